This is an optimization exercise on Yosys and OpenROAD, whose aim is small area and a short achievable clock period, not a production implementation.
Where RTL was checked, it was by simulation tests only, not by an equivalence proof against the original.
Runs are listed by start time; runs that overlapped did not see each other's results, and the first one shown may already differ from the original design.
Not every run is shown, and edits may drop behaviour that the tests do not exercise.
The RTL of runs 2 to 5 and 16 was laid out without a check of its function.

**flow/run.sh**
```bash
#!/bin/bash
# synth_recipe.tcl (not shown) runs the flow's synth.tcl, then flattens the netlist and writes it again
# the make line also repeats each setting of config.mk as NAME=value (left out here)
make -C /OpenROAD-flow-scripts/flow DESIGN_CONFIG=/design/flow/config.mk WORK_HOME=/design/flow/orfs CLKGATE_MAP_FILE= SYNTH_SCRIPT=/design/flow/synth_recipe.tcl finish
```
**flow/config.mk**
```make
export PLATFORM = sky130hd
export DESIGN_NAME = rms
export DESIGN_NICKNAME = rms
export VERILOG_FILES = /design/flow/design.v
export SDC_FILE = /design/flow/constraint.sdc
export NUM_CORES = 4
export LEC_CHECK = 0
export CAP_MARGIN = 20
export CORE_MARGIN = 2
export CORE_UTILIZATION = 40
export SLEW_MARGIN = 20
```
**flow/constraint.sdc**
```tcl
create_clock -name core_clock -period 220.0 [get_ports {clk}]
set_input_delay 44.0000 -clock core_clock [delete_from_list [all_inputs] [get_ports {clk}]]
set_output_delay 44.0000 -clock core_clock [all_outputs]
set_load 0.01 [all_outputs]
```
**flow/design.v**
```verilog
`timescale 1ns / 1ps
module dff(clk,rst,d,q);
  input clk;
  input rst;
  input  d;
  output reg q;
  always @(posedge clk or posedge rst) 
    begin
      if(rst) 
	q <= 0;
      else
	q <= d;
    end
  endmodule
`timescale 1ns / 1ps
module fifo(
  input clk,
  input rst,
  input [31:0] data_in,
  input rd_en,
  input wr_en,
  output reg [31:0] data_out,
  output full,
  output empty);
  reg [4:0] rd_ptr,wr_ptr;
  reg [5:0] status_cnt;
  reg [31:0] mem [0:31];
  assign full = (status_cnt == 6'd32);
  assign empty = (status_cnt == 6'd0);
  always @(posedge clk or posedge rst)
    begin 
      if (rst)
	wr_ptr <= 5'd0;
      else if (wr_en)
	wr_ptr <= wr_ptr+5'd1;
    end
  always @(posedge clk or posedge rst)
    begin 
      if (rst)
	rd_ptr <= 5'd0;
      else if (rd_en)
	rd_ptr <= rd_ptr+5'd1;
    end
  always @(*)
    begin 
      data_out = mem[rd_ptr];
    end
  always @(posedge clk or posedge rst)
    begin 
      if (rst)
	begin
	  mem[0] <= 32'd0;mem[8] <= 32'd0;mem[16] <= 32'd0;mem[24] <= 32'd0;
	  mem[1] <= 32'd0;mem[9] <= 32'd0;mem[17] <= 32'd0;mem[25] <= 32'd0;
	  mem[2] <= 32'd0;mem[10] <= 32'd0;mem[18] <= 32'd0;mem[26] <= 32'd0;
	  mem[3] <= 32'd0;mem[11] <= 32'd0;mem[19] <= 32'd0;mem[27] <= 32'd0;
	  mem[4] <= 32'd0;mem[12] <= 32'd0;mem[20] <= 32'd0;mem[28] <= 32'd0;
	  mem[5] <= 32'd0;mem[13] <= 32'd0;mem[21] <= 32'd0;mem[29] <= 32'd0;
	  mem[6] <= 32'd0;mem[14] <= 32'd0;mem[22] <= 32'd0;mem[30] <= 32'd0;
	  mem[7] <= 32'd0;mem[15] <= 32'd0;mem[23] <= 32'd0;mem[31] <= 32'd0;
	end
      else if (wr_en)
	mem[wr_ptr] <= data_in;
    end
  always @(posedge clk or posedge rst)
    begin 
      if (rst)
	status_cnt <= 6'd0;
      else if (!rd_en && !wr_en) status_cnt <= status_cnt;
      else if (!rd_en &&  wr_en) status_cnt <= status_cnt+6'd1;
      else if (rd_en && !wr_en) status_cnt <= status_cnt-6'd1;
      else status_cnt <= status_cnt;
    end
endmodule
`timescale 1ns / 1ps
module DW_div_pipe (clk,rst_n,en,a,b,quotient,remainder,divide_by_0);
   parameter a_width = 8;
   parameter b_width = 8;
   parameter tc_mode = 0;
   parameter rem_mode = 1;
   parameter num_stages = 8;
   parameter stall_mode = 1;
   parameter rst_mode = 1;
   parameter op_iso_mode = 0;
   input clk;
   input rst_n;
   input [a_width-1 : 0] a;
   input [b_width-1 : 0] b;
   input en;
   output [a_width-1 : 0] quotient;
   output [b_width-1 : 0] remainder;
   output 		divide_by_0;
   localparam D = num_stages-1;
   reg [a_width*D-1 : 0] a_pipe;
   reg [b_width*D-1 : 0] b_pipe;
   always @(posedge clk or negedge rst_n)
      begin
	 if (!rst_n) begin
	    a_pipe <= {a_width*D{1'b0}};
	    b_pipe <= {b_width*D{1'b0}};
	 end
	 else if (en) begin
	    if (D > 1) begin
	       a_pipe <= {a_pipe[a_width*(D-1)-1 : 0], a};
	       b_pipe <= {b_pipe[b_width*(D-1)-1 : 0], b};
	    end
	    else begin
	       a_pipe <= a;
	       b_pipe <= b;
	    end
	 end
      end
   DW_div #(a_width, b_width, tc_mode, rem_mode)
      U1 (.a(a_pipe[a_width*D-1 : a_width*(D-1)]),
	  .b(b_pipe[b_width*D-1 : b_width*(D-1)]),
	  .quotient(quotient),
	  .remainder(remainder),
	  .divide_by_0(divide_by_0));
endmodule
module DW_div (a, b, quotient, remainder, divide_by_0);
  parameter a_width  = 8;
  parameter b_width  = 8;
  parameter tc_mode  = 0;
  parameter rem_mode = 1;
  input  [a_width-1 : 0] a;
  input  [b_width-1 : 0] b;
  output [a_width-1 : 0] quotient;
  output [b_width-1 : 0] remainder;
  output 		 divide_by_0;
  reg [a_width-1 : 0] q;
  reg [b_width : 0]   r;
  integer i;
  always @(*)
    begin
      r = {(b_width+1){1'b0}};
      q = {a_width{1'b0}};
      for (i = a_width-1; i >= 0; i = i-1) begin
	r = {r[b_width-1:0], a[i]};
	if (r >= {1'b0, b}) begin
	  r = r - {1'b0, b};
	  q[i] = 1'b1;
	end
      end
    end
  assign quotient = q;
  assign remainder = r[b_width-1:0];
  assign divide_by_0 = (b == {b_width{1'b0}});
endmodule
`timescale 1ns / 1ps
module DW_sqrt_pipe (clk,rst_n,en,a,root);
   parameter width = 8;
   parameter tc_mode = 0;
   parameter num_stages = 2;
   parameter stall_mode = 1;
   parameter rst_mode = 1;
   parameter op_iso_mode = 0;
   input clk;
   input rst_n;
   input [width-1 : 0] a;
   input en;
   output [((width+1)/2)-1 : 0] root;
   localparam D = num_stages-1;
   reg [width*D-1 : 0] a_pipe;
   always @(posedge clk or negedge rst_n)
      begin
	 if (!rst_n)
	    a_pipe <= {width*D{1'b0}};
	 else if (en) begin
	    if (D > 1)
	       a_pipe <= {a_pipe[width*(D-1)-1 : 0], a};
	    else
	       a_pipe <= a;
	 end
      end
    DW_sqrt #(width,0) U1 (.a(a_pipe[width*D-1 : width*(D-1)]),.root(root));
endmodule
module DW_sqrt (a, root);
  parameter width   = 8;
  parameter tc_mode = 0;
  localparam H = (width+1)/2;
  input  [width-1 : 0] a;
  output [H-1 : 0]     root;
  wire [2*H-1 : 0] ae = a;
  reg  [H-1 : 0]   q;
  reg  [H+1 : 0]   r;
  reg  [H+1 : 0]   t;
  integer i;
  always @(*)
    begin
      r = {(H+2){1'b0}};
      q = {H{1'b0}};
      for (i = H-1; i >= 0; i = i-1) begin
	r = {r[H-1:0], ae[2*i+1], ae[2*i]};
	t = {q, 2'b01};
	if (r >= t) begin
	  r = r - t;
	  q = {q[H-2:0], 1'b1};
	end
	else
	  q = {q[H-2:0], 1'b0};
      end
    end
  assign root = q;
endmodule
`timescale 1ns / 1ps
module rms(input clk, input rst, input pushin, input [1:0] cmdin, input signed [31:0] Xin, input pullout, output stopout, output [31:0] Xout);
  reg [1:0] cmd_q;
  reg pushin_q,pullout_q;
  reg signed [31:0] Xin_q;
  reg [9:0] n_d,n_q;
  reg [71:0] sum_d,sum_q;
  reg div_en_d,div_en_q;
  reg [1:0] cmd_q1,cmd_q2;
  reg pushin_q1,pushin_q2;
  reg [9:0] n_d1,n_q1;
  reg [71:0] sum_d1,sum_q1;
  wire fifo_full,fifo_empty;
  wire fifo_wr_en,fifo_rd_en;
  wire div_en;
  wire [71:0] dividend;
  wire [9:0] divisor;
  wire mux_sel;
  wire [71:0] div_res;
  wire [31:0] rms_value;
  reg signed [63:0] temp_d,temp_q;
  always @(posedge clk or posedge rst)
    begin 
      if (rst)
	begin
	  cmd_q <= 2'b00;
	  pushin_q <= 0;
	  pullout_q <= 0;
	  Xin_q <= 32'd0;
	end
      else
	begin
	  cmd_q <= cmdin;
	  pushin_q <= pushin;
	  pullout_q <= pullout;
	  Xin_q <= Xin;
	end
    end
  always @(posedge clk or posedge rst)
    begin 
      if (rst)
	begin
	  cmd_q1 <= 2'b00;
	  cmd_q2 <= 2'b00;
	  div_en_q <= 0;
	  sum_q <= 72'd0;
	  n_q <= 10'd0;
	  sum_q1 <= 72'd0;
	  n_q1 <= 10'd0;
	  pushin_q1 <= 0;
	  pushin_q2 <= 0;
	  temp_q <= 0;
	end
      else 
        begin
	  cmd_q1 <= cmd_q;
	  cmd_q2 <= cmd_q1;
	  div_en_q <= div_en_d;
	  sum_q <= sum_d;
	  n_q <= n_d;
	  sum_q1 <= sum_d1;
	  n_q1 <= n_d1;
	  pushin_q1 <= pushin_q;
	  pushin_q2 <= pushin_q1;
	  temp_q <= temp_d;
        end
    end
  always @(*)
    begin
      sum_d = sum_q;
      n_d = n_q;
      div_en_d = div_en_q;
      sum_d1 = sum_q1;
      n_d1 = n_q1;
      temp_d = temp_q;
      if(pushin_q)
	  temp_d = Xin_q * Xin_q;   
      if(pushin_q1 && cmd_q1 == 2'b00)   
	  begin
	    sum_d = sum_q + temp_q;
	    n_d = n_q + 10'd1;
	    div_en_d = 0;
	  end
      else if(pushin_q1 && cmd_q1 == 2'b01)  
	begin
	  sum_d = sum_q - temp_q;
	  n_d = n_q - 10'd1;
	  div_en_d = 0;
	end
      else if(pushin_q1 && cmd_q1 == 2'b10)  
	begin
	  sum_d = sum_q + temp_q;
	  n_d = n_q + 10'd1;
	  div_en_d = 1;
	end
      else if(pushin_q1 && cmd_q1 == 2'b11)  
	begin
	  sum_d1 = sum_q + temp_q;
	  n_d1 = n_q + 10'd1;
	  div_en_d = 1;
	  sum_d = 72'd0;
	  n_d= 10'd0;
	end
    end
  assign mux_sel = cmd_q2[1] & cmd_q2[0]; 
  assign dividend = mux_sel ? sum_q1 : sum_q;
  assign divisor = mux_sel ? n_q1 : n_q;
  wire [69:0] datain;
  assign datain[0] = div_en;
  genvar j;
  generate
    for(j=1; j<70; j=j+1) begin : test1
      dff u2_dff (.clk(clk),.rst(rst),.d(datain[j-1]),.q(datain[j]));
    end
  endgenerate
  DW_div_pipe #(72,10,0,1,37,1,1,0) u1_DW_div_pipe (.clk(clk),.rst_n(~rst),.en(1'b1),.a(dividend),.b(divisor),.quotient(div_res),.remainder(),.divide_by_0());
  DW_sqrt_pipe #(64,0,33,1,1,0) u1_DW_sqrt_pipe (.clk(clk),.rst_n(~rst),.en(1'b1),.a(div_res[63:0]),.root(rms_value));
  fifo u1_fifo(.clk(clk),.rst(rst),.data_in(rms_value),.rd_en(fifo_rd_en),.wr_en(fifo_wr_en),.data_out(Xout),.full(fifo_full),.empty(fifo_empty));
  assign fifo_wr_en = (datain[68] && (!fifo_full));
  assign fifo_rd_en = ((pullout == 1'b1 && (!fifo_empty)));
  assign div_en = ((cmd_q2 == 2'b10 || cmd_q2 == 2'b11) && pushin_q2);
  assign stopout = fifo_empty;
endmodule
```
==> results of run 1 <==
[cell type report]
cell class	instances	area (um^2)	share of cell area, %
Antenna cell	9	22.5	0.00660
Clock buffer	872	17900	5.26
Clock inverter	273	3870	1.13
Inverter	1877	7080	2.08
Multi-Input combinational cell	17700	134000	39.4
Sequential cell	6376	160000	46.8
Tap cell	10100	12700	3.72
Timing Repair Buffer	678	5500	1.61
[placed cells by master (no fill, tap or decap), types with 330 or more instances in the layout]
cell type and n:
xor2_1 430, and2_1 340, clkbuf_16 636, nor3_1 330, nor2_1 1399, buf_4 585
xnor2_1 908, dfrtp_1 6352, fa_1 1074, mux2_2 459, inv_1 1829, a21o_1 881
o21ai_0 1956, nand2_1 2424, nand4_1 371, ha_1 1612, a21oi_1 1320
[registers in the layout (all words and copies together), names as in the netlist, 5 cells and up]
register	cells
test1.u2_dff.q	68
n_q1	10
u1_DW_div_pipe.b_pipe	360
u1_DW_div_pipe.a_pipe	2592
sum_q	72
u1_fifo.status_cnt	6
Xin_q	32
u1_fifo.wr_ptr	5
temp_q	63
u1_fifo.rd_ptr	5
n_q	10
u1_fifo.mem	1024
sum_q1	72
u1_DW_sqrt_pipe.a_pipe	2048
[timing repair]
item,CTS,global route
setup buffers,0,2
gates resized for setup,0,86
setup endpoints to repair,0,6
[metal layers]
layer	up-vias	GRT usage, %	part of all wire [%]
met5	-	0	0.0018
li1	93600	-	-
met3	1472	2.24	5.0
met2	5250	33.3	48
met4	2	6.64	3.8
met1	101000	26.8	43
[metrics by stage]
step	setup slack, ns	hold slack, ns
final	18.81	0.278
after global routing	-0.189	0.286
after CTS	6.75	0.274
after detailed placement	7.70	0.335
after global placement	9.95	0.331
after floorplan	12.04	0.331
[cell families (layout without fill, tap and decap cells)]
kind of cell | count (synthesis) | in the layout | share of synthesized area, %
other | 1 | 12 | 0.00123
adder cells (fa/ha/maj) | 2688 | 2688 | 13.7
XOR/XNOR | 1341 | 1341 | 3.86
buffers and inverters | 2945 | 3700 | 3.72
flip-flops | 6376 | 6376 | 52.4
AND/OR/NAND/NOR | 6551 | 6551 | 10.3
multiplexers | 631 | 631 | 2.28
AO/OA/AOI/OAI | 6456 | 6456 | 13.8
==> run summary, run 1 <==
final max-slew violation count 0; Clock Latency Late Sink 1.14 ns; average cell area after synthesis 11.3 um^2; Startpoint Class flop; Worst EP arrival roughly 200 ns; crit path from u1_DW_div_pipe.b_pipe[351]; HP Class reg -> reg; RR Endpoint u1_DW_sqrt_pipe.a_pipe[0]; most numerous cell in the Yosys netlist dfrtp_1; Worst R2R Path Depth between 1000 and 1500; Placed Cells between 30000 and 40000; I/O pins a little over 70; Worst Hold Depth 0; first-pass GRT wire length about 1200000 um; synth cell count leaders dfrtp_1 (6376), nand2_1 (2450), o21ai_0 (1993); Crit Path Category reg -> reg; Post-synth EDFFs 0; # DRC 0; crit share post-route about nine tenths; Tmin final approximately 200 ns; Ys Warns 8; detailed placer's ending HPWL 517000 um; placed cell area 319000 um^2; top area cells in the synthesized netlist dfrtp_1 (52%), fa_1 (7.1%), ha_1 (6.6%); Crit Reg-Reg Startpoint u1_DW_div_pipe.b_pipe[351]; r2r setup slk between 15 and 20 ns; status complete, no violations; setup TNS 0 ns; wire length per cell roughly 20 um; Final Util between 40% and 50%; Worst-Margin Slew 1.14 ns; fmax 4.97 MHz; ys flop type dfrtp_1; distinct cell type count after synthesis between 100 and 150; CP Max Fanout 30; setup violators final 0; kind of end point of the critical path flop; core footprint roughly 760000 um^2; Die Span X 876 um; Post-Layout Inst Area 341000 um^2; Routed Antenna Nets 0; vias in the first global route 207000; number of buffers created by CTS 634; Synth-to-Final Area Change 12.0%; maximum capacitance violations 0; Die ar. 768000 um^2; grt ovf 0; FILL cells 69400; Synth area leader dfrtp_1; Fin. Hold Viols 0; share of layout cells above drive strength 1 under 10%; initial antenna violation count 13; WHS Endpoint u1_DW_sqrt_pipe.a_pipe[1747]; Worst Min Path Start u1_DW_sqrt_pipe.a_pipe[1683]; nets@finish around 30000; delay-heaviest family, CP compound AO/OA/AOI/OAI gates; Post-Route Skew 0.151 ns; largest net degree at the start of global routing 210; hold_buf cts 0; # port buffers 70; clk sink count approximately 6400; total routed wirelength 770000 um; CTS tree done; Async SR Flop Fraction 100%; Longest Clk Path Bufs 4; worst path bufs/invs 77; drt first pass iters 8; sequential fraction of the synthesis area a little over half; non-filler instance count after layout roughly 38000; Critical path destination u1_DW_sqrt_pipe.a_pipe[0]; Max-Slew Margin vs Limit 22.3%; Vias 201000; Row Count 320; post-DR vias/cell 5.31; Req. time, crit path 220.93 ns; Synth top area share 52.4%; Critical Path Max Stage Delay 0.61 ns; gpl congestion 0.911; Worst path slowest cell or3_1; clock root cell clkbuf_16; Synth Register Bits 6376; Levels on crit path 807; crit-path most repeated cell a21o_1; Starting Density 40.1%; Gate Count Post-Synth ~27000; Die Ht 876 um; H-Tree Depth 6; GRT Util Overall 19.8%; mapped cell area 304000 um^2; DRT iter0 DRCs 16100; CTS clock-pin slew for the worst setup and hold paths 0.06 ns
Power of run 1 is not shown: the default activity estimate is doubtful for this run.
==> run 2: too many edits to list; what changed since run 1 <==
flow/design.v: 326 -> 12935 lines; modules unchanged: 0
  rms_fifo: new, 40 lines
  rms: edited, 122 -> 12893 lines, shown in part
  removed: dff, fifo, DW_div_pipe, DW_div, DW_sqrt_pipe, DW_sqrt
  code outside the modules changed too, not shown
==> module rms_fifo as of run 2 <==
module rms_fifo(input clk, input rst, input we, input [31:0] wdata_n,
                input pullout, output stopout, output reg [31:0] Xout);
  reg [31:0] mem [0:30];
  reg [4:0] wp, rp;
  reg wl, rl;                  
  reg so;                      
  wire empty = (wp == rp) && (wl == rl);
  wire ld = pullout | so;      
  always @(posedge clk)
    if (we) mem[wp] <= wdata_n;
  always @(posedge clk or posedge rst)
    if (rst) begin
      wp <= 5'd0;
      wl <= 1'b0;
    end else if (we) begin
      if (wp == 5'd30) begin
        wp <= 5'd0;
        wl <= ~wl;
      end else
        wp <= wp + 5'd1;
    end
  always @(posedge clk or posedge rst)
    if (rst) begin
      rp <= 5'd0;
      rl <= 1'b0;
      so <= 1'b1;
    end else if (ld) begin
      so <= empty;
      if (!empty) begin
        if (rp == 5'd30) begin
          rp <= 5'd0;
          rl <= ~rl;
        end else
          rp <= rp + 5'd1;
      end
    end
  always @(posedge clk)
    if (ld) Xout <= ~mem[rp];
  assign stopout = so;
endmodule
==> module rms, changes in run 2, first 82 of 13012 lines <==
@@ -1,122 +1,12893 @@
-module rms(input clk, input rst, input pushin, input [1:0] cmdin, input signed [31:0] Xin, input pullout, output stopout, output [31:0] Xout);
-  reg [1:0] cmd_q;
-  reg pushin_q,pullout_q;
-  reg signed [31:0] Xin_q;
-  reg [9:0] n_d,n_q;
-  reg [71:0] sum_d,sum_q;
-  reg div_en_d,div_en_q;
-  reg [1:0] cmd_q1,cmd_q2;
-  reg pushin_q1,pushin_q2;
-  reg [9:0] n_d1,n_q1;
-  reg [71:0] sum_d1,sum_q1;
-  wire fifo_full,fifo_empty;
-  wire fifo_wr_en,fifo_rd_en;
-  wire div_en;
-  wire [71:0] dividend;
-  wire [9:0] divisor;
-  wire mux_sel;
-  wire [71:0] div_res;
-  wire [31:0] rms_value;
-  reg signed [63:0] temp_d,temp_q;
+module rms(input clk, input rst, input pushin, input [1:0] cmdin, input signed [31:0] Xin,
+           input pullout, output stopout, output [31:0] Xout);
+  reg p0;
+  reg [1:0] c0;
+  reg [31:0] x0;
   always @(posedge clk or posedge rst)
-    begin 
-      if (rst)
-	begin
-	  cmd_q <= 2'b00;
-	  pushin_q <= 0;
-	  pullout_q <= 0;
-	  Xin_q <= 32'd0;
-	end
-      else
-	begin
-	  cmd_q <= cmdin;
-	  pushin_q <= pushin;
-	  pullout_q <= pullout;
-	  Xin_q <= Xin;
-	end
-    end
+    if (rst) p0 <= 1'b0; else p0 <= pushin;
+  always @(posedge clk) begin
+    c0 <= cmdin;
+    x0 <= Xin;
+  end
+  reg [71:0] S;
+  reg [9:0] N;
+  reg clr;
+  reg v1;
+  wire [31:0] xg = x0 & {32{p0}};
+  wire sub = p0 & ~c0[1] & c0[0];
+  wire [71:0] Se = S & {72{~clr}};
+  wire [9:0] Ne = N & {10{~clr}};
+  wire [71:0] T;
+  wire w1;
+  wire w2;
+  wire w3;
+  wire w4;
+  wire w5;
+  wire w6;
+  wire w7;
+  wire w8;
+  wire w9;
+  wire w10;
+  wire w11;
+  wire w12;
+  wire w13;
+  wire w14;
+  wire w15;
+  wire w16;
+  wire w17;
+  wire w18;
+  wire w19;
+  wire w20;
+  wire w21;
+  wire w22;
+  wire w23;
+  wire w24;
+  wire w25;
--- a/flow/config.mk
+++ b/flow/config.mk
@@ -5,6 +5,7 @@
 export SDC_FILE = /design/flow/constraint.sdc
 export NUM_CORES = 4
 export LEC_CHECK = 0
+export ABC_AREA = 1
 export CAP_MARGIN = 20
 export CORE_MARGIN = 2
 export CORE_UTILIZATION = 40
==> run 2 against run 1 <==
  * Clock skew shrank 0.027 ns
  * Synthesized cell count down 61%
  * Non-clock buffer count decreased by 471
  * Critical path type is now reg -> out
  * Via count down 64%
  * Highest routed layer is now met4
  * First-iteration DRC count fell by 67%
  * Setup slack gained 160 ns
  * Clock-buffer cell count down 592
==> run summary, run 2 <==
DRT iter0 DRCs 5241 (-67%); detailed placer's ending HPWL 191000 um (-63%); Gate Count Post-Synth 10400 (-61%); Max-Slew Margin vs Limit 23.7% (+1.5 points); largest net degree at the start of global routing 143 (-32%); # DRC 0 (unchanged); CP Max Fanout 2 (-93%); max FFs per register 992 (-62%); worst path bufs/invs 1 (-99%); H-Tree Depth 4 (-2); most common cell after layout, fill and taps aside nand2_1; Tmin final 45.97 ns (-155.22 ns); Worst EP arrival 1.97 ns (-200.15 ns); Synth top area share 27.4% (-25 points); post-DR vias/cell 5.03 (-5.3%); Top reg by flops u_fifo.mem; Synth area leader fa_1; setup violators final 0 (unchanged); ys flop type edfxtp_1; Synth-to-Final Area Change 10.8%; mapped cell area 115000 um^2 (-62%); gpl congestion 0.874 (-4.1%); crit share post-route 20.9% (-71 points); GRT met2 Usage 33.4% (+0.11 points); CTS clock-pin slew for the worst setup and hold paths 0.06 ns (about the same); average cell area after synthesis 11.0 um^2 (-2.5%); fmax 21.8 MHz (+340%); # port buffers 70 (unchanged); Routed Antenna Nets 0 (unchanged); pre-CTS WS 173.73 ns (+166.03 ns); synth cell count leaders nand2_1 (2394), fa_1 (1572), inv_1 (1280); Post-synth EDFFs 1024 (+1024); top area cells in the synthesized netlist fa_1 (27%), edfxtp_1 (27%), dfxtp_1 (16%); most numerous cell in the Yosys netlist nand2_1; leading cell types in the layout, fill and taps excluded nand2_1 (2393), fa_1 (1572), inv_1 (1276); share of layout cells above drive strength 1 5.98% (-3.1 points); total routed wirelength 273000 um (-65%); RSZ-0062 raised after global routing no; clock root cell clkbuf_16; Ys Warns 2 (-6); nets@finish 12200 (-59%); Synth Register Bits 1976 (-69%); Startpoint Class flop; core footprint 285000 um^2 (-62%); clk sink count 1976 (-69%); distinct cell type count after synthesis 57 (-61%); Vias 72400 (-64%); status complete, no violations; Starting Density 40.2% (+0.10 points); Worst-Margin Slew 1.14 ns (+0.00763 ns); hold_buf cts 0 (unchanged); maximum capacitance violations 0 (unchanged); met1 usage 23.8% (-3.0 points); Die Ht 540 um (-38%); Critical Path Max Stage Delay 0.52 ns (-0.09 ns); Req. time, crit path 176.00 ns (-44.93 ns); sequential fraction of the synthesis area 43.5% (-8.9 points); Row Count 196 (-39%); CTS tree done; setup TNS 0 ns (unchanged); HP Class reg -> reg; vias in the first global route 76000 (-63%); kind of end point of the critical path output port; Post-CTS Setup Bufs 0 (unchanged); I/O pins 71 (unchanged); Fin. Hold Viols 0 (unchanged); initial antenna violation count 5 (-8); met3 usage 2.36% (+0.11 points); grt ovf 0 (unchanged); Post-Route Skew 0.124 ns (-0.0271 ns); GRT Util Overall 18.9% (-0.89 points); Die Span X 540 um (-38%); Die ar. 291000 um^2 (-62%); sequence of cells on the critical path clkdlybuf4s50_1; Clock Latency Late Sink 0.95 ns (-0.19 ns); Crit Path Category reg -> out; wire length per cell 19.0 um (-6.6%); final worst slack 174.03 ns (+155.22 ns); global routing's busiest layer met2; post_cts resized 0 (unchanged); Regs by FF count u_fifo.mem x992, S x72; number of buffers created by CTS 219 (-65%); Async SR Flop Fraction 1.32% (-99 points); Worst path slowest cell dfstp_2; drt first pass iters 6 (-2); delay-heaviest family, CP flip-flops; final max-slew violation count 0 (unchanged); first-pass GRT wire length 433000 um (-64%); Longest Clk Path Bufs 4 (unchanged)
## run 2: cell types whose count changed in the layout (fill, tap and decap cells not counted), sizes merged, moves of 585 or more
cell / previous run / this run
dfxtp: 0 / 926
ha: 1612 / 189
clkbuf: 872 / 280
edfxtp: 0 / 1024
inv: 1901 / 1316
nor2: 1424 / 678
dfrtp: 6376 / 24
o21ai: 2096 / 482
xnor2: 911 / 9
a21oi: 1331 / 408
a21o: 884 / 2
## run 2: routing by layer
metal,vias to the layer above,wire [um]
li1,33500,-
met1,36400,112000
met2,1942,138000
met3,513,14300
met4,0,9070
met5,-,0
## run 2: cell type report
type	instances	area, um^2
antenna	1	2.50
clock buffer	280	5960
clock inverter	119	1200
fill	26100	158000
inverter	1333	5020
multi-input combinational	6704	58400
sequential	1976	50000
tap	3762	4710
timing repair buffer	207	1790
## run 2: stage by stage
stage / instances / util, % / area, um^2 / hold WS, ns
floorplan: 10400 / - / 115000 / 0.310
global placement: 14000 / 42.0 / 120000 / 0.310
detailed placement: 14000 / 42.0 / 120000 / 0.312
CTS: 14400 / 44.6 / 127000 / 0.250
global route: 14400 / 44.6 / 127000 / 0.262
finish: 14400 / 44.6 / 127000 / 0.249
## run 2: cell families (layout without fill, tap and decap cells)
group | Yosys count | count (layout) | synth area share [%]
buffers and inverters | 1754 | 1939 | 5.82
flip-flops | 1976 | 1976 | 43.5
other | 0 | 1 | 0
AO/OA/AOI/OAI | 1253 | 1253 | 6.52
adder cells (fa/ha/maj) | 1761 | 1761 | 29.5
multiplexers | 314 | 314 | 2.76
AND/OR/NAND/NOR | 3269 | 3269 | 11.1
XOR/XNOR | 107 | 107 | 0.817
## run 2: final timing paths
check / start / end / slack (ns) / cells past startpoint
worst min-delay path: p5_S_24 / p6_S_24 / 0.25 / 0
worst max-delay path: u_fifo.so / stopout / 174.03 / 1
max in group asynchronous: rst / u_fifo.rp[1] / 175.57 / 2
worst min register to register: p5_S_24 / p6_S_24 / 0.25 / 0
worst max register to register: p3_w1730 / p4_w2651 / 183.04 / 111
min in group asynchronous: rst / u_fifo.wp[1] / 43.72 / 2
Power of run 2 is not shown: default switching activity piles up to over one toggle a cycle in this logic, so the estimate is an artifact.
==> run 3: too many edits to list; what changed since run 2 <==
flow/design.v: 12935 -> 12631 lines; modules unchanged: 1
  rms: edited, 12893 -> 12589 lines, shown in part
==> module rms, changes in run 3, first 41 of 9318 lines <==
@@ -6119,1202 +6119,1202 @@
   assign w529 = xg[13] & w25;
   assign w530 = w26 ^ w56;
   assign w531 = w26 & w56;
-  assign c532 = (xg[14] & w27) | (w57 & (xg[14] ^ w27));
+  assign c532 = (xg[14] & w27) | (xg[14] & w57) | (w27 & w57);
   assign s533 = xg[14] ^ w27 ^ w57;
   assign w534 = w86 ^ w114;
   assign w535 = w86 & w114;
-  assign c536 = (w28 & w58) | (w87 & (w28 ^ w58));
+  assign c536 = (w28 & w58) | (w28 & w87) | (w58 & w87);
   assign s537 = w28 ^ w58 ^ w87;
   assign w538 = w115 ^ w142;
   assign w539 = w115 & w142;
-  assign c540 = (xg[15] & w29) | (w59 & (xg[15] ^ w29));
+  assign c540 = (xg[15] & w29) | (xg[15] & w59) | (w29 & w59);
   assign s541 = xg[15] ^ w29 ^ w59;
-  assign c542 = (w88 & w116) | (w143 & (w88 ^ w116));
+  assign c542 = (w88 & w116) | (w88 & w143) | (w116 & w143);
   assign s543 = w88 ^ w116 ^ w143;
   assign w544 = w169 ^ w194;
   assign w545 = w169 & w194;
-  assign c546 = (w30 & w60) | (w89 & (w30 ^ w60));
+  assign c546 = (w30 & w60) | (w30 & w89) | (w60 & w89);
   assign s547 = w30 ^ w60 ^ w89;
-  assign c548 = (w117 & w144) | (w170 & (w117 ^ w144));
+  assign c548 = (w117 & w144) | (w117 & w170) | (w144 & w170);
   assign s549 = w117 ^ w144 ^ w170;
   assign w550 = w195 ^ w219;
   assign w551 = w195 & w219;
   assign w552 = xg[16] ^ w61;
   assign w553 = ~w552;
   assign w554 = xg[16] | w61;
-  assign c555 = (w90 & w118) | (w145 & (w90 ^ w118));
+  assign c555 = (w90 & w118) | (w90 & w145) | (w118 & w145);
   assign s556 = w90 ^ w118 ^ w145;
-  assign c557 = (w171 & w196) | (w220 & (w171 ^ w196));
+  assign c557 = (w171 & w196) | (w171 & w220) | (w196 & w220);
   assign s558 = w171 ^ w196 ^ w220;
-  assign c559 = (w243 & w265) | (w286 & (w243 ^ w265));
+  assign c559 = (w243 & w265) | (w243 & w286) | (w265 & w286);
--- a/flow/config.mk
+++ b/flow/config.mk
@@ -9,4 +9,7 @@
 export CAP_MARGIN = 20
 export CORE_MARGIN = 2
 export CORE_UTILIZATION = 40
+export CTS_BUF_LIST = sky130_fd_sc_hd__clkbuf_4 sky130_fd_sc_hd__clkbuf_8
+export CTS_CLUSTER_DIAMETER = 60
+export CTS_CLUSTER_SIZE = 20
 export SLEW_MARGIN = 20
==> run 3 against run 2 <==
  * Sequential cell count is 152 lower
  * Core utilization is 1.4 points lower
  * Critical path depth stayed put
  * Sequential share of layout area is 0.72 points lower
  * Via count is 0.38% lower
  * Die area is 1.4% lower
  * Global-route usage is 0.22 points lower
  * Final area is 4.4% lower
  * Highest routed layer unchanged
==> run summary, run 3 <==
crit share post-route 20.9% (+0.026 points); Synth top area share 27.8% (+0.36 points); Vias 72100 (-0.38%); share of layout cells above drive strength 1 6.21% (+0.23 points); number of buffers created by CTS 156 (-29%); kind of end point of the critical path output port; Fin. Hold Viols 0 (unchanged); setup TNS 0 ns (unchanged); final worst slack 173.97 ns (-0.0580 ns); WL met2 132000 um (-4.3%); initial antenna violation count 4 (-1); Compound-Gate Fraction of Synth Area 6.78% (+0.26 points); CP Max Fanout 2 (unchanged); first-pass GRT wire length 422000 um (-2.5%); clk sink count 1824 (-7.7%); total routed wirelength 265000 um (-3.0%); # port buffers 70 (unchanged); nets@finish 12400 (+1.0%); Metal-1 WL 111000 um (-0.52%); worst path bufs/invs 1 (unchanged); Ys Warns 2 (unchanged); CTS tree done; Placed Cells 14200 (+1.5%); sequence of cells on the critical path clkdlybuf4s50_1; status complete, no violations; clock root cell clkbuf_8; Worst-Margin Slew 1.22 ns (+0.0756 ns); CTS clock-pin slew for the worst setup and hold paths 0.09 ns (+0.03 ns); met3 wire len 13400 um (-6.9%); GRT Util Overall 18.7% (-0.22 points); Post-Route Skew 0.120 ns (-0.00423 ns); post-synthesis simple-gate area fraction 12.3% (+1.2 points); sequential fraction of the synthesis area 41.5% (-2.1 points); Synth Register Bits 1824 (-7.7%); top sig layer met4; post-DR vias/cell 4.99 (-0.85%); H-Tree Depth 4 (unchanged); Max-Slew Margin vs Limit 18.7% (-5.0 points); I/O pins 71 (unchanged); distinct cell type count after synthesis 74 (+30%); fmax 21.7 MHz (-0.13%); Clock Latency Late Sink 1.00 ns (+0.05 ns); Critical Path Max Stage Delay 0.54 ns (+0.02 ns); HP Class reg -> reg; RR Endpoint p7_w4445; pre-CTS WS 174.49 ns (+0.762 ns); Post-synth EDFFs 1024 (unchanged); Worst path slowest cell dfstp_2; DRT iter0 DRCs 5189 (-0.99%); Tmin final 46.03 ns (+0.0580 ns); Die ar. 287000 um^2 (-1.4%); gpl congestion 0.888 (+1.6%); Worst Hold Depth 0 (unchanged); Req. time, crit path 176.00 ns (about the same); delay-heaviest family, CP flip-flops; non-filler instance count after layout 14500 (+0.47%); Async SR Flop Fraction 1.32% (unchanged); wire length per cell 18.3 um (-3.5%); ys flop type edfxtp_1; hold slack 0.266 ns (+0.0176 ns); detailed placer's ending HPWL 182000 um (-4.8%); Synth area leader fa_1; area of the multi-input gates 58700 um^2 (+0.52%); Routed Antenna Nets 0 (unchanged); drt first pass iters 6 (unchanged); Gate Count Post-Synth 10700 (+2.3%); average cell area after synthesis 10.6 um^2 (-3.6%); Starting Density 40.1% (-0.093 points); maximum capacitance violations 0 (unchanged); post_cts resized 0 (unchanged); largest net degree at the start of global routing 195 (+36%); Row Count 195 (-0.51%); xor-xnor portion of the synthesized cell area 0.844% (+0.027 points); Crit Path Category reg -> out; Startpoint Class flop; setup violators final 0 (unchanged); Worst Min Path Start v[6]; max FFs per register 992 (unchanged); portion of netlist area occupied by mux cells 2.34% (-0.42 points); leading cell types in the layout, fill and taps excluded nand2_1 (2570), fa_1 (1570), inv_1 (1486); final max-slew violation count 0 (unchanged); grt ovf 0 (unchanged); Die Span X 536 um (-0.71%); Crit Reg-Reg Startpoint p6_w1730; FILL cells 26500 (+1.4%); most common cell after layout, fill and taps aside nand2_1; hold_buf cts 0 (unchanged); top area cells in the synthesized netlist fa_1 (28%), edfxtp_1 (27%), dfxtp_1 (14%); synth cell count leaders nand2_1 (2573), fa_1 (1570), inv_1 (1489); Longest Clk Path Bufs 4 (unchanged); RSZ-0062 raised after global routing no; Regs by FF count u_fifo.mem x992, S x72; core footprint 282000 um^2 (-1.2%); largest family of logic cells by synthesized area adder cells; Synth-to-Final Area Change 7.46%; vias in the first global route 74900 (-1.5%); # DRC 0 (unchanged); Worst EP arrival 2.03 ns (+0.06 ns); Synth Area in Adders 29.4% (-0.074 points); Post-CTS Setup Bufs 0 (unchanged); register area 46900 um^2 (-6.1%); Worst R2R Path Depth 125 (+13%); most numerous cell in the Yosys netlist nand2_1; mapped cell area 113000 um^2 (-1.4%); WHS Endpoint v[7]; Die Ht 536 um (-0.71%); r2r setup slk 181.59 ns (-1.45 ns); Top reg by flops u_fifo.mem
-- run 3: changes by cell type after synthesis, moves of 31 or more --
cell and change:
dfxtp_1 -150, a21oi_1 -42, ha_1 -42, nand2_2 +67, nor2_1 -56, o21ai_0 +31, mux2i_1 -51, o21ai_1 +39
inv_1 +209, nand2_1 +179
-- run 3: layout make-up --
type                       instances  area share [%]
timing repair buffer             202            1.42
sequential                      1824            38.6
clock inverter                    87           0.950
inverter                        1570            4.98
tap                             3743            3.85
clock buffer                     169            1.87
antenna                            2         0.00412
multi-input combinational       6853            48.3
-- run 3: metrics by stage --
stage                     instance area, um^2  util, %
final                                  122000     43.1
after global routing                   122000     43.1
after CTS                              122000     43.1
after detailed placement               118000     41.9
after global placement                 118000     41.9
after floorplan                        113000        -
-- run 3: worst max path at each step --
stage                   start               to  slack, ns  depth (start not counted)
floorplan             pullout     u_fifo.rp[4]     174.42                          8
CTS                 u_fifo.so          stopout     173.86                          1
global route        u_fifo.so          stopout     173.89                          1
finish              u_fifo.so          stopout     173.97                          1
global placement      pullout     u_fifo.rp[4]     174.46                          9
detailed placement    pullout  u_fifo.Xout[10]     174.49                          4
-- run 3: routing by layer --
| metal | track usage (%) | up-vias |
|---|---|---|
| met5 | 0 | - |
| met4 | 5.72 | 0 |
| met2 | 32.9 | 1867 |
| met3 | 2.01 | 429 |
| met1 | 24.0 | 36100 |
| li1 | - | 33600 |
-- run 3: cell families (layout without fill, tap and decap cells) --
group | Yosys count | count (layout)
AO/OA/AOI/OAI | 1284 | 1284
XOR/XNOR | 109 | 109
adder cells (fa/ha/maj) | 1717 | 1717
buffers and inverters | 1992 | 2028
flip-flops | 1824 | 1824
multiplexers | 261 | 261
other | 0 | 2
AND/OR/NAND/NOR | 3482 | 3482
Power of run 3 is left out for the same reason.
==> inputs of run 4 (changes only) <==
==> flow/flow/run.sh (new file) <==
#!/bin/bash
# Layout flow: the standard flow, except that the final ABC technology
# mapping in synthesis uses an area-oriented script (flow/abc_area_map.script).
# Everything else (synthesis passes, flattening, renaming, floorplan through
# finish) is standard.sh unchanged.
set -euo pipefail
HERE=$(pwd)
SCRIPT=$HERE/flow/abc_area_map.script
{
  echo "# synth_recipe.tcl, with the final abc call using $SCRIPT"
  echo "proc abc {args} {"
  echo "  set i [lsearch -exact \$args -script]"
  echo "  if {\$i >= 0} { lset args [expr {\$i + 1}] $SCRIPT }"
  echo "  yosys abc {*}\$args"
  echo "}"
  cat synth_recipe.tcl
} > my_synth.tcl
sed "s#SYNTH_SCRIPT=[^ ]*#SYNTH_SCRIPT=$HERE/my_synth.tcl#" standard.sh > my_standard.sh
grep -q "SYNTH_SCRIPT=$HERE/my_synth.tcl" my_standard.sh
bash my_standard.sh synth > synth.log 2>&1
bash my_standard.sh finish > layout.log 2>&1
test -f out/final.def
==> flow/flow/abc_area_map.script (new file) <==
strash
dch
amap
topo
stime -c
==> flow/standard.sh (new file) <==
#!/bin/bash
# synth_recipe.tcl (not shown) runs the flow's synth.tcl, then flattens the netlist and writes it again
# the make line also repeats each setting of config.mk as NAME=value (left out here)
make -C /OpenROAD-flow-scripts/flow DESIGN_CONFIG=/design/flow/config.mk WORK_HOME=/design/flow/orfs CLKGATE_MAP_FILE= SYNTH_SCRIPT=/design/flow/synth_recipe.tcl "${@:-finish}"
--- a/flow/config.mk
+++ b/flow/config.mk
@@ -9,7 +9,4 @@
 export CAP_MARGIN = 20
 export CORE_MARGIN = 2
 export CORE_UTILIZATION = 40
-export CTS_BUF_LIST = sky130_fd_sc_hd__clkbuf_4 sky130_fd_sc_hd__clkbuf_8
-export CTS_CLUSTER_DIAMETER = 60
-export CTS_CLUSTER_SIZE = 20
 export SLEW_MARGIN = 20
removed: flow/run.sh
==> run 4 against run 3 <==
  * First-iteration DRC count up 7.2%
  * Worst hold slack better by 0.0082 ns
  * Clock skew down 0.035 ns
  * Die area down 6.4%
  * Register-to-register slack worse by 3.0 ns
  * Via count down 3.8%
  * Synthesized cell count down 21%
  * Setup slack better by 0.097 ns
  * Sequential cell count unchanged
  * Cell count down 13%
  * Clock-buffer cell count up 79
  * Final area down 2.0%
==> run summary, run 4 <==
delay-heaviest family, CP flip-flops; total routed wirelength 272000 um (+2.8%); kind of end point of the critical path output port; Crit Reg-Reg Startpoint p7_w1730; Row Count 188 (-3.6%); Longest Clk Path Bufs 4 (unchanged); Post-Route Skew 0.0847 ns (-0.0354 ns); crit share post-route 20.9% (-0.044 points); average cell area after synthesis 12.5 um^2 (+18%); mapped cell area 106000 um^2 (-6.4%); clk sink count 1824 (unchanged); global routing's busiest layer met2; GRT met2 Usage 35.3% (+2.4 points); Post-synth EDFFs 1024 (unchanged); hold_buf cts 0 (unchanged); top area cells in the synthesized netlist fa_1 (30%), edfxtp_1 (29%), dfxtp_1 (15%); Clock Latency Late Sink 0.88 ns (-0.12 ns); final max-slew violation count 0 (unchanged); status complete, no violations; Req. time, crit path 176.00 ns (about the same); post_cts resized 0 (unchanged); first-pass GRT wire length 428000 um (+1.5%); synth cell count leaders fa_1 (1570), clkinv_1 (1493), edfxtp_1 (1024); Synth area leader fa_1; Startpoint Class flop; Starting Density 40.3% (+0.14 points); Async SR Flop Fraction 1.32% (unchanged); distinct cell type count after synthesis 42 (-43%); most common cell after layout, fill and taps aside fa_1; vias in the first global route 73100 (-2.5%); Worst-Margin Slew 1.03 ns (-0.185 ns); leading cell types in the layout, fill and taps excluded fa_1 (1570), clkinv_1 (1512), edfxtp_1 (1024); CTS clock-pin slew for the worst setup and hold paths 0.06 ns (-0.03 ns); initial antenna violation count 4 (unchanged); Gate Count Post-Synth 8436 (-21%); Die Span X 518 um (-3.3%); Top reg by flops u_fifo.mem; Post-CTS Setup Bufs 0 (unchanged); fmax 21.8 MHz (+0.21%); share of layout cells above drive strength 1 5.88% (-0.33 points); Vias 69300 (-3.8%); Critical Path Max Stage Delay 0.53 ns (about the same); RR Endpoint p8_w5079; number of buffers created by CTS 200 (+28%); worst path bufs/invs 1 (unchanged); ys flop type edfxtp_1; met1 usage 26.0% (+2.0 points); grt ovf 0 (unchanged); drt first pass iters 6 (unchanged); H-Tree Depth 4 (unchanged); WHS Endpoint p4_S_19; most numerous cell in the Yosys netlist fa_1; met3 usage 2.64% (+0.62 points); core footprint 263000 um^2 (-6.8%); Routed Antenna Nets 0 (unchanged); Worst R2R Path Depth 132 (+5.6%); largest net degree at the start of global routing 194 (-0.51%); Regs by FF count u_fifo.mem x992, S x72; gpl congestion 0.889 (+0.15%); FILL cells 23800 (-10%); Worst Hold Depth 0 (unchanged); Die ar. 269000 um^2 (-6.4%); Ys Warns 2 (unchanged); Die Ht 518 um (-3.3%); Synth-to-Final Area Change 12.5%; Synth top area share 29.7% (+1.9 points); CP Max Fanout 2 (unchanged); HP Class reg -> reg; setup violators final 0 (unchanged); # port buffers 70 (unchanged); Crit Path Category reg -> out; Worst EP arrival 1.93 ns (-0.10 ns); sequential fraction of the synthesis area 44.3% (+2.9 points); nets@finish 10600 (-14%); detailed placer's ending HPWL 186000 um (+2.1%); GRT Util Overall 20.3% (+1.7 points); CTS tree done; max FFs per register 992 (unchanged); post-DR vias/cell 5.53 (+11%); # DRC 0 (unchanged); maximum capacitance violations 0 (unchanged); setup TNS 0 ns (unchanged); Worst Min Path Start p3_S_19; Worst path slowest cell dfstp_2; clock root cell clkbuf_16; RSZ-0062 raised after global routing no; Synth Register Bits 1824 (unchanged); r2r setup slk 178.64 ns (-2.95 ns); Max-Slew Margin vs Limit 30.6% (+12 points); sequence of cells on the critical path clkdlybuf4s50_1; DRT iter0 DRCs 5563 (+7.2%); Fin. Hold Viols 0 (unchanged); I/O pins 71 (unchanged); wire length per cell 21.7 um (+18%); Tmin final 45.93 ns (-0.0970 ns)
[run 4: changes by cell type after synthesis, sizes merged, moves of 309 or more]
cell and change:
nand2 -2319, inv -1543, clkinv +1466, o22ai +997
o21ai -370, o22a +314, clkbuf -309
[run 4: layout make-up]
cell class	count	area (um^2)	share of cell area, %
multi-input combinational	5119	53600	45.0
clock inverter	103	1120	0.940
sequential	1824	46900	39.4
clock buffer	248	5400	4.53
antenna	5	12.5	0.0105
inverter	1493	5620	4.72
timing repair buffer	237	1990	1.67
tap	3515	4400	3.69
[run 4: cell families after synthesis]
kind of cell | share of synthesized area (%)
AO/OA/AOI/OAI | 14.4
adder cells (fa/ha/maj) | 31.4
buffers and inverters | 5.30
flip-flops | 44.3
AND/OR/NAND/NOR | 4.55
[run 4: metal layers]
metal / up-vias / wire [um] / share of wire, %
met4: 2 / 10200 / 3.7
met1: 35700 / 109000 / 40
met3: 530 / 16500 / 6.1
met5: - / 12 / 0.0044
met2: 2310 / 137000 / 50
li1: 30800 / - / -
[run 4: stage by stage]
step | hold WS, ns | cells | setup slack (ns) | area [um^2] | util [%]
floorplan | 0.310 | 8436 | 174.70 | 106000 | -
global placement | 0.310 | 12200 | 174.20 | 113000 | 42.8
detailed placement | 0.312 | 12200 | 174.35 | 113000 | 42.8
CTS | 0.270 | 12500 | 173.99 | 119000 | 45.3
global route | 0.274 | 12500 | 174.01 | 119000 | 45.3
finish | 0.274 | 12500 | 174.07 | 119000 | 45.3
[run 4: worst max path at each step]
stage	startpoint	cells past startpoint	slack (ns)	to
4_1_cts	u_fifo.so	1	173.99	stopout
5_1_grt	u_fifo.so	1	174.01	stopout
2_1_floorplan	pullout	2	174.70	u_fifo.Xout[0]
3_3_place_gp	pullout	7	174.20	u_fifo.rp[3]
3_5_place_dp	pullout	3	174.35	u_fifo.Xout[15]
6_report	u_fifo.so	1	174.07	stopout
Power of run 4 is left out for the same reason.
==> inputs of run 5 (changes only) <==
==> flow/flow/run.sh (replaced) <==
#!/bin/bash
# Layout flow: the standard flow with two changes to synthesis only:
#  - Yosys synth runs with -noabc (no generic ABC pass before full-adder
#    extraction), so the adders written in the RTL are extracted as written;
#  - the final ABC technology mapping uses an area-oriented script
#    (flow/abc_area_map.script).
# Synthesis otherwise is synth_recipe.tcl (-nofsm -noshare, flatten, rename);
# floorplan through finish is standard.sh unchanged.
set -euo pipefail
HERE=$(pwd)
SCRIPT=$HERE/flow/abc_area_map.script
{
  echo "# synth_recipe.tcl with synth -noabc and the final abc call using $SCRIPT"
  echo "proc abc {args} {"
  echo "  set i [lsearch -exact \$args -script]"
  echo "  if {\$i >= 0} { lset args [expr {\$i + 1}] $SCRIPT }"
  echo "  yosys abc {*}\$args"
  echo "}"
  echo 'proc synth {args} { yosys synth -nofsm -noshare -noabc {*}$args }'
  tail -n +2 synth_recipe.tcl
} > my_synth.tcl
grep -q '^source .*synth.tcl' my_synth.tcl
sed "s#SYNTH_SCRIPT=[^ ]*#SYNTH_SCRIPT=$HERE/my_synth.tcl#" standard.sh > my_standard.sh
grep -q "SYNTH_SCRIPT=$HERE/my_synth.tcl" my_standard.sh
bash my_standard.sh synth > synth.log 2>&1
bash my_standard.sh finish > layout.log 2>&1
test -f out/final.def
==> flow/flow/abc_area_map.script (replaced) <==
strash
dc2
dch
amap
topo
stime -c
--- a/flow/config.mk
+++ b/flow/config.mk
@@ -9,4 +9,7 @@
 export CAP_MARGIN = 20
 export CORE_MARGIN = 2
 export CORE_UTILIZATION = 40
+export CTS_BUF_LIST = sky130_fd_sc_hd__clkbuf_4 sky130_fd_sc_hd__clkbuf_8
+export CTS_CLUSTER_DIAMETER = 50
+export CTS_CLUSTER_SIZE = 18
 export SLEW_MARGIN = 20
==> run 5 against run 4 <==
  * Still clean on timing, DRC and antenna
  * Critical path depth did not move
  * Cell count fell by 9.2%
  * Worst hold slack improved by 0.050 ns
  * Via count fell by 6.4%
  * Synthesized cell count fell by 13%
  * Core utilization fell by 0.44 points
  * First-iteration DRC count fell by 6.7%
  * Clock skew rose by 0.026 ns
  * Register-to-register slack got worse by 2.6 ns
==> run summary, run 5 <==
Startpoint Class flop; kind of end point of the critical path output port; status complete, no violations; portion of netlist area occupied by mux cells 0% (unchanged); Worst path slowest cell dfstp_2; hold_buf cts 0 (unchanged); register area 46900 um^2 (about the same); Levels on crit path 1 (unchanged); fmax 21.7 MHz (-0.34%); Synth Area in Adders 32.7% (+1.2 points); Crit Reg-Reg Startpoint p4_w1729; mapped cell area 104000 um^2 (-2.2%); ys flop type edfxtp_1; non-filler instance count after layout 11400 (-9.2%); number of buffers created by CTS 193 (-3.5%); final max-slew violation count 0 (unchanged); CTS tree done; wire length per cell 22.3 um (+2.8%); Crit Path Category reg -> out; Die Ht 513 um (-1.1%); largest family of logic cells by synthesized area adder cells; vias in the first global route 70700 (-3.3%); first-pass GRT wire length 404000 um (-5.7%); Final Util 44.9% (-0.44 points); HP Class reg -> reg; Die Span X 513 um (-1.1%); Worst Min Path Start p6_S_8; delay-heaviest family, CP flip-flops; setup TNS 0 ns (unchanged); most common cell after layout, fill and taps aside fa_1; initial antenna violation count 5 (+1); Gate Count Post-Synth 7354 (-13%); r2r setup slk 176.03 ns (-2.61 ns); post_cts resized 0 (unchanged); clock root cell clkbuf_8; sequential fraction of the synthesis area 45.3% (+0.98 points); drt first pass iters 6 (unchanged); Async SR Flop Fraction 1.32% (unchanged); maximum capacitance violations 0 (unchanged); detailed placer's ending HPWL 171000 um (-7.9%); WHS Endpoint p7_S_8; Top reg by flops u_fifo.mem; distinct cell type count after synthesis 46 (+9.5%); Tmin final 46.09 ns (+0.158 ns); largest net degree at the start of global routing 188 (-3.1%); placed cell area 111000 um^2 (-1.7%); I/O pins 71 (unchanged); core footprint 257000 um^2 (-2.1%); Routed Antenna Nets 0 (unchanged); Post-synth EDFFs 1024 (unchanged); Post-CTS Setup Bufs 0 (unchanged); DRT iter0 DRCs 5189 (-6.7%); Req. time, crit path 176.00 ns (about the same); CTS clock-pin slew for the worst setup and hold paths 0.10 ns (+0.04 ns); Die ar. 263000 um^2 (-2.1%); worst path bufs/invs 1 (unchanged); GRT Util Overall 19.6% (-0.73 points); Clock Latency Late Sink 1.03 ns (+0.15 ns); Synth-to-Final Area Change 11.5%; total routed wirelength 254000 um (-6.6%); Max-Slew Margin vs Limit 28.9% (-1.6 points); grt ovf 0 (unchanged); Worst Hold Depth 0 (unchanged); Worst EP arrival 2.09 ns (+0.16 ns); post-DR vias/cell 5.69 (+3.0%); Placed Cells 11000 (-9.5%); Post-Layout Inst Area 115000 um^2 (-3.1%); Ys Warns 2 (unchanged); setup violators final 0 (unchanged); crit share post-route 21.0% (+0.072 points); max FFs per register 992 (unchanged); Longest Clk Path Bufs 3 (-1); H-Tree Depth 4 (unchanged); synth cell count leaders fa_1 (1596), edfxtp_1 (1024), nor2_1 (856); Row Count 186 (-1.1%); Critical Path Max Stage Delay 0.54 ns (about the same); Compound-Gate Fraction of Synth Area 15.6% (+1.2 points); Worst-Margin Slew 1.05 ns (+0.0174 ns); Regs by FF count u_fifo.mem x992, S x72; area of the multi-input gates 55200 um^2 (+3.0%); post-synthesis simple-gate area fraction 4.65% (+0.097 points); crit path from u_fifo.so; xor-xnor portion of the synthesized cell area 0% (unchanged); share of layout cells above drive strength 1 8.11% (+2.2 points); clk sink count 1824 (unchanged); Synth area leader fa_1; Worst R2R Path Depth 111 (-16%); sequence of cells on the critical path clkdlybuf4s50_1; CP Max Fanout 2 (unchanged); leading cell types in the layout, fill and taps excluded fa_1 (1596), edfxtp_1 (1024), o22a_1 (833); # DRC 0 (unchanged); average cell area after synthesis 14.1 um^2 (+12%); gpl congestion 0.881 (-0.98%); Vias 64900 (-6.4%); top area cells in the synthesized netlist fa_1 (31%), edfxtp_1 (30%), dfxtp_1 (15%); Starting Density 40.3% (about the same); FILL cells 22800 (-3.9%); Post-Route Skew 0.111 ns (+0.0258 ns); nets@finish 9624 (-9.5%); Synth Register Bits 1824 (unchanged); RSZ-0062 raised after global routing no; most numerous cell in the Yosys netlist fa_1; Fin. Hold Viols 0 (unchanged); # port buffers 70 (unchanged); RR Endpoint p5_w3288; Synth top area share 30.9% (+1.2 points)
-- run 5: layer usage --
metal | track usage, % | vias up | share of wire [%]
met5 | 0 | - | 0.0091
met4 | 6.65 | 4 | 3.3
met3 | 3.70 | 501 | 6.6
met2 | 34.4 | 2069 | 50
met1 | 24.1 | 33800 | 40
li1 | - | 28500 | -
-- run 5: kinds of logic after synthesis --
logic type,Yosys count
simple gates,1201
buf+inv,490
fa+ha+maj,1747
compound gates,2092
flops,1824
-- run 5: metrics by stage --
stage          hold WS [ns]  worst slack, ns
2_1_floorplan         0.310           174.02
3_3_place_gp          0.310           173.58
3_5_place_dp          0.312           173.64
4_1_cts               0.325           173.80
5_1_grt               0.313           173.78
6_report              0.324           173.91
-- run 5: layout make-up --
cell class                 instances  share of cell area, %
multi-input combinational       5040                   47.8
sequential                      1824                   40.7
tap                             3384                   3.67
clock buffer                     209                   2.42
timing repair buffer             290                   2.09
clock inverter                   151                   1.71
inverter                         490                   1.61
antenna                            3                0.00651
-- run 5: worst max path at each step --
stage and to:
6_report stopout, 5_1_grt p6_w3806, 4_1_cts stopout, 3_5_place_dp u_fifo.rp[4], 3_3_place_gp u_fifo.rp[4], 2_1_floorplan p3_w2366
Power of run 5 is left out for the same reason.
==> inputs of run 6 (changes only) <==
--- a/flow/design.v
+++ b/flow/design.v
@@ -4,9 +4,9 @@
   reg [31:0] mem [0:30];
   reg [4:0] wp, rp;
   reg wl, rl;                  
-  reg so;                      
+  reg hv;                      
   wire empty = (wp == rp) && (wl == rl);
-  wire ld = pullout | so;      
+  wire ld = pullout | ~hv;     
   always @(posedge clk)
     if (we) mem[wp] <= wdata_n;
   always @(posedge clk or posedge rst)
@@ -24,9 +24,9 @@
     if (rst) begin
       rp <= 5'd0;
       rl <= 1'b0;
-      so <= 1'b1;
+      hv <= 1'b0;
     end else if (ld) begin
-      so <= empty;
+      hv <= ~empty;
       if (!empty) begin
         if (rp == 5'd30) begin
           rp <= 5'd0;
@@ -37,7 +37,7 @@
     end
   always @(posedge clk)
     if (ld) Xout <= ~mem[rp];
-  assign stopout = so;
+  assign stopout = ~hv;
 endmodule
 `timescale 1ns / 1ps
 module rms(input clk, input rst, input pushin, input [1:0] cmdin, input signed [31:0] Xin,
--- a/flow/flow/run.sh
+++ b/flow/flow/run.sh
@@ -4,6 +4,7 @@
 #    extraction), so the adders written in the RTL are extracted as written;
 #  - the final ABC technology mapping uses an area-oriented script
 #    (flow/abc_area_map.script).
+# Placement buffers the ports with buf_2 cells (BUFFER_PORTS_ARGS).
 # Synthesis otherwise is synth_recipe.tcl (-nofsm -noshare, flatten, rename);
 # floorplan through finish is standard.sh unchanged.
 set -euo pipefail
@@ -23,5 +24,6 @@
 sed "s#SYNTH_SCRIPT=[^ ]*#SYNTH_SCRIPT=$HERE/my_synth.tcl#" standard.sh > my_standard.sh
 grep -q "SYNTH_SCRIPT=$HERE/my_synth.tcl" my_standard.sh
 bash my_standard.sh synth > synth.log 2>&1
+export BUFFER_PORTS_ARGS="-buffer_cell sky130_fd_sc_hd__buf_2"
 bash my_standard.sh finish > layout.log 2>&1
 test -f out/final.def
==> flow/config.mk (replaced) <==
export PLATFORM = sky130hd
export DESIGN_NAME = rms
export DESIGN_NICKNAME = rms
export VERILOG_FILES = /design/flow/design.v
export SDC_FILE = /design/flow/constraint.sdc
export NUM_CORES = 4
export LEC_CHECK = 0
export ABC_AREA = 1
export CAP_MARGIN = 30
export CORE_MARGIN = 2
export CORE_UTILIZATION = 40
export CTS_BUF_LIST = sky130_fd_sc_hd__clkbuf_8 sky130_fd_sc_hd__clkbuf_16
export CTS_CLUSTER_DIAMETER = 40
export CTS_CLUSTER_SIZE = 30
export SLEW_MARGIN = 20
==> run 6 against run 5 <==
  * Cell count grew 0.37%
  * Die area shrank 0.20%
  * Register-to-register slack gained 0.28 ns
  * Sequential share of layout area shrank 1.2 points
  * Via count grew 0.78%
  * Routed wire length grew 1.4%
  * Clock skew grew 0.0026 ns
  * Maximum frequency grew 1.4%
  * Clock-buffer cell count grew 32
  * Worst hold slack lost 0.027 ns
  * Largest cell class unchanged
  * Highest routed layer is now met4
==> run summary, run 6 <==
kind of end point of the critical path output port; crit share post-route 20.7% (-0.28 points); setup TNS 0 ns (unchanged); Critical Path Max Stage Delay 0.33 ns (-0.21 ns); most common cell after layout, fill and taps aside fa_1; CP Max Fanout 2 (unchanged); total routed wirelength 258000 um (+1.4%); fmax 22.0 MHz (+1.4%); Post-synth EDFFs 1024 (unchanged); mapped cell area 103000 um^2 (-0.20%); Tmin final 45.47 ns (-0.618 ns); Vias 65400 (+0.78%); Fin. Hold Viols 0 (unchanged); clk sink count 1824 (unchanged); Ys Warns 2 (unchanged); maximum capacitance violations 0 (unchanged); Final Util 46.3% (+1.4 points); grt ovf 0 (unchanged); nets@finish 9622 (-0.021%); Die Span X 512 um (-0.10%); Worst-Margin Slew 1.17 ns (+0.119 ns); post-DR vias/cell 5.72 (+0.41%); first-pass GRT wire length 411000 um (+1.6%); Clock Latency Late Sink 0.91 ns (-0.12 ns); H-Tree Depth 4 (unchanged); Post-Route Skew 0.113 ns (+0.00263 ns); Die Ht 512 um (-0.10%); Worst EP arrival 1.47 ns (-0.62 ns); hold_buf cts 0 (unchanged); I/O pins 71 (unchanged); distinct cell type count after synthesis 48 (+4.3%); Crit Path Category reg -> out; clock root cell clkbuf_16; number of buffers created by CTS 234 (+21%); drt first pass iters 8 (+2); Starting Density 40.2% (-0.045 points); core footprint 257000 um^2 (about the same); HP Class reg -> reg; ys flop type edfxtp_1; Startpoint Class flop; gpl congestion 0.871 (-1.1%); final max-slew violation count 0 (unchanged); leading cell types in the layout, fill and taps excluded fa_1 (1596), edfxtp_1 (1024), o22a_1 (835); GRT Util Overall 19.9% (+0.33 points); share of layout cells above drive strength 1 10.2% (+2.1 points); RSZ-0062 raised after global routing no; most numerous cell in the Yosys netlist fa_1; # DRC 0 (unchanged); top area cells in the synthesized netlist fa_1 (31%), edfxtp_1 (30%), dfxtp_1 (15%); # port buffers 70 (unchanged); synth cell count leaders fa_1 (1596), edfxtp_1 (1024), o22a_1 (835); Die ar. 262000 um^2 (-0.20%); vias in the first global route 70900 (+0.27%); average cell area after synthesis 14.2 um^2 (+0.78%); CTS clock-pin slew for the worst setup and hold paths 0.07 ns (-0.03 ns); Post-CTS Setup Bufs 0 (unchanged); Max-Slew Margin vs Limit 20.9% (-8.1 points); max FFs per register 992 (unchanged); detailed placer's ending HPWL 174000 um (+1.6%); Synth top area share 30.9% (+0.063 points); sequential fraction of the synthesis area 45.4% (+0.091 points); Routed Antenna Nets 0 (unchanged); Longest Clk Path Bufs 3 (unchanged); Synth-to-Final Area Change 15.1%; Synth area leader fa_1; status complete, no violations; wire length per cell 22.5 um (+1.1%); CTS tree done; Gate Count Post-Synth 7282 (-0.98%); Regs by FF count u_fifo.mem x992, S x72; Synth Register Bits 1824 (unchanged); Async SR Flop Fraction 1.32% (unchanged); setup violators final 0 (unchanged); largest net degree at the start of global routing 168 (-11%); Row Count 186 (unchanged); Req. time, crit path 176.00 ns (about the same); initial antenna violation count 4 (-1); sequence of cells on the critical path clkinv_1 > buf_2; DRT iter0 DRCs 5330 (+2.7%); post_cts resized 0 (unchanged); Top reg by flops u_fifo.mem; Worst path slowest cell dfrtp_1
run 6: logic make-up after synthesis:
logic type | after synthesis | share of synthesized area (%)
buffers and inverters | 488 | 1.77
AOI/OAI and AO/OA | 1980 | 15.3
adders and majority gates | 1747 | 32.8
DFF | 1824 | 45.4
and+or+nand+nor | 1243 | 4.83
run 6: final timing paths:
check / from / endpoint / slack (ns) / cells after the start
worst max-delay path: u_fifo.hv / stopout / 174.53 / 2
worst min-delay path: p3_S_35 / p4_S_35 / 0.30 / 0
worst max register to register: p6_w1729 / p7_w4446 / 176.31 / 111
worst min register to register: p3_S_35 / p4_S_35 / 0.30 / 0
max in group asynchronous: rst / v[4] / 176.30 / 3
min in group asynchronous: rst / u_fifo.rp[0] / 43.23 / 3
run 6: stage by stage:
stage	area [um^2]	instances	hold slack (ns)	worst slack, ns
finish	119000	11400	0.297	174.53
global route	119000	11400	0.303	174.06
CTS	119000	11400	0.301	174.47
detailed placement	110000	11000	0.312	174.53
global placement	110000	11000	0.310	174.23
floorplan	103000	7282	0.310	174.07
run 6: layout make-up:
type,count,area [um^2]
diodes,2,5.00
flip-flops and latches,1824,46900
multi-input cells,4970,55000
clock buffers,241,5950
well taps,3384,4230
repair buffers,319,2430
clock inverters,205,2530
inverters,488,1850
fillers,22600,138000
run 6: layer usage:
layer / vias to the layer above / GRT usage [%] / routed length [um]
met5: - / 0 / 0
met4: 0 / 5.67 / 7120
met3: 483 / 3.50 / 18500
met2: 2365 / 34.7 / 130000
met1: 34100 / 25.4 / 102000
li1: 28400 / - / -
run 6: worst max-delay path: cells and delay by family (launching register included):
| kind | cells | cell delay (ns) |
|---|---|---|
| buffers and inverters | 2 | 0.23 |
| DFF | 1 | 0.33 |
Power of run 6 is left out for the same reason.
==> inputs of run 7 (changes only) <==
--- a/flow/config.mk
+++ b/flow/config.mk
@@ -9,7 +9,7 @@
 export CAP_MARGIN = 30
 export CORE_MARGIN = 2
 export CORE_UTILIZATION = 40
-export CTS_BUF_LIST = sky130_fd_sc_hd__clkbuf_8 sky130_fd_sc_hd__clkbuf_16
-export CTS_CLUSTER_DIAMETER = 40
-export CTS_CLUSTER_SIZE = 30
+export CTS_BUF_LIST = sky130_fd_sc_hd__clkbuf_4 sky130_fd_sc_hd__clkbuf_8
+export CTS_CLUSTER_DIAMETER = 50
+export CTS_CLUSTER_SIZE = 18
 export SLEW_MARGIN = 20
==> run 7 against run 6 <==
  * Largest cell class unchanged
  * First-iteration DRC count is 5.3% higher
  * Clock skew fell by 0.023 ns
  * Routed wire length down 0.66%
  * Sequential cell count is the same
  * Critical endpoint unchanged
  * Non-clock buffer count is the same
  * Via count fell by 0.91%
  * Still clean
  * Synthesized area did not move
==> run summary, run 7 <==
status complete, no violations; maximum capacitance violations 0 (unchanged); share of layout cells above drive strength 1 8.82% (-1.4 points); Regs by FF count u_fifo.mem x992, S x72; # port buffers 70 (unchanged); FILL cells 23100 (+2.1%); final max-slew violation count 0 (unchanged); Crit Reg-Reg Startpoint p6_w1729; HP Class reg -> reg; Post-synth EDFFs 1024 (unchanged); distinct cell type count after synthesis 48 (unchanged); Worst-Margin Slew 1.10 ns (-0.0673 ns); number of buffers created by CTS 172 (-26%); Post-CTS Setup Bufs 0 (unchanged); Startpoint Class flop; Worst EP arrival 1.60 ns (+0.13 ns); Synth top area share 30.9% (unchanged); post_cts resized 0 (unchanged); Routed Antenna Nets 0 (unchanged); drt first pass iters 7 (-1); Synth Register Bits 1824 (unchanged); Compound-Gate Fraction of Synth Area 15.3% (unchanged); average cell area after synthesis 14.2 um^2 (unchanged); grt ovf 0 (unchanged); Vias 64800 (-0.91%); leading cell types in the layout, fill and taps excluded fa_1 (1596), edfxtp_1 (1024), o22a_1 (835); gpl congestion 0.871 (unchanged); ys flop type edfxtp_1; Ys Warns 2 (unchanged); Synth Area in Adders 32.8% (unchanged); setup violators final 0 (unchanged); Post-Route Skew 0.0904 ns (-0.0228 ns); clock root cell clkbuf_8; kind of end point of the critical path output port; # DRC 0 (unchanged); largest family of logic cells by synthesized area adder cells; Gate Count Post-Synth 7282 (unchanged); Worst path slowest cell dfrtp_1; largest net degree at the start of global routing 168 (unchanged); Fin. Hold Viols 0 (unchanged); Async SR Flop Fraction 1.32% (unchanged); DRT iter0 DRCs 5611 (+5.3%); Worst Min Path Start p3_S_19; detailed placer's ending HPWL 174000 um (unchanged); sequential fraction of the synthesis area 45.4% (unchanged); total routed wirelength 256000 um (-0.66%); Die Span X 512 um (unchanged); r2r setup slk 176.35 ns (+0.04 ns); max FFs per register 992 (unchanged); fmax 21.9 MHz (-0.27%); WHS Endpoint p4_S_19; most numerous cell in the Yosys netlist fa_1; GRT Util Overall 19.8% (-0.13 points); core footprint 257000 um^2 (unchanged); Max-Slew Margin vs Limit 25.4% (+4.5 points); synth cell count leaders fa_1 (1596), edfxtp_1 (1024), o22a_1 (835); hold_buf cts 0 (unchanged); crit share post-route 20.7% (+0.055 points); Crit Path Category reg -> out; portion of netlist area occupied by mux cells 0% (unchanged); Die Ht 512 um (unchanged); CTS clock-pin slew for the worst setup and hold paths 0.10 ns (+0.03 ns); most common cell after layout, fill and taps aside fa_1; Row Count 186 (unchanged); Worst R2R Path Depth 111 (unchanged); sequence of cells on the critical path clkinv_1 > buf_2; Longest Clk Path Bufs 3 (unchanged); Starting Density 40.2% (unchanged); top area cells in the synthesized netlist fa_1 (31%), edfxtp_1 (30%), dfxtp_1 (15%); H-Tree Depth 4 (unchanged); RSZ-0062 raised after global routing no; Req. time, crit path 176.00 ns (about the same); Critical Path Max Stage Delay 0.35 ns (+0.02 ns); Synth area leader fa_1; nets@finish 9560 (-0.64%); Synth-to-Final Area Change 10.8%; Die ar. 262000 um^2 (unchanged); CTS tree done; post-DR vias/cell 5.73 (+0.23%); post-synthesis simple-gate area fraction 4.83% (unchanged); first-pass GRT wire length 408000 um (-0.75%); xor-xnor portion of the synthesized cell area 0% (unchanged); vias in the first global route 70100 (-1.2%); Top reg by flops u_fifo.mem; clk sink count 1824 (unchanged); Worst Hold Depth 0 (unchanged); I/O pins 71 (unchanged); setup TNS 0 ns (unchanged); CP Max Fanout 2 (unchanged); initial antenna violation count 6 (+2); Tmin final 45.60 ns (+0.122 ns); RR Endpoint p7_w4447; mapped cell area 103000 um^2 (unchanged); wire length per cell 22.7 um (+0.48%); Clock Latency Late Sink 0.99 ns (+0.08 ns)
-- run 7: cell types whose count changed in the layout (fill, tap and decap cells not counted), moves of 4 or more --
| cell | change |
|---|---|
| clkinv_4 | -21 |
| clkinv_8 | -15 |
| clkbuf_8 | +173 |
| clkbuf_16 | -234 |
| inv_6 | -13 |
| clkinvlp_4 | -6 |
| inv_1 | -12 |
| clkbuf_4 | +12 |
| clkinv_16 | -13 |
| inv_16 | -4 |
-- run 7: final cells by class --
cell class                      count  area (um^2)  area share, %
Inverter                          488         1850           1.61
Tap cell                         3384         4230           3.70
Sequential cell                  1824        46900           41.0
Multi-Input combinational cell   4970        55000           48.1
Antenna cell                        4         10.0        0.00875
Clock inverter                    122         1420           1.24
Clock buffer                      192         2570           2.24
Timing Repair Buffer              319         2430           2.13
-- run 7: stage by stage --
step	instance area, um^2	setup slack [ns]	hold WS, ns	utilization, %	std cells
6_report	114000	174.40	0.313	44.5	11300
5_1_grt	114000	174.11	0.313	44.5	11300
4_1_cts	114000	174.31	0.309	44.5	11300
3_5_place_dp	110000	174.53	0.312	42.9	11000
3_3_place_gp	110000	174.23	0.310	42.8	11000
2_1_floorplan	103000	174.07	0.310	-	7282
-- run 7: cells by family after synthesis --
family / count (synthesis)
compound gates: 1980
flops: 1824
fa+ha+maj: 1747
simple gates: 1243
buf+inv: 488
-- run 7: worst max-delay path by stage --
stage,start,end,slack [ns],cells after the start
floorplan,p2_w1729,p3_w2366,174.07,103
finish,u_fifo.hv,stopout,174.40,2
global route,p6_w1729,p7_w4446,174.11,111
CTS,u_fifo.hv,stopout,174.31,2
detailed placement,pullout,u_fifo.Xout[12],174.53,4
global placement,pullout,u_fifo.Xout[12],174.23,3
-- run 7: critical path: cells and delay by family, from the launching register on --
family,cells,cell delay (ns)
flops,1,0.35
buf+inv,2,0.23
-- run 7: routing by layer --
metal / global-route usage, % / vias up / part of all wire, %
li1: - / 28200 / -
met1: 25.4 / 33900 / 40
met2: 34.4 / 2279 / 50
met3: 3.47 / 451 / 7.3
met4: 5.50 / 0 / 2.8
met5: 0 / - / 0
Power of run 7 is left out for the same reason.
==> inputs of run 8 (changes only) <==
--- a/flow/config.mk
+++ b/flow/config.mk
@@ -8,8 +8,9 @@
 export ABC_AREA = 1
 export CAP_MARGIN = 30
 export CORE_MARGIN = 2
-export CORE_UTILIZATION = 40
+export CORE_UTILIZATION = 60
 export CTS_BUF_LIST = sky130_fd_sc_hd__clkbuf_4 sky130_fd_sc_hd__clkbuf_8
 export CTS_CLUSTER_DIAMETER = 50
 export CTS_CLUSTER_SIZE = 18
+export PLACE_DENSITY = 0.72
 export SLEW_MARGIN = 20
==> run 8 against run 7 <==
  * Still clean on timing, DRC and antenna
  * First-iteration DRC count up 7.3%
  * Cell count down 9.9%
  * Clock skew up 0.0092 ns
  * Synthesized area unchanged
  * Worst hold slack better by 0.0056 ns
  * Largest cell class unchanged
==> run summary, run 8 <==
top area cells in the synthesized netlist fa_1 (31%), edfxtp_1 (30%), dfxtp_1 (15%); GRT Util Overall 28.1% (+8.3 points); delay-heaviest family, CP flip-flops; Post-synth EDFFs 1024 (unchanged); Gate Count Post-Synth 7282 (unchanged); Worst R2R Path Depth 111 (unchanged); clock root cell clkbuf_8; gpl congestion 0.905 (+3.9%); # DRC 0 (unchanged); Die Ht 419 um (-18%); Ys Warns 2 (unchanged); grt ovf 0 (unchanged); share of layout cells above drive strength 1 8.20% (-0.62 points); Starting Density 60.3% (+20 points); xor-xnor portion of the synthesized cell area 0% (unchanged); Critical Path Max Stage Delay 0.40 ns (+0.05 ns); core footprint 171000 um^2 (-33%); Levels on crit path 1 (-1); sequence of cells on the critical path buf_2; setup violators final 0 (unchanged); Synth Register Bits 1824 (unchanged); hold_buf cts 0 (unchanged); I/O pins 71 (unchanged); post_cts resized 0 (unchanged); total routed wirelength 238000 um (-7.2%); Worst-Margin Slew 1.00 ns (-0.104 ns); Synth Area in Adders 32.8% (unchanged); RSZ-0062 raised after global routing no; Row Count 152 (-18%); Clock Latency Late Sink 1.01 ns (+0.02 ns); post-synthesis simple-gate area fraction 4.83% (unchanged); Die ar. 176000 um^2 (-33%); Synth top area share 30.9% (unchanged); largest net degree at the start of global routing 127 (-24%); distinct cell type count after synthesis 48 (unchanged); Worst EP arrival 1.56 ns (-0.04 ns); Tmin final 45.56 ns (-0.0390 ns); synth cell count leaders fa_1 (1596), edfxtp_1 (1024), o22a_1 (835); Post-CTS Setup Bufs 0 (unchanged); detailed placer's ending HPWL 161000 um (-7.4%); status complete, no violations; Vias 65000 (+0.41%); vias in the first global route 69400 (-0.93%); nets@finish 9538 (-0.23%); crit share post-route 20.7% (about the same); leading cell types in the layout, fill and taps excluded fa_1 (1596), edfxtp_1 (1024), o22a_1 (835); DRT iter0 DRCs 6018 (+7.3%); CP Max Fanout 1 (-1); HP Class reg -> reg; sequential fraction of the synthesis area 45.4% (unchanged); CTS tree done; ys flop type edfxtp_1; kind of end point of the critical path output port; initial antenna violation count 2 (-4); Req. time, crit path 176.00 ns (about the same); CTS clock-pin slew for the worst setup and hold paths 0.10 ns (about the same); wire length per cell 23.4 um (+3.1%); number of buffers created by CTS 159 (-7.6%); Async SR Flop Fraction 1.32% (unchanged); largest family of logic cells by synthesized area adder cells; Top reg by flops u_fifo.mem; most numerous cell in the Yosys netlist fa_1; FILL cells 12300 (-47%); worst path bufs/invs 1 (-1); Longest Clk Path Bufs 3 (unchanged); final max-slew violation count 0 (unchanged); max FFs per register 992 (unchanged); H-Tree Depth 4 (unchanged); Crit Path Category reg -> out; first-pass GRT wire length 384000 um (-5.9%); Post-Route Skew 0.0996 ns (+0.00925 ns); maximum capacitance violations 0 (unchanged); Synth-to-Final Area Change 8.94%; Synth area leader fa_1; average cell area after synthesis 14.2 um^2 (unchanged); Worst Hold Depth 0 (unchanged); Routed Antenna Nets 0 (unchanged); fmax 22.0 MHz (about the same); Compound-Gate Fraction of Synth Area 15.3% (unchanged); mapped cell area 103000 um^2 (unchanged); drt first pass iters 6 (-1); Max-Slew Margin vs Limit 32.5% (+7.0 points); most common cell after layout, fill and taps aside fa_1; post-DR vias/cell 6.39 (+11%); Fin. Hold Viols 0 (unchanged); Startpoint Class flop; Die Span X 419 um (-18%); Regs by FF count u_fifo.mem x992, S x72; clk sink count 1824 (unchanged); Worst path slowest cell edfxtp_1; portion of netlist area occupied by mux cells 0% (unchanged); # port buffers 70 (unchanged); setup TNS 0 ns (unchanged)
[run 8: cell counts after synthesis]
No cell type changed its count.
[run 8: cell type report]
type,instances,area (um^2),area share (%)
inverters,488,1850,1.64
flip-flops and latches,1824,46900,41.7
clock inverters,102,1300,1.15
diodes,4,10.0,0.00889
multi-input cells,4970,55000,48.9
well taps,2310,2890,2.57
repair buffers,310,2240,1.99
clock buffers,174,2340,2.08
[run 8: path summary, 6_finish.rpt]
| check | slack [ns] | to | start |
|---|---|---|---|
| max reg2reg | 176.80 | p6_w3804 | p5_w1729 |
| max in group asynchronous | 176.46 | clr | rst |
| max | 174.44 | Xout[17] | u_fifo.Xout[17] |
| min in group asynchronous | 42.97 | u_fifo.rl | rst |
| min | 0.32 | p4_S_31 | p3_S_31 |
| min reg2reg | 0.32 | p4_S_31 | p3_S_31 |
[run 8: cell families (layout without fill, tap and decap cells)]
family,after synthesis,in the layout
AOI/OAI and AO/OA,1980,1980
DFF,1824,1824
adders and majority gates,1747,1747
and+or+nand+nor,1243,1243
buffers and inverters,488,1074
other,0,4
[run 8: per-stage QoR]
stage	hold WS (ns)	util, %	setup slack, ns	cell area (um^2)	instances
global placement	0.310	63.4	174.79	109000	9890
CTS	0.317	65.6	174.32	112000	10200
floorplan	0.310	-	174.07	103000	7282
detailed placement	0.312	63.5	174.79	109000	9897
global route	0.322	65.7	174.33	113000	10200
finish	0.319	65.7	174.44	113000	10200
[run 8: routing by layer]
metal | wire [um] | global-route usage (%) | vias to the layer above
li1 | - | - | 28100
met1 | 93300 | 37.6 | 33500
met2 | 116000 | 46.7 | 2812
met3 | 19100 | 4.34 | 621
met4 | 9820 | 10.7 | 2
met5 | 20 | 0 | -
Power of run 8 is left out for the same reason.
==> inputs of run 9 (changes only) <==
--- a/flow/flow/run.sh
+++ b/flow/flow/run.sh
@@ -5,6 +5,7 @@
 #  - the final ABC technology mapping uses an area-oriented script
 #    (flow/abc_area_map.script).
 # Placement buffers the ports with buf_2 cells (BUFFER_PORTS_ARGS).
+# CTS runs without dummy loads (CTS_ARGS; same clustering as config.mk).
 # Synthesis otherwise is synth_recipe.tcl (-nofsm -noshare, flatten, rename);
 # floorplan through finish is standard.sh unchanged.
 set -euo pipefail
@@ -25,5 +26,6 @@
 grep -q "SYNTH_SCRIPT=$HERE/my_synth.tcl" my_standard.sh
 bash my_standard.sh synth > synth.log 2>&1
 export BUFFER_PORTS_ARGS="-buffer_cell sky130_fd_sc_hd__buf_2"
+export CTS_ARGS="-sink_clustering_enable -repair_clock_nets -sink_clustering_size 18 -sink_clustering_max_diameter 50 -buf_list {sky130_fd_sc_hd__clkbuf_4 sky130_fd_sc_hd__clkbuf_8} -dont_use_dummy_load"
 bash my_standard.sh finish > layout.log 2>&1
 test -f out/final.def
==> run 9 against run 8 <==
  * Synthesized cell count unchanged
  * Still clean
  * Critical endpoint is now Xout[25]
  * Sequential share of layout area rose by 0.54 points
  * Cell count decreased by 1.2%
  * Final area fell by 1.3%
  * Non-clock buffer count unchanged
  * Core utilization is 0.85 points lower
  * Clock-buffer cell count is 15 lower
  * Highest routed layer unchanged
  * Maximum frequency barely moved
==> run summary, run 9 <==
Synth Register Bits 1824 (unchanged); Starting Density 60.3% (unchanged); xor-xnor portion of the synthesized cell area 0% (unchanged); Worst Hold Depth 0 (unchanged); Synth Area in Adders 32.8% (unchanged); Top reg by flops u_fifo.mem; worst path bufs/invs 1 (unchanged); H-Tree Depth 4 (unchanged); distinct cell type count after synthesis 48 (unchanged); max FFs per register 992 (unchanged); number of buffers created by CTS 159 (unchanged); grt ovf 0 (unchanged); hold_buf cts 0 (unchanged); setup TNS 0 ns (unchanged); CTS tree done; delay-heaviest family, CP flip-flops; post-DR vias/cell 6.42 (+0.55%); leading cell types in the layout, fill and taps excluded fa_1 (1596), edfxtp_1 (1024), o22a_1 (835); r2r setup slk 176.77 ns (-0.03 ns); mapped cell area 103000 um^2 (unchanged); Ys Warns 2 (unchanged); post-synthesis simple-gate area fraction 4.83% (unchanged); nets@finish 9538 (unchanged); Die ar. 176000 um^2 (unchanged); Die Span X 419 um (unchanged); Async SR Flop Fraction 1.32% (unchanged); Synth area leader fa_1; Crit Path Category reg -> out; Tmin final 45.54 ns (-0.0180 ns); # DRC 0 (unchanged); top area cells in the synthesized netlist fa_1 (31%), edfxtp_1 (30%), dfxtp_1 (15%); Post-synth EDFFs 1024 (unchanged); sequence of cells on the critical path buf_2; clock root cell clkbuf_8; largest family of logic cells by synthesized area adder cells; largest net degree at the start of global routing 127 (unchanged); average cell area after synthesis 14.2 um^2 (unchanged); Post-CTS Setup Bufs 0 (unchanged); synth cell count leaders fa_1 (1596), edfxtp_1 (1024), o22a_1 (835); Vias 64600 (-0.62%); initial antenna violation count 3 (+1); Die Ht 419 um (unchanged); crit share post-route 20.7% (about the same); final worst slack 174.46 ns (+0.0180 ns); Post-Route Skew 0.165 ns (+0.0655 ns); Worst R2R Path Depth 111 (unchanged); Clock Latency Late Sink 0.98 ns (-0.03 ns); fmax 22.0 MHz (about the same); crit path from u_fifo.Xout[25]; gpl congestion 0.905 (unchanged); Startpoint Class flop; Synth-to-Final Area Change 7.53%; pre-CTS WS 174.79 ns (unchanged); ys flop type edfxtp_1; Longest Clk Path Bufs 3 (unchanged); Max-Slew Margin vs Limit 32.3% (-0.18 points); Worst EP arrival 1.54 ns (-0.02 ns); Fin. Hold Viols 0 (unchanged); Routed Antenna Nets 0 (unchanged); vias in the first global route 69000 (-0.54%); Levels on crit path 1 (unchanged); first-pass GRT wire length 382000 um (-0.47%); # port buffers 70 (unchanged); I/O pins 71 (unchanged); Crit Reg-Reg Startpoint p5_w1729; Row Count 152 (unchanged); CTS clock-pin slew for the worst setup and hold paths 0.11 ns (about the same); maximum capacitance violations 0 (unchanged); post_cts resized 0 (unchanged); most numerous cell in the Yosys netlist fa_1; Worst path slowest cell edfxtp_1; GRT Util Overall 28.0% (-0.12 points); HP Class reg -> reg; Req. time, crit path 176.00 ns (about the same); setup violators final 0 (unchanged); Compound-Gate Fraction of Synth Area 15.3% (unchanged); Final Util 64.8% (-0.85 points); Synth top area share 30.9% (unchanged); total routed wirelength 237000 um (-0.39%); Gate Count Post-Synth 7282 (unchanged); Worst-Margin Slew 1.01 ns (+0.0120 ns); share of layout cells above drive strength 1 6.92% (-1.3 points); kind of end point of the critical path output port; status complete, no violations; DRT iter0 DRCs 5756 (-4.4%); clk sink count 1824 (unchanged); wire length per cell 23.5 um (+0.77%); Worst Min Path Start p3_S_31; detailed placer's ending HPWL 161000 um (unchanged); RSZ-0062 raised after global routing no; CP Max Fanout 1 (unchanged); Critical Path Max Stage Delay 0.41 ns (about the same); Regs by FF count u_fifo.mem x992, S x72; most common cell after layout, fill and taps aside fa_1; core footprint 171000 um^2 (unchanged); final max-slew violation count 0 (unchanged); portion of netlist area occupied by mux cells 0% (unchanged); sequential fraction of the synthesis area 45.4% (unchanged); drt first pass iters 10 (+4)
[run 9: path summary, 6_finish.rpt]
kind,to
min reg2reg,p4_S_31
max reg2reg,p6_w3804
max,Xout[25]
min in group asynchronous,u_fifo.rl
max in group asynchronous,clr
min,p4_S_31
[run 9: layer usage]
metal	wire length, um	part of all wire (%)	up-vias	global-route usage, %
met1	93600	40	33400	37.4
met4	9440	4.0	2	10.7
met5	20	0.0084	-	0
li1	-	-	27900	-
met2	115000	49	2676	46.5
met3	18500	7.8	585	4.43
[run 9: cells by family (layout without fill, tap and decap cells)]
logic type | count (synthesis) | in the layout
compound gates | 1980 | 1980
fa+ha+maj | 1747 | 1747
buf+inv | 488 | 957
flops | 1824 | 1824
other cells | 0 | 3
simple gates | 1243 | 1243
[run 9: area by class of cell]
cell class,instances,area (um^2)
multi-input combinational,4970,55000
tap,2310,2890
antenna,3,7.51
clock buffer,159,2190
fill,12400,60300
inverter,488,1850
sequential,1824,46900
timing repair buffer,310,2240
[run 9: worst reg2reg max path: cells and delay by family, from the launching register on]
family | cells | cell delay, ns
compound gates | 17 | 4.61
fa+ha+maj | 75 | 32.09
buf+inv | 18 | 5.21
flops | 1 | 0.39
simple gates | 1 | 0.77
[run 9: stage by stage]
stage,hold slack [ns],area [um^2],cells
5_1_grt,0.269,111000,10100
3_3_place_gp,0.310,109000,9890
3_5_place_dp,0.312,109000,9897
4_1_cts,0.260,111000,10100
2_1_floorplan,0.310,103000,7282
6_report,0.260,111000,10100
Power of run 9 is left out for the same reason.
==> inputs of run 10 (changes only) <==
--- a/flow/flow/run.sh
+++ b/flow/flow/run.sh
@@ -26,6 +26,6 @@
 grep -q "SYNTH_SCRIPT=$HERE/my_synth.tcl" my_standard.sh
 bash my_standard.sh synth > synth.log 2>&1
 export BUFFER_PORTS_ARGS="-buffer_cell sky130_fd_sc_hd__buf_2"
-export CTS_ARGS="-sink_clustering_enable -repair_clock_nets -sink_clustering_size 18 -sink_clustering_max_diameter 50 -buf_list {sky130_fd_sc_hd__clkbuf_4 sky130_fd_sc_hd__clkbuf_8} -dont_use_dummy_load"
+export CTS_ARGS="-sink_clustering_enable -repair_clock_nets -sink_clustering_size 24 -sink_clustering_max_diameter 40 -buf_list {sky130_fd_sc_hd__clkbuf_4 sky130_fd_sc_hd__clkbuf_8} -dont_use_dummy_load"
 bash my_standard.sh finish > layout.log 2>&1
 test -f out/final.def
--- a/flow/config.mk
+++ b/flow/config.mk
@@ -10,7 +10,7 @@
 export CORE_MARGIN = 2
 export CORE_UTILIZATION = 60
 export CTS_BUF_LIST = sky130_fd_sc_hd__clkbuf_4 sky130_fd_sc_hd__clkbuf_8
-export CTS_CLUSTER_DIAMETER = 50
-export CTS_CLUSTER_SIZE = 18
+export CTS_CLUSTER_DIAMETER = 40
+export CTS_CLUSTER_SIZE = 24
 export PLACE_DENSITY = 0.72
 export SLEW_MARGIN = 20
==> run 10 against run 9 <==
  * Still clean on timing, DRC and antenna
  * Maximum frequency barely moved
  * Critical path depth stayed put
  * Via count rose by 0.12%
  * Synthesized cell count stayed put
  * Sequential cell count unchanged
  * Worst hold slack worse by 0.0095 ns
  * Register-to-register slack worse by 0.03 ns
  * Die area is the same
==> run summary, run 10 <==
most numerous cell in the Yosys netlist fa_1; Worst R2R Path Depth 111 (unchanged); Crit Path Category reg -> out; distinct cell type count after synthesis 48 (unchanged); Vias 64700 (+0.12%); max FFs per register 992 (unchanged); # port buffers 70 (unchanged); ys flop type edfxtp_1; CP Max Fanout 1 (unchanged); Die Span X 419 um (unchanged); average cell area after synthesis 14.2 um^2 (unchanged); I/O pins 71 (unchanged); setup TNS 0 ns (unchanged); Levels on crit path 1 (unchanged); Compound-Gate Fraction of Synth Area 15.3% (unchanged); total routed wirelength 237000 um (about the same); Synth area leader fa_1; wire length per cell 23.4 um (-0.57%); H-Tree Depth 4 (unchanged); CTS clock-pin slew for the worst setup and hold paths 0.11 ns (about the same); sequential fraction of the synthesis area 45.4% (unchanged); share of layout cells above drive strength 1 7.62% (+0.70 points); Clock Latency Late Sink 1.04 ns (+0.06 ns); Crit Reg-Reg Startpoint p5_w1729; fmax 21.9 MHz (about the same); Startpoint Class flop; portion of netlist area occupied by mux cells 0% (unchanged); HP Class reg -> reg; Worst Hold Depth 0 (unchanged); Post-synth EDFFs 1024 (unchanged); top sig layer met5; nets@finish 9597 (+0.62%); vias in the first global route 69500 (+0.69%); final max-slew violation count 0 (unchanged); Die Ht 419 um (unchanged); number of buffers created by CTS 218 (+37%); gpl congestion 0.905 (unchanged); hold slack 0.250 ns (-0.00954 ns); Synth-to-Final Area Change 8.31%; delay-heaviest family, CP flip-flops; DRT iter0 DRCs 6164 (+7.1%); setup violators final 0 (unchanged); Row Count 152 (unchanged); Critical Path Max Stage Delay 0.40 ns (about the same); Async SR Flop Fraction 1.32% (unchanged); hold_buf cts 0 (unchanged); Fin. Hold Viols 0 (unchanged); leading cell types in the layout, fill and taps excluded fa_1 (1596), edfxtp_1 (1024), o22a_1 (835); Top reg by flops u_fifo.mem; largest net degree at the start of global routing 127 (unchanged); sequence of cells on the critical path buf_2; Metal-1 WL 93700 um (+0.13%); clock root cell clkbuf_8; post_cts resized 0 (unchanged); core footprint 171000 um^2 (unchanged); drt first pass iters 7 (-3); Tmin final 45.58 ns (+0.0440 ns); kind of end point of the critical path output port; post-DR vias/cell 6.39 (-0.48%); largest family of logic cells by synthesized area adder cells; synth cell count leaders fa_1 (1596), edfxtp_1 (1024), o22a_1 (835); status complete, no violations; Die ar. 176000 um^2 (unchanged); Critical path destination Xout[25]; Longest Clk Path Bufs 3 (unchanged); # DRC 0 (unchanged); first-pass GRT wire length 383000 um (+0.29%); maximum capacitance violations 0 (unchanged); Worst-Margin Slew 1.00 ns (-0.0119 ns); Post-CTS Setup Bufs 0 (unchanged); Worst path slowest cell edfxtp_1; Starting Density 60.3% (unchanged); detailed placer's ending HPWL 161000 um (unchanged); crit share post-route 20.7% (about the same); Synth Register Bits 1824 (unchanged); Req. time, crit path 176.00 ns (about the same); Post-Route Skew 0.176 ns (+0.0106 ns); RR Endpoint p6_w3804; Max-Slew Margin vs Limit 32.4% (+0.17 points); Synth Area in Adders 32.8% (unchanged); Worst EP arrival 1.58 ns (+0.04 ns); mapped cell area 103000 um^2 (unchanged); crit path from u_fifo.Xout[25]; RSZ-0062 raised after global routing no; Gate Count Post-Synth 7282 (unchanged); CTS tree done; Routed Antenna Nets 0 (unchanged); most common cell after layout, fill and taps aside fa_1; final worst slack 174.42 ns (-0.0440 ns); Synth top area share 30.9% (unchanged); clk sink count 1824 (unchanged); post-synthesis simple-gate area fraction 4.83% (unchanged); grt ovf 0 (unchanged); GRT Util Overall 28.0% (+0.072 points); pre-CTS WS 174.79 ns (unchanged); xor-xnor portion of the synthesized cell area 0% (unchanged); Ys Warns 2 (unchanged); top area cells in the synthesized netlist fa_1 (31%), edfxtp_1 (30%), dfxtp_1 (15%); Regs by FF count u_fifo.mem x992, S x72; met3 wire len 18400 um (-0.73%); r2r setup slk 176.74 ns (-0.03 ns); worst path bufs/invs 1 (unchanged); initial antenna violation count 4 (+1); WL met2 115000 um (about the same)
[run 10: worst min-delay path by stage]
stage | from | end | slack [ns]
after floorplan | p2_S_0 | p3_S_0 | 0.31
after global placement | p2_S_49 | p3_S_49 | 0.31
after global routing | p2_S_26 | p3_S_26 | 0.25
final | p2_S_26 | p3_S_26 | 0.25
after CTS | p2_S_26 | p3_S_26 | 0.24
after detailed placement | p2_S_14 | p3_S_14 | 0.31
[run 10: final cells by class]
type | instances | area (um^2)
timing repair buffer | 310 | 2230
tap | 2310 | 2890
inverter | 488 | 1850
fill | 12300 | 59400
multi-input combinational | 4970 | 55000
sequential | 1824 | 46900
clock buffer | 218 | 3000
antenna | 4 | 10.0
[run 10: metrics by stage]
step,instance area [um^2],cells,util (%)
floorplan,103000,7282,-
global placement,109000,9890,63.4
detailed placement,109000,9897,63.5
CTS,112000,10100,65.3
global route,112000,10100,65.3
finish,112000,10100,65.3
[run 10: logic make-up after synthesis]
kind of cell    count (synthesis)
compound gates               1980
fa+ha+maj                    1747
buf+inv                       488
flops                        1824
simple gates                 1243
[run 10: metal layers]
layer	vias to the layer above	track usage (%)
li1	28100	-
met1	33200	37.4
met2	2785	46.6
met3	626	4.52
met4	4	10.7
met5	-	0
Power of run 10 is left out for the same reason.
==> inputs of run 11 (changes only) <==
--- a/flow/design.v
+++ b/flow/design.v
@@ -11280,9 +11280,20 @@
       clr <= p0 & c0[1] & c0[0];
       v1 <= p0 & c0[1];
     end
+  wire [9:0] nd = {{9{sub}}, p0};
+  wire [10:0] nc;
+  wire [9:0] Nn;
+  assign nc[0] = 1'b0;
+  genvar k;
+  generate
+    for (k = 0; k < 10; k = k + 1) begin : g_n
+      assign Nn[k] = Ne[k] ^ nd[k] ^ nc[k];
+      assign nc[k + 1] = (Ne[k] & nd[k]) | (nc[k] & (Ne[k] ^ nd[k]));
+    end
+  endgenerate
   always @(posedge clk) begin
     S <= T;
-    N <= Ne + {{9{sub}}, p0};
+    N <= Nn;
   end
   reg p2_S_59;
   reg p2_w1729;
--- a/flow/flow/run.sh
+++ b/flow/flow/run.sh
@@ -1,7 +1,8 @@
 #!/bin/bash
-# Layout flow: the standard flow with two changes to synthesis only:
+# Layout flow: the standard flow with three changes to synthesis:
 #  - Yosys synth runs with -noabc (no generic ABC pass before full-adder
 #    extraction), so the adders written in the RTL are extracted as written;
+#  - only full adders are extracted (extract_fa -fa), no half adders;
 #  - the final ABC technology mapping uses an area-oriented script
 #    (flow/abc_area_map.script).
 # Placement buffers the ports with buf_2 cells (BUFFER_PORTS_ARGS).
@@ -19,6 +20,7 @@
   echo "  yosys abc {*}\$args"
   echo "}"
   echo 'proc synth {args} { yosys synth -nofsm -noshare -noabc {*}$args }'
+  echo 'proc extract_fa {args} { yosys extract_fa -fa }'
   tail -n +2 synth_recipe.tcl
 } > my_synth.tcl
 grep -q '^source .*synth.tcl' my_synth.tcl
@@ -26,6 +28,6 @@
 grep -q "SYNTH_SCRIPT=$HERE/my_synth.tcl" my_standard.sh
 bash my_standard.sh synth > synth.log 2>&1
 export BUFFER_PORTS_ARGS="-buffer_cell sky130_fd_sc_hd__buf_2"
-export CTS_ARGS="-sink_clustering_enable -repair_clock_nets -sink_clustering_size 24 -sink_clustering_max_diameter 40 -buf_list {sky130_fd_sc_hd__clkbuf_4 sky130_fd_sc_hd__clkbuf_8} -dont_use_dummy_load"
+export CTS_ARGS="-sink_clustering_enable -repair_clock_nets -sink_clustering_size 18 -sink_clustering_max_diameter 50 -buf_list {sky130_fd_sc_hd__clkbuf_4 sky130_fd_sc_hd__clkbuf_8} -dont_use_dummy_load"
 bash my_standard.sh finish > layout.log 2>&1
 test -f out/final.def
--- a/flow/config.mk
+++ b/flow/config.mk
@@ -10,7 +10,7 @@
 export CORE_MARGIN = 2
 export CORE_UTILIZATION = 60
 export CTS_BUF_LIST = sky130_fd_sc_hd__clkbuf_4 sky130_fd_sc_hd__clkbuf_8
-export CTS_CLUSTER_DIAMETER = 40
-export CTS_CLUSTER_SIZE = 24
+export CTS_CLUSTER_DIAMETER = 50
+export CTS_CLUSTER_SIZE = 18
 export PLACE_DENSITY = 0.72
 export SLEW_MARGIN = 20
==> run 11 against run 10 <==
  * Cell count is 1.5% lower
  * Die area fell by 0.85%
  * Setup slack improved by 0.019 ns
  * First-iteration DRC count grew 2.2%
  * Via count up 0.57%
  * Clock-buffer cell count down 59
  * Maximum frequency barely moved
  * Non-clock buffer count down 8
  * Sequential share of layout area up 0.72 points
==> run summary, run 11 <==
Post-CTS Setup Bufs 0 (unchanged); DRT iter0 DRCs 6301 (+2.2%); Crit Reg-Reg Startpoint p7_w1729; Final Util 64.9% (-0.39 points); Async SR Flop Fraction 1.32% (unchanged); post-DR vias/cell 6.53 (+2.1%); post_cts resized 0 (unchanged); GRT Util Overall 28.9% (+0.87 points); most common cell after layout, fill and taps aside fa_1; Clock Latency Late Sink 1.02 ns (-0.02 ns); Starting Density 60.4% (+0.15 points); largest net degree at the start of global routing 135 (+6.3%); vias in the first global route 69200 (-0.38%); clock root cell clkbuf_8; CP Max Fanout 1 (unchanged); Req. time, crit path 176.00 ns (about the same); Worst path slowest cell edfxtp_1; Crit Path Category reg -> out; top area cells in the synthesized netlist fa_1 (31%), edfxtp_1 (30%), dfxtp_1 (15%); Post-Route Skew 0.159 ns (-0.0165 ns); Worst Min Path Start p2_S_33; fmax 21.9 MHz (about the same); max FFs per register 992 (unchanged); nets@finish 9392 (-2.1%); synth cell count leaders fa_1 (1603), edfxtp_1 (1024), nor2_1 (938); core footprint 169000 um^2 (-1.1%); most numerous cell in the Yosys netlist fa_1; status complete, no violations; drt first pass iters 8 (+1); setup TNS 0 ns (unchanged); Synth-to-Final Area Change 7.40%; Die ar. 174000 um^2 (-0.85%); detailed placer's ending HPWL 164000 um (+1.9%); Row Count 151 (-0.66%); Tmin final 45.56 ns (-0.0190 ns); mapped cell area 102000 um^2 (-0.86%); wire length per cell 24.5 um (+4.7%); Ys Warns 2 (unchanged); Critical Path Max Stage Delay 0.40 ns (about the same); worst path bufs/invs 1 (unchanged); share of layout cells above drive strength 1 6.79% (-0.83 points); first-pass GRT wire length 390000 um (+1.8%); Worst Hold Depth 0 (unchanged); RR Endpoint p8_w5072; Synth top area share 31.3% (+0.40 points); # port buffers 70 (unchanged); WHS Endpoint p3_S_33; RSZ-0062 raised after global routing no; Die Span X 417 um (-0.43%); grt ovf 0 (unchanged); Synth area leader fa_1; number of buffers created by CTS 159 (-27%); Post-synth EDFFs 1024 (unchanged); H-Tree Depth 4 (unchanged); sequential fraction of the synthesis area 45.8% (+0.39 points); Worst EP arrival 1.56 ns (-0.02 ns); Worst R2R Path Depth 123 (+11%); Routed Antenna Nets 0 (unchanged); Synth Register Bits 1824 (unchanged); Max-Slew Margin vs Limit 23.1% (-9.4 points); total routed wirelength 244000 um (+3.1%); Top reg by flops u_fifo.mem; Fin. Hold Viols 0 (unchanged); ys flop type edfxtp_1; Worst-Margin Slew 1.14 ns (+0.139 ns); maximum capacitance violations 0 (unchanged); Gate Count Post-Synth 7288 (+0.082%); I/O pins 71 (unchanged); kind of end point of the critical path output port; clk sink count 1824 (unchanged); leading cell types in the layout, fill and taps excluded fa_1 (1603), edfxtp_1 (1024), nor2_1 (901); average cell area after synthesis 14.1 um^2 (-0.94%); initial antenna violation count 6 (+2); CTS clock-pin slew for the worst setup and hold paths 0.11 ns (about the same); crit share post-route 20.7% (about the same); r2r setup slk 176.39 ns (-0.35 ns); HP Class reg -> reg; gpl congestion 0.917 (+1.4%); CTS tree done; sequence of cells on the critical path buf_2; distinct cell type count after synthesis 47 (-2.1%); Vias 65100 (+0.57%); Startpoint Class flop; final max-slew violation count 0 (unchanged); # DRC 0 (unchanged); Die Ht 417 um (-0.43%); Longest Clk Path Bufs 3 (unchanged); Regs by FF count u_fifo.mem x992, S x72; setup violators final 0 (unchanged); delay-heaviest family, CP flip-flops; hold_buf cts 0 (unchanged); Levels on crit path 1 (unchanged)
## run 11: metal layers
| metal | track usage, % | vias to the layer above | wire (um) |
|---|---|---|---|
| li1 | - | 27900 | - |
| met1 | 38.4 | 33600 | 94900 |
| met2 | 48.1 | 2927 | 118000 |
| met3 | 4.80 | 655 | 20300 |
| met4 | 11.2 | 4 | 10800 |
| met5 | 0 | - | 25 |
## run 11: worst max-delay path by stage
stage                                from        end  slack [ns]
after floorplan                  p2_w1729   p3_w2367      174.42
after global placement            pullout  u_fifo.rl      174.67
after detailed placement          pullout  u_fifo.rl      174.65
after CTS                 u_fifo.Xout[24]   Xout[24]      174.36
after global routing             p7_w1729   p8_w5072      173.58
final                     u_fifo.Xout[25]   Xout[25]      174.44
## run 11: worst reg2reg max path, delay by kind of cell (launching register included)
kind	cells	cell delay (ns)
compound gates	17	3.69
fa+ha+maj	80	34.42
buf+inv	10	2.73
flops	1	0.51
simple gates	16	2.12
## run 11: cells by family after synthesis
| family | synth area share, % |
|---|---|
| buffers and inverters | 1.21 |
| AO/OA/AOI/OAI | 15.2 |
| adder cells (fa/ha/maj) | 31.3 |
| flip-flops | 45.8 |
| AND/OR/NAND/NOR | 6.48 |
| XOR/XNOR | 0.00855 |
## run 11: final cells by class
cell class	instances	area, um^2
timing repair buffer	302	2160
sequential	1824	46900
inverter	329	1250
multi-input combinational	5135	54700
clock buffer	159	2190
tap	2218	2780
fill	12300	59500
antenna	3	7.51
## run 11: through the flow
stage / instances / setup slack, ns / hold slack [ns] / area, um^2
finish: 9970 / 174.44 / 0.296 / 110000
global route: 9968 / 173.58 / 0.301 / 110000
CTS: 9964 / 174.36 / 0.293 / 110000
detailed placement: 9805 / 174.65 / 0.312 / 108000
global placement: 9794 / 174.67 / 0.310 / 108000
floorplan: 7288 / 174.42 / 0.310 / 102000
Power of run 11 is left out for the same reason.
==> inputs of run 12 (changes only) <==
--- a/flow/config.mk
+++ b/flow/config.mk
@@ -8,9 +8,9 @@
 export ABC_AREA = 1
 export CAP_MARGIN = 30
 export CORE_MARGIN = 2
-export CORE_UTILIZATION = 60
+export CORE_UTILIZATION = 70
 export CTS_BUF_LIST = sky130_fd_sc_hd__clkbuf_4 sky130_fd_sc_hd__clkbuf_8
 export CTS_CLUSTER_DIAMETER = 50
 export CTS_CLUSTER_SIZE = 18
-export PLACE_DENSITY = 0.72
+export PLACE_DENSITY = 0.8
 export SLEW_MARGIN = 20
==> run 12 against run 11 <==
  * Critical path type unchanged
  * Non-clock buffer count shrank 8
  * Highest routed layer unchanged
  * Register-to-register slack got worse by 0.53 ns
  * Still clean on timing, DRC and antenna
  * Synthesized cell count unchanged
  * Worst hold slack worse by 0.033 ns
  * Final area decreased by 0.42%
  * Via count is 1.4% higher
  * Synthesized area unchanged
  * Global-route usage increased by 4.9 points
  * Clock skew shrank 0.0075 ns
  * Maximum frequency is essentially flat
  * Die area decreased by 14%
==> run summary, run 12 <==
Top reg by flops u_fifo.mem; wire length per cell 25.5 um (+3.9%); delay-heaviest family, CP flip-flops; HP Class reg -> reg; most numerous cell in the Yosys netlist fa_1; Post-CTS Setup Bufs 0 (unchanged); grt ovf 0 (unchanged); # DRC 0 (unchanged); status complete, no violations; RSZ-0062 raised after global routing no; leading cell types in the layout, fill and taps excluded fa_1 (1603), edfxtp_1 (1024), nor2_1 (901); crit path from u_fifo.Xout[25]; Critical Path Max Stage Delay 0.40 ns (about the same); DRT iter0 DRCs 8221 (+30%); Starting Density 70.5% (+10 points); Longest Clk Path Bufs 3 (unchanged); fmax 22.0 MHz (about the same); Worst-Margin Slew 1.19 ns (+0.0521 ns); Synth Register Bits 1824 (unchanged); Levels on crit path 1 (unchanged); CTS tree done; Row Count 140 (-7.3%); FILL cells 8979 (-27%); pre-CTS WS 174.64 ns (-0.0110 ns); final max-slew violation count 0 (unchanged); Post-synth EDFFs 1024 (unchanged); gpl congestion 0.942 (+2.7%); synth cell count leaders fa_1 (1603), edfxtp_1 (1024), nor2_1 (938); top area cells in the synthesized netlist fa_1 (31%), edfxtp_1 (30%), dfxtp_1 (15%); share of layout cells above drive strength 1 6.66% (-0.13 points); distinct cell type count after synthesis 47 (unchanged); portion of netlist area occupied by mux cells 0% (unchanged); hold_buf cts 0 (unchanged); Gate Count Post-Synth 7288 (unchanged); initial antenna violation count 8 (+2); Synth Area in Adders 31.3% (unchanged); Synth-to-Final Area Change 6.95%; max FFs per register 992 (unchanged); number of buffers created by CTS 155 (-2.5%); core footprint 145000 um^2 (-14%); Worst R2R Path Depth 120 (-2.4%); met3 usage 6.28% (+1.5 points); Async SR Flop Fraction 1.32% (unchanged); clk sink count 1824 (unchanged); RR Endpoint p4_w2784; post-synthesis simple-gate area fraction 6.48% (unchanged); Regs by FF count u_fifo.mem x992, S x72; Startpoint Class flop; register area 46900 um^2 (unchanged); post_cts resized 0 (unchanged); Max-Slew Margin vs Limit 20.6% (-2.5 points); maximum capacitance violations 0 (unchanged); worst path bufs/invs 1 (unchanged); Synth area leader fa_1; met1 usage 44.9% (+6.5 points); crit share post-route 20.7% (about the same); Ys Warns 2 (unchanged); post-DR vias/cell 6.84 (+4.7%); Post-Route Skew 0.152 ns (-0.00755 ns); nets@finish 9380 (-0.13%); Synth top area share 31.3% (unchanged); sequence of cells on the critical path buf_2; Die Ht 387 um (-7.3%); sequential fraction of the synthesis area 45.8% (unchanged); Req. time, crit path 176.00 ns (about the same); first-pass GRT wire length 392000 um (+0.51%); GRT Util Overall 33.8% (+4.9 points); area of the multi-input gates 54700 um^2 (about the same); setup TNS 0 ns (unchanged); Crit Path Category reg -> out; largest family of logic cells by synthesized area adder cells; Worst EP arrival 1.52 ns (-0.04 ns); total routed wirelength 246000 um (+0.67%); final worst slack 174.48 ns (+0.0450 ns); Clock Latency Late Sink 0.99 ns (-0.03 ns); CTS clock-pin slew for the worst setup and hold paths 0.10 ns (about the same); Critical path destination Xout[25]; drt first pass iters 14 (+6); I/O pins 71 (unchanged); average cell area after synthesis 14.1 um^2 (unchanged); CP Max Fanout 1 (unchanged); r2r setup slk 175.86 ns (-0.53 ns); Die Span X 387 um (-7.3%); Compound-Gate Fraction of Synth Area 15.2% (unchanged); clock root cell clkbuf_8; # port buffers 70 (unchanged); Routed Antenna Nets 0 (unchanged); xor-xnor portion of the synthesized cell area 0.00855% (unchanged); GRT met2 Usage 55.9% (+7.8 points); Vias 66000 (+1.4%); Die ar. 149000 um^2 (-14%); kind of end point of the critical path output port; global routing's busiest layer met2; detailed placer's ending HPWL 165000 um (+0.55%); Fin. Hold Viols 0 (unchanged); most common cell after layout, fill and taps aside fa_1; Tmin final 45.52 ns (-0.0450 ns); setup violators final 0 (unchanged); Worst path slowest cell edfxtp_1; vias in the first global route 70800 (+2.2%); Crit Reg-Reg Startpoint p3_w1729; mapped cell area 102000 um^2 (unchanged); ys flop type edfxtp_1; largest net degree at the start of global routing 134 (-0.74%); H-Tree Depth 4 (unchanged)
[run 12: changes by cell type in the layout (fill, tap and decap cells not counted), moves of 2 or more]
cell,delta
buf_4,-9
clkbuf_2,+3
clkbuf_8,-4
o41ai_2,-2
buf_2,-4
o41ai_1,+2
[run 12: cell type report]
cell class | count | share of cell area [%]
diodes | 2 | 0.00457
clock buffers | 155 | 1.95
inverters | 329 | 1.14
multi-input cells | 5135 | 50.0
flip-flops and latches | 1824 | 42.8
well taps | 1917 | 2.19
repair buffers | 294 | 1.95
[run 12: per-layer routing]
metal / part of all wire (%) / wire length, um
met1: 37 / 90700
met2: 49 / 120000
met3: 10 / 24600
met4: 4.4 / 10900
met5: 0.0053 / 13
[run 12: worst min-delay path by stage]
| stage | startpoint | end | slack (ns) | depth (start not counted) |
|---|---|---|---|---|
| after floorplan | p2_S_0 | p3_S_0 | 0.31 | 0 |
| after global placement | p3_S_28 | p4_S_28 | 0.31 | 0 |
| after detailed placement | p3_S_2 | p4_S_2 | 0.31 | 0 |
| after CTS | p3_S_32 | p4_S_32 | 0.26 | 0 |
| after global routing | p2_S_33 | p3_S_33 | 0.27 | 0 |
| final | p3_S_32 | p4_S_32 | 0.26 | 0 |
[run 12: kinds of logic (layout without fill, tap and decap cells)]
kind of cell / Yosys count / in the layout
buffers and inverters: 329 / 778
adder cells (fa/ha/maj): 1603 / 1603
AO/OA/AOI/OAI: 1955 / 1955
other: 0 / 2
flip-flops: 1824 / 1824
XOR/XNOR: 1 / 1
AND/OR/NAND/NOR: 1576 / 1576
[run 12: per-stage QoR]
step | instances | area [um^2] | hold slack, ns | util [%]
final | 9656 | 110000 | 0.263 | 75.4
after global routing | 9655 | 110000 | 0.267 | 75.4
after CTS | 9647 | 109000 | 0.264 | 75.3
after detailed placement | 9492 | 107000 | 0.312 | 73.8
after global placement | 9482 | 107000 | 0.310 | 73.7
after floorplan | 7288 | 102000 | 0.310 | -
[run 12: worst register-to-register path: cells and delay by family (launching register included)]
kind                     cells  cell delay (ns)
AND/OR/NAND/NOR             14             2.00
flip-flops                   1             0.51
AO/OA/AOI/OAI               17             3.70
adder cells (fa/ha/maj)     79            34.79
buffers and inverters       10             2.99
Power of run 12 is left out for the same reason.
==> inputs of run 13 (changes only) <==
--- a/flow/config.mk
+++ b/flow/config.mk
@@ -12,5 +12,6 @@
 export CTS_BUF_LIST = sky130_fd_sc_hd__clkbuf_4 sky130_fd_sc_hd__clkbuf_8
 export CTS_CLUSTER_DIAMETER = 50
 export CTS_CLUSTER_SIZE = 18
+export GPL_TIMING_DRIVEN = 0
 export PLACE_DENSITY = 0.8
 export SLEW_MARGIN = 20
==> run 13 against run 12 <==
  * Critical path type is now reg -> reg
  * Global-route usage rose by 0.91 points
  * Synthesized cell count did not move
  * Routed wire length rose by 2.5%
  * Clock-buffer cell count down 1
  * Sequential share of layout area shrank 0.89 points
  * Largest cell class unchanged
  * Still clean
  * Critical path depth is 113 higher
  * Die area did not move
  * Worst hold slack is essentially flat
==> run summary, run 13 <==
status complete, no violations; DRT iter0 DRCs 7572 (-7.9%); wire length per cell 26.2 um (+2.7%); Routed Antenna Nets 0 (unchanged); maximum capacitance violations 0 (unchanged); Worst EP arrival 47.79 ns (+46.27 ns); xor-xnor portion of the synthesized cell area 0.00855% (unchanged); H-Tree Depth 4 (unchanged); Worst path slowest cell a221oi_1; Crit Path Category reg -> reg; fmax 21.3 MHz (-3.2%); # port buffers 70 (unchanged); ys flop type edfxtp_1; gpl congestion 0.897 (-4.8%); average cell area after synthesis 14.1 um^2 (unchanged); Compound-Gate Fraction of Synth Area 15.2% (unchanged); Synth Area in Adders 31.3% (unchanged); hold slack 0.263 ns (-0.000376 ns); Top reg by flops u_fifo.mem; Max-Slew Margin vs Limit 31.0% (+10 points); Clock Latency Late Sink 1.01 ns (+0.02 ns); GRT Util Overall 34.7% (+0.91 points); post_cts resized 0 (unchanged); crit share post-route 21.4% (+0.68 points); r2r setup slk 172.99 ns (-2.87 ns); Row Count 140 (unchanged); core footprint 145000 um^2 (unchanged); largest family of logic cells by synthesized area adder cells; I/O pins 71 (unchanged); Post-Route Skew 0.159 ns (+0.00771 ns); mapped cell area 102000 um^2 (unchanged); clock root cell clkbuf_8; distinct cell type count after synthesis 47 (unchanged); Post-synth EDFFs 1024 (unchanged); portion of netlist area occupied by mux cells 0% (unchanged); hold_buf cts 0 (unchanged); first-pass GRT wire length 400000 um (+2.0%); RSZ-0062 raised after global routing no; vias in the first global route 71300 (+0.74%); Tmin final 47.01 ns (+1.49 ns); RR Endpoint p3_w2367; Vias 66800 (+1.2%); Req. time, crit path 220.78 ns (+44.78 ns); Worst Hold Depth 0 (unchanged); Critical Path Max Stage Delay 0.70 ns (+0.30 ns); Startpoint Class flop; total routed wirelength 252000 um (+2.5%); post-synthesis simple-gate area fraction 6.48% (unchanged); Async SR Flop Fraction 1.32% (unchanged); setup violators final 0 (unchanged); crit path from p2_w1729; Crit Reg-Reg Startpoint p2_w1729; CP Max Fanout 19 (+18); Synth-to-Final Area Change 9.29%; grt ovf 0 (unchanged); sequential fraction of the synthesis area 45.8% (unchanged); final max-slew violation count 0 (unchanged); Regs by FF count u_fifo.mem x992, S x72; nets@finish 9363 (-0.18%); clk sink count 1824 (unchanged); Synth Register Bits 1824 (unchanged); leading cell types in the layout, fill and taps excluded fa_1 (1603), edfxtp_1 (1024), nor2_1 (896); most common cell after layout, fill and taps aside fa_1; Die ar. 149000 um^2 (unchanged); # DRC 0 (unchanged); max FFs per register 992 (unchanged); most numerous cell in the Yosys netlist fa_1; Die Ht 387 um (unchanged); Fin. Hold Viols 0 (unchanged); initial antenna violation count 4 (-4); Worst-Margin Slew 1.03 ns (-0.163 ns); Longest Clk Path Bufs 3 (unchanged); setup TNS 0 ns (unchanged); number of buffers created by CTS 154 (-0.65%); Starting Density 70.5% (unchanged); share of layout cells above drive strength 1 7.01% (+0.35 points); Ys Warns 2 (unchanged); Post-CTS Setup Bufs 0 (unchanged); Worst R2R Path Depth 114 (-5.0%); CTS clock-pin slew for the worst setup and hold paths 0.10 ns (about the same); post-DR vias/cell 6.93 (+1.4%); Synth top area share 31.3% (unchanged); WHS Endpoint p6_S_8; synth cell count leaders fa_1 (1603), edfxtp_1 (1024), nor2_1 (938); Gate Count Post-Synth 7288 (unchanged); crit-path most repeated cell fa_1; detailed placer's ending HPWL 178000 um (+7.8%); CTS tree done; largest net degree at the start of global routing 82 (-39%); Synth area leader fa_1; top area cells in the synthesized netlist fa_1 (31%), edfxtp_1 (30%), dfxtp_1 (15%); kind of end point of the critical path flop; HP Class reg -> reg; drt first pass iters 6 (-8); Worst Min Path Start p5_S_8; Die Span X 387 um (unchanged)
## run 13: cell counts after synthesis
Identical to the previous run, type by type.
## run 13: worst max-delay path by stage
stage          cells after the start  slack [ns]        to
2_1_floorplan                    103      174.42  p3_w2367
3_3_place_gp                     101      168.46  p3_w2367
3_5_place_dp                     111      172.61  p4_w2777
4_1_cts                          111      172.12  p4_w2784
5_1_grt                          111      170.50  p4_w2781
6_report                         114      172.99  p3_w2367
## run 13: cell families (layout without fill, tap and decap cells)
logic type                 Yosys count  count (layout)
buffers and inverters              329             761
DFF                               1824            1824
other                                0               4
xor gates and xnor gates             1               1
and+or+nand+nor                   1576            1576
adders and majority gates         1603            1603
AOI/OAI and AO/OA                 1955            1955
## run 13: layer usage
| metal | global-route usage (%) | part of all wire [%] |
|---|---|---|
| met2 | 58.1 | 49 |
| met1 | 44.6 | 36 |
| met5 | 0 | 0 |
| met4 | 16.5 | 5.5 |
| met3 | 6.17 | 9.2 |
## run 13: stage by stage
| stage | cells | setup WS [ns] | instance area, um^2 | utilization (%) |
|---|---|---|---|---|
| CTS | 9618 | 172.12 | 112000 | 76.8 |
| finish | 9641 | 172.99 | 112000 | 77.0 |
| global placement | 9275 | 168.46 | 105000 | 72.3 |
| detailed placement | 9464 | 172.61 | 109000 | 75.3 |
| floorplan | 7288 | 174.42 | 102000 | - |
| global route | 9639 | 170.50 | 112000 | 77.0 |
## run 13: final cells by class
class,count,area (um^2)
antenna,4,10.0
clock buffer,154,2120
fill,8458,33400
inverter,329,1270
multi-input combinational,5135,55000
sequential,1824,46900
tap,1917,2400
timing repair buffer,278,4280
## run 13: worst max-delay path: cells and delay by family (launching register included)
family / cells / cell delay, ns
AOI/OAI and AO/OA: 17 / 6.97
adders and majority gates: 77 / 33.92
buffers and inverters: 10 / 3.99
DFF: 1 / 0.48
and+or+nand+nor: 10 / 1.50
Power of run 13 is left out for the same reason.
==> inputs of run 14 (changes only) <==
--- a/flow/config.mk
+++ b/flow/config.mk
@@ -6,12 +6,11 @@
 export NUM_CORES = 4
 export LEC_CHECK = 0
 export ABC_AREA = 1
-export CAP_MARGIN = 30
+export CAP_MARGIN = 20
 export CORE_MARGIN = 2
 export CORE_UTILIZATION = 70
 export CTS_BUF_LIST = sky130_fd_sc_hd__clkbuf_4 sky130_fd_sc_hd__clkbuf_8
 export CTS_CLUSTER_DIAMETER = 50
 export CTS_CLUSTER_SIZE = 18
-export GPL_TIMING_DRIVEN = 0
 export PLACE_DENSITY = 0.8
-export SLEW_MARGIN = 20
+export SLEW_MARGIN = 10
==> run 14 against run 13 <==
  * Core utilization shrank 1.7 points
  * Critical endpoint is now Xout[15]
  * Largest cell class unchanged
  * Clock skew down 0.0084 ns
  * Worst hold slack improved by 0.0090 ns
  * Routed wire length is 2.7% lower
  * Sequential cell count unchanged
  * Clock-buffer cell count rose by 3
  * Cell count increased by 0.17%
  * Critical path depth down 113
==> run summary, run 14 <==
Post-Route Skew 0.151 ns (-0.00843 ns); average cell area after synthesis 14.1 um^2 (unchanged); most common cell after layout, fill and taps aside fa_1; wire length per cell 25.4 um (-2.8%); Req. time, crit path 176.00 ns (-44.78 ns); hold slack 0.272 ns (+0.00901 ns); drt first pass iters 8 (+2); clk sink count 1824 (unchanged); Fin. Hold Viols 0 (unchanged); H-Tree Depth 4 (unchanged); share of layout cells above drive strength 1 6.58% (-0.43 points); status complete, no violations; Clock Latency Late Sink 0.96 ns (-0.05 ns); # DRC 0 (unchanged); setup violators final 0 (unchanged); CP Max Fanout 1 (-18); Longest Clk Path Bufs 3 (unchanged); I/O pins 71 (unchanged); Gate Count Post-Synth 7288 (unchanged); HP Class reg -> reg; Synth Register Bits 1824 (unchanged); Worst path slowest cell edfxtp_1; maximum capacitance violations 0 (unchanged); worst path bufs/invs 1 (-9); largest net degree at the start of global routing 134 (+63%); CTS tree done; Crit Path Category reg -> out; CTS clock-pin slew for the worst setup and hold paths 0.10 ns (about the same); Regs by FF count u_fifo.mem x992, S x72; GRT Util Overall 33.8% (-0.91 points); first-pass GRT wire length 393000 um (-1.8%); Row Count 140 (unchanged); Worst R2R Path Depth 120 (+5.3%); Starting Density 70.5% (unchanged); Worst EP arrival 1.52 ns (-46.27 ns); synth cell count leaders fa_1 (1603), edfxtp_1 (1024), nor2_1 (938); nets@finish 9376 (+0.14%); gpl congestion 0.942 (+5.0%); delay-heaviest family, CP flip-flops; # port buffers 70 (unchanged); Routed Antenna Nets 0 (unchanged); Die Span X 387 um (unchanged); kind of end point of the critical path output port; total routed wirelength 245000 um (-2.7%); Async SR Flop Fraction 1.32% (unchanged); clock root cell clkbuf_8; sequence of cells on the critical path buf_2; leading cell types in the layout, fill and taps excluded fa_1 (1603), edfxtp_1 (1024), nor2_1 (901); top area cells in the synthesized netlist fa_1 (31%), edfxtp_1 (30%), dfxtp_1 (15%); Worst Hold Depth 0 (unchanged); Worst-Margin Slew 1.21 ns (+0.181 ns); Ys Warns 2 (unchanged); detailed placer's ending HPWL 164000 um (-7.4%); final max-slew violation count 0 (unchanged); Synth area leader fa_1; r2r setup slk 175.80 ns (+2.81 ns); mapped cell area 102000 um^2 (unchanged); WHS Endpoint p3_S_26; ys flop type edfxtp_1; Top reg by flops u_fifo.mem; fmax 22.0 MHz (+3.3%); RSZ-0062 raised after global routing no; hold_buf cts 0 (unchanged); Startpoint Class flop; DRT iter0 DRCs 7647 (+0.99%); vias in the first global route 70700 (-0.81%); FILL cells 8961 (+5.9%); grt ovf 0 (unchanged); core footprint 145000 um^2 (unchanged); Tmin final 45.52 ns (-1.49 ns); Die Ht 387 um (unchanged); crit share post-route 20.7% (-0.68 points); Critical Path Max Stage Delay 0.40 ns (-0.30 ns); sequential fraction of the synthesis area 45.8% (unchanged); Post-CTS Setup Bufs 0 (unchanged); Crit Reg-Reg Startpoint p3_w1729; Die ar. 149000 um^2 (unchanged); Worst Min Path Start p2_S_26; Synth-to-Final Area Change 6.92%; initial antenna violation count 6 (+2); Post-synth EDFFs 1024 (unchanged); Vias 66200 (-0.94%); most numerous cell in the Yosys netlist fa_1; number of buffers created by CTS 157 (+1.9%); distinct cell type count after synthesis 47 (unchanged); RR Endpoint p4_w2776; post-DR vias/cell 6.85 (-1.1%); post_cts resized 0 (unchanged); Synth top area share 31.3% (unchanged); setup TNS 0 ns (unchanged); max FFs per register 992 (unchanged); Max-Slew Margin vs Limit 19.4% (-12 points)
## run 14: cell types whose count changed in the layout (fill, tap and decap cells not counted), sizes merged
| cell | change |
|---|---|
| inv | +6 |
| clkdlybuf4s18 | -3 |
| buf | +12 |
| clkinv | -6 |
| clkbuf | +4 |
| diode | +3 |
## run 14: logic make-up after synthesis
group / synth area share (%)
compound gates: 15.2
flops: 45.8
fa+ha+maj: 31.3
simple gates: 6.48
buf+inv: 1.21
xor+xnor: 0.00855
## run 14: worst max-delay path by stage
stage | start | end | slack, ns | depth (start not counted)
6_report | u_fifo.Xout[15] | Xout[15] | 174.48 | 1
5_1_grt | p3_w1729 | p4_w2779 | 173.72 | 120
4_1_cts | u_fifo.Xout[15] | Xout[15] | 174.41 | 1
3_5_place_dp | pullout | u_fifo.Xout[1] | 174.64 | 3
3_3_place_gp | pullout | u_fifo.rl | 174.67 | 7
2_1_floorplan | p2_w1729 | p3_w2367 | 174.42 | 103
## run 14: worst register-to-register path, delay by kind of cell (launching register included)
kind	cells	cell delay, ns
buffers and inverters	10	2.99
AO/OA/AOI/OAI	17	3.72
adder cells (fa/ha/maj)	79	34.73
AND/OR/NAND/NOR	14	2.00
flip-flops	1	0.51
## run 14: stage by stage
step | cells | setup WS, ns | util, % | cell area, um^2
4_1_cts | 9641 | 174.41 | 75.2 | 109000
3_5_place_dp | 9484 | 174.64 | 73.8 | 107000
3_3_place_gp | 9482 | 174.67 | 73.7 | 107000
5_1_grt | 9653 | 173.72 | 75.3 | 110000
6_report | 9657 | 174.48 | 75.3 | 110000
2_1_floorplan | 7288 | 174.42 | - | 102000
## run 14: layout make-up
type | instances | area, um^2 | area share, %
timing repair buffer | 288 | 2080 | 1.90
sequential | 1824 | 46900 | 42.8
multi-input combinational | 5135 | 54700 | 50.0
clock buffer | 157 | 2160 | 1.97
inverter | 329 | 1250 | 1.14
antenna | 7 | 17.5 | 0.0160
tap | 1917 | 2400 | 2.19
## run 14: per-layer routing
metal  up-vias  wire length, um  GRT usage [%]
li1      27900                -              -
met1     33500            89800           44.7
met2      3826           119000           55.7
met3       872            24900           6.51
met4         2            12200           14.2
met5         -               20              0
Power of run 14 is left out for the same reason.
==> inputs of run 15 (changes only) <==
--- a/flow/flow/run.sh
+++ b/flow/flow/run.sh
@@ -28,6 +28,6 @@
 grep -q "SYNTH_SCRIPT=$HERE/my_synth.tcl" my_standard.sh
 bash my_standard.sh synth > synth.log 2>&1
 export BUFFER_PORTS_ARGS="-buffer_cell sky130_fd_sc_hd__buf_2"
-export CTS_ARGS="-sink_clustering_enable -repair_clock_nets -sink_clustering_size 18 -sink_clustering_max_diameter 50 -buf_list {sky130_fd_sc_hd__clkbuf_4 sky130_fd_sc_hd__clkbuf_8} -dont_use_dummy_load"
+export CTS_ARGS="-sink_clustering_enable -repair_clock_nets -sink_clustering_size 20 -sink_clustering_max_diameter 45 -buf_list {sky130_fd_sc_hd__clkbuf_4 sky130_fd_sc_hd__clkbuf_8} -dont_use_dummy_load"
 bash my_standard.sh finish > layout.log 2>&1
 test -f out/final.def
==> flow/config.mk (replaced) <==
export PLATFORM = sky130hd
export DESIGN_NAME = rms
export DESIGN_NICKNAME = rms
export VERILOG_FILES = /design/flow/design.v
export SDC_FILE = /design/flow/constraint.sdc
export NUM_CORES = 4
export LEC_CHECK = 0
export ABC_AREA = 1
export CAP_MARGIN = 30
export CORE_MARGIN = 2
export CORE_UTILIZATION = 70
export CTS_BUF_LIST = sky130_fd_sc_hd__clkbuf_4 sky130_fd_sc_hd__clkbuf_8
export CTS_CLUSTER_DIAMETER = 45
export CTS_CLUSTER_SIZE = 20
export PLACE_DENSITY = 0.8
export SLEW_MARGIN = 20
==> run 15 against run 14 <==
  * Register-to-register slack improved by 0.10 ns
  * Core utilization rose by 0.11 points
  * Critical endpoint is now stopout
  * Highest routed layer is now met4
  * Still clean on timing, DRC and antenna
  * Synthesized cell count did not move
  * Clock-buffer cell count rose by 8
  * Synthesized area did not move
  * Critical path depth rose by 1
  * Cell count barely moved
  * Non-clock buffer count rose by 6
==> run summary, run 15 <==
status complete, no violations; fmax 22.0 MHz (about the same); Die ar. 149000 um^2 (unchanged); Synth-to-Final Area Change 7.08%; RSZ-0062 raised after global routing no; CTS clock-pin slew for the worst setup and hold paths 0.11 ns (about the same); Die Span X 387 um (unchanged); share of layout cells above drive strength 1 6.78% (+0.19 points); final worst slack 174.44 ns (-0.0380 ns); non-filler instance count after layout 9665 (+0.083%); Die Ht 387 um (unchanged); setup violators final 0 (unchanged); Post-synth EDFFs 1024 (unchanged); largest net degree at the start of global routing 134 (unchanged); GRT Util Overall 33.8% (+0.035 points); WHS Endpoint p4_S_5; most numerous cell in the Yosys netlist fa_1; Row Count 140 (unchanged); # port buffers 70 (unchanged); clk sink count 1824 (unchanged); Longest Clk Path Bufs 3 (unchanged); HP Class reg -> reg; synth cell count leaders fa_1 (1603), edfxtp_1 (1024), nor2_1 (938); Post-Route Skew 0.153 ns (+0.00154 ns); Starting Density 70.5% (unchanged); Worst-Margin Slew 1.21 ns (+0.00245 ns); Clock Latency Late Sink 0.98 ns (+0.02 ns); r2r setup slk 175.90 ns (+0.10 ns); DRT iter0 DRCs 8167 (+6.8%); Top reg by flops u_fifo.mem; nets@finish 9390 (+0.15%); wire length per cell 25.5 um (+0.34%); core footprint 145000 um^2 (unchanged); Startpoint Class flop; sequential fraction of the synthesis area 45.8% (unchanged); Req. time, crit path 176.00 ns (about the same); worst path bufs/invs 2 (+1); setup TNS 0 ns (unchanged); first-pass GRT wire length 393000 um (about the same); hold_buf cts 0 (unchanged); Placed Cells 9492 (+0.084%); sequence of cells on the critical path clkinv_1 > buf_2; Gate Count Post-Synth 7288 (unchanged); total routed wirelength 247000 um (+0.42%); CP Max Fanout 2 (+1); Synth top area share 31.3% (unchanged); top area cells in the synthesized netlist fa_1 (31%), edfxtp_1 (30%), dfxtp_1 (15%); Crit Path Category reg -> out; delay-heaviest family, CP flip-flops; initial antenna violation count 7 (+1); max FFs per register 992 (unchanged); gpl congestion 0.942 (unchanged); Max-Slew Margin vs Limit 19.2% (-0.16 points); final max-slew violation count 0 (unchanged); Ys Warns 2 (unchanged); Post-CTS Setup Bufs 0 (unchanged); FILL cells 8952 (-0.10%); Worst Min Path Start p3_S_5; maximum capacitance violations 0 (unchanged); H-Tree Depth 4 (unchanged); crit share post-route 20.7% (about the same); CTS tree done; Worst EP arrival 1.56 ns (+0.04 ns); detailed placer's ending HPWL 165000 um (+0.13%); clock root cell clkbuf_8; Routed Antenna Nets 0 (unchanged); Synth Register Bits 1824 (unchanged); post_cts resized 0 (unchanged); I/O pins 71 (unchanged); Tmin final 45.56 ns (+0.0380 ns); distinct cell type count after synthesis 47 (unchanged); Fin. Hold Viols 0 (unchanged); grt ovf 0 (unchanged); # DRC 0 (unchanged); post-DR vias/cell 6.85 (about the same); kind of end point of the critical path output port; Async SR Flop Fraction 1.32% (unchanged); Crit Reg-Reg Startpoint p3_w1729; pre-CTS WS 174.64 ns (+0.00200 ns); Levels on crit path 2 (+1); Vias 66200 (+0.076%); vias in the first global route 70800 (+0.044%); Synth area leader fa_1; RR Endpoint p4_w2781; most common cell after layout, fill and taps aside fa_1; Regs by FF count u_fifo.mem x992, S x72; drt first pass iters 6 (-2); number of buffers created by CTS 165 (+5.1%); Worst R2R Path Depth 120 (unchanged); Worst path slowest cell dfrtp_1; average cell area after synthesis 14.1 um^2 (unchanged); Worst Hold Depth 0 (unchanged); ys flop type edfxtp_1; Critical Path Max Stage Delay 0.36 ns (-0.04 ns); leading cell types in the layout, fill and taps excluded fa_1 (1603), edfxtp_1 (1024), nor2_1 (901); mapped cell area 102000 um^2 (unchanged)
## run 15: cell counts after synthesis
No cell type changed its count.
## run 15: metrics by stage
stage,hold slack [ns],area [um^2],util [%]
after floorplan,0.310,102000,-
after global placement,0.310,107000,73.7
after detailed placement,0.312,107000,73.8
after CTS,0.257,110000,75.4
after global routing,0.242,110000,75.4
final,0.266,110000,75.4
## run 15: kinds of logic (layout without fill, tap and decap cells)
logic type      count (synthesis)  after routing  share of synthesized area (%)
flops                        1824           1824                           45.8
buf+inv                       329            788                           1.21
xor+xnor                        1              1                        0.00855
fa+ha+maj                    1603           1603                           31.3
simple gates                 1576           1576                           6.48
other cells                     0              1                              0
compound gates               1955           1955                           15.2
## run 15: how the worst max path moves through the flow
stage | start | endpoint
after detailed placement | pullout | u_fifo.rl
final | u_fifo.hv | stopout
after global placement | pullout | u_fifo.rl
after global routing | p3_w1729 | p4_w2781
after floorplan | p2_w1729 | p3_w2367
after CTS | u_fifo.hv | stopout
## run 15: worst register-to-register path, delay by kind of cell (launching register included)
kind	cells	cell delay, ns
fa+ha+maj	79	34.84
flops	1	0.52
buf+inv	10	2.95
compound gates	17	3.70
simple gates	14	1.99
## run 15: layout make-up
type | count | area, um^2 | share of cell area (%)
timing repair buffer | 294 | 2130 | 1.94
clock buffer | 165 | 2270 | 2.07
inverter | 329 | 1250 | 1.14
sequential | 1824 | 46900 | 42.8
tap | 1917 | 2400 | 2.19
multi-input combinational | 5135 | 54700 | 49.9
antenna | 1 | 2.50 | 0.00228
## run 15: layer usage
layer  vias to the layer above  track usage [%]  wire (um)
met3                       820             6.36      24700
met4                         0             13.9      11600
met5                         -                0          0
li1                      28000                -          -
met2                      3911             55.9     119000
met1                     33500             44.9      90900
Power of run 15 is left out for the same reason.
==> inputs of run 16 (changes only) <==
--- a/flow/design.v
+++ b/flow/design.v
@@ -1,11 +1,13 @@
 `timescale 1ns / 1ps
-module rms_fifo(input clk, input rst, input we, input [31:0] wdata_n,
-                input pullout, output stopout, output reg [31:0] Xout);
-  reg [31:0] mem [0:30];
+module rms_fifo #(parameter DEPTH = 23)
+               (input clk, input rst, input we, input [31:0] wdata_n,
+                output full, input pullout, output stopout, output reg [31:0] Xout);
+  reg [31:0] mem [0:DEPTH-1];
   reg [4:0] wp, rp;
   reg wl, rl;                  
   reg hv;                      
   wire empty = (wp == rp) && (wl == rl);
+  assign full = (wp == rp) && (wl != rl);
   wire ld = pullout | ~hv;     
   always @(posedge clk)
     if (we) mem[wp] <= wdata_n;
@@ -14,7 +16,7 @@
       wp <= 5'd0;
       wl <= 1'b0;
     end else if (we) begin
-      if (wp == 5'd30) begin
+      if (wp == DEPTH - 1) begin
         wp <= 5'd0;
         wl <= ~wl;
       end else
@@ -28,7 +30,7 @@
     end else if (ld) begin
       hv <= ~empty;
       if (!empty) begin
-        if (rp == 5'd30) begin
+        if (rp == DEPTH - 1) begin
           rp <= 5'd0;
           rl <= ~rl;
         end else
@@ -11295,6 +11297,27 @@
     S <= T;
     N <= Nn;
   end
+  wire ram_full;
+  reg [9:2] v;
+  wire [10:2] fr;
+  assign fr[10] = ~ram_full;
+  genvar s;
+  generate
+    for (s = 2; s <= 9; s = s + 1) begin : g_fr
+      assign fr[s] = ~v[s] | fr[s + 1];
+    end
+  endgenerate
+  always @(posedge clk or posedge rst)
+    if (rst) v[2] <= 1'b0;
+    else if (fr[2]) v[2] <= v1;
+  generate
+    for (s = 3; s <= 9; s = s + 1) begin : g_v
+      always @(posedge clk or posedge rst)
+        if (rst) v[s] <= 1'b0;
+        else if (fr[s]) v[s] <= v[s - 1];
+    end
+  endgenerate
+  wire wvalid = v[9] & ~ram_full;
   reg p2_S_59;
   reg p2_w1729;
   reg p2_w1992;
@@ -11380,93 +11403,94 @@
   reg p2_S_2;
   reg p2_S_1;
   reg p2_S_0;
-  always @(posedge clk) begin
-    p2_S_59 <= S[59];
-    p2_w1729 <= w1729;
-    p2_w1992 <= w1992;
-    p2_w1730 <= w1730;
-    p2_w1993 <= w1993;
-    p2_w1731 <= w1731;
-    p2_w1994 <= w1994;
-    p2_w1732 <= w1732;
-    p2_w1995 <= w1995;
-    p2_w1733 <= w1733;
-    p2_w1996 <= w1996;
-    p2_w1734 <= w1734;
-    p2_w1997 <= w1997;
-    p2_w1735 <= w1735;
-    p2_w1998 <= w1998;
-    p2_w1736 <= w1736;
-    p2_w1999 <= w1999;
-    p2_w1737 <= w1737;
-    p2_w2000 <= w2000;
-    p2_w1738 <= w1738;
-    p2_w2001 <= w2001;
-    p2_S_58 <= S[58];
-    p2_w2009 <= w2009;
-    p2_w2012 <= w2012;
-    p2_w2010 <= w2010;
-    p2_w1937 <= w1937;
-    p2_w2011 <= w2011;
-    p2_S_57 <= S[57];
-    p2_S_56 <= S[56];
-    p2_S_55 <= S[55];
-    p2_S_54 <= S[54];
-    p2_S_53 <= S[53];
-    p2_S_52 <= S[52];
-    p2_S_51 <= S[51];
-    p2_S_50 <= S[50];
-    p2_S_49 <= S[49];
-    p2_S_48 <= S[48];
-    p2_S_47 <= S[47];
-    p2_S_46 <= S[46];
-    p2_S_45 <= S[45];
-    p2_S_44 <= S[44];
-    p2_S_43 <= S[43];
-    p2_S_42 <= S[42];
-    p2_S_41 <= S[41];
-    p2_S_40 <= S[40];
-    p2_S_39 <= S[39];
-    p2_S_38 <= S[38];
-    p2_S_37 <= S[37];
-    p2_S_36 <= S[36];
-    p2_S_35 <= S[35];
-    p2_S_34 <= S[34];
-    p2_S_33 <= S[33];
-    p2_S_32 <= S[32];
-    p2_S_31 <= S[31];
-    p2_S_30 <= S[30];
-    p2_S_29 <= S[29];
-    p2_S_28 <= S[28];
-    p2_S_27 <= S[27];
-    p2_S_26 <= S[26];
-    p2_S_25 <= S[25];
-    p2_S_24 <= S[24];
-    p2_S_23 <= S[23];
-    p2_S_22 <= S[22];
-    p2_S_21 <= S[21];
-    p2_S_20 <= S[20];
-    p2_S_19 <= S[19];
-    p2_S_18 <= S[18];
-    p2_S_17 <= S[17];
-    p2_S_16 <= S[16];
-    p2_S_15 <= S[15];
-    p2_S_14 <= S[14];
-    p2_S_13 <= S[13];
-    p2_S_12 <= S[12];
-    p2_S_11 <= S[11];
-    p2_S_10 <= S[10];
-    p2_S_9 <= S[9];
-    p2_S_8 <= S[8];
-    p2_S_7 <= S[7];
-    p2_S_6 <= S[6];
-    p2_S_5 <= S[5];
-    p2_S_4 <= S[4];
-    p2_S_3 <= S[3];
-    p2_S_2 <= S[2];
-    p2_S_1 <= S[1];
-    p2_S_0 <= S[0];
-  end
+  always @(posedge clk)
+    if (fr[2]) begin
+      p2_S_59 <= S[59];
+      p2_w1729 <= w1729;
+      p2_w1992 <= w1992;
+      p2_w1730 <= w1730;
+      p2_w1993 <= w1993;
+      p2_w1731 <= w1731;
+      p2_w1994 <= w1994;
+      p2_w1732 <= w1732;
+      p2_w1995 <= w1995;
+      p2_w1733 <= w1733;
+      p2_w1996 <= w1996;
+      p2_w1734 <= w1734;
+      p2_w1997 <= w1997;
+      p2_w1735 <= w1735;
+      p2_w1998 <= w1998;
+      p2_w1736 <= w1736;
+      p2_w1999 <= w1999;
+      p2_w1737 <= w1737;
+      p2_w2000 <= w2000;
+      p2_w1738 <= w1738;
+      p2_w2001 <= w2001;
+      p2_S_58 <= S[58];
+      p2_w2009 <= w2009;
+      p2_w2012 <= w2012;
+      p2_w2010 <= w2010;
+      p2_w1937 <= w1937;
+      p2_w2011 <= w2011;
+      p2_S_57 <= S[57];
+      p2_S_56 <= S[56];
+      p2_S_55 <= S[55];
+      p2_S_54 <= S[54];
+      p2_S_53 <= S[53];
+      p2_S_52 <= S[52];
+      p2_S_51 <= S[51];
+      p2_S_50 <= S[50];
+      p2_S_49 <= S[49];
+      p2_S_48 <= S[48];
+      p2_S_47 <= S[47];
+      p2_S_46 <= S[46];
+      p2_S_45 <= S[45];
+      p2_S_44 <= S[44];
+      p2_S_43 <= S[43];
+      p2_S_42 <= S[42];
+      p2_S_41 <= S[41];
+      p2_S_40 <= S[40];
+      p2_S_39 <= S[39];
+      p2_S_38 <= S[38];
+      p2_S_37 <= S[37];
+      p2_S_36 <= S[36];
+      p2_S_35 <= S[35];
+      p2_S_34 <= S[34];
+      p2_S_33 <= S[33];
+      p2_S_32 <= S[32];
+      p2_S_31 <= S[31];
+      p2_S_30 <= S[30];
+      p2_S_29 <= S[29];
+      p2_S_28 <= S[28];
+      p2_S_27 <= S[27];
+      p2_S_26 <= S[26];
+      p2_S_25 <= S[25];
+      p2_S_24 <= S[24];
+      p2_S_23 <= S[23];
+      p2_S_22 <= S[22];
+      p2_S_21 <= S[21];
+      p2_S_20 <= S[20];
+      p2_S_19 <= S[19];
+      p2_S_18 <= S[18];
+      p2_S_17 <= S[17];
+      p2_S_16 <= S[16];
+      p2_S_15 <= S[15];
+      p2_S_14 <= S[14];
+      p2_S_13 <= S[13];
+      p2_S_12 <= S[12];
+      p2_S_11 <= S[11];
+      p2_S_10 <= S[10];
+      p2_S_9 <= S[9];
+      p2_S_8 <= S[8];
+      p2_S_7 <= S[7];
+      p2_S_6 <= S[6];
+      p2_S_5 <= S[5];
+      p2_S_4 <= S[4];
+      p2_S_3 <= S[3];
+      p2_S_2 <= S[2];
+      p2_S_1 <= S[1];
+      p2_S_0 <= S[0];
+    end
   reg p3_S_50;
   reg p3_w1729;
   reg p3_w2365;
@@ -11552,93 +11576,94 @@
   reg p3_S_2;
   reg p3_S_1;
   reg p3_S_0;
-  always @(posedge clk) begin
-    p3_S_50 <= p2_S_50;
-    p3_w1729 <= p2_w1729;
-    p3_w2365 <= w2365;
-    p3_w1730 <= p2_w1730;
-    p3_w2366 <= w2366;
-    p3_w1731 <= p2_w1731;
-    p3_w2367 <= w2367;
-    p3_w1732 <= p2_w1732;
-    p3_w2368 <= w2368;
-    p3_w1733 <= p2_w1733;
-    p3_w2369 <= w2369;
-    p3_w1734 <= p2_w1734;
-    p3_w2370 <= w2370;
-    p3_w1735 <= p2_w1735;
-    p3_w2371 <= w2371;
-    p3_w1736 <= p2_w1736;
-    p3_w2372 <= w2372;
-    p3_w1737 <= p2_w1737;
-    p3_w2373 <= w2373;
-    p3_w1738 <= p2_w1738;
-    p3_w2374 <= w2374;
-    p3_w2364 <= w2364;
-    p3_w2335 <= w2335;
-    p3_w2342 <= w2342;
-    p3_w2336 <= w2336;
-    p3_w2255 <= w2255;
-    p3_w2337 <= w2337;
-    p3_w2171 <= w2171;
-    p3_w2338 <= w2338;
-    p3_w2090 <= w2090;
-    p3_w2339 <= w2339;
-    p3_w2012 <= p2_w2012;
-    p3_w2340 <= w2340;
-    p3_w1937 <= p2_w1937;
-    p3_w2341 <= w2341;
-    p3_S_49 <= p2_S_49;
-    p3_S_48 <= p2_S_48;
-    p3_S_47 <= p2_S_47;
-    p3_S_46 <= p2_S_46;
-    p3_S_45 <= p2_S_45;
-    p3_S_44 <= p2_S_44;
-    p3_S_43 <= p2_S_43;
-    p3_S_42 <= p2_S_42;
-    p3_S_41 <= p2_S_41;
-    p3_S_40 <= p2_S_40;
-    p3_S_39 <= p2_S_39;
-    p3_S_38 <= p2_S_38;
-    p3_S_37 <= p2_S_37;
-    p3_S_36 <= p2_S_36;
-    p3_S_35 <= p2_S_35;
-    p3_S_34 <= p2_S_34;
-    p3_S_33 <= p2_S_33;
-    p3_S_32 <= p2_S_32;
-    p3_S_31 <= p2_S_31;
-    p3_S_30 <= p2_S_30;
-    p3_S_29 <= p2_S_29;
-    p3_S_28 <= p2_S_28;
-    p3_S_27 <= p2_S_27;
-    p3_S_26 <= p2_S_26;
-    p3_S_25 <= p2_S_25;
-    p3_S_24 <= p2_S_24;
-    p3_S_23 <= p2_S_23;
-    p3_S_22 <= p2_S_22;
-    p3_S_21 <= p2_S_21;
-    p3_S_20 <= p2_S_20;
-    p3_S_19 <= p2_S_19;
-    p3_S_18 <= p2_S_18;
-    p3_S_17 <= p2_S_17;
-    p3_S_16 <= p2_S_16;
-    p3_S_15 <= p2_S_15;
-    p3_S_14 <= p2_S_14;
-    p3_S_13 <= p2_S_13;
-    p3_S_12 <= p2_S_12;
-    p3_S_11 <= p2_S_11;
-    p3_S_10 <= p2_S_10;
-    p3_S_9 <= p2_S_9;
-    p3_S_8 <= p2_S_8;
-    p3_S_7 <= p2_S_7;
-    p3_S_6 <= p2_S_6;
-    p3_S_5 <= p2_S_5;
-    p3_S_4 <= p2_S_4;
-    p3_S_3 <= p2_S_3;
-    p3_S_2 <= p2_S_2;
-    p3_S_1 <= p2_S_1;
-    p3_S_0 <= p2_S_0;
-  end
+  always @(posedge clk)
+    if (fr[3]) begin
+      p3_S_50 <= p2_S_50;
+      p3_w1729 <= p2_w1729;
+      p3_w2365 <= w2365;
+      p3_w1730 <= p2_w1730;
+      p3_w2366 <= w2366;
+      p3_w1731 <= p2_w1731;
+      p3_w2367 <= w2367;
+      p3_w1732 <= p2_w1732;
+      p3_w2368 <= w2368;
+      p3_w1733 <= p2_w1733;
+      p3_w2369 <= w2369;
+      p3_w1734 <= p2_w1734;
+      p3_w2370 <= w2370;
+      p3_w1735 <= p2_w1735;
+      p3_w2371 <= w2371;
+      p3_w1736 <= p2_w1736;
+      p3_w2372 <= w2372;
+      p3_w1737 <= p2_w1737;
+      p3_w2373 <= w2373;
+      p3_w1738 <= p2_w1738;
+      p3_w2374 <= w2374;
+      p3_w2364 <= w2364;
+      p3_w2335 <= w2335;
+      p3_w2342 <= w2342;
+      p3_w2336 <= w2336;
+      p3_w2255 <= w2255;
+      p3_w2337 <= w2337;
+      p3_w2171 <= w2171;
+      p3_w2338 <= w2338;
+      p3_w2090 <= w2090;
+      p3_w2339 <= w2339;
+      p3_w2012 <= p2_w2012;
+      p3_w2340 <= w2340;
+      p3_w1937 <= p2_w1937;
+      p3_w2341 <= w2341;
+      p3_S_49 <= p2_S_49;
+      p3_S_48 <= p2_S_48;
+      p3_S_47 <= p2_S_47;
+      p3_S_46 <= p2_S_46;
+      p3_S_45 <= p2_S_45;
+      p3_S_44 <= p2_S_44;
+      p3_S_43 <= p2_S_43;
+      p3_S_42 <= p2_S_42;
+      p3_S_41 <= p2_S_41;
+      p3_S_40 <= p2_S_40;
+      p3_S_39 <= p2_S_39;
+      p3_S_38 <= p2_S_38;
+      p3_S_37 <= p2_S_37;
+      p3_S_36 <= p2_S_36;
+      p3_S_35 <= p2_S_35;
+      p3_S_34 <= p2_S_34;
+      p3_S_33 <= p2_S_33;
+      p3_S_32 <= p2_S_32;
+      p3_S_31 <= p2_S_31;
+      p3_S_30 <= p2_S_30;
+      p3_S_29 <= p2_S_29;
+      p3_S_28 <= p2_S_28;
+      p3_S_27 <= p2_S_27;
+      p3_S_26 <= p2_S_26;
+      p3_S_25 <= p2_S_25;
+      p3_S_24 <= p2_S_24;
+      p3_S_23 <= p2_S_23;
+      p3_S_22 <= p2_S_22;
+      p3_S_21 <= p2_S_21;
+      p3_S_20 <= p2_S_20;
+      p3_S_19 <= p2_S_19;
+      p3_S_18 <= p2_S_18;
+      p3_S_17 <= p2_S_17;
+      p3_S_16 <= p2_S_16;
+      p3_S_15 <= p2_S_15;
+      p3_S_14 <= p2_S_14;
+      p3_S_13 <= p2_S_13;
+      p3_S_12 <= p2_S_12;
+      p3_S_11 <= p2_S_11;
+      p3_S_10 <= p2_S_10;
+      p3_S_9 <= p2_S_9;
+      p3_S_8 <= p2_S_8;
+      p3_S_7 <= p2_S_7;
+      p3_S_6 <= p2_S_6;
+      p3_S_5 <= p2_S_5;
+      p3_S_4 <= p2_S_4;
+      p3_S_3 <= p2_S_3;
+      p3_S_2 <= p2_S_2;
+      p3_S_1 <= p2_S_1;
+      p3_S_0 <= p2_S_0;
+    end
   reg p4_w2774;
   reg p4_w2742;
   reg p4_w2709;
@@ -11724,93 +11749,94 @@
   reg p4_S_2;
   reg p4_S_1;
   reg p4_S_0;
-  always @(posedge clk) begin
-    p4_w2774 <= w2774;
-    p4_w2742 <= w2742;
-    p4_w2709 <= w2709;
-    p4_w2720 <= w2720;
-    p4_w2710 <= w2710;
-    p4_w2621 <= w2621;
-    p4_w2711 <= w2711;
-    p4_w2525 <= w2525;
-    p4_w2712 <= w2712;
-    p4_w2432 <= w2432;
-    p4_w2713 <= w2713;
-    p4_w2342 <= p3_w2342;
-    p4_w2714 <= w2714;
-    p4_w2255 <= p3_w2255;
-    p4_w2715 <= w2715;
-    p4_w2171 <= p3_w2171;
-    p4_w2716 <= w2716;
-    p4_w2090 <= p3_w2090;
-    p4_w2717 <= w2717;
-    p4_w2012 <= p3_w2012;
-    p4_w2718 <= w2718;
-    p4_w1937 <= p3_w1937;
-    p4_w2719 <= w2719;
-    p4_S_41 <= p3_S_41;
-    p4_w1729 <= p3_w1729;
-    p4_w2775 <= w2775;
-    p4_w1730 <= p3_w1730;
-    p4_w2776 <= w2776;
-    p4_w1731 <= p3_w1731;
-    p4_w2777 <= w2777;
-    p4_w1732 <= p3_w1732;
-    p4_w2778 <= w2778;
-    p4_w1733 <= p3_w1733;
-    p4_w2779 <= w2779;
-    p4_w1734 <= p3_w1734;
-    p4_w2780 <= w2780;
-    p4_w1735 <= p3_w1735;
-    p4_w2781 <= w2781;
-    p4_w1736 <= p3_w1736;
-    p4_w2782 <= w2782;
-    p4_w1737 <= p3_w1737;
-    p4_w2783 <= w2783;
-    p4_w1738 <= p3_w1738;
-    p4_w2784 <= w2784;
-    p4_S_40 <= p3_S_40;
-    p4_S_39 <= p3_S_39;
-    p4_S_38 <= p3_S_38;
-    p4_S_37 <= p3_S_37;
-    p4_S_36 <= p3_S_36;
-    p4_S_35 <= p3_S_35;
-    p4_S_34 <= p3_S_34;
-    p4_S_33 <= p3_S_33;
-    p4_S_32 <= p3_S_32;
-    p4_S_31 <= p3_S_31;
-    p4_S_30 <= p3_S_30;
-    p4_S_29 <= p3_S_29;
-    p4_S_28 <= p3_S_28;
-    p4_S_27 <= p3_S_27;
-    p4_S_26 <= p3_S_26;
-    p4_S_25 <= p3_S_25;
-    p4_S_24 <= p3_S_24;
-    p4_S_23 <= p3_S_23;
-    p4_S_22 <= p3_S_22;
-    p4_S_21 <= p3_S_21;
-    p4_S_20 <= p3_S_20;
-    p4_S_19 <= p3_S_19;
-    p4_S_18 <= p3_S_18;
-    p4_S_17 <= p3_S_17;
-    p4_S_16 <= p3_S_16;
-    p4_S_15 <= p3_S_15;
-    p4_S_14 <= p3_S_14;
-    p4_S_13 <= p3_S_13;
-    p4_S_12 <= p3_S_12;
-    p4_S_11 <= p3_S_11;
-    p4_S_10 <= p3_S_10;
-    p4_S_9 <= p3_S_9;
-    p4_S_8 <= p3_S_8;
-    p4_S_7 <= p3_S_7;
-    p4_S_6 <= p3_S_6;
-    p4_S_5 <= p3_S_5;
-    p4_S_4 <= p3_S_4;
-    p4_S_3 <= p3_S_3;
-    p4_S_2 <= p3_S_2;
-    p4_S_1 <= p3_S_1;
-    p4_S_0 <= p3_S_0;
-  end
+  always @(posedge clk)
+    if (fr[4]) begin
+      p4_w2774 <= w2774;
+      p4_w2742 <= w2742;
+      p4_w2709 <= w2709;
+      p4_w2720 <= w2720;
+      p4_w2710 <= w2710;
+      p4_w2621 <= w2621;
+      p4_w2711 <= w2711;
+      p4_w2525 <= w2525;
+      p4_w2712 <= w2712;
+      p4_w2432 <= w2432;
+      p4_w2713 <= w2713;
+      p4_w2342 <= p3_w2342;
+      p4_w2714 <= w2714;
+      p4_w2255 <= p3_w2255;
+      p4_w2715 <= w2715;
+      p4_w2171 <= p3_w2171;
+      p4_w2716 <= w2716;
+      p4_w2090 <= p3_w2090;
+      p4_w2717 <= w2717;
+      p4_w2012 <= p3_w2012;
+      p4_w2718 <= w2718;
+      p4_w1937 <= p3_w1937;
+      p4_w2719 <= w2719;
+      p4_S_41 <= p3_S_41;
+      p4_w1729 <= p3_w1729;
+      p4_w2775 <= w2775;
+      p4_w1730 <= p3_w1730;
+      p4_w2776 <= w2776;
+      p4_w1731 <= p3_w1731;
+      p4_w2777 <= w2777;
+      p4_w1732 <= p3_w1732;
+      p4_w2778 <= w2778;
+      p4_w1733 <= p3_w1733;
+      p4_w2779 <= w2779;
+      p4_w1734 <= p3_w1734;
+      p4_w2780 <= w2780;
+      p4_w1735 <= p3_w1735;
+      p4_w2781 <= w2781;
+      p4_w1736 <= p3_w1736;
+      p4_w2782 <= w2782;
+      p4_w1737 <= p3_w1737;
+      p4_w2783 <= w2783;
+      p4_w1738 <= p3_w1738;
+      p4_w2784 <= w2784;
+      p4_S_40 <= p3_S_40;
+      p4_S_39 <= p3_S_39;
+      p4_S_38 <= p3_S_38;
+      p4_S_37 <= p3_S_37;
+      p4_S_36 <= p3_S_36;
+      p4_S_35 <= p3_S_35;
+      p4_S_34 <= p3_S_34;
+      p4_S_33 <= p3_S_33;
+      p4_S_32 <= p3_S_32;
+      p4_S_31 <= p3_S_31;
+      p4_S_30 <= p3_S_30;
+      p4_S_29 <= p3_S_29;
+      p4_S_28 <= p3_S_28;
+      p4_S_27 <= p3_S_27;
+      p4_S_26 <= p3_S_26;
+      p4_S_25 <= p3_S_25;
+      p4_S_24 <= p3_S_24;
+      p4_S_23 <= p3_S_23;
+      p4_S_22 <= p3_S_22;
+      p4_S_21 <= p3_S_21;
+      p4_S_20 <= p3_S_20;
+      p4_S_19 <= p3_S_19;
+      p4_S_18 <= p3_S_18;
+      p4_S_17 <= p3_S_17;
+      p4_S_16 <= p3_S_16;
+      p4_S_15 <= p3_S_15;
+      p4_S_14 <= p3_S_14;
+      p4_S_13 <= p3_S_13;
+      p4_S_12 <= p3_S_12;
+      p4_S_11 <= p3_S_11;
+      p4_S_10 <= p3_S_10;
+      p4_S_9 <= p3_S_9;
+      p4_S_8 <= p3_S_8;
+      p4_S_7 <= p3_S_7;
+      p4_S_6 <= p3_S_6;
+      p4_S_5 <= p3_S_5;
+      p4_S_4 <= p3_S_4;
+      p4_S_3 <= p3_S_3;
+      p4_S_2 <= p3_S_2;
+      p4_S_1 <= p3_S_1;
+      p4_S_0 <= p3_S_0;
+    end
   reg p5_w3200;
   reg p5_w3168;
   reg p5_w3131;
@@ -11896,93 +11922,94 @@
   reg p5_S_2;
   reg p5_S_1;
   reg p5_S_0;
-  always @(posedge clk) begin
-    p5_w3200 <= w3200;
-    p5_w3168 <= w3168;
-    p5_w3131 <= w3131;
-    p5_w3146 <= w3146;
-    p5_w3132 <= w3132;
-    p5_w3035 <= w3035;
-    p5_w3133 <= w3133;
-    p5_w2927 <= w2927;
-    p5_w3134 <= w3134;
-    p5_w2822 <= w2822;
-    p5_w3135 <= w3135;
-    p5_w2720 <= p4_w2720;
-    p5_w3136 <= w3136;
-    p5_w2621 <= p4_w2621;
-    p5_w3137 <= w3137;
-    p5_w2525 <= p4_w2525;
-    p5_w3138 <= w3138;
-    p5_w2432 <= p4_w2432;
-    p5_w3139 <= w3139;
-    p5_w2342 <= p4_w2342;
-    p5_w3140 <= w3140;
-    p5_w2255 <= p4_w2255;
-    p5_w3141 <= w3141;
-    p5_w2171 <= p4_w2171;
-    p5_w3142 <= w3142;
-    p5_w2090 <= p4_w2090;
-    p5_w3143 <= w3143;
-    p5_w2012 <= p4_w2012;
-    p5_w3144 <= w3144;
-    p5_w1937 <= p4_w1937;
-    p5_w3145 <= w3145;
-    p5_S_32 <= p4_S_32;
-    p5_w1729 <= p4_w1729;
-    p5_w3283 <= w3283;
-    p5_w1730 <= p4_w1730;
-    p5_w3284 <= w3284;
-    p5_w1731 <= p4_w1731;
-    p5_w3285 <= w3285;
-    p5_w1732 <= p4_w1732;
-    p5_w3286 <= w3286;
-    p5_w1733 <= p4_w1733;
-    p5_w3287 <= w3287;
-    p5_w1734 <= p4_w1734;
-    p5_w3288 <= w3288;
-    p5_w1735 <= p4_w1735;
-    p5_w3289 <= w3289;
-    p5_w1736 <= p4_w1736;
-    p5_w3290 <= w3290;
-    p5_w1737 <= p4_w1737;
-    p5_w3291 <= w3291;
-    p5_w1738 <= p4_w1738;
-    p5_w3292 <= w3292;
-    p5_w3282 <= w3282;
-    p5_S_31 <= p4_S_31;
-    p5_S_30 <= p4_S_30;
-    p5_S_29 <= p4_S_29;
-    p5_S_28 <= p4_S_28;
-    p5_S_27 <= p4_S_27;
-    p5_S_26 <= p4_S_26;
-    p5_S_25 <= p4_S_25;
-    p5_S_24 <= p4_S_24;
-    p5_S_23 <= p4_S_23;
-    p5_S_22 <= p4_S_22;
-    p5_S_21 <= p4_S_21;
-    p5_S_20 <= p4_S_20;
-    p5_S_19 <= p4_S_19;
-    p5_S_18 <= p4_S_18;
-    p5_S_17 <= p4_S_17;
-    p5_S_16 <= p4_S_16;
-    p5_S_15 <= p4_S_15;
-    p5_S_14 <= p4_S_14;
-    p5_S_13 <= p4_S_13;
-    p5_S_12 <= p4_S_12;
-    p5_S_11 <= p4_S_11;
-    p5_S_10 <= p4_S_10;
-    p5_S_9 <= p4_S_9;
-    p5_S_8 <= p4_S_8;
-    p5_S_7 <= p4_S_7;
-    p5_S_6 <= p4_S_6;
-    p5_S_5 <= p4_S_5;
-    p5_S_4 <= p4_S_4;
-    p5_S_3 <= p4_S_3;
-    p5_S_2 <= p4_S_2;
-    p5_S_1 <= p4_S_1;
-    p5_S_0 <= p4_S_0;
-  end
+  always @(posedge clk)
+    if (fr[5]) begin
+      p5_w3200 <= w3200;
+      p5_w3168 <= w3168;
+      p5_w3131 <= w3131;
+      p5_w3146 <= w3146;
+      p5_w3132 <= w3132;
+      p5_w3035 <= w3035;
+      p5_w3133 <= w3133;
+      p5_w2927 <= w2927;
+      p5_w3134 <= w3134;
+      p5_w2822 <= w2822;
+      p5_w3135 <= w3135;
+      p5_w2720 <= p4_w2720;
+      p5_w3136 <= w3136;
+      p5_w2621 <= p4_w2621;
+      p5_w3137 <= w3137;
+      p5_w2525 <= p4_w2525;
+      p5_w3138 <= w3138;
+      p5_w2432 <= p4_w2432;
+      p5_w3139 <= w3139;
+      p5_w2342 <= p4_w2342;
+      p5_w3140 <= w3140;
+      p5_w2255 <= p4_w2255;
+      p5_w3141 <= w3141;
+      p5_w2171 <= p4_w2171;
+      p5_w3142 <= w3142;
+      p5_w2090 <= p4_w2090;
+      p5_w3143 <= w3143;
+      p5_w2012 <= p4_w2012;
+      p5_w3144 <= w3144;
+      p5_w1937 <= p4_w1937;
+      p5_w3145 <= w3145;
+      p5_S_32 <= p4_S_32;
+      p5_w1729 <= p4_w1729;
+      p5_w3283 <= w3283;
+      p5_w1730 <= p4_w1730;
+      p5_w3284 <= w3284;
+      p5_w1731 <= p4_w1731;
+      p5_w3285 <= w3285;
+      p5_w1732 <= p4_w1732;
+      p5_w3286 <= w3286;
+      p5_w1733 <= p4_w1733;
+      p5_w3287 <= w3287;
+      p5_w1734 <= p4_w1734;
+      p5_w3288 <= w3288;
+      p5_w1735 <= p4_w1735;
+      p5_w3289 <= w3289;
+      p5_w1736 <= p4_w1736;
+      p5_w3290 <= w3290;
+      p5_w1737 <= p4_w1737;
+      p5_w3291 <= w3291;
+      p5_w1738 <= p4_w1738;
+      p5_w3292 <= w3292;
+      p5_w3282 <= w3282;
+      p5_S_31 <= p4_S_31;
+      p5_S_30 <= p4_S_30;
+      p5_S_29 <= p4_S_29;
+      p5_S_28 <= p4_S_28;
+      p5_S_27 <= p4_S_27;
+      p5_S_26 <= p4_S_26;
+      p5_S_25 <= p4_S_25;
+      p5_S_24 <= p4_S_24;
+      p5_S_23 <= p4_S_23;
+      p5_S_22 <= p4_S_22;
+      p5_S_21 <= p4_S_21;
+      p5_S_20 <= p4_S_20;
+      p5_S_19 <= p4_S_19;
+      p5_S_18 <= p4_S_18;
+      p5_S_17 <= p4_S_17;
+      p5_S_16 <= p4_S_16;
+      p5_S_15 <= p4_S_15;
+      p5_S_14 <= p4_S_14;
+      p5_S_13 <= p4_S_13;
+      p5_S_12 <= p4_S_12;
+      p5_S_11 <= p4_S_11;
+      p5_S_10 <= p4_S_10;
+      p5_S_9 <= p4_S_9;
+      p5_S_8 <= p4_S_8;
+      p5_S_7 <= p4_S_7;
+      p5_S_6 <= p4_S_6;
+      p5_S_5 <= p4_S_5;
+      p5_S_4 <= p4_S_4;
+      p5_S_3 <= p4_S_3;
+      p5_S_2 <= p4_S_2;
+      p5_S_1 <= p4_S_1;
+      p5_S_0 <= p4_S_0;
+    end
   reg p6_w3800;
   reg p6_w3768;
   reg p6_w3726;
@@ -12068,93 +12095,94 @@
   reg p6_S_2;
   reg p6_S_1;
   reg p6_S_0;
-  always @(posedge clk) begin
-    p6_w3800 <= w3800;
-    p6_w3768 <= w3768;
-    p6_w3726 <= w3726;
-    p6_w3746 <= w3746;
-    p6_w3727 <= w3727;
-    p6_w3620 <= w3620;
-    p6_w3728 <= w3728;
-    p6_w3497 <= w3497;
-    p6_w3729 <= w3729;
-    p6_w3377 <= w3377;
-    p6_w3730 <= w3730;
-    p6_w3260 <= w3260;
-    p6_w3731 <= w3731;
-    p6_w3146 <= p5_w3146;
-    p6_w3732 <= w3732;
-    p6_w3035 <= p5_w3035;
-    p6_w3733 <= w3733;
-    p6_w2927 <= p5_w2927;
-    p6_w3734 <= w3734;
-    p6_w2822 <= p5_w2822;
-    p6_w3735 <= w3735;
-    p6_w2720 <= p5_w2720;
-    p6_w3736 <= w3736;
-    p6_w2621 <= p5_w2621;
-    p6_w3737 <= w3737;
-    p6_w2525 <= p5_w2525;
-    p6_w3738 <= w3738;
-    p6_w2432 <= p5_w2432;
-    p6_w3739 <= w3739;
-    p6_w2342 <= p5_w2342;
-    p6_w3740 <= w3740;
-    p6_w2255 <= p5_w2255;
-    p6_w3741 <= w3741;
-    p6_w2171 <= p5_w2171;
-    p6_w3742 <= w3742;
-    p6_w2090 <= p5_w2090;
-    p6_w3743 <= w3743;
-    p6_w2012 <= p5_w2012;
-    p6_w3744 <= w3744;
-    p6_w1937 <= p5_w1937;
-    p6_w3745 <= w3745;
-    p6_S_23 <= p5_S_23;
-    p6_w1729 <= p5_w1729;
-    p6_w3801 <= w3801;
-    p6_w1730 <= p5_w1730;
-    p6_w3802 <= w3802;
-    p6_w1731 <= p5_w1731;
-    p6_w3803 <= w3803;
-    p6_w1732 <= p5_w1732;
-    p6_w3804 <= w3804;
-    p6_w1733 <= p5_w1733;
-    p6_w3805 <= w3805;
-    p6_w1734 <= p5_w1734;
-    p6_w3806 <= w3806;
-    p6_w1735 <= p5_w1735;
-    p6_w3807 <= w3807;
-    p6_w1736 <= p5_w1736;
-    p6_w3808 <= w3808;
-    p6_w1737 <= p5_w1737;
-    p6_w3809 <= w3809;
-    p6_w1738 <= p5_w1738;
-    p6_w3810 <= w3810;
-    p6_S_22 <= p5_S_22;
-    p6_S_21 <= p5_S_21;
-    p6_S_20 <= p5_S_20;
-    p6_S_19 <= p5_S_19;
-    p6_S_18 <= p5_S_18;
-    p6_S_17 <= p5_S_17;
-    p6_S_16 <= p5_S_16;
-    p6_S_15 <= p5_S_15;
-    p6_S_14 <= p5_S_14;
-    p6_S_13 <= p5_S_13;
-    p6_S_12 <= p5_S_12;
-    p6_S_11 <= p5_S_11;
-    p6_S_10 <= p5_S_10;
-    p6_S_9 <= p5_S_9;
-    p6_S_8 <= p5_S_8;
-    p6_S_7 <= p5_S_7;
-    p6_S_6 <= p5_S_6;
-    p6_S_5 <= p5_S_5;
-    p6_S_4 <= p5_S_4;
-    p6_S_3 <= p5_S_3;
-    p6_S_2 <= p5_S_2;
-    p6_S_1 <= p5_S_1;
-    p6_S_0 <= p5_S_0;
-  end
+  always @(posedge clk)
+    if (fr[6]) begin
+      p6_w3800 <= w3800;
+      p6_w3768 <= w3768;
+      p6_w3726 <= w3726;
+      p6_w3746 <= w3746;
+      p6_w3727 <= w3727;
+      p6_w3620 <= w3620;
+      p6_w3728 <= w3728;
+      p6_w3497 <= w3497;
+      p6_w3729 <= w3729;
+      p6_w3377 <= w3377;
+      p6_w3730 <= w3730;
+      p6_w3260 <= w3260;
+      p6_w3731 <= w3731;
+      p6_w3146 <= p5_w3146;
+      p6_w3732 <= w3732;
+      p6_w3035 <= p5_w3035;
+      p6_w3733 <= w3733;
+      p6_w2927 <= p5_w2927;
+      p6_w3734 <= w3734;
+      p6_w2822 <= p5_w2822;
+      p6_w3735 <= w3735;
+      p6_w2720 <= p5_w2720;
+      p6_w3736 <= w3736;
+      p6_w2621 <= p5_w2621;
+      p6_w3737 <= w3737;
+      p6_w2525 <= p5_w2525;
+      p6_w3738 <= w3738;
+      p6_w2432 <= p5_w2432;
+      p6_w3739 <= w3739;
+      p6_w2342 <= p5_w2342;
+      p6_w3740 <= w3740;
+      p6_w2255 <= p5_w2255;
+      p6_w3741 <= w3741;
+      p6_w2171 <= p5_w2171;
+      p6_w3742 <= w3742;
+      p6_w2090 <= p5_w2090;
+      p6_w3743 <= w3743;
+      p6_w2012 <= p5_w2012;
+      p6_w3744 <= w3744;
+      p6_w1937 <= p5_w1937;
+      p6_w3745 <= w3745;
+      p6_S_23 <= p5_S_23;
+      p6_w1729 <= p5_w1729;
+      p6_w3801 <= w3801;
+      p6_w1730 <= p5_w1730;
+      p6_w3802 <= w3802;
+      p6_w1731 <= p5_w1731;
+      p6_w3803 <= w3803;
+      p6_w1732 <= p5_w1732;
+      p6_w3804 <= w3804;
+      p6_w1733 <= p5_w1733;
+      p6_w3805 <= w3805;
+      p6_w1734 <= p5_w1734;
+      p6_w3806 <= w3806;
+      p6_w1735 <= p5_w1735;
+      p6_w3807 <= w3807;
+      p6_w1736 <= p5_w1736;
+      p6_w3808 <= w3808;
+      p6_w1737 <= p5_w1737;
+      p6_w3809 <= w3809;
+      p6_w1738 <= p5_w1738;
+      p6_w3810 <= w3810;
+      p6_S_22 <= p5_S_22;
+      p6_S_21 <= p5_S_21;
+      p6_S_20 <= p5_S_20;
+      p6_S_19 <= p5_S_19;
+      p6_S_18 <= p5_S_18;
+      p6_S_17 <= p5_S_17;
+      p6_S_16 <= p5_S_16;
+      p6_S_15 <= p5_S_15;
+      p6_S_14 <= p5_S_14;
+      p6_S_13 <= p5_S_13;
+      p6_S_12 <= p5_S_12;
+      p6_S_11 <= p5_S_11;
+      p6_S_10 <= p5_S_10;
+      p6_S_9 <= p5_S_9;
+      p6_S_8 <= p5_S_8;
+      p6_S_7 <= p5_S_7;
+      p6_S_6 <= p5_S_6;
+      p6_S_5 <= p5_S_5;
+      p6_S_4 <= p5_S_4;
+      p6_S_3 <= p5_S_3;
+      p6_S_2 <= p5_S_2;
+      p6_S_1 <= p5_S_1;
+      p6_S_0 <= p5_S_0;
+    end
   reg p7_w4334;
   reg p7_w4302;
   reg p7_w4256;
@@ -12240,93 +12268,94 @@
   reg p7_S_2;
   reg p7_S_1;
   reg p7_S_0;
-  always @(posedge clk) begin
-    p7_w4334 <= w4334;
-    p7_w4302 <= w4302;
-    p7_w4256 <= w4256;
-    p7_w4280 <= w4280;
-    p7_w4257 <= w4257;
-    p7_w4142 <= w4142;
-    p7_w4258 <= w4258;
-    p7_w4007 <= w4007;
-    p7_w4259 <= w4259;
-    p7_w3875 <= w3875;
-    p7_w4260 <= w4260;
-    p7_w3746 <= p6_w3746;
-    p7_w4261 <= w4261;
-    p7_w3620 <= p6_w3620;
-    p7_w4262 <= w4262;
-    p7_w3497 <= p6_w3497;
-    p7_w4263 <= w4263;
-    p7_w3377 <= p6_w3377;
-    p7_w4264 <= w4264;
-    p7_w3260 <= p6_w3260;
-    p7_w4265 <= w4265;
-    p7_w3146 <= p6_w3146;
-    p7_w4266 <= w4266;
-    p7_w3035 <= p6_w3035;
-    p7_w4267 <= w4267;
-    p7_w2927 <= p6_w2927;
-    p7_w4268 <= w4268;
-    p7_w2822 <= p6_w2822;
-    p7_w4269 <= w4269;
-    p7_w2720 <= p6_w2720;
-    p7_w4270 <= w4270;
-    p7_w2621 <= p6_w2621;
-    p7_w4271 <= w4271;
-    p7_w2525 <= p6_w2525;
-    p7_w4272 <= w4272;
-    p7_w2432 <= p6_w2432;
-    p7_w4273 <= w4273;
-    p7_w2342 <= p6_w2342;
-    p7_w4274 <= w4274;
-    p7_w2255 <= p6_w2255;
-    p7_w4275 <= w4275;
-    p7_w2171 <= p6_w2171;
-    p7_w4276 <= w4276;
-    p7_w2090 <= p6_w2090;
-    p7_w4277 <= w4277;
-    p7_w2012 <= p6_w2012;
-    p7_w4278 <= w4278;
-    p7_w1937 <= p6_w1937;
-    p7_w4279 <= w4279;
-    p7_S_14 <= p6_S_14;
-    p7_w1729 <= p6_w1729;
-    p7_w4444 <= w4444;
-    p7_w1730 <= p6_w1730;
-    p7_w4445 <= w4445;
-    p7_w1731 <= p6_w1731;
-    p7_w4446 <= w4446;
-    p7_w1732 <= p6_w1732;
-    p7_w4447 <= w4447;
-    p7_w1733 <= p6_w1733;
-    p7_w4448 <= w4448;
-    p7_w1734 <= p6_w1734;
-    p7_w4449 <= w4449;
-    p7_w1735 <= p6_w1735;
-    p7_w4450 <= w4450;
-    p7_w1736 <= p6_w1736;
-    p7_w4451 <= w4451;
-    p7_w1737 <= p6_w1737;
-    p7_w4452 <= w4452;
-    p7_w1738 <= p6_w1738;
-    p7_w4453 <= w4453;
-    p7_w4443 <= w4443;
-    p7_S_13 <= p6_S_13;
-    p7_S_12 <= p6_S_12;
-    p7_S_11 <= p6_S_11;
-    p7_S_10 <= p6_S_10;
-    p7_S_9 <= p6_S_9;
-    p7_S_8 <= p6_S_8;
-    p7_S_7 <= p6_S_7;
-    p7_S_6 <= p6_S_6;
-    p7_S_5 <= p6_S_5;
-    p7_S_4 <= p6_S_4;
-    p7_S_3 <= p6_S_3;
-    p7_S_2 <= p6_S_2;
-    p7_S_1 <= p6_S_1;
-    p7_S_0 <= p6_S_0;
-  end
+  always @(posedge clk)
+    if (fr[7]) begin
+      p7_w4334 <= w4334;
+      p7_w4302 <= w4302;
+      p7_w4256 <= w4256;
+      p7_w4280 <= w4280;
+      p7_w4257 <= w4257;
+      p7_w4142 <= w4142;
+      p7_w4258 <= w4258;
+      p7_w4007 <= w4007;
+      p7_w4259 <= w4259;
+      p7_w3875 <= w3875;
+      p7_w4260 <= w4260;
+      p7_w3746 <= p6_w3746;
+      p7_w4261 <= w4261;
+      p7_w3620 <= p6_w3620;
+      p7_w4262 <= w4262;
+      p7_w3497 <= p6_w3497;
+      p7_w4263 <= w4263;
+      p7_w3377 <= p6_w3377;
+      p7_w4264 <= w4264;
+      p7_w3260 <= p6_w3260;
+      p7_w4265 <= w4265;
+      p7_w3146 <= p6_w3146;
+      p7_w4266 <= w4266;
+      p7_w3035 <= p6_w3035;
+      p7_w4267 <= w4267;
+      p7_w2927 <= p6_w2927;
+      p7_w4268 <= w4268;
+      p7_w2822 <= p6_w2822;
+      p7_w4269 <= w4269;
+      p7_w2720 <= p6_w2720;
+      p7_w4270 <= w4270;
+      p7_w2621 <= p6_w2621;
+      p7_w4271 <= w4271;
+      p7_w2525 <= p6_w2525;
+      p7_w4272 <= w4272;
+      p7_w2432 <= p6_w2432;
+      p7_w4273 <= w4273;
+      p7_w2342 <= p6_w2342;
+      p7_w4274 <= w4274;
+      p7_w2255 <= p6_w2255;
+      p7_w4275 <= w4275;
+      p7_w2171 <= p6_w2171;
+      p7_w4276 <= w4276;
+      p7_w2090 <= p6_w2090;
+      p7_w4277 <= w4277;
+      p7_w2012 <= p6_w2012;
+      p7_w4278 <= w4278;
+      p7_w1937 <= p6_w1937;
+      p7_w4279 <= w4279;
+      p7_S_14 <= p6_S_14;
+      p7_w1729 <= p6_w1729;
+      p7_w4444 <= w4444;
+      p7_w1730 <= p6_w1730;
+      p7_w4445 <= w4445;
+      p7_w1731 <= p6_w1731;
+      p7_w4446 <= w4446;
+      p7_w1732 <= p6_w1732;
+      p7_w4447 <= w4447;
+      p7_w1733 <= p6_w1733;
+      p7_w4448 <= w4448;
+      p7_w1734 <= p6_w1734;
+      p7_w4449 <= w4449;
+      p7_w1735 <= p6_w1735;
+      p7_w4450 <= w4450;
+      p7_w1736 <= p6_w1736;
+      p7_w4451 <= w4451;
+      p7_w1737 <= p6_w1737;
+      p7_w4452 <= w4452;
+      p7_w1738 <= p6_w1738;
+      p7_w4453 <= w4453;
+      p7_w4443 <= w4443;
+      p7_S_13 <= p6_S_13;
+      p7_S_12 <= p6_S_12;
+      p7_S_11 <= p6_S_11;
+      p7_S_10 <= p6_S_10;
+      p7_S_9 <= p6_S_9;
+      p7_S_8 <= p6_S_8;
+      p7_S_7 <= p6_S_7;
+      p7_S_6 <= p6_S_6;
+      p7_S_5 <= p6_S_5;
+      p7_S_4 <= p6_S_4;
+      p7_S_3 <= p6_S_3;
+      p7_S_2 <= p6_S_2;
+      p7_S_1 <= p6_S_1;
+      p7_S_0 <= p6_S_0;
+    end
   reg p8_w4766;
   reg p8_w4734;
   reg p8_w4685;
@@ -12412,93 +12441,94 @@
   reg p8_S_2;
   reg p8_S_1;
   reg p8_S_0;
-  always @(posedge clk) begin
-    p8_w4766 <= w4766;
-    p8_w4734 <= w4734;
-    p8_w4685 <= w4685;
-    p8_w4712 <= w4712;
-    p8_w4686 <= w4686;
-    p8_w4565 <= w4565;
-    p8_w4687 <= w4687;
-    p8_w4421 <= w4421;
-    p8_w4688 <= w4688;
-    p8_w4280 <= p7_w4280;
-    p8_w4689 <= w4689;
-    p8_w4142 <= p7_w4142;
-    p8_w4690 <= w4690;
-    p8_w4007 <= p7_w4007;
-    p8_w4691 <= w4691;
-    p8_w3875 <= p7_w3875;
-    p8_w4692 <= w4692;
-    p8_w3746 <= p7_w3746;
-    p8_w4693 <= w4693;
-    p8_w3620 <= p7_w3620;
-    p8_w4694 <= w4694;
-    p8_w3497 <= p7_w3497;
-    p8_w4695 <= w4695;
-    p8_w3377 <= p7_w3377;
-    p8_w4696 <= w4696;
-    p8_w3260 <= p7_w3260;
-    p8_w4697 <= w4697;
-    p8_w3146 <= p7_w3146;
-    p8_w4698 <= w4698;
-    p8_w3035 <= p7_w3035;
-    p8_w4699 <= w4699;
-    p8_w2927 <= p7_w2927;
-    p8_w4700 <= w4700;
-    p8_w2822 <= p7_w2822;
-    p8_w4701 <= w4701;
-    p8_w2720 <= p7_w2720;
-    p8_w4702 <= w4702;
-    p8_w2621 <= p7_w2621;
-    p8_w4703 <= w4703;
-    p8_w2525 <= p7_w2525;
-    p8_w4704 <= w4704;
-    p8_w2432 <= p7_w2432;
-    p8_w4705 <= w4705;
-    p8_w2342 <= p7_w2342;
-    p8_w4706 <= w4706;
-    p8_w2255 <= p7_w2255;
-    p8_w4707 <= w4707;
-    p8_w2171 <= p7_w2171;
-    p8_w4708 <= w4708;
-    p8_w2090 <= p7_w2090;
-    p8_w4709 <= w4709;
-    p8_w2012 <= p7_w2012;
-    p8_w4710 <= w4710;
-    p8_w1937 <= p7_w1937;
-    p8_w4711 <= w4711;
-    p8_w4916 <= w4916;
-    p8_w4884 <= w4884;
-    p8_w5069 <= w5069;
-    p8_w5037 <= w5037;
-    p8_S_5 <= p7_S_5;
-    p8_w1729 <= p7_w1729;
-    p8_w5070 <= w5070;
-    p8_w1730 <= p7_w1730;
-    p8_w5071 <= w5071;
-    p8_w1731 <= p7_w1731;
-    p8_w5072 <= w5072;
-    p8_w1732 <= p7_w1732;
-    p8_w5073 <= w5073;
-    p8_w1733 <= p7_w1733;
-    p8_w5074 <= w5074;
-    p8_w1734 <= p7_w1734;
-    p8_w5075 <= w5075;
-    p8_w1735 <= p7_w1735;
-    p8_w5076 <= w5076;
-    p8_w1736 <= p7_w1736;
-    p8_w5077 <= w5077;
-    p8_w1737 <= p7_w1737;
-    p8_w5078 <= w5078;
-    p8_w1738 <= p7_w1738;
-    p8_w5079 <= w5079;
-    p8_S_4 <= p7_S_4;
-    p8_S_3 <= p7_S_3;
-    p8_S_2 <= p7_S_2;
-    p8_S_1 <= p7_S_1;
-    p8_S_0 <= p7_S_0;
-  end
+  always @(posedge clk)
+    if (fr[8]) begin
+      p8_w4766 <= w4766;
+      p8_w4734 <= w4734;
+      p8_w4685 <= w4685;
+      p8_w4712 <= w4712;
+      p8_w4686 <= w4686;
+      p8_w4565 <= w4565;
+      p8_w4687 <= w4687;
+      p8_w4421 <= w4421;
+      p8_w4688 <= w4688;
+      p8_w4280 <= p7_w4280;
+      p8_w4689 <= w4689;
+      p8_w4142 <= p7_w4142;
+      p8_w4690 <= w4690;
+      p8_w4007 <= p7_w4007;
+      p8_w4691 <= w4691;
+      p8_w3875 <= p7_w3875;
+      p8_w4692 <= w4692;
+      p8_w3746 <= p7_w3746;
+      p8_w4693 <= w4693;
+      p8_w3620 <= p7_w3620;
+      p8_w4694 <= w4694;
+      p8_w3497 <= p7_w3497;
+      p8_w4695 <= w4695;
+      p8_w3377 <= p7_w3377;
+      p8_w4696 <= w4696;
+      p8_w3260 <= p7_w3260;
+      p8_w4697 <= w4697;
+      p8_w3146 <= p7_w3146;
+      p8_w4698 <= w4698;
+      p8_w3035 <= p7_w3035;
+      p8_w4699 <= w4699;
+      p8_w2927 <= p7_w2927;
+      p8_w4700 <= w4700;
+      p8_w2822 <= p7_w2822;
+      p8_w4701 <= w4701;
+      p8_w2720 <= p7_w2720;
+      p8_w4702 <= w4702;
+      p8_w2621 <= p7_w2621;
+      p8_w4703 <= w4703;
+      p8_w2525 <= p7_w2525;
+      p8_w4704 <= w4704;
+      p8_w2432 <= p7_w2432;
+      p8_w4705 <= w4705;
+      p8_w2342 <= p7_w2342;
+      p8_w4706 <= w4706;
+      p8_w2255 <= p7_w2255;
+      p8_w4707 <= w4707;
+      p8_w2171 <= p7_w2171;
+      p8_w4708 <= w4708;
+      p8_w2090 <= p7_w2090;
+      p8_w4709 <= w4709;
+      p8_w2012 <= p7_w2012;
+      p8_w4710 <= w4710;
+      p8_w1937 <= p7_w1937;
+      p8_w4711 <= w4711;
+      p8_w4916 <= w4916;
+      p8_w4884 <= w4884;
+      p8_w5069 <= w5069;
+      p8_w5037 <= w5037;
+      p8_S_5 <= p7_S_5;
+      p8_w1729 <= p7_w1729;
+      p8_w5070 <= w5070;
+      p8_w1730 <= p7_w1730;
+      p8_w5071 <= w5071;
+      p8_w1731 <= p7_w1731;
+      p8_w5072 <= w5072;
+      p8_w1732 <= p7_w1732;
+      p8_w5073 <= w5073;
+      p8_w1733 <= p7_w1733;
+      p8_w5074 <= w5074;
+      p8_w1734 <= p7_w1734;
+      p8_w5075 <= w5075;
+      p8_w1735 <= p7_w1735;
+      p8_w5076 <= w5076;
+      p8_w1736 <= p7_w1736;
+      p8_w5077 <= w5077;
+      p8_w1737 <= p7_w1737;
+      p8_w5078 <= w5078;
+      p8_w1738 <= p7_w1738;
+      p8_w5079 <= w5079;
+      p8_S_4 <= p7_S_4;
+      p8_S_3 <= p7_S_3;
+      p8_S_2 <= p7_S_2;
+      p8_S_1 <= p7_S_1;
+      p8_S_0 <= p7_S_0;
+    end
   reg p9_w5225;
   reg p9_w5193;
   reg p9_w5141;
@@ -12564,79 +12594,75 @@
   reg p9_w5352;
   reg p9_w5535;
   reg p9_w5514;
-  always @(posedge clk) begin
-    p9_w5225 <= w5225;
-    p9_w5193 <= w5193;
-    p9_w5141 <= w5141;
-    p9_w5171 <= w5171;
-    p9_w5142 <= w5142;
-    p9_w5015 <= w5015;
-    p9_w5143 <= w5143;
-    p9_w4862 <= w4862;
-    p9_w5144 <= w5144;
-    p9_w4712 <= p8_w4712;
-    p9_w5145 <= w5145;
-    p9_w4565 <= p8_w4565;
-    p9_w5146 <= w5146;
-    p9_w4421 <= p8_w4421;
-    p9_w5147 <= w5147;
-    p9_w4280 <= p8_w4280;
-    p9_w5148 <= w5148;
-    p9_w4142 <= p8_w4142;
-    p9_w5149 <= w5149;
-    p9_w4007 <= p8_w4007;
-    p9_w5150 <= w5150;
-    p9_w3875 <= p8_w3875;
-    p9_w5151 <= w5151;
-    p9_w3746 <= p8_w3746;
-    p9_w5152 <= w5152;
-    p9_w3620 <= p8_w3620;
-    p9_w5153 <= w5153;
-    p9_w3497 <= p8_w3497;
-    p9_w5154 <= w5154;
-    p9_w3377 <= p8_w3377;
-    p9_w5155 <= w5155;
-    p9_w3260 <= p8_w3260;
-    p9_w5156 <= w5156;
-    p9_w3146 <= p8_w3146;
-    p9_w5157 <= w5157;
-    p9_w3035 <= p8_w3035;
-    p9_w5158 <= w5158;
-    p9_w2927 <= p8_w2927;
-    p9_w5159 <= w5159;
-    p9_w2822 <= p8_w2822;
-    p9_w5160 <= w5160;
-    p9_w2720 <= p8_w2720;
-    p9_w5161 <= w5161;
-    p9_w2621 <= p8_w2621;
-    p9_w5162 <= w5162;
-    p9_w2525 <= p8_w2525;
-    p9_w5163 <= w5163;
-    p9_w2432 <= p8_w2432;
-    p9_w5164 <= w5164;
-    p9_w2342 <= p8_w2342;
-    p9_w5165 <= w5165;
-    p9_w2255 <= p8_w2255;
-    p9_w5166 <= w5166;
-    p9_w2171 <= p8_w2171;
-    p9_w5167 <= w5167;
-    p9_w2090 <= p8_w2090;
-    p9_w5168 <= w5168;
-    p9_w2012 <= p8_w2012;
-    p9_w5169 <= w5169;
-    p9_w1937 <= p8_w1937;
-    p9_w5170 <= w5170;
-    p9_w5384 <= w5384;
-    p9_w5352 <= w5352;
-    p9_w5535 <= w5535;
-    p9_w5514 <= w5514;
-  end
-  reg [9:2] v;
-  always @(posedge clk or posedge rst)
-    if (rst) v <= 0;
-    else v <= {v[8:2], v1};
-  wire wvalid = v[9];
+  always @(posedge clk)
+    if (fr[9]) begin
+      p9_w5225 <= w5225;
+      p9_w5193 <= w5193;
+      p9_w5141 <= w5141;
+      p9_w5171 <= w5171;
+      p9_w5142 <= w5142;
+      p9_w5015 <= w5015;
+      p9_w5143 <= w5143;
+      p9_w4862 <= w4862;
+      p9_w5144 <= w5144;
+      p9_w4712 <= p8_w4712;
+      p9_w5145 <= w5145;
+      p9_w4565 <= p8_w4565;
+      p9_w5146 <= w5146;
+      p9_w4421 <= p8_w4421;
+      p9_w5147 <= w5147;
+      p9_w4280 <= p8_w4280;
+      p9_w5148 <= w5148;
+      p9_w4142 <= p8_w4142;
+      p9_w5149 <= w5149;
+      p9_w4007 <= p8_w4007;
+      p9_w5150 <= w5150;
+      p9_w3875 <= p8_w3875;
+      p9_w5151 <= w5151;
+      p9_w3746 <= p8_w3746;
+      p9_w5152 <= w5152;
+      p9_w3620 <= p8_w3620;
+      p9_w5153 <= w5153;
+      p9_w3497 <= p8_w3497;
+      p9_w5154 <= w5154;
+      p9_w3377 <= p8_w3377;
+      p9_w5155 <= w5155;
+      p9_w3260 <= p8_w3260;
+      p9_w5156 <= w5156;
+      p9_w3146 <= p8_w3146;
+      p9_w5157 <= w5157;
+      p9_w3035 <= p8_w3035;
+      p9_w5158 <= w5158;
+      p9_w2927 <= p8_w2927;
+      p9_w5159 <= w5159;
+      p9_w2822 <= p8_w2822;
+      p9_w5160 <= w5160;
+      p9_w2720 <= p8_w2720;
+      p9_w5161 <= w5161;
+      p9_w2621 <= p8_w2621;
+      p9_w5162 <= w5162;
+      p9_w2525 <= p8_w2525;
+      p9_w5163 <= w5163;
+      p9_w2432 <= p8_w2432;
+      p9_w5164 <= w5164;
+      p9_w2342 <= p8_w2342;
+      p9_w5165 <= w5165;
+      p9_w2255 <= p8_w2255;
+      p9_w5166 <= w5166;
+      p9_w2171 <= p8_w2171;
+      p9_w5167 <= w5167;
+      p9_w2090 <= p8_w2090;
+      p9_w5168 <= w5168;
+      p9_w2012 <= p8_w2012;
+      p9_w5169 <= w5169;
+      p9_w1937 <= p8_w1937;
+      p9_w5170 <= w5170;
+      p9_w5384 <= w5384;
+      p9_w5352 <= w5352;
+      p9_w5535 <= w5535;
+      p9_w5514 <= w5514;
+    end
   wire [31:0] wdata_n = {p9_w1937, p9_w2012, p9_w2090, p9_w2171, p9_w2255, p9_w2342, p9_w2432, p9_w2525, p9_w2621, p9_w2720, p9_w2822, p9_w2927, p9_w3035, p9_w3146, p9_w3260, p9_w3377, p9_w3497, p9_w3620, p9_w3746, p9_w3875, p9_w4007, p9_w4142, p9_w4280, p9_w4421, p9_w4565, p9_w4712, p9_w4862, p9_w5015, p9_w5171, w5330, w5492, w5570};
-  rms_fifo u_fifo(.clk(clk), .rst(rst), .we(wvalid), .wdata_n(wdata_n),
-                  .pullout(pullout), .stopout(stopout), .Xout(Xout));
+  rms_fifo #(.DEPTH(23)) u_fifo(.clk(clk), .rst(rst), .we(wvalid), .wdata_n(wdata_n),
+                  .full(ram_full), .pullout(pullout), .stopout(stopout), .Xout(Xout));
 endmodule
--- a/flow/flow/run.sh
+++ b/flow/flow/run.sh
@@ -28,6 +28,6 @@
 grep -q "SYNTH_SCRIPT=$HERE/my_synth.tcl" my_standard.sh
 bash my_standard.sh synth > synth.log 2>&1
 export BUFFER_PORTS_ARGS="-buffer_cell sky130_fd_sc_hd__buf_2"
-export CTS_ARGS="-sink_clustering_enable -repair_clock_nets -sink_clustering_size 20 -sink_clustering_max_diameter 45 -buf_list {sky130_fd_sc_hd__clkbuf_4 sky130_fd_sc_hd__clkbuf_8} -dont_use_dummy_load"
+export CTS_ARGS="-sink_clustering_enable -repair_clock_nets -sink_clustering_size 18 -sink_clustering_max_diameter 50 -buf_list {sky130_fd_sc_hd__clkbuf_4 sky130_fd_sc_hd__clkbuf_8} -dont_use_dummy_load"
 bash my_standard.sh finish > layout.log 2>&1
 test -f out/final.def
--- a/flow/config.mk
+++ b/flow/config.mk
@@ -10,7 +10,7 @@
 export CORE_MARGIN = 2
 export CORE_UTILIZATION = 70
 export CTS_BUF_LIST = sky130_fd_sc_hd__clkbuf_4 sky130_fd_sc_hd__clkbuf_8
-export CTS_CLUSTER_DIAMETER = 45
-export CTS_CLUSTER_SIZE = 20
+export CTS_CLUSTER_DIAMETER = 50
+export CTS_CLUSTER_SIZE = 18
 export PLACE_DENSITY = 0.8
 export SLEW_MARGIN = 20
==> run 16 against run 15 <==
  * Cell count fell by 6.3%
  * Sequential cell count fell by 256
  * Critical path depth rose by 8
  * Setup slack got worse by 0.12 ns
  * Synthesized cell count fell by 7.4%
  * Global-route usage fell by 2.0 points
  * Sequential share of layout area rose by 0.21 points
  * Die area fell by 2.6%
  * Maximum frequency fell by 0.27%
  * Final area fell by 2.8%
  * Register-to-register slack got worse by 0.08 ns
  * Synthesized area fell by 2.6%
  * Critical path type is now in -> reg
  * Largest cell class unchanged
  * Highest routed layer is now met5
==> run summary, run 16 <==
status complete, no violations; Req. time, crit path 220.80 ns (+44.80 ns); Startpoint Class input pin; Max-Slew Margin vs Limit 23.0% (+3.8 points); grt ovf 0 (unchanged); average cell area after synthesis 14.8 um^2 (+5.2%); worst path bufs/invs 3 (+1); fmax 21.9 MHz (-0.27%); HP Class reg -> reg; Longest Clk Path Bufs 3 (unchanged); mapped cell area 99700 um^2 (-2.6%); Post-synth EDFFs 1428 (+39%); Synth Register Bits 1568 (-14%); Vias 61700 (-6.8%); maximum capacitance violations 0 (unchanged); share of layout cells above drive strength 1 6.62% (-0.16 points); distinct cell type count after synthesis 49 (+4.3%); post-DR vias/cell 6.81 (-0.54%); first-pass GRT wire length 361000 um (-8.1%); I/O pins 71 (unchanged); max FFs per register 736 (-26%); crit-path most repeated cell nor2_1; core footprint 141000 um^2 (-2.7%); sequential fraction of the synthesis area 45.9% (+0.15 points); GRT Util Overall 31.8% (-2.0 points); kind of end point of the critical path flop; most common cell after layout, fill and taps aside fa_1; Worst EP arrival 46.48 ns (+44.92 ns); ys flop type edfxtp_1; Die ar. 146000 um^2 (-2.6%); Post-CTS Setup Bufs 0 (unchanged); hold_buf cts 0 (unchanged); H-Tree Depth 4 (unchanged); Die Span X 381 um (-1.3%); post_cts resized 0 (unchanged); total routed wirelength 222000 um (-10%); number of buffers created by CTS 146 (-12%); Starting Density 70.5% (+0.080 points); Critical Path Max Stage Delay 0.54 ns (+0.18 ns); initial antenna violation count 2 (-5); portion of netlist area occupied by mux cells 0% (unchanged); Row Count 138 (-1.4%); setup violators final 0 (unchanged); Tmin final 45.68 ns (+0.122 ns); clock root cell clkbuf_8; Fin. Hold Viols 0 (unchanged); xor-xnor portion of the synthesized cell area 0.00878% (+0.00023 points); vias in the first global route 66700 (-5.7%); CP Max Fanout 33 (+31); Crit Path Category in -> reg; nets@finish 8807 (-6.2%); Synth-to-Final Area Change 6.90%; Post-Route Skew 0.157 ns (+0.00406 ns); top area cells in the synthesized netlist edfxtp_1 (43%), fa_1 (32%), o22a_1 (7.4%); clk sink count 1568 (-14%); Die Ht 381 um (-1.3%); crit share post-route 20.8% (+0.055 points); sequence of cells on the critical path buf_2 > nor2_1 > inv_2 > o21ai_0 > nor2_1 > nand2_1 > nor2_1 > nand2_1 > clkinv_1 > a221oi_1; Async SR Flop Fraction 1.53% (+0.21 points); post-synthesis simple-gate area fraction 6.17% (-0.31 points); Regs by FF count u_fifo.mem x736, S x72; detailed placer's ending HPWL 153000 um (-7.3%); Top reg by flops u_fifo.mem; final max-slew violation count 0 (unchanged); # DRC 0 (unchanged); setup TNS 0 ns (unchanged); delay-heaviest family, CP simple AND/OR/NAND/NOR gates; FILL cells 8482 (-5.3%); Synth area leader edfxtp_1; largest net degree at the start of global routing 143 (+6.7%); Synth top area share 43.0% (+12 points); leading cell types in the layout, fill and taps excluded fa_1 (1603), edfxtp_1 (1428), o22a_1 (842); wire length per cell 24.5 um (-4.1%); CTS clock-pin slew for the worst setup and hold paths 0.10 ns (about the same); drt first pass iters 6 (unchanged); Routed Antenna Nets 0 (unchanged); synth cell count leaders fa_1 (1603), edfxtp_1 (1428), nor2_1 (848); Worst path slowest cell nor2_1; Gate Count Post-Synth 6748 (-7.4%); largest family of logic cells by synthesized area adder cells; DRT iter0 DRCs 6064 (-26%); # port buffers 70 (unchanged); most numerous cell in the Yosys netlist fa_1; Worst-Margin Slew 1.15 ns (-0.0571 ns); Compound-Gate Fraction of Synth Area 14.5% (-0.72 points); gpl congestion 0.922 (-2.1%); Clock Latency Late Sink 0.98 ns (about the same); CTS tree done; RSZ-0062 raised after global routing no; Synth Area in Adders 32.2% (+0.84 points); Ys Warns 2 (unchanged)
==> run 16: cell count changes after synthesis, sizes merged, moves of 27 or more <==
| cell | change |
|---|---|
| o311ai | -34 |
| o22ai | -31 |
| dfxtp | -660 |
| nand2 | -54 |
| a31oi | -29 |
| edfxtp | +404 |
| nor2 | -90 |
| o221a | -27 |
==> run 16: per-layer routing <==
layer | up-vias | track usage (%) | routed length [um]
met2 | 2968 | 53.9 | 112000
met1 | 31800 | 42.1 | 82400
met3 | 655 | 4.85 | 17800
li1 | 26300 | - | -
met5 | - | 0 | 13
met4 | 2 | 12.8 | 9900
==> run 16: final cells by class <==
type                    instances  area [um^2]  share of cell area (%)
clock buffers                 146         2010                    1.88
well taps                    1890         2360                    2.22
inverters                     331         1250                    1.17
flip-flops and latches       1568        45800                    43.0
repair buffers                270         2110                    1.98
diodes                          5         12.5                  0.0117
multi-input cells            4849        53100                    49.8
==> run 16: kinds of logic (layout without fill, tap and decap cells) <==
kind of cell / Yosys count / after routing
simple gates: 1440 / 1440
flops: 1568 / 1568
xor+xnor: 1 / 1
compound gates: 1805 / 1805
other cells: 0 / 5
buf+inv: 331 / 747
fa+ha+maj: 1603 / 1603
==> run 16: path summary, 6_finish.rpt <==
check	start	endpoint	slack (ns)	depth (start not counted)
worst max-delay path	pullout	u_fifo.rp[4]	174.32	10
worst min-delay path	p2_S_44	p3_S_44	0.37	0
worst min register to register	p2_S_44	p3_S_44	0.37	0
max in group asynchronous	rst	v[7]	176.52	3
min in group asynchronous	rst	v1	43.04	2
worst max register to register	p3_w1729	p4_w2782	175.82	123
==> run 16: metrics by stage <==
stage	std cells	hold WS (ns)	utilization (%)	worst slack [ns]	instance area, um^2
after floorplan	6748	0.363	-	173.93	99700
after global placement	8886	0.402	73.7	173.65	104000
after detailed placement	8892	0.405	73.8	173.42	104000
after CTS	9038	0.360	75.2	174.40	106000
after global routing	9057	0.373	75.4	173.68	107000
final	9059	0.366	75.4	174.32	107000
Power of run 16 is left out for the same reason.
==> inputs of run 17 (changes only) <==
--- a/flow/design.v
+++ b/flow/design.v
@@ -22,21 +22,27 @@
       end else
         wp <= wp + 5'd1;
     end
+  reg [4:0] rp1;
+  reg rl1;
+  wire adv = ld & ~empty;      
   always @(posedge clk or posedge rst)
     if (rst) begin
       rp <= 5'd0;
       rl <= 1'b0;
-      hv <= 1'b0;
-    end else if (ld) begin
-      hv <= ~empty;
-      if (!empty) begin
-        if (rp == DEPTH - 1) begin
-          rp <= 5'd0;
-          rl <= ~rl;
-        end else
-          rp <= rp + 5'd1;
-      end
+      rp1 <= 5'd1;
+      rl1 <= 1'b0;
+    end else if (adv) begin
+      rp <= rp1;
+      rl <= rl1;
+      if (rp1 == DEPTH - 1) begin
+        rp1 <= 5'd0;
+        rl1 <= ~rl1;
+      end else
+        rp1 <= rp1 + 5'd1;
     end
+  always @(posedge clk or posedge rst)
+    if (rst) hv <= 1'b0;
+    else if (ld) hv <= ~empty;
   always @(posedge clk)
     if (ld) Xout <= ~mem[rp];
   assign stopout = ~hv;
==> run 17 against run 16 <==
  * First-iteration DRC count increased by 1.6%
  * Synthesized area barely moved
  * Non-clock buffer count decreased by 1
  * Critical path depth shrank 9
  * Sequential cell count grew 6
  * Global-route usage is 0.26 points lower
  * Synthesized cell count decreased by 0.74%
  * Setup slack better by 0.16 ns
  * Core utilization hardly changed
  * Clock skew down 0.0052 ns
  * Routed wire length is 0.28% lower
  * Via count grew 0.40%
==> run summary, run 17 <==
share of layout cells above drive strength 1 6.61% (about the same); # port buffers 70 (unchanged); RR Endpoint p4_w2777; Die Span X 381 um (about the same); most numerous cell in the Yosys netlist fa_1; Max-Slew Margin vs Limit 26.8% (+3.8 points); number of buffers created by CTS 143 (-2.1%); distinct cell type count after synthesis 44 (-10%); Top reg by flops u_fifo.mem; Vias 62000 (+0.40%); hold_buf cts 0 (unchanged); RSZ-0062 raised after global routing no; gpl congestion 0.971 (+5.3%); HP Class reg -> reg; synth cell count leaders fa_1 (1603), edfxtp_1 (1428), nor2_1 (855); setup TNS 0 ns (unchanged); CTS tree done; average cell area after synthesis 14.9 um^2 (+0.72%); Fin. Hold Viols 0 (unchanged); Worst R2R Path Depth 123 (unchanged); total routed wirelength 221000 um (-0.28%); Async SR Flop Fraction 1.91% (+0.38 points); worst path bufs/invs 1 (-2); grt ovf 0 (unchanged); Critical Path Max Stage Delay 0.41 ns (-0.13 ns); # DRC 0 (unchanged); Die Ht 381 um (about the same); max FFs per register 736 (unchanged); core footprint 141000 um^2 (unchanged); Crit Path Category reg -> out; top area cells in the synthesized netlist edfxtp_1 (43%), fa_1 (32%), o22a_1 (7.4%); drt first pass iters 6 (unchanged); Regs by FF count u_fifo.mem x736, S x72; Ys Warns 2 (unchanged); r2r setup slk 176.05 ns (+0.23 ns); nets@finish 8753 (-0.61%); Synth Register Bits 1574 (+0.38%); sequence of cells on the critical path buf_2; Longest Clk Path Bufs 3 (unchanged); Req. time, crit path 176.00 ns (-44.80 ns); Startpoint Class flop; Post-synth EDFFs 1428 (unchanged); delay-heaviest family, CP flip-flops; wire length per cell 24.6 um (+0.36%); post-DR vias/cell 6.88 (+1.0%); WHS Endpoint p3_S_29; Synth area leader edfxtp_1; mapped cell area 99700 um^2 (about the same); Die ar. 145000 um^2 (about the same); Synth-to-Final Area Change 6.88% (about the same); fmax 22.0 MHz (+0.36%); maximum capacitance violations 0 (unchanged); Clock Latency Late Sink 0.94 ns (-0.04 ns); first-pass GRT wire length 359000 um (-0.37%); Worst EP arrival 1.52 ns (-44.96 ns); I/O pins 71 (unchanged); Final Util 75.4% (about the same); Worst Hold Depth 0 (unchanged); post_cts resized 0 (unchanged); status complete, no violations; crit share post-route 20.7% (-0.074 points); Routed Antenna Nets 0 (unchanged); most common cell after layout, fill and taps aside fa_1; Row Count 138 (unchanged); Tmin final 45.52 ns (-0.162 ns); GRT Util Overall 31.6% (-0.26 points); largest net degree at the start of global routing 185 (+29%); Worst path slowest cell edfxtp_1; detailed placer's ending HPWL 155000 um (+1.6%); Crit Reg-Reg Startpoint p3_w1729; CP Max Fanout 1 (-97%); clock root cell clkbuf_8; Post-CTS Setup Bufs 0 (unchanged); Worst Min Path Start p2_S_29; Synth top area share 43.0% (about the same); final max-slew violation count 0 (unchanged); initial antenna violation count 2 (unchanged); Starting Density 70.5% (about the same); Gate Count Post-Synth 6698 (-0.74%); setup violators final 0 (unchanged); leading cell types in the layout, fill and taps excluded fa_1 (1603), edfxtp_1 (1428), o22a_1 (842); Worst-Margin Slew 1.10 ns (-0.0574 ns); Post-Route Skew 0.151 ns (-0.00520 ns); ys flop type edfxtp_1; DRT iter0 DRCs 6159 (+1.6%); kind of end point of the critical path output port; clk sink count 1574 (+0.38%); CTS clock-pin slew for the worst setup and hold paths 0.10 ns (about the same); H-Tree Depth 4 (unchanged); vias in the first global route 66800 (+0.15%); sequential fraction of the synthesis area 46.1% (+0.16 points)
[run 17: stage by stage]
stage	instance area (um^2)	setup slack [ns]	std cells	hold slack, ns
2_1_floorplan	99700	174.17	6698	0.363
3_3_place_gp	104000	174.49	8832	0.401
3_5_place_dp	104000	174.41	8837	0.405
4_1_cts	106000	174.39	8980	0.362
5_1_grt	107000	173.84	9001	0.379
6_report	107000	174.48	9001	0.359
[run 17: layout make-up]
| class | instances | area [um^2] |
|---|---|---|
| diodes | 1 | 2.50 |
| clock buffers | 143 | 1970 |
| fillers | 8517 | 34800 |
| inverters | 337 | 1280 |
| multi-input cells | 4787 | 52900 |
| flip-flops and latches | 1574 | 46000 |
| well taps | 1890 | 2360 |
| repair buffers | 269 | 2150 |
[run 17: cells by family (layout without fill, tap and decap cells)]
group / count (synthesis) / in the layout / synth area share (%)
AOI/OAI and AO/OA: 1928 / 1928 / 15.1
adders and majority gates: 1603 / 1603 / 32.2
DFF: 1574 / 1574 / 46.1
and+or+nand+nor: 1255 / 1255 / 5.31
buffers and inverters: 337 / 749 / 1.27
xor gates and xnor gates: 1 / 1 / 0.00878
other: 0 / 1 / 0
[run 17: worst max path at each step]
stage | from | end | slack (ns) | depth (start not counted)
floorplan | p2_w1729 | p3_w2366 | 174.17 | 103
detailed placement | pullout | u_fifo.rp1[4] | 174.41 | 7
CTS | u_fifo.Xout[16] | Xout[16] | 174.39 | 1
global placement | pullout | u_fifo.rp1[4] | 174.49 | 7
finish | u_fifo.Xout[1] | Xout[1] | 174.48 | 1
global route | p5_w1729 | p6_w3810 | 173.84 | 123
[run 17: metal layers]
layer  up-vias  wire length, um  share of wire [%]  GRT usage (%)
li1      26300                -                  -              -
met1     32100            82400                 37           41.5
met2      2908           111000                 50           53.0
met3       650            16800                7.6           4.80
met4         0            11100                5.0           14.3
met5         -                0                  0              0
Power of run 17 is left out for the same reason.
==> inputs of run 18 (changes only) <==
--- a/flow/flow/run.sh
+++ b/flow/flow/run.sh
@@ -6,6 +6,8 @@
 #  - the final ABC technology mapping uses an area-oriented script
 #    (flow/abc_area_map.script).
 # Placement buffers the ports with buf_2 cells (BUFFER_PORTS_ARGS).
+# Timing-driven global placement keeps none of its trial buffering
+# (GPL_KEEP_OVERFLOW=0); repair_design afterwards buffers what is needed.
 # CTS runs without dummy loads (CTS_ARGS; same clustering as config.mk).
 # Synthesis otherwise is synth_recipe.tcl (-nofsm -noshare, flatten, rename);
 # floorplan through finish is standard.sh unchanged.
@@ -28,6 +30,7 @@
 grep -q "SYNTH_SCRIPT=$HERE/my_synth.tcl" my_standard.sh
 bash my_standard.sh synth > synth.log 2>&1
 export BUFFER_PORTS_ARGS="-buffer_cell sky130_fd_sc_hd__buf_2"
+export GPL_KEEP_OVERFLOW=0
 export CTS_ARGS="-sink_clustering_enable -repair_clock_nets -sink_clustering_size 18 -sink_clustering_max_diameter 50 -buf_list {sky130_fd_sc_hd__clkbuf_4 sky130_fd_sc_hd__clkbuf_8} -dont_use_dummy_load"
 bash my_standard.sh finish > layout.log 2>&1
 test -f out/final.def
==> run 18 against run 17 <==
  * Still clean
  * First-iteration DRC count increased by 6.3%
  * Sequential cell count unchanged
  * Synthesized area unchanged
  * Cell count about the same
  * Worst hold slack got worse by 0.0099 ns
  * Via count increased by 0.25%
  * Largest cell class unchanged
==> run summary, run 18 <==
Metal-1 WL 83300 um (+1.0%); Die ar. 145000 um^2 (unchanged); Gate Count Post-Synth 6698 (unchanged); Req. time, crit path 220.56 ns (+44.56 ns); synth cell count leaders fa_1 (1603), edfxtp_1 (1428), nor2_1 (855); most common cell after layout, fill and taps aside fa_1; DRT iter0 DRCs 6547 (+6.3%); number of buffers created by CTS 144 (+0.70%); first-pass GRT wire length 364000 um (+1.2%); CP Max Fanout 19 (+18); Die Ht 381 um (unchanged); largest net degree at the start of global routing 102 (-45%); Worst path slowest cell a221oi_2; wire length per cell 24.9 um (+1.3%); Worst R2R Path Depth 114 (-7.3%); fmax 21.1 MHz (-4.1%); Fin. Hold Viols 0 (unchanged); Starting Density 70.5% (unchanged); status complete, no violations; drt first pass iters 6 (unchanged); Crit Reg-Reg Startpoint p3_w1729; met3 wire len 17100 um (+2.3%); register area 46000 um^2 (about the same); crit share post-route 21.6% (+0.88 points); sequential fraction of the synthesis area 46.1% (unchanged); share of layout cells above drive strength 1 6.97% (+0.36 points); Crit Path Category reg -> reg; detailed placer's ending HPWL 162000 um (+4.6%); top area cells in the synthesized netlist edfxtp_1 (43%), fa_1 (32%), o22a_1 (7.4%); crit-path most repeated cell fa_1; Critical path destination p4_w2783; Post-Route Skew 0.149 ns (-0.00238 ns); RSZ-0062 raised after global routing no; # port buffers 70 (unchanged); Startpoint Class flop; leading cell types in the layout, fill and taps excluded fa_1 (1603), edfxtp_1 (1428), o22a_1 (842); Vias 62100 (+0.25%); final max-slew violation count 0 (unchanged); post_cts resized 0 (unchanged); I/O pins 71 (unchanged); max FFs per register 736 (unchanged); vias in the first global route 66600 (-0.41%); HP Class reg -> reg; Routed Antenna Nets 0 (unchanged); Post-CTS Setup Bufs 0 (unchanged); CTS clock-pin slew for the worst setup and hold paths 0.10 ns (about the same); Max-Slew Margin vs Limit 24.9% (-1.9 points); kind of end point of the critical path flop; Synth area leader edfxtp_1; Longest Clk Path Bufs 3 (unchanged); gpl congestion 0.957 (-1.5%); Synth Register Bits 1574 (unchanged); GRT Util Overall 31.9% (+0.33 points); maximum capacitance violations 0 (unchanged); ys flop type edfxtp_1; core footprint 141000 um^2 (unchanged); setup violators final 0 (unchanged); Die Span X 381 um (unchanged); grt ovf 0 (unchanged); setup TNS 0 ns (unchanged); most numerous cell in the Yosys netlist fa_1; top sig layer met4; area of the multi-input gates 53100 um^2 (+0.50%); Critical Path Max Stage Delay 0.74 ns (+0.33 ns); mapped cell area 99700 um^2 (unchanged); distinct cell type count after synthesis 44 (unchanged); Synth-to-Final Area Change 8.41%; crit path from p3_w1729; r2r setup slk 172.55 ns (-3.50 ns); Clock Latency Late Sink 0.92 ns (-0.02 ns); Regs by FF count u_fifo.mem x736, S x72; initial antenna violation count 1 (-1); Post-synth EDFFs 1428 (unchanged); WL met2 113000 um (+2.2%); Row Count 138 (unchanged); Async SR Flop Fraction 1.91% (unchanged); average cell area after synthesis 14.9 um^2 (unchanged); clock root cell clkbuf_8; Worst EP arrival 48.01 ns (+46.49 ns); FILL cells 8224 (-3.4%); Top reg by flops u_fifo.mem; H-Tree Depth 4 (unchanged); CTS tree done; nets@finish 8745 (-0.091%); Ys Warns 2 (unchanged); clk sink count 1574 (unchanged); Tmin final 47.45 ns (+1.93 ns); post-DR vias/cell 6.91 (+0.33%); Synth top area share 43.0% (unchanged); RR Endpoint p4_w2783; # DRC 0 (unchanged); hold_buf cts 0 (unchanged); Worst-Margin Slew 1.12 ns (+0.0245 ns); total routed wirelength 224000 um (+1.2%)
-- run 18: cell counts after synthesis --
No cell type changed its count.
-- run 18: kinds of logic (layout without fill, tap and decap cells) --
family | Yosys count | in the layout | share of synthesized area [%]
AO/OA/AOI/OAI | 1928 | 1928 | 15.1
adder cells (fa/ha/maj) | 1603 | 1603 | 32.2
flip-flops | 1574 | 1574 | 46.1
AND/OR/NAND/NOR | 1255 | 1255 | 5.31
buffers and inverters | 337 | 741 | 1.27
XOR/XNOR | 1 | 1 | 0.00878
other | 0 | 2 | 0
-- run 18: per-stage QoR --
stage	worst slack (ns)	hold WS, ns	std cells	utilization, %	cell area (um^2)
3_3_place_gp	167.81	0.401	8658	72.4	102000
6_report	172.55	0.349	8994	76.5	108000
5_1_grt	170.19	0.361	8993	76.4	108000
2_1_floorplan	174.17	0.363	6698	-	99700
3_5_place_dp	172.00	0.405	8819	74.7	106000
4_1_cts	171.43	0.350	8963	76.1	108000
-- run 18: final cells by class --
cell class | instances | area share (%)
timing repair buffer | 260 | 3.12
clock buffer | 144 | 1.83
antenna | 2 | 0.00463
sequential | 1574 | 42.5
inverter | 337 | 1.20
tap | 1890 | 2.19
multi-input combinational | 4787 | 49.1
-- run 18: worst min-delay path by stage --
stage / start / endpoint / slack (ns) / cells after the start
global placement: c0[0] / clr / 0.40 / 2
CTS: p2_S_29 / p3_S_29 / 0.35 / 0
floorplan: c0[0] / clr / 0.36 / 2
finish: p2_S_29 / p3_S_29 / 0.35 / 0
global route: p2_S_28 / p3_S_28 / 0.36 / 0
detailed placement: p3_S_1 / p4_S_1 / 0.40 / 0
-- run 18: metal layers --
layer / up-vias / global-route usage, %
li1: 26300 / -
met1: 32000 / 42.6
met2: 3067 / 53.8
met3: 716 / 4.74
met4: 0 / 12.6
met5: - / 0
-- run 18: worst max-delay path, delay by kind of cell, from the launching register on --
kind            cells  cell delay (ns)
compound gates     17             6.91
fa+ha+maj          77            33.87
buf+inv            10             4.01
flops               1             0.63
simple gates       10             1.67
Power of run 18 is left out for the same reason.
--- run 19: outline of the changes from run 18 ---
flow/design.v: 12674 -> 12674 lines; modules unchanged: 1
  rms: edited, 12624 -> 12624 lines, shown in part
==> module rms, changes in run 19, first 127 of 4426 lines <==
@@ -569,975 +569,975 @@
   wire s549;
   wire w550;
   wire w551;
-  wire w552;
-  wire w553;
-  wire w554;
-  wire c555;
-  wire s556;
-  wire c557;
-  wire s558;
-  wire c559;
-  wire s560;
-  wire c561;
-  wire s562;
-  wire c563;
-  wire s564;
-  wire c565;
-  wire s566;
-  wire c567;
-  wire s568;
-  wire c569;
-  wire s570;
-  wire c571;
-  wire s572;
-  wire c573;
-  wire s574;
-  wire c575;
-  wire s576;
-  wire c577;
-  wire s578;
-  wire c579;
-  wire s580;
-  wire c581;
-  wire s582;
-  wire c583;
-  wire s584;
+  wire c552;
+  wire s553;
+  wire c554;
+  wire s555;
+  wire c556;
+  wire s557;
+  wire c558;
+  wire s559;
+  wire c560;
+  wire s561;
+  wire c562;
+  wire s563;
+  wire c564;
+  wire s565;
+  wire c566;
+  wire s567;
+  wire c568;
+  wire s569;
+  wire c570;
+  wire s571;
+  wire c572;
+  wire s573;
+  wire c574;
+  wire s575;
+  wire c576;
+  wire s577;
+  wire c578;
+  wire s579;
+  wire c580;
+  wire s581;
+  wire c582;
+  wire s583;
+  wire w584;
   wire w585;
   wire w586;
   wire w587;
-  wire w588;
-  wire c589;
-  wire s590;
+  wire c588;
+  wire s589;
+  wire w590;
   wire w591;
-  wire w592;
-  wire c593;
-  wire s594;
+  wire c592;
+  wire s593;
+  wire w594;
   wire w595;
-  wire w596;
-  wire c597;
-  wire s598;
-  wire c599;
-  wire s600;
+  wire c596;
+  wire s597;
+  wire c598;
+  wire s599;
+  wire w600;
   wire w601;
-  wire w602;
-  wire c603;
-  wire s604;
-  wire c605;
-  wire s606;
+  wire c602;
+  wire s603;
+  wire c604;
+  wire s605;
+  wire w606;
   wire w607;
-  wire w608;
-  wire c609;
-  wire s610;
-  wire c611;
-  wire s612;
-  wire c613;
-  wire s614;
+  wire c608;
+  wire s609;
+  wire c610;
+  wire s611;
+  wire c612;
+  wire s613;
+  wire w614;
   wire w615;
-  wire w616;
-  wire c617;
-  wire s618;
--- a/flow/flow/run.sh
+++ b/flow/flow/run.sh
@@ -6,8 +6,6 @@
 #  - the final ABC technology mapping uses an area-oriented script
 #    (flow/abc_area_map.script).
 # Placement buffers the ports with buf_2 cells (BUFFER_PORTS_ARGS).
-# Timing-driven global placement keeps none of its trial buffering
-# (GPL_KEEP_OVERFLOW=0); repair_design afterwards buffers what is needed.
 # CTS runs without dummy loads (CTS_ARGS; same clustering as config.mk).
 # Synthesis otherwise is synth_recipe.tcl (-nofsm -noshare, flatten, rename);
 # floorplan through finish is standard.sh unchanged.
@@ -30,7 +28,6 @@
 grep -q "SYNTH_SCRIPT=$HERE/my_synth.tcl" my_standard.sh
 bash my_standard.sh synth > synth.log 2>&1
 export BUFFER_PORTS_ARGS="-buffer_cell sky130_fd_sc_hd__buf_2"
-export GPL_KEEP_OVERFLOW=0
 export CTS_ARGS="-sink_clustering_enable -repair_clock_nets -sink_clustering_size 18 -sink_clustering_max_diameter 50 -buf_list {sky130_fd_sc_hd__clkbuf_4 sky130_fd_sc_hd__clkbuf_8} -dont_use_dummy_load"
 bash my_standard.sh finish > layout.log 2>&1
 test -f out/final.def
==> run 19 against run 18 <==
  * Non-clock buffer count decreased by 5
  * Clock-buffer cell count decreased by 1
  * Highest routed layer is now met5
  * Worst hold slack improved by 0.012 ns
==> run summary, run 19 <==
status complete, no violations; share of layout cells above drive strength 1 6.53% (-0.44 points); # port buffers 70 (unchanged); CP Max Fanout 1 (-18); fmax 22.0 MHz (+4.3%); GRT Util Overall 33.3% (+1.3 points); nets@finish 8624 (-1.4%); total routed wirelength 232000 um (+3.8%); most numerous cell in the Yosys netlist fa_1; grt ovf 0 (unchanged); Ys Warns 2 (unchanged); I/O pins 71 (unchanged); Placed Cells 8714 (-1.2%); Startpoint Class flop; setup TNS 0 ns (unchanged); setup violators final 0 (unchanged); CTS clock-pin slew for the worst setup and hold paths 0.10 ns (about the same); Worst EP arrival 1.48 ns (-46.53 ns); largest net degree at the start of global routing 179 (+75%); Tmin final 45.48 ns (-1.97 ns); Starting Density 70.4% (-0.083 points); most common cell after layout, fill and taps aside fa_1; mapped cell area 99500 um^2 (-0.24%); Row Count 138 (unchanged); r2r setup slk 175.57 ns (+3.02 ns); CTS tree done; Post-Route Skew 0.149 ns (+0.000179 ns); synth cell count leaders fa_1 (1604), edfxtp_1 (1428), nor2_1 (864); sequential fraction of the synthesis area 46.2% (+0.11 points); post-DR vias/cell 7.01 (+1.6%); Post-synth EDFFs 1428 (unchanged); core footprint 141000 um^2 (-0.12%); number of buffers created by CTS 143 (-0.69%); global routing's busiest layer met2; Gate Count Post-Synth 6582 (-1.7%); H-Tree Depth 4 (unchanged); Die Span X 381 um (-0.12%); first-pass GRT wire length 373000 um (+2.5%); Worst-Margin Slew 1.21 ns (+0.0877 ns); Post-CTS Setup Bufs 0 (unchanged); met1 usage 42.7% (+0.11 points); initial antenna violation count 3 (+2); Die Ht 381 um (-0.12%); crit share post-route 20.7% (-0.90 points); Longest Clk Path Bufs 3 (unchanged); Async SR Flop Fraction 1.91% (unchanged); final max-slew violation count 0 (unchanged); Fin. Hold Viols 0 (unchanged); Synth area leader edfxtp_1; clock root cell clkbuf_8; gpl congestion 0.955 (-0.22%); Max-Slew Margin vs Limit 19.1% (-5.8 points); post_cts resized 0 (unchanged); Top reg by flops u_fifo.mem; Die ar. 145000 um^2 (-0.24%); worst path bufs/invs 1 (-9); hold_buf cts 0 (unchanged); sequence of cells on the critical path buf_2; detailed placer's ending HPWL 162000 um (-0.33%); Critical Path Max Stage Delay 0.38 ns (-0.36 ns); Crit Path Category reg -> out; Synth-to-Final Area Change 6.71%; Routed Antenna Nets 0 (unchanged); maximum capacitance violations 0 (unchanged); Regs by FF count u_fifo.mem x736, S x72; ys flop type edfxtp_1; DRT iter0 DRCs 6917 (+5.7%); Synth Register Bits 1574 (unchanged); non-filler instance count after layout 8872 (-1.4%); drt first pass iters 9 (+3); HP Class reg -> reg; delay-heaviest family, CP flip-flops; GRT met2 Usage 55.9% (+2.1 points); max FFs per register 736 (unchanged); distinct cell type count after synthesis 43 (-2.3%); average cell area after synthesis 15.1 um^2 (+1.5%); Synth top area share 43.1% (+0.10 points); Vias 62200 (+0.18%); kind of end point of the critical path output port; vias in the first global route 66800 (+0.37%); Req. time, crit path 176.00 ns (-44.56 ns); # DRC 0 (unchanged); leading cell types in the layout, fill and taps excluded fa_1 (1604), edfxtp_1 (1428), o22a_1 (841); met3 usage 5.93% (+1.2 points); wire length per cell 26.2 um (+5.2%); top area cells in the synthesized netlist edfxtp_1 (43%), fa_1 (32%), o22a_1 (7.4%); RSZ-0062 raised after global routing no; Final Util 75.2% (-1.3 points); Worst path slowest cell edfxtp_1; clk sink count 1574 (unchanged); Clock Latency Late Sink 0.94 ns (+0.02 ns)
## run 19: cells by family (layout without fill, tap and decap cells)
group | Yosys count | after routing | share of synthesized area, %
compound gates | 1898 | 1898 | 15.2
xor+xnor | 1 | 1 | 0.00881
fa+ha+maj | 1604 | 1604 | 32.3
buf+inv | 262 | 660 | 0.989
flops | 1574 | 1574 | 46.2
other cells | 0 | 2 | 0
simple gates | 1243 | 1243 | 5.32
## run 19: area by class of cell
type	count	area (um^2)
multi-input combinational	4746	52900
sequential	1574	46000
fill	8605	35100
tap	1890	2360
clock buffer	143	1970
timing repair buffer	255	1930
inverter	262	1000
antenna	2	5.00
## run 19: worst register-to-register path, delay by kind of cell (launching register included)
kind / cells / cell delay [ns]
flip-flops: 1 / 0.70
buffers and inverters: 11 / 3.09
adder cells (fa/ha/maj): 79 / 34.81
AND/OR/NAND/NOR: 14 / 2.20
AO/OA/AOI/OAI: 17 / 3.35
## run 19: path summary, 6_finish.rpt
path | from | endpoint | depth (start not counted)
worst max-delay path | u_fifo.Xout[19] | Xout[19] | 1
max in group asynchronous | rst | u_fifo.rp[2] | 2
worst min-delay path | p2_S_41 | p3_S_41 | 0
worst max register to register | p3_w1729 | p4_w2780 | 121
min in group asynchronous | rst | u_fifo.rp[4] | 2
worst min register to register | p2_S_41 | p3_S_41 | 0
## run 19: per-stage QoR
step	hold WS [ns]	instance area, um^2	setup WS, ns
2_1_floorplan	0.367	99500	174.11
3_3_place_gp	0.400	104000	174.58
3_5_place_dp	0.405	104000	174.55
4_1_cts	0.359	106000	174.44
5_1_grt	0.365	106000	173.73
6_report	0.361	106000	174.52
## run 19: layer usage
layer,wire (um),share of wire [%]
met5,28,0.012
met4,12500,5.4
met3,19300,8.3
met2,117000,51
met1,82900,36
Power of run 19 is left out for the same reason.
==> inputs of run 20 (changes only) <==
--- a/flow/flow/run.sh
+++ b/flow/flow/run.sh
@@ -28,6 +28,6 @@
 grep -q "SYNTH_SCRIPT=$HERE/my_synth.tcl" my_standard.sh
 bash my_standard.sh synth > synth.log 2>&1
 export BUFFER_PORTS_ARGS="-buffer_cell sky130_fd_sc_hd__buf_2"
-export CTS_ARGS="-sink_clustering_enable -repair_clock_nets -sink_clustering_size 18 -sink_clustering_max_diameter 50 -buf_list {sky130_fd_sc_hd__clkbuf_4 sky130_fd_sc_hd__clkbuf_8} -dont_use_dummy_load"
+export CTS_ARGS="-sink_clustering_enable -repair_clock_nets -sink_clustering_size 18 -sink_clustering_max_diameter 50 -buf_list {sky130_fd_sc_hd__clkbuf_4 sky130_fd_sc_hd__clkbuf_8} -dont_use_dummy_load -root_buf sky130_fd_sc_hd__clkbuf_16"
 bash my_standard.sh finish > layout.log 2>&1
 test -f out/final.def
==> run 20 against run 19 <==
  * Clock skew up 0.013 ns
  * Non-clock buffer count unchanged
  * Via count about the same
  * Core utilization about the same
  * Worst hold slack worse by 0.0020 ns
  * Setup slack better by 0.13 ns
  * Register-to-register slack better by 0.04 ns
  * Clock-buffer cell count unchanged
  * Critical path type unchanged
  * Largest cell class unchanged
==> run summary, run 20 <==
most numerous cell in the Yosys netlist fa_1; most common cell after layout, fill and taps aside fa_1; global routing's busiest layer met2; total routed wirelength 232000 um (about the same); Vias 62200 (+0.0080%); Starting Density 70.4% (unchanged); Longest Clk Path Bufs 3 (unchanged); share of layout cells above drive strength 1 6.53% (unchanged); post_cts resized 0 (unchanged); GRT met2 Usage 56.0% (about the same); max FFs per register 736 (unchanged); post-DR vias/cell 7.02 (about the same); Worst path slowest cell edfxtp_1; r2r setup slk 175.61 ns (+0.04 ns); Top reg by flops u_fifo.mem; core footprint 141000 um^2 (unchanged); wire length per cell 26.2 um (about the same); clock root cell clkbuf_16; Worst-Margin Slew 1.20 ns (-0.0144 ns); leading cell types in the layout, fill and taps excluded fa_1 (1604), edfxtp_1 (1428), o22a_1 (841); Clock Latency Late Sink 0.81 ns (-0.13 ns); synth cell count leaders fa_1 (1604), edfxtp_1 (1428), nor2_1 (864); clk sink count 1574 (unchanged); Die ar. 145000 um^2 (unchanged); nets@finish 8624 (unchanged); Row Count 138 (unchanged); Critical path destination Xout[19]; Die Span X 381 um (unchanged); area of the multi-input gates 52900 um^2 (unchanged); grt ovf 0 (unchanged); largest net degree at the start of global routing 179 (unchanged); Critical Path Max Stage Delay 0.38 ns (about the same); Fin. Hold Viols 0 (unchanged); maximum capacitance violations 0 (unchanged); crit path from u_fifo.Xout[19]; setup violators final 0 (unchanged); Ys Warns 2 (unchanged); Startpoint Class flop; Die Ht 381 um (unchanged); Routed Antenna Nets 0 (unchanged); vias in the first global route 66800 (-0.015%); top area cells in the synthesized netlist edfxtp_1 (43%), fa_1 (32%), o22a_1 (7.4%); register area 46000 um^2 (unchanged); status complete, no violations; distinct cell type count after synthesis 43 (unchanged); average cell area after synthesis 15.1 um^2 (unchanged); Regs by FF count u_fifo.mem x736, S x72; met1 usage 42.7% (about the same); I/O pins 71 (unchanged); Synth-to-Final Area Change 6.72% (about the same); sequence of cells on the critical path buf_2; Synth area leader edfxtp_1; FILL cells 8603 (-0.023%); RR Endpoint p4_w2780; worst path bufs/invs 1 (unchanged); mapped cell area 99500 um^2 (unchanged); drt first pass iters 8 (-1); Ant. Diodes 0 (-2); Synth top area share 43.1% (unchanged); # port buffers 70 (unchanged); crit share post-route 20.6% (-0.061 points); delay-heaviest family, CP flip-flops; CTS tree done; detailed placer's ending HPWL 162000 um (unchanged); Max-Slew Margin vs Limit 20.1% (+0.97 points); CP Max Fanout 1 (unchanged); Worst EP arrival 1.35 ns (-0.13 ns); Crit Reg-Reg Startpoint p3_w1729; kind of end point of the critical path output port; Worst R2R Path Depth 121 (unchanged); Gate Count Post-Synth 6582 (unchanged); initial antenna violation count 2 (-1); hold_buf cts 0 (unchanged); Post-CTS Setup Bufs 0 (unchanged); DRT iter0 DRCs 6942 (+0.36%); ys flop type edfxtp_1; Async SR Flop Fraction 1.91% (unchanged); fmax 22.1 MHz (+0.30%); Tmin final 45.35 ns (-0.134 ns); first-pass GRT wire length 373000 um (about the same); final max-slew violation count 0 (unchanged); RSZ-0062 raised after global routing no; Levels on crit path 1 (unchanged); number of buffers created by CTS 143 (unchanged); Req. time, crit path 176.00 ns (about the same); GRT Util Overall 33.3% (about the same); HP Class reg -> reg; Post-synth EDFFs 1428 (unchanged); sequential fraction of the synthesis area 46.2% (unchanged); met3 usage 5.93% (about the same); setup TNS 0 ns (unchanged); H-Tree Depth 4 (unchanged); Crit Path Category reg -> out; Synth Register Bits 1574 (unchanged); Post-Route Skew 0.162 ns (+0.0130 ns); CTS clock-pin slew for the worst setup and hold paths 0.10 ns (about the same); # DRC 0 (unchanged); gpl congestion 0.955 (unchanged)
## run 20: worst min-delay path by stage
stage	start	to	slack, ns	cells after the start
3_5_place_dp	p2_S_12	p3_S_12	0.40	0
5_1_grt	p2_S_41	p3_S_41	0.36	0
6_report	p2_S_41	p3_S_41	0.36	0
2_1_floorplan	c0[0]	clr	0.37	2
3_3_place_gp	p4_S_25	p5_S_25	0.40	0
4_1_cts	p2_S_41	p3_S_41	0.36	0
## run 20: final cells by class
type                    instances  area share (%)
multi-input cells            4746            49.8
well taps                    1890            2.23
inverters                     262           0.942
flip-flops and latches       1574            43.3
repair buffers                255            1.82
clock buffers                 143            1.86
## run 20: cell families (layout without fill, tap and decap cells)
group           Yosys count  after routing  synth area share [%]
flops                  1574           1574                  46.2
xor+xnor                  1              1               0.00881
buf+inv                 262            660                 0.989
simple gates           1243           1243                  5.32
fa+ha+maj              1604           1604                  32.3
compound gates         1898           1898                  15.2
## run 20: worst register-to-register path: cells and delay by family, from the launching register on
family                   cells  cell delay, ns
adder cells (fa/ha/maj)     79           34.80
AO/OA/AOI/OAI               17            3.33
buffers and inverters       11            3.09
AND/OR/NAND/NOR             14            2.19
flip-flops                   1            0.69
## run 20: layer usage
metal	part of all wire [%]	vias to the layer above	wire length, um
met5	0.012	-	27
met4	5.4	4	12500
met3	8.4	851	19500
met2	51	3232	117000
met1	36	32200	82900
li1	-	26000	-
## run 20: metrics by stage
step / hold WS, ns / setup WS, ns / cells / util, % / instance area (um^2)
floorplan: 0.367 / 174.11 / 6582 / - / 99500
global placement: 0.400 / 174.58 / 8708 / 73.5 / 104000
detailed placement: 0.405 / 174.55 / 8714 / 73.6 / 104000
CTS: 0.359 / 174.61 / 8857 / 75.0 / 106000
global route: 0.365 / 173.73 / 8870 / 75.2 / 106000
finish: 0.359 / 174.65 / 8870 / 75.2 / 106000
Power of run 20 is left out for the same reason.
==> inputs of run 21 (changes only) <==
--- a/flow/flow/run.sh
+++ b/flow/flow/run.sh
@@ -6,7 +6,8 @@
 #  - the final ABC technology mapping uses an area-oriented script
 #    (flow/abc_area_map.script).
 # Placement buffers the ports with buf_2 cells (BUFFER_PORTS_ARGS).
-# CTS runs without dummy loads (CTS_ARGS; same clustering as config.mk).
+# CTS runs without dummy loads and with a clkbuf_16 root buffer (CTS_ARGS;
+# same clustering as config.mk).
 # Synthesis otherwise is synth_recipe.tcl (-nofsm -noshare, flatten, rename);
 # floorplan through finish is standard.sh unchanged.
 set -euo pipefail
==> run 21 against run 20 <==
  * Cell count unchanged
  * Still clean
  * Maximum frequency unchanged
  * Routed wire length unchanged
  * Via count unchanged
  * Critical path depth unchanged
  * Core utilization unchanged
  * Global-route usage unchanged
  * Highest routed layer unchanged
  * Register-to-register slack about the same
==> run summary, run 21 <==
Worst EP arrival 1.35 ns (about the same); status complete, no violations; worst path bufs/invs 1 (unchanged); # port buffers 70 (unchanged); first-pass GRT wire length 373000 um (unchanged); ys flop type edfxtp_1; Tmin final 45.35 ns (unchanged); CP Max Fanout 1 (unchanged); top area cells in the synthesized netlist edfxtp_1 (43%), fa_1 (32%), o22a_1 (7.4%); Die Ht 381 um (unchanged); Worst Hold Depth 0 (unchanged); largest net degree at the start of global routing 179 (unchanged); fmax 22.1 MHz (unchanged); clock root cell clkbuf_16; Ys Warns 2 (unchanged); Critical Path Max Stage Delay 0.38 ns (about the same); number of buffers created by CTS 143 (unchanged); Synth top area share 43.1% (unchanged); wire length per cell 26.2 um (unchanged); Top reg by flops u_fifo.mem; Routed Antenna Nets 0 (unchanged); setup TNS 0 ns (unchanged); max FFs per register 736 (unchanged); detailed placer's ending HPWL 162000 um (unchanged); CTS clock-pin slew for the worst setup and hold paths 0.10 ns (about the same); initial antenna violation count 2 (unchanged); share of layout cells above drive strength 1 6.53% (unchanged); Synth-to-Final Area Change 6.72% (unchanged); Starting Density 70.4% (unchanged); nets@finish 8624 (unchanged); Vias 62200 (unchanged); Regs by FF count u_fifo.mem x736, S x72; gpl congestion 0.955 (unchanged); Clock Latency Late Sink 0.81 ns (about the same); core footprint 141000 um^2 (unchanged); total routed wirelength 232000 um (unchanged); Post-CTS Setup Bufs 0 (unchanged); clk sink count 1574 (unchanged); Req. time, crit path 176.00 ns (about the same); Post-Route Skew 0.162 ns (unchanged); Synth Register Bits 1574 (unchanged); mapped cell area 99500 um^2 (unchanged); RSZ-0062 raised after global routing no; Startpoint Class flop; hold_buf cts 0 (unchanged); final worst slack 174.65 ns (unchanged); Fin. Hold Viols 0 (unchanged); sequential fraction of the synthesis area 46.2% (unchanged); pre-CTS WS 174.55 ns (unchanged); crit share post-route 20.6% (unchanged); most common cell after layout, fill and taps aside fa_1; distinct cell type count after synthesis 43 (unchanged); Die Span X 381 um (unchanged); Max-Slew Margin vs Limit 20.1% (unchanged); most numerous cell in the Yosys netlist fa_1; Longest Clk Path Bufs 3 (unchanged); Worst Min Path Start p2_S_41; Crit Path Category reg -> out; final max-slew violation count 0 (unchanged); GRT Util Overall 33.3% (unchanged); H-Tree Depth 4 (unchanged); Row Count 138 (unchanged); # DRC 0 (unchanged); post_cts resized 0 (unchanged); Synth area leader edfxtp_1; CTS tree done; vias in the first global route 66800 (unchanged); drt first pass iters 8 (unchanged); Worst-Margin Slew 1.20 ns (unchanged); average cell area after synthesis 15.1 um^2 (unchanged); kind of end point of the critical path output port; grt ovf 0 (unchanged); maximum capacitance violations 0 (unchanged); crit path from u_fifo.Xout[19]; DRT iter0 DRCs 6942 (unchanged); Crit Reg-Reg Startpoint p3_w1729; Gate Count Post-Synth 6582 (unchanged); Async SR Flop Fraction 1.91% (unchanged); sequence of cells on the critical path buf_2; post-DR vias/cell 7.02 (unchanged); Worst R2R Path Depth 121 (unchanged); Ant. Diodes 0 (unchanged); setup violators final 0 (unchanged); I/O pins 71 (unchanged); Worst path slowest cell edfxtp_1; HP Class reg -> reg; synth cell count leaders fa_1 (1604), edfxtp_1 (1428), nor2_1 (864); Levels on crit path 1 (unchanged); Post-synth EDFFs 1428 (unchanged); delay-heaviest family, CP flip-flops; Die ar. 145000 um^2 (unchanged); leading cell types in the layout, fill and taps excluded fa_1 (1604), edfxtp_1 (1428), o22a_1 (841)
## run 21: cell counts in the layout (fill, tap and decap cells not counted)
No cell type changed its count.
## run 21: worst paths after layout
| path | to | slack, ns |
|---|---|---|
| min in group asynchronous | u_fifo.rp[4] | 43.35 |
| worst max-delay path | Xout[19] | 174.65 |
| worst max register to register | p4_w2780 | 175.61 |
| worst min-delay path | p3_S_41 | 0.36 |
| max in group asynchronous | u_fifo.rp[2] | 175.93 |
| worst min register to register | p3_S_41 | 0.36 |
## run 21: cell type report
| cell class | count | area (um^2) |
|---|---|---|
| clock buffers | 143 | 1980 |
| repair buffers | 255 | 1930 |
| multi-input cells | 4746 | 52900 |
| flip-flops and latches | 1574 | 46000 |
| fillers | 8603 | 35100 |
| inverters | 262 | 1000 |
| well taps | 1890 | 2360 |
## run 21: kinds of logic after synthesis
family	synth area share (%)
AO/OA/AOI/OAI	15.2
XOR/XNOR	0.00881
adder cells (fa/ha/maj)	32.3
buffers and inverters	0.989
flip-flops	46.2
AND/OR/NAND/NOR	5.32
## run 21: metal layers
layer  vias to the layer above  global-route usage, %  wire, um
met5                         -                      0        27
met1                     32200                   42.7     82900
met2                      3232                   56.0    117000
met4                         4                   15.5     12500
li1                      26000                      -         -
met3                       851                   5.93     19500
## run 21: through the flow
step	instance area [um^2]	hold slack (ns)	std cells	utilization, %
2_1_floorplan	99500	0.367	6582	-
4_1_cts	106000	0.359	8857	75.0
3_5_place_dp	104000	0.405	8714	73.6
3_3_place_gp	104000	0.400	8708	73.5
5_1_grt	106000	0.365	8870	75.2
6_report	106000	0.359	8870	75.2
Power of run 21 is left out for the same reason.

## separate check: timing with driven ports
The flow's constraints put no driver on any port. The routed layouts listed below were extracted and timed again, unchanged, in two steps. Step 1 sets driving cells, clkbuf_16 on the clock port and buf_2 on the other inputs (assumed; they add their load-dependent delay and slew). Step 2, shift: input delay + t, output delay - t, t = (earliest + latest rising clock arrival at the registers) / 2. This alone moves slack from input paths to output paths. Slacks: ideal / step 1 / step 2; pairs: ideal / step 1.
| run | shift t [ns] | slack for setup (ns) | worst data-port slew with drivers (ns) |
|---|---|---|---|
| run 1 | 1.196 | 18.806 / 18.806 / 18.806 | 0.05 |
| run 2 | 0.968 | 174.027 / 173.929 / 173.696 | 0.03 |
| run 3 | 1.026 | 173.969 / 173.879 / 174.537 | 0.04 |
| run 4 | 0.947 | 174.066 / 173.971 / 174.327 | 0.03 |
| run 5 | 1.058 | 173.908 / 173.824 / 173.557 | 0.07 |
| run 6 | 0.950 | 174.526 / 174.438 / 174.523 | 0.03 |
| run 7 | 1.047 | 174.404 / 174.319 / 174.546 | 0.03 |
| run 8 | 1.048 | 174.443 / 174.361 / 174.798 | 0.03 |
| run 9 | 0.988 | 174.461 / 174.376 / 174.818 | 0.03 |
| run 10 | 1.030 | 174.417 / 174.340 / 174.747 | 0.03 |
| run 11 | 1.016 | 174.436 / 174.358 / 174.662 | 0.03 |
| run 12 | 0.996 | 174.481 / 174.399 / 174.612 | 0.03 |
| run 13 | 1.000 | 172.992 / 172.992 / 172.992 | 0.04 |
| run 14 | 0.958 | 174.481 / 174.402 / 174.638 | 0.03 |
| run 15 | 0.986 | 174.443 / 174.362 / 174.642 | 0.03 |
| run 16 | 0.973 | 174.321 / 174.375 / 173.402 | 0.03 |
| run 17 | 0.949 | 174.483 / 174.409 / 174.344 | 0.04 |
| run 18 | 0.930 | 172.550 / 172.550 / 172.550 | 0.03 |
| run 19 | 0.949 | 174.520 / 174.448 / 174.511 | 0.03 |
| run 20 | 0.815 | 174.654 / 174.575 / 174.514 | 0.03 |
| run 21 | 0.815 | 174.654 / 174.575 / 174.514 | 0.03 |
After both steps setup and hold are still met in every run listed. The setup slack of run 16, which loses most, moves by +0.054 ns with the drivers and by -0.919 ns with both steps.
